Context: an optimization exercise on an open-source flow, tuned for a short achievable clock period and few clock cycles. The choices shown serve that exercise and are no tape-out recipe.
At most, simulation tests tie the RTL to the original design; equivalence was not proved.
Order is by start time. A run may have started before the one above it ended, and the first run may already hold edits.
Some runs may be left out. An edit can pass the tests and still lose a function that they never use.
Function not checked in runs 1 to 8, 11 to 14, 21 to 23 and 28: the RTL went through the layout flow alone.
In runs 10 to 17 and 19 to 29 the design's own scripts or RTL, not TritonCTS, make the clock network.
The flow treats the clock pin as an ideal source. Dropping or thinning the clock tree relies on that and would not hold on a real chip.
No activity file was given, so power comes from the tool's default toggle rates.

### config.mk
export PLATFORM = sky130hd
export DESIGN_NAME = procesamiento
export DESIGN_NICKNAME = procesamiento
export VERILOG_FILES = /design/flow/design.v
export SDC_FILE = /design/flow/constraint.sdc
export NUM_CORES = 4
export LEC_CHECK = 0
export CAP_MARGIN = 20
export CORE_MARGIN = 2
export CORE_UTILIZATION = 40
export SLEW_MARGIN = 20
### constraint.sdc
create_clock -name core_clock -period 5.0 [get_ports {clk}]
set_input_delay 1.0000 -clock core_clock [delete_from_list [all_inputs] [get_ports {clk}]]
set_output_delay 1.0000 -clock core_clock [all_outputs]
set_load 0.01 [all_outputs]
### design.v
`timescale 10ns / 1ns
module procesamiento#(
		parameter n = 120,   
		parameter m = 160,   
		parameter AW = 15,		  
	    parameter DW = 12		  
		)
		(
		clk,
		rst,
		init_procesamiento,
		proc_addr_in,  
	    proc_data_in,  
	    color,
	    figure,
	    done
   );
        input clk;
		input rst;
		input init_procesamiento;
		output reg [AW-1: 0] proc_addr_in;  
	    input [DW-1: 0] proc_data_in;  
		output reg [1:0] color; 
		output reg [1:0] figure;
		output reg  done;
		reg [18:0] R;
		reg [18:0] G;
		reg [18:0] B;
		localparam min_R=1;
		localparam min_G=1;
		localparam min_B=1;
localparam INIT=0,ADD_COL=1,SEL_COL=2,ADD_ACH_MAY=3,DONE=4,CARGAR_DATO=5,NOTHING=6, imaSiz=19200;
reg Done,Add_Anc_May, Sel_Color, Add_Columna, Cargar_Dato, Reset;
reg [2:0]status;
reg was_init_procesamiento;  
reg aux_init_procesamiento;  
reg enable;
reg [7:0] col;
reg [6:0] fil;
localparam min_ancho_actual=7;
reg [7:0] ancho_actual;
reg [7:0] ancho_anterior;
reg [6:0] ancho_mayor;
reg [6:0] fila_valida;
always @(negedge clk) begin
    if(rst|Reset) begin
        color<=0; 
        figure<=0;
        done<=0;
        col<=1;
        fil<=1;
        ancho_actual<=0;
        ancho_anterior<=0;
        ancho_mayor<=0;
        fila_valida<=0;
        R<=0;
        G<=0;
        B<=0;
        aux_init_procesamiento<=0;
        proc_addr_in<=15'b1111_1111_1111_111;
        end
        else begin
        if(Cargar_Dato) begin
          proc_addr_in=proc_addr_in+1;
        end
        else if(Done) begin
        done<=1;
        aux_init_procesamiento<=0;
        if(ancho_actual>min_ancho_actual)begin 
                fila_valida<=fila_valida+1;
                if(ancho_anterior<ancho_actual)ancho_mayor<=ancho_mayor+1;
            end
        if(R>G&R>B) color<=1;  
        else if(G>R&G>B) color<=2;  
        else if(B>R&B>G) color<=3;  
        else color<=0;
        if(fila_valida>=ancho_mayor&ancho_mayor>(fila_valida>>1)) figure<=1; 
        else if((fila_valida>>1)>=ancho_mayor&ancho_mayor>(fila_valida>>2)) figure<=2;  
        else if(fila_valida>0) figure<=3;  
        else figure<=0;
        end
        else if (Add_Anc_May)begin
        fil<=fil+3;
        proc_addr_in<=proc_addr_in+2*m;
        col<=0;
            if(ancho_actual>min_ancho_actual)begin 
                fila_valida<=fila_valida+1;
                if(ancho_anterior<ancho_actual)ancho_mayor<=ancho_mayor+1;
            end
        ancho_anterior<=ancho_actual;
        ancho_actual<=0;       
        end
        else if (Sel_Color)begin
        ancho_actual<=ancho_actual+1;
        R<=R+proc_data_in[11:8];
        G<=G+proc_data_in[7:4];
        B<=B+proc_data_in[3:0];
        end
        else if (Add_Columna)begin
        col<=col+1; 
        end
    end        
end
always @(posedge clk)begin
    if(rst|Reset)begin
    status<=0;
    Done<=0;
    Add_Anc_May<=0; 
    Sel_Color<=0; 
    Add_Columna<=0; 
    Cargar_Dato<=0;
    Reset<=0;
    enable<=1;
    was_init_procesamiento<=0;
    end
    else begin
     case (status)
         INIT:begin
         Done<=0;
         Add_Anc_May<=0;
         Sel_Color<=0;
         Add_Columna<=0;
         Cargar_Dato<=0;
         if((~was_init_procesamiento)|enable)begin
            if(init_procesamiento|enable)begin
               was_init_procesamiento<=1;
               Reset<=0;
               status<=CARGAR_DATO;
               enable<=0;       
            end
         aux_init_procesamiento<=init_procesamiento;
         end
         if(~init_procesamiento) Reset<=1;
         end
         CARGAR_DATO:begin 
         Done<=0;
         Add_Anc_May<=0;
         Sel_Color<=0;
         Add_Columna<=0;
         Cargar_Dato<=1;
         if(proc_data_in[11:8]>=min_R|proc_data_in[7:4]>=min_G|proc_data_in[3:0]>=min_B) begin 
         status<=SEL_COL;
         end
         else if(col>=m) begin
         status<=ADD_ACH_MAY;
         end
         else status<=ADD_COL;
         end
         SEL_COL: begin
         Done<=0;
         Add_Anc_May<=0;
         Sel_Color<=1;
         Add_Columna<=0;
         Cargar_Dato<=0;
         if(col>=m)begin
         status<=ADD_ACH_MAY;
         end
         else status<=ADD_COL;
         end
         ADD_ACH_MAY:begin
         Add_Anc_May<=1;
         Sel_Color<=0;
         Add_Columna<=0;
         Cargar_Dato<=0;
         status<=ADD_COL;
         end
         ADD_COL:begin 
         Done<=0;
         Add_Anc_May<=0;
         Sel_Color<=0;
         Add_Columna<=1;
         Cargar_Dato<=0;
         if(fil>n) status=DONE;
         else status=CARGAR_DATO;      
         end
         DONE:begin
             Done<=1;
             Add_Anc_May<=0;
             Sel_Color<=0;
             Add_Columna<=0;
             Cargar_Dato<=0;
             was_init_procesamiento<=0;
         status<=NOTHING;
         end
         NOTHING:begin
             if(init_procesamiento)begin
                 status<=INIT;
                 enable<=1;
                 Reset<=1;  
              end
         end
         default: status<=INIT;
    endcase
 end
end
endmodule
### run.sh
#!/bin/bash
# synth_recipe.tcl (not shown) runs the flow's synth.tcl, then flattens the netlist and writes it again
# the make line also repeats each setting of config.mk as NAME=value (left out here)
make -C /OpenROAD-flow-scripts/flow DESIGN_CONFIG=/design/flow/config.mk WORK_HOME=/design/flow/orfs CLKGATE_MAP_FILE= SYNTH_SCRIPT=/design/flow/synth_recipe.tcl finish
==> run notes, run 1 <==
----------------------------------------------------
[Outcome]
  Result of the run ... complete, no violations

[Setup path]
  CP max stage delay ... 0.38 ns
  Worst setup path class ... input pin to flip-flop
  Arr. time, crit path ... approximately 2.8 ns
  Worst endpoint required time ... around 2.8 ns
  Internal reg-to-reg setup slack ... 0.31 ns
  Master of the slowest instance on the critical path ... fa_2
  Nature of the critical path endpoint ... flip-flop
  CP Max Fanout ... 3
  Reg-to-Reg Start ... Done
  Critical R2R Capture ... R[18]
  Number of cells traversed by the worst register-to-register path ... 7
  CP Launch Type ... input pin
  Cells along the critical path ... buf_8 -> ha_4 -> inv_2 -> fa_2 -> nor2b_4 -> o21ai_4 -> a2111oi_4 -> nor2b_4 -> nand4_1 -> xnor2_1 -> nor2_1
  Critical path's most frequent cell ... nor2b_4

[Clock tree]
  Bufs on Longest Clock Path ... 2
  Clock transition at path regs ... 0.03 ns
  Clock latency of the later-clocked register in the worst-skew pair ... approximately 0.46 ns
  TritonCTS clock tree ... built
  CTS H-Tree Depth ... 4
  Number of buffers inserted during clock tree synthesis ... 17
  Quantity of hold-fixing buffers added after cts ... 0
  Cell at the root of the clock tree ... clkbuf_16
  TritonCTS Sinks ... roughly 130

[Routing]
  Met3 layer wire length in the routed design ... 636 µm
  Number of DRC violations after detailed routing ... 0
  Top Layer Used ... met4
  Final ANT Viol Nets ... 0
  Wirelength per Cell ... around 13 µm
  Final WL ... a little under 20000 µm
  Per-cell via count in the routed design ... 5.01
  Count of routing violations after the opening detailed-route iteration ... approximately 280
  Wire length the detailed router placed on met1 ... 9570 µm
  TritonRoute pass-1 iters ... 5
  WL met2 ... between 8000 and 9000 µm
  Vias ... roughly 7000

[Power]
  Ratio of total power to cell area ... approximately 330 nW/µm²
  Static leakage ... between 4 and 5 nW
  Relative contribution of sequential cells to total power ... 0.358
  Clock share of power ... 0.510
  Net switching power figure ... approximately 1.1 mW
  Combinational share of power ... 0.133
  Maximum ir drop on the vdd rail ... 226 µV
  Internal power summed over all cells ... approximately 2.2 mW
  Switching part of the total power ... 0.328

[Yosys]
  Yosys warnings ... 1
  Synth Net Count ... ~1100
  Post-synth EDFFs ... 0
  Average cell area after synthesis ... 8.20 µm²
  Post-synth cell types ... 55
  Share of the yosys chip area belonging to registers ... 0.334
  Gate count of the mapped netlist ... 972
  Dominant cell by count in the synthesized netlist ... dfxtp_1
  Biggest area contributors in the synthesized netlist ... dfxtp_1 33%, ha_1 16%, nor2_1 5.3%
  Post-synth top area cell ... dfxtp_1
  Most instantiated cells after synthesis ... 133 x dfxtp_1, 113 x nor2_1, 103 x ha_1
  Register bit total from synthesis ... 133
  Top-area cell type share of the netlist area ... 0.334
  Most instantiated flip-flop cell in the synthesis netlist ... dfxtp_1
  Total standard cell area after synthesis ... roughly 8000 µm²
  Async SR Flop Fraction ... 0

[Finish]
  Number of diodes added for antenna fixing ... 0
  Non-filler instance count after layout ... between 1000 and 1500
  Number of nets in the finished design ... roughly 1300
  Final core utilization ... 0.517
  Layout area overhead ... 26.8%
  Layout cell share with drive strength beyond 1 ... 0.0945

[Timing]
  Setup TNS after final layout ... 0 ns
  Actual transition at the worst max-transition pin ... roughly 0.73 ns
  Hold violation total from the final report ... 0
  Setup slack of the critical path after layout ... about 0.038 ns
  Slew headroom ... 0.509
  Clock tree skew after final layout ... around 0.04 ns
  Final Slew Violations ... 0
  RSZ-0062 raised after global routing ... yes
  Worst Hold Margin ... about 0.45 ns
  Total setup violations reported at the end of the flow ... 0

[Worst hold path]
  End point of the most critical hold path ... ancho_anterior[0]
  Launch point of the worst hold path ... ancho_anterior[0]
  Worst Hold Depth ... 2
  Worst hold path class ... flip-flop to flip-flop

[Floorplan]
  Starting utilization of the core area ... 0.408
  Top-level I/O count ... 35
  Vert. Die Dim ... 145 µm
  Die Area ... roughly 21000 µm²
  Placeable core region ... slightly below 20000 µm²
  Number of cell rows ... between 50 and 60
  Width of the die ... 145 µm

[Global route]
  Vias in the first global route ... around 7200
  Overall routing resource usage ... 0.189
  Total congestion overflow after global routing ... 0
  First-pass GRT wire length ... 33300 µm
  Initial antenna violation count ... 0
  Maximum number of pins on one net before global-route repair ... 26

[Placed design]
  HPWL after detailed placement ... roughly 14000 µm
  Number of cells in the design after placement ... about 1300
  Worst-case setup slack after placement ... -0.991 ns
  Count of buffers inserted at the top-level ports ... 34
  Final estimated routing congestion in global placement ... between 0.8 and 0.9

[Job]
  Total of max-cap violations ... 0

----------------------------------------------------
-- cell usage in the layout, fill, tap and decap left out, types with 4 or more instances in the layout --
master and n:
a2111oi_0 4, clkdlybuf4s50_1 25, nor2b_1 6, nor3_1 13
mux2i_1 5, ha_1 99, o21ai_0 44, a21oi_1 76
xnor2_1 47, or3_1 15, inv_4 5, inv_2 4
nor4_1 7, dfxtp_1 133, inv_1 199, buf_12 4
clkbuf_16 18, o21a_1 8, nand3_1 48, and4_1 13
nand4_1 20, buf_4 38, nand2b_1 5, and3_1 12
nor2_1 113, nand2_1 94, a21o_1 12, xor2_1 26
or2_2 4, a211oi_1 9
-- power by group through the flow --
stage	Clock [mW]	Sequential [mW]	Combinational, mW
after floorplan	0.149	1.18	0.278
final	1.69	1.19	0.439
after global routing	1.87	1.19	0.492
after CTS	1.75	1.19	0.439
after global placement	0.149	1.20	0.430
after detailed placement	0.149	1.20	0.434
-- state kept, by name, indices dropped and copies added (netlist names), 2 cells and up --
register and flops:
B 19, G 19, R 19, proc_addr_in 15
ancho_actual 8, ancho_anterior 8, col 8, ancho_mayor 7
fil 7, fila_valida 7, status 3, color 2
figure 2
-- what timing repair did --
item	4_1_cts	5_1_grt
pin swaps	11	13
buffers inserted	2	2
endpoints found under the setup margin	35	19
gates resized for setup	25	16
-- worst max-delay path: cells and delay by family --
family,cells,cell delay [ns]
buf+inv,2,0.12
compound gates,2,0.45
simple gates,4,0.56
xor+xnor,1,0.18
fa+ha+maj,2,0.50
-- cell families after synthesis --
family,count (synthesis),share of synthesized area
adder cells (fa/ha/maj),107,0.171
XOR/XNOR,73,0.0802
AND/OR/NAND/NOR,367,0.223
buffers and inverters,108,0.0510
flip-flops,133,0.334
AO/OA/AOI/OAI,179,0.135
multiplexers,5,0.00628
-- metal layers --
metal,track usage,vias to the layer above
met5,0,-
met4,0.0922,0
met3,0.0440,24
met2,0.302,99
met1,0.241,3322
li1,-,3759
-- area by class of cell --
class	instances	area [µm²]
Timing Repair Buffer	76	694
Inverter	81	304
Multi-Input combinational cell	731	5050
Clock buffer	19	464
Sequential cell	133	2660
Tap cell	265	332
Clock inverter	134	598
Fill cell	1927	9430
-- worst max-delay path by stage --
stage	start	cells after the start	end	slack, ns
after floorplan	proc_data_in[4]	10	G[18]	-0.25
after global placement	proc_data_in[4]	11	G[18]	-0.96
after detailed placement	proc_data_in[4]	11	G[18]	-0.99
after CTS	proc_data_in[2]	10	B[6]	0.003
after global routing	proc_data_in[4]	11	G[18]	-0.04
final	proc_data_in[4]	11	G[18]	0.04
-- through the flow --
step / total power, mW / instance area, µm²
after detailed placement: 1.78 / 8920
after CTS: 3.37 / 10100
after global placement: 1.78 / 8920
after global routing: 3.55 / 10100
final: 3.31 / 10100
after floorplan: 1.60 / 8000
==> run 2: changes to the inputs <==
==> design.v (replaced) <==
`timescale 10ns / 1ns
module procesamiento#(
		parameter n = 120,
		parameter m = 160,
		parameter AW = 15,
		parameter DW = 12
		)
		(
		clk,
		rst,
		init_procesamiento,
		proc_addr_in,
		proc_data_in,
		color,
		figure,
		done
   );
input clk;
input rst;
input init_procesamiento;
output reg [AW-1:0] proc_addr_in;
input [DW-1:0] proc_data_in;
output reg [1:0] color;
output reg [1:0] figure;
output reg done;
localparam [14:0] IDLE_ADDR = 15'd158;
reg busy, rdv;
reg s0, s1, sA, s159, s160;       
reg first, fin, lastrow;
reg [7:0] pc;
reg [5:0] r;
reg [14:0] addr_p1;              
reg [14:0] X;                    
reg [14:0] c_m1, c_0;            
reg [14:0] c_159;                
reg [14:0] an, am1n, a0n;        
reg Snz;                         
reg rf3, rf4, fin3, fin4, fin5;   
wire start = ~busy & init_procesamiento;
wire rowend = (s159 & ~Snz) | s160;
always @(posedge clk) begin
	an   <= lastrow ? IDLE_ADDR : X + 15'd480;
	am1n <= lastrow ? 15'h7fff  : X + 15'd321;
	a0n  <= lastrow ? 15'd0     : X + 15'd322;
	c_159 <= X + 15'd1;
end
always @(posedge clk) begin
	if (rst) begin
		busy <= 0; rdv <= 0;
		s0 <= 1; s1 <= 0; sA <= 0; s159 <= 0; s160 <= 0;
		first <= 1; fin <= 0; lastrow <= 0;
		pc <= 0; r <= 0;
		proc_addr_in <= IDLE_ADDR;
		addr_p1 <= IDLE_ADDR + 15'd1;
		X <= IDLE_ADDR;
		c_m1 <= 15'h7fff;
		c_0 <= 15'd0;
	end else begin
		if (fin5) busy <= 0;
		if (rdv) begin
			if (s0) begin
				if (fin) begin
					rdv <= 0; first <= 1; fin <= 0; r <= 0; lastrow <= 0;
				end else begin
					s0 <= 0; s1 <= 1;
					proc_addr_in <= c_m1; addr_p1 <= c_0;
				end
			end
			if (s1) begin
				s1 <= 0; sA <= 1; pc <= 8'd2;
				proc_addr_in <= addr_p1; addr_p1 <= addr_p1 + 15'd1;
			end
			if (sA & ~s159) begin
				pc <= pc + 8'd1;
				s159 <= (pc == 8'd158);
				proc_addr_in <= addr_p1; addr_p1 <= addr_p1 + 15'd1;
			end
			if (s159 & Snz) begin
				sA <= 0; s159 <= 0; s160 <= 1;
				proc_addr_in <= c_159;
			end
			if (rowend) begin
				sA <= 0; s159 <= 0; s160 <= 0; s0 <= 1;
				proc_addr_in <= an;
				X <= an; c_m1 <= am1n; c_0 <= a0n;
				first <= 0;
				fin <= lastrow;
				r <= r + 6'd1;
				lastrow <= (r == 6'd38);
			end
		end else if (start) begin
			busy <= 1; rdv <= 1;
			s0 <= 0; s1 <= 1;
			proc_addr_in <= c_m1; addr_p1 <= c_0;
		end
	end
end
reg [11:0] d1;
reg f1_p0, f1_first, f1_fin, f1_pa, f1_p159, f1_p160;
wire v = rdv | start;
always @(posedge clk) begin
	d1 <= proc_data_in;
	f1_first <= first;
	f1_fin <= fin;
	if (rst) begin
		f1_p0 <= 0; f1_pa <= 0; f1_p159 <= 0; f1_p160 <= 0;
	end else begin
		f1_p0 <= v & s0;
		f1_pa <= rdv & sA;
		f1_p159 <= rdv & s159;
		f1_p160 <= rdv & s160;
	end
end
reg [11:0] t2, Sreg;
reg nz2, nz157, en2, re2, fin2, clr2;
wire nz1 = |d1;
always @(posedge clk) begin
	nz2 <= nz1;
	t2 <= f1_p0 ? Sreg : d1;
	if (f1_p0) begin Sreg <= d1; Snz <= nz1; end
	if (f1_p159) nz157 <= nz1;
	if (rst) begin
		en2 <= 0; re2 <= 0; fin2 <= 0; clr2 <= 0;
	end else begin
		en2 <= (f1_pa & nz2) | f1_p160 | (f1_p0 & ~f1_first & nz157);
		re2 <= f1_p0 & ~f1_first;
		fin2 <= f1_p0 & f1_fin;
		clr2 <= f1_p0 & f1_first;
	end
end
reg [7:0] Rl, Gl, Bl;
reg [8:0] Rh, Gh, Bh;
reg Rc, Gc, Bc;
reg [7:0] w, wb, wf, wprev;
reg wi;
reg [5:0] fv, am;
wire [3:0] tr = en2 ? t2[11:8] : 4'd0;
wire [3:0] tg = en2 ? t2[7:4]  : 4'd0;
wire [3:0] tb = en2 ? t2[3:0]  : 4'd0;
always @(posedge clk) begin
	if (clr2) begin
		Rl <= 0; Gl <= 0; Bl <= 0;
		Rh <= 0; Gh <= 0; Bh <= 0;
		Rc <= 0; Gc <= 0; Bc <= 0;
		w <= 0;
	end else begin
		{Rc, Rl} <= Rl + tr;
		{Gc, Gl} <= Gl + tg;
		{Bc, Bl} <= Bl + tb;
		Rh <= Rh + Rc;
		Gh <= Gh + Gc;
		Bh <= Bh + Bc;
		if (re2) w <= 0;
		else w <= w + en2;
	end
	if (re2) begin wb <= w; wi <= en2; end
	if (rf3) wf <= wb + wi;
	if (clr2) begin
		fv <= 0; am <= 0; wprev <= 0;
	end else if (rf4) begin
		if (wf > 8'd7) begin
			fv <= fv + 6'd1;
			if (wprev < wf) am <= am + 6'd1;
		end
		wprev <= wf;
	end
	if (rst) begin
		rf3 <= 0; rf4 <= 0; fin3 <= 0; fin4 <= 0; fin5 <= 0;
	end else begin
		rf3 <= re2;
		rf4 <= rf3;
		fin3 <= fin2;
		fin4 <= fin3;
		fin5 <= fin4;
	end
end
wire [16:0] R = {Rh, Rl};
wire [16:0] G = {Gh, Gl};
wire [16:0] B = {Bh, Bl};
reg rg, rb, gb, gr, br, bg;
always @(posedge clk) begin
	rg <= R > G; rb <= R > B;
	gr <= G > R; gb <= G > B;
	br <= B > R; bg <= B > G;
end
always @(posedge clk) begin
	if (rst) begin
		done <= 0; color <= 0; figure <= 0;
	end else if (start) begin
		done <= 0;
	end else if (fin5) begin
		done <= 1;
		if (rg & rb) color <= 2'd1;
		else if (gr & gb) color <= 2'd2;
		else if (br & bg) color <= 2'd3;
		else color <= 2'd0;
		if (fv >= am && am > (fv >> 1)) figure <= 2'd1;
		else if ((fv >> 1) >= am && am > (fv >> 2)) figure <= 2'd2;
		else if (fv > 0) figure <= 2'd3;
		else figure <= 2'd0;
	end
end
endmodule
==> run 2 against run 1 <==
  * Synthesized cell count rose by 60%
  * Total power is 76% higher
  * Still clean
  * Critical endpoint is now proc_addr_in[4]
  * Wire length grew 65%
  * Setup slack better by 2.0 ns
  * Combinational power is 3% higher
  * Critical path type unchanged
  * Global-route usage down 2.0 points
  * Clock power up 56%
  * First-iteration DRC count grew 69%
  * Via count grew 51%
  * Critical path depth down 3
  * Final cell count grew 43%
  * Sequential cell count rose by 188
==> run notes, run 2 <==
----------------------------------------------------
[Outcome]
  Result of the run ... complete, no violations

[Timing]
  Clock tree skew after final layout ... 0.00868 ns
  Ratio of final minimum period to clock period ... 0.588
  RSZ-0062 raised after global routing ... no
  Slew headroom ... 0.274
  Actual transition at the worst max-transition pin ... between 1 and 1.5 ns
  Final Slew Violations ... 0
  Total setup violations reported at the end of the flow ... 0
  Final Critical Period ... roughly 3 ns
  Hold violation total from the final report ... 0
  Highest achievable clock rate ... 0.340 GHz
  Setup TNS after final layout ... 0 ns

[Global route]
  Overall routing resource usage ... 0.169
  Total congestion overflow after global routing ... 0
  Maximum number of pins on one net before global-route repair ... 77
  Vias in the first global route ... approximately 11000
  First-pass GRT wire length ... 53400 µm
  Initial antenna violation count ... 0

[Setup path]
  Nature of the critical path endpoint ... flip-flop
  Critical R2R Capture ... proc_addr_in[1]
  Worst endpoint required time ... 5.44 ns
  Arr. time, crit path ... ~3.4 ns
  Worst setup path class ... input pin to flip-flop
  CP Max Fanout ... 21
  Critical path origin ... init_procesamiento
  Internal reg-to-reg setup slack ... about 2.1 ns
  Number of cells traversed by the worst register-to-register path ... 6
  Reg-to-Reg Start ... rdv
  CP Launch Type ... input pin

[Clock tree]
  Quantity of hold-fixing buffers added after cts ... 0
  CTS H-Tree Depth ... 2
  Count of buffers added by post-CTS timing repair for setup ... 0
  Gates resized, CTS repair ... 0
  TritonCTS Sinks ... around 320
  Clock transition at path regs ... 0.06 ns
  Bufs on Longest Clock Path ... 3
  Clock latency of the later-clocked register in the worst-skew pair ... approximately 0.52 ns
  Cell at the root of the clock tree ... clkbuf_16
  TritonCTS clock tree ... built
  Number of buffers inserted during clock tree synthesis ... 37

[Worst hold path]
  Worst hold path class ... flip-flop to flip-flop
  End point of the most critical hold path ... f1_first
  Worst Hold Depth ... 0
  Launch point of the worst hold path ... first

[Yosys]
  Synth Net Count ... 1684
  Biggest area contributors in the synthesized netlist ... dfxtp_1 40%, ha_1 9.3%, edfxtp_1 6.4%
  Post-synth cell types ... between 60 and 70
  Most instantiated cells after synthesis ... 290 x dfxtp_1, 146 x nand2_1, 118 x nor2_1
  Total standard cell area after synthesis ... roughly 15000 µm²
  Top-area cell type share of the netlist area ... 0.400
  Share of the yosys chip area belonging to registers ... 0.464
  Post-synth top area cell ... dfxtp_1
  Average cell area after synthesis ... a little over 9 µm²
  Async SR Flop Fraction ... 0
  Dominant cell by count in the synthesized netlist ... dfxtp_1
  Gate count of the mapped netlist ... ~1600
  Register bit total from synthesis ... approximately 320
  Post-synth EDFFs ... 31
  Yosys warnings ... 1
  Most instantiated flip-flop cell in the synthesis netlist ... dfxtp_1

[Power]
  Switching part of the total power ... 0.237
  Maximum ir drop on the vdd rail ... about 240 µV
  Total power of the final layout ... 5.84 mW
  Combinational share of power ... 0.078
  Internal power summed over all cells ... approximately 4.5 mW
  Net switching power figure ... 1.38 mW
  Relative contribution of sequential cells to total power ... 0.472
  Static leakage ... 6.61 nW
  Clock share of power ... 0.450
  Ratio of total power to cell area ... between 300 and 400 nW/µm²

[Finish]
  Most common library cell in the layout ignoring fill and taps ... dfxtp_1
  Commonest cells after routing, fill and taps aside ... 288 x dfxtp_1, 145 x nand2_1, 118 x nor2_1
  Layout cell share with drive strength beyond 1 ... 0.0771
  Fill cell instance count of the final layout ... roughly 3400
  Number of nets in the finished design ... about 1700
  Number of diodes added for antenna fixing ... 0
  Final core utilization ... 0.461
  Post-route design area ... 16500 µm²
  Layout area overhead ... 13.2%

[Routing]
  Final ANT Viol Nets ... 0
  Final WL ... between 30000 and 40000 µm
  Wirelength per Cell ... approximately 15 µm
  Count of routing violations after the opening detailed-route iteration ... ~480
  Per-cell via count in the routed design ... about 5.3
  TritonRoute pass-1 iters ... 5
  Vias ... roughly 11000
  Number of DRC violations after detailed routing ... 0

[Floorplan]
  Top-level I/O count ... 35
  Die Area ... 37900 µm²
  Number of cell rows ... 69
  Vert. Die Dim ... a little under 200 µm
  Width of the die ... ~190 µm
  Placeable core region ... 35700 µm²
  Starting utilization of the core area ... 0.407

[Placed design]
  Post-DP Area ... 15200 µm²
  HPWL after detailed placement ... between 20000 and 25000 µm
  Count of buffers inserted at the top-level ports ... 34
  Final estimated routing congestion in global placement ... roughly 0.82

[Job]
  Total of max-cap violations ... 0

----------------------------------------------------
-- run 2: cell count changes after synthesis, sizes merged, moves of 17 or more --
cell / change
dfxtp: +157
mux2: +17
and2: +19
nand3: +20
a21oi: +32
clkbuf: +24
nor2b: +18
o21ai: +35
buf: +26
nand2: +51
edfxtp: +31
-- run 2: power groups by stage --
stage | Combinational, mW | Sequential, mW | Clock (mW)
2_1_floorplan | 0.317 | 2.79 | 0
3_3_place_gp | 0.447 | 2.81 | 0
3_5_place_dp | 0.455 | 2.82 | 0
4_1_cts | 0.458 | 2.76 | 2.70
5_1_grt | 0.507 | 2.77 | 2.80
6_report | 0.454 | 2.76 | 2.63
-- run 2: worst max path at each step --
stage	endpoint	slack (ns)	depth (start not counted)
finish	proc_addr_in[4]	2.06	8
global route	proc_addr_in[1]	1.88	6
CTS	proc_addr_in[4]	2.09	8
detailed placement	proc_addr_in[4]	1.56	8
global placement	proc_addr_in[3]	1.60	8
floorplan	addr_p1[4]	2.81	6
-- run 2: worst max-delay path: stages --
cell	delay, ns
clkdlybuf4s50_1	0.48
nor2b_1	0.14
buf_4	0.16
nor2_1	0.11
a41oi_2	0.92
buf_4	0.31
nor3_1	0.06
a31oi_1	0.19
-- run 2: metal layers --
metal / share of wire / track usage
met2: 0.49 / 0.300
met3: 0.033 / 0.0255
met5: 0 / 0
met1: 0.46 / 0.210
met4: 0.025 / 0.0524
-- run 2: logic make-up after synthesis --
group	Yosys count	synth area share
multiplexers	29	0.0214
flip-flops	321	0.464
XOR/XNOR	72	0.0434
buffers and inverters	150	0.0408
AO/OA/AOI/OAI	334	0.149
adder cells (fa/ha/maj)	111	0.0971
AND/OR/NAND/NOR	541	0.184
-- run 2: layout make-up --
class,count,area (µm²),share of cell area
repair buffers,48,440,0.0268
clock inverters,10,97.6,0.00593
flip-flops and latches,321,6740,0.410
clock buffers,56,1100,0.0669
inverters,74,278,0.0169
multi-input cells,1087,7220,0.439
well taps,461,577,0.0351
-- run 2: metrics by stage --
stage	hold slack, ns	setup slack, ns	std cells
4_1_cts	0.372	2.09	2057
3_3_place_gp	0.362	1.60	1991
3_5_place_dp	0.361	1.56	1991
2_1_floorplan	0.331	2.81	1558
5_1_grt	0.373	1.88	2057
6_report	0.374	2.06	2057
==> run 3: changes to the inputs <==
--- a/config.mk
+++ b/config.mk
@@ -5,7 +5,10 @@
 export SDC_FILE = /design/flow/constraint.sdc
 export NUM_CORES = 4
 export LEC_CHECK = 0
+export ABC_CLOCK_PERIOD_IN_PS = 1500
 export CAP_MARGIN = 20
 export CORE_MARGIN = 2
 export CORE_UTILIZATION = 40
+export SETUP_SLACK_MARGIN = 3.5
 export SLEW_MARGIN = 20
+export TNS_END_PERCENT = 100
==> run 3 against run 2 <==
  * Fmax up 45%
  * Combinational power up 69%
  * Synthesized cell count unchanged
  * Final area up 24%
  * First-iteration DRC count up 34%
  * Critical path depth down 7
==> run notes, run 3 <==
----------------------------------------------------
[Routing]
  Final WL ... between 40000 and 50000 µm
  Per-cell via count in the routed design ... about 5.5
  Vias ... approximately 12000
  Count of routing violations after the opening detailed-route iteration ... roughly 640
  Number of DRC violations after detailed routing ... 0
  Final ANT Viol Nets ... 0
  TritonRoute pass-1 iters ... 5
  Wirelength per Cell ... ~18 µm

[Yosys]
  Top-area cell type share of the netlist area ... 0.400
  Post-synth cell types ... slightly below 70
  Synth Net Count ... 1684
  Biggest area contributors in the synthesized netlist ... dfxtp_1 40%, ha_1 9.3%, edfxtp_1 6.4%
  Dominant cell by count in the synthesized netlist ... dfxtp_1
  Register bit total from synthesis ... 321
  Total standard cell area after synthesis ... approximately 15000 µm²
  Most instantiated cells after synthesis ... 290 x dfxtp_1, 146 x nand2_1, 118 x nor2_1
  Post-synth top area cell ... dfxtp_1
  Most instantiated flip-flop cell in the synthesis netlist ... dfxtp_1
  Post-synth EDFFs ... 31
  Async SR Flop Fraction ... 0
  Average cell area after synthesis ... ~9.3 µm²
  Gate count of the mapped netlist ... ~1600
  Yosys warnings ... 1
  Share of the yosys chip area belonging to registers ... 0.464

[Clock tree]
  Number of buffers inserted during clock tree synthesis ... 37
  CTS H-Tree Depth ... 2
  TritonCTS clock tree ... built
  Clock transition at path regs ... 0.06 ns
  Cell at the root of the clock tree ... clkbuf_16
  TritonCTS Sinks ... about 320
  Quantity of hold-fixing buffers added after cts ... 0
  Clock latency of the later-clocked register in the worst-skew pair ... 0.54 ns
  Bufs on Longest Clock Path ... 3

[Timing]
  Final Critical Period ... approximately 2 ns
  Highest achievable clock rate ... 0.494 GHz
  Worst Hold Margin ... around 0.36 ns
  Final Slew Violations ... 0
  Clock tree skew after final layout ... about 0.038 ns
  Total setup violations reported at the end of the flow ... 0
  Actual transition at the worst max-transition pin ... roughly 0.65 ns
  Ratio of final minimum period to clock period ... 0.405
  Hold violation total from the final report ... 0
  Setup TNS after final layout ... 0 ns
  Slew headroom ... 0.566
  RSZ-0062 raised after global routing ... yes

[Finish]
  Post-route design area ... ~20000 µm²
  Most common library cell in the layout ignoring fill and taps ... dfxtp_1
  Number of diodes added for antenna fixing ... 0
  Layout cell share with drive strength beyond 1 ... 0.376
  Commonest cells after routing, fill and taps aside ... 196 x dfxtp_1, 130 x nand2_1, 115 x buf_4
  Fill cell instance count of the final layout ... approximately 3000
  Non-filler instance count after layout ... between 2000 and 2500
  Layout area overhead ... 40.1%
  Number of nets in the finished design ... around 1900

[Power]
  Combinational share of power ... 0.118
  Internal power summed over all cells ... 4.91 mW
  Switching part of the total power ... 0.244
  Ratio of total power to cell area ... 319 nW/µm²
  Net switching power figure ... about 1.6 mW
  Total power of the final layout ... 6.49 mW
  Maximum ir drop on the vdd rail ... a little under 200 µV
  Static leakage ... slightly above 8 nW
  Clock share of power ... 0.455
  Relative contribution of sequential cells to total power ... 0.427

[Setup path]
  Critical path buffers and inverters ... 1
  CP Launch Type ... flip-flop
  Nature of the critical path endpoint ... primary output
  Reg-to-Reg Start ... wf[2]
  Critical R2R Capture ... am[5]
  CP max stage delay ... about 0.37 ns
  Worst setup path class ... flip-flop to primary output
  Master of the slowest instance on the critical path ... dfxtp_2
  Worst endpoint required time ... around 4.0 ns
  Arr. time, crit path ... between 1 and 1.5 ns
  CP Max Fanout ... 2
  Cells along the critical path ... buf_6
  Number of cells traversed by the worst register-to-register path ... 7
  Internal reg-to-reg setup slack ... between 2 and 3 ns
  Cell family with most CP delay ... flip-flops

[Worst hold path]
  End point of the most critical hold path ... f1_first
  Worst Hold Depth ... 0
  Launch point of the worst hold path ... first
  Worst hold path class ... flip-flop to flip-flop

[Global route]
  Vias in the first global route ... 11862
  Layer with the highest usage ... met2
  Overall routing resource usage ... 0.202
  First-pass GRT wire length ... 62300 µm
  Global-route met2 utilization ... 0.346
  Maximum number of pins on one net before global-route repair ... 45
  Total congestion overflow after global routing ... 0
  Initial antenna violation count ... 0
  Met3 demand-to-capacity share in global routing ... 0.0342
  Global-route track usage on met1 ... 0.254

[Floorplan]
  Top-level I/O count ... 35
  Die Area ... ~38000 µm²
  Placeable core region ... between 30000 and 40000 µm²
  Number of cell rows ... 69
  Starting utilization of the core area ... 0.407
  Vert. Die Dim ... 195 µm
  Width of the die ... between 150 and 200 µm

[Placed design]
  HPWL after detailed placement ... between 20000 and 25000 µm
  Number of cells in the design after placement ... approximately 2000
  Count of buffers inserted at the top-level ports ... 34
  Final estimated routing congestion in global placement ... 0.788
  Post-DP Area ... between 15000 and 20000 µm²

[Outcome]
  Result of the run ... complete, no violations

[Job]
  Total of max-cap violations ... 0

----------------------------------------------------
[run 3: cell counts after synthesis]
No cell type changed its count.
[run 3: area by class of cell]
cell class / count / area [µm²] / share of cell area
inverters: 74 / 329 / 0.0162
flip-flops and latches: 321 / 6950 / 0.342
repair buffers: 209 / 2160 / 0.106
clock buffers: 47 / 1010 / 0.0498
well taps: 461 / 577 / 0.0283
multi-input cells: 1091 / 9010 / 0.443
clock inverters: 20 / 310 / 0.0152
[run 3: metal layers]
metal  vias up  wire length [µm]
li1       5876                 -
met2       312             19900
met4         0              1290
met3        93              2120
met1      5937             17400
met5         -                 0
[run 3: cell families after synthesis]
family | Yosys count | share of synthesized area
buffers and inverters | 150 | 0.0408
AO/OA/AOI/OAI | 334 | 0.149
flip-flops | 321 | 0.464
multiplexers | 29 | 0.0214
adder cells (fa/ha/maj) | 111 | 0.0971
AND/OR/NAND/NOR | 541 | 0.184
XOR/XNOR | 72 | 0.0434
[run 3: worst register-to-register path, stage by stage, from the launching register on]
cell and delay, ns:
edfxtp_1 0.40, inv_2 0.08, ha_4 0.19, a211o_1 0.32
a31oi_4 0.21, o311ai_4 0.15, nor4_2 0.18, mux2_2 0.35
[run 3: power groups by stage]
| stage | Combinational, mW | Sequential, mW | Clock, mW |
|---|---|---|---|
| after global placement | 0.451 | 2.83 | 0 |
| after CTS | 0.681 | 2.77 | 3.00 |
| after detailed placement | 0.460 | 2.83 | 0 |
| after floorplan | 0.345 | 2.79 | 0 |
| after global routing | 0.821 | 2.78 | 3.11 |
| final | 0.768 | 2.77 | 2.95 |
[run 3: worst max-delay path by stage]
| stage | cells past startpoint | from | slack, ns | to |
|---|---|---|---|---|
| after floorplan | 6 | init_procesamiento | 3.03 | addr_p1[4] |
| after global placement | 5 | rdv | 2.32 | addr_p1[2] |
| after detailed placement | 7 | init_procesamiento | 2.26 | proc_addr_in[5] |
| after CTS | 1 | proc_addr_in[14] | 2.98 | proc_addr_in[14] |
| after global routing | 7 | wf[2] | 2.91 | am[3] |
| final | 1 | proc_addr_in[5] | 2.98 | proc_addr_in[5] |
[run 3: what timing repair did]
action | 4_1_cts | 5_1_grt
setup buffers | 92 | 59
pin swaps | 89 | 93
setup endpoints to repair | 230 | 152
cloned | 14 | 4
resized for setup | 431 | 167
[run 3: through the flow]
step / utilization / setup WS, ns
after floorplan: - / 3.03
after global placement: 0.437 / 2.32
after detailed placement: 0.437 / 2.26
after CTS: 0.536 / 2.98
after global routing: 0.571 / 2.91
final: 0.571 / 2.98
==> run 4: changes to the inputs <==
--- a/config.mk
+++ b/config.mk
@@ -9,6 +9,6 @@
 export CAP_MARGIN = 20
 export CORE_MARGIN = 2
 export CORE_UTILIZATION = 40
-export SETUP_SLACK_MARGIN = 3.5
+export SETUP_SLACK_MARGIN = 3.0
 export SLEW_MARGIN = 20
 export TNS_END_PERCENT = 100
==> run 4 against run 3 <==
  * Count of clock-buffer cells in the layout down 1
  * Critical path type is now flip-flop to flip-flop
  * Combinational power is 35% lower
  * Setup slack better by 0.012 ns
  * Highest routed layer unchanged
  * Global-route usage fell by 2.6 points
  * Still clean
  * Synthesized cell count did not move
==> run notes, run 4 <==
----------------------------------------------------
[Outcome]
  Result of the run ... complete, no violations

[Timing]
  Slew headroom ... 0.394
  Hold violation total from the final report ... 0
  Total setup violations reported at the end of the flow ... 0
  Highest achievable clock rate ... 0.497 GHz
  Clock tree skew after final layout ... approximately 0.016 ns
  Setup TNS after final layout ... 0 ns
  RSZ-0062 raised after global routing ... yes
  Worst Hold Margin ... about 0.37 ns
  Ratio of final minimum period to clock period ... 0.402
  Final Slew Violations ... 0
  Final Critical Period ... 2.01 ns
  Actual transition at the worst max-transition pin ... about 0.9 ns

[Yosys]
  Async SR Flop Fraction ... 0
  Most instantiated cells after synthesis ... 290 x dfxtp_1, 146 x nand2_1, 118 x nor2_1
  Biggest area contributors in the synthesized netlist ... dfxtp_1 40%, ha_1 9.3%, edfxtp_1 6.4%
  Share of synthesized cell area in full adder, half adder and majority cells ... 0.0971
  Top-area cell type share of the netlist area ... 0.400
  Most instantiated flip-flop cell in the synthesis netlist ... dfxtp_1
  Combinational family with the most area after synthesis ... simple AND/OR/NAND/NOR gates
  Synth Net Count ... 1684
  Post-synth EDFFs ... 31
  Yosys warnings ... 1
  Register bit total from synthesis ... between 300 and 400
  Share of the yosys chip area belonging to registers ... 0.464
  Post-synth cell types ... between 60 and 70
  Fraction of the mapped netlist area in compound gates ... 0.149
  Gate count of the mapped netlist ... ~1600
  Area share of xor/xnor cells in the synthesized design ... 0.0434
  Total standard cell area after synthesis ... roughly 15000 µm²
  Post-synthesis mux area share ... 0.0214
  Average cell area after synthesis ... 9.32 µm²
  Post-Synth Simple-Gate Area ... 0.184
  Dominant cell by count in the synthesized netlist ... dfxtp_1
  Post-synth top area cell ... dfxtp_1

[Clock tree]
  Quantity of hold-fixing buffers added after cts ... 0
  Clock latency of the later-clocked register in the worst-skew pair ... around 0.53 ns
  Cell at the root of the clock tree ... clkbuf_16
  Number of buffers inserted during clock tree synthesis ... 36
  TritonCTS clock tree ... built
  Bufs on Longest Clock Path ... 3
  CTS H-Tree Depth ... 2
  TritonCTS Sinks ... 321
  Clock transition at path regs ... approximately 0.06 ns

[Setup path]
  CP Launch Type ... flip-flop
  Master of the slowest instance on the critical path ... edfxtp_1
  Number of cells traversed by the worst register-to-register path ... 9
  Worst setup path class ... flip-flop to flip-flop
  CP Max Fanout ... 4
  Critical path origin ... wf[2]
  Worst endpoint required time ... 5.37 ns
  Reg-to-Reg Start ... wf[2]
  Cells along the critical path ... inv_2 -> ha_4 -> a211o_1 -> a31oi_4 -> buf_4 -> buf_6 -> o311a_4 -> a31o_2 -> a21oi_2
  Critical R2R Capture ... am[2]
  Nature of the critical path endpoint ... flip-flop
  CP max stage delay ... roughly 0.4 ns
  Arr. time, crit path ... about 2.4 ns
  Internal reg-to-reg setup slack ... 2.99 ns

[Power]
  Maximum ir drop on the vdd rail ... around 210 µV
  Ratio of total power to cell area ... approximately 340 nW/µm²
  Static leakage ... between 6 and 7 nW

[Worst hold path]
  Launch point of the worst hold path ... first
  Worst hold path class ... flip-flop to flip-flop
  End point of the most critical hold path ... f1_first
  Worst Hold Depth ... 0

[Finish]
  Layout area overhead ... 17.5%
  Number of diodes added for antenna fixing ... 0
  Layout cell share with drive strength beyond 1 ... 0.153
  Post-route design area ... around 17000 µm²
  Most common library cell in the layout ignoring fill and taps ... dfxtp_1
  Number of nets in the finished design ... between 1500 and 2000
  Fill cell instance count of the final layout ... around 3400
  Commonest cells after routing, fill and taps aside ... 254 x dfxtp_1, 144 x nand2_1, 113 x nor2_1

[Global route]
  Maximum number of pins on one net before global-route repair ... between 70 and 80
  Initial antenna violation count ... 1
  First-pass GRT wire length ... about 55000 µm
  Overall routing resource usage ... 0.175
  Vias in the first global route ... approximately 11000
  Total congestion overflow after global routing ... 0

[Routing]
  Number of DRC violations after detailed routing ... 0
  Wirelength per Cell ... 16.1 µm
  Count of routing violations after the opening detailed-route iteration ... about 490
  Vias ... 11134
  TritonRoute pass-1 iters ... 5
  Final ANT Viol Nets ... 0
  Final WL ... between 30000 and 40000 µm
  Per-cell via count in the routed design ... ~5.3

[Placed design]
  HPWL after detailed placement ... about 22000 µm
  Final estimated routing congestion in global placement ... between 0.7 and 0.8
  Count of buffers inserted at the top-level ports ... 34
  Post-DP Area ... ~15000 µm²

[Floorplan]
  Starting utilization of the core area ... 0.407
  Vert. Die Dim ... 195 µm
  Die Area ... roughly 38000 µm²
  Width of the die ... approximately 190 µm
  Placeable core region ... 35700 µm²
  Number of cell rows ... 69
  Top-level I/O count ... 35

[Job]
  Total of max-cap violations ... 0

----------------------------------------------------
==> run 4: cell counts after synthesis <==
Identical to the previous run, type by type.
==> run 4: cell families after synthesis <==
kind of cell | count (synthesis)
XOR/XNOR | 72
AND/OR/NAND/NOR | 541
buffers and inverters | 150
flip-flops | 321
AO/OA/AOI/OAI | 334
adder cells (fa/ha/maj) | 111
multiplexers | 29
==> run 4: layout make-up <==
cell class / instances / area [µm²] / area share
flip-flops and latches: 321 / 6790 / 0.398
inverters: 74 / 282 / 0.0165
clock inverters: 16 / 146 / 0.00858
repair buffers: 75 / 728 / 0.0427
clock buffers: 46 / 1010 / 0.0591
well taps: 461 / 577 / 0.0338
multi-input cells: 1091 / 7540 / 0.442
==> run 4: what timing repair did <==
item,in CTS,in global routing
pin swaps,8,10
cloned,4,0
setup endpoints to repair,142,83
resized for setup,153,50
setup buffers,17,12
==> run 4: worst max-delay path by stage <==
stage,slack (ns),to,depth (start not counted)
2_1_floorplan,2.98,addr_p1[4],6
3_3_place_gp,1.72,proc_addr_in[1],7
3_5_place_dp,1.59,proc_addr_in[3],7
4_1_cts,2.90,am[5],7
5_1_grt,2.90,am[4],7
6_report,2.99,am[2],9
==> run 4: power by group <==
part           internal, mW  total [mW]  switching, mW
clock                  1.53        2.59           1.06
combinational         0.228       0.501          0.273
sequential             2.69        2.77         0.0843
total                  4.45        5.86           1.41
==> run 4: per-layer routing <==
metal	part of all wire	GRT usage
met1	0.45	0.219
met3	0.042	0.0278
met5	0	0
met2	0.49	0.309
met4	0.023	0.0570
==> run 4: critical path, delay by kind of cell (launching register included) <==
kind | cells | cell delay, ns
AOI/OAI and AO/OA | 5 | 0.92
buffers and inverters | 3 | 0.32
adders and majority gates | 1 | 0.21
DFF | 1 | 0.40
==> run 4: metrics by stage <==
step / setup WS (ns) / utilization / cells / power, mW
detailed placement: 1.59 / 0.428 / 1989 / 3.26
global placement: 1.72 / 0.428 / 1989 / 3.25
global route: 2.90 / 0.479 / 2084 / 6.10
CTS: 2.90 / 0.471 / 2072 / 5.90
finish: 2.99 / 0.479 / 2084 / 5.86
floorplan: 2.98 / - / 1558 / 3.11
==> run 5: changes to the inputs <==
--- a/design.v
+++ b/design.v
@@ -35,8 +35,9 @@
 reg [14:0] c_159;                
 reg [14:0] an, am1n, a0n;        
 reg Snz;                         
-reg rf3, rf4, fin3, fin4, fin5;   
-wire start = ~busy & init_procesamiento;
+reg rf3, rf4, rf5, fin3, fin4, fin5, fin7;   
+reg init_q;                      
+wire start = ~busy & init_q;
 wire rowend = (s159 & ~Snz) | s160;
 always @(posedge clk) begin
 	an   <= lastrow ? IDLE_ADDR : X + 15'd480;
@@ -44,19 +45,20 @@
 	a0n  <= lastrow ? 15'd0     : X + 15'd322;
 	c_159 <= X + 15'd1;
 end
-always @(posedge clk) begin
+always @(posedge clk) init_q <= ~rst & init_procesamiento;
+always @(posedge clk) begin
+	proc_addr_in <= IDLE_ADDR;
 	if (rst) begin
 		busy <= 0; rdv <= 0;
 		s0 <= 1; s1 <= 0; sA <= 0; s159 <= 0; s160 <= 0;
 		first <= 1; fin <= 0; lastrow <= 0;
 		pc <= 0; r <= 0;
-		proc_addr_in <= IDLE_ADDR;
 		addr_p1 <= IDLE_ADDR + 15'd1;
 		X <= IDLE_ADDR;
 		c_m1 <= 15'h7fff;
 		c_0 <= 15'd0;
 	end else begin
-		if (fin5) busy <= 0;
+		if (fin7) busy <= 0;
 		if (rdv) begin
 			if (s0) begin
 				if (fin) begin
@@ -114,89 +116,115 @@
 reg [11:0] t2, Sreg;
 reg nz2, nz157, en2, re2, fin2, clr2;
 wire nz1 = |d1;
+wire en1 = (f1_pa & nz2) | f1_p160 | (f1_p0 & ~f1_first & nz157);
 always @(posedge clk) begin
 	nz2 <= nz1;
-	t2 <= f1_p0 ? Sreg : d1;
+	t2 <= en1 ? (f1_p0 ? Sreg : d1) : 12'd0;
 	if (f1_p0) begin Sreg <= d1; Snz <= nz1; end
 	if (f1_p159) nz157 <= nz1;
 	if (rst) begin
 		en2 <= 0; re2 <= 0; fin2 <= 0; clr2 <= 0;
 	end else begin
-		en2 <= (f1_pa & nz2) | f1_p160 | (f1_p0 & ~f1_first & nz157);
+		en2 <= en1;
 		re2 <= f1_p0 & ~f1_first;
 		fin2 <= f1_p0 & f1_fin;
 		clr2 <= f1_p0 & f1_first;
 	end
 end
-reg [7:0] Rl, Gl, Bl;
-reg [8:0] Rh, Gh, Bh;
-reg Rc, Gc, Bc;
+reg [3:0] R0, R1, R2, G0, G1, G2, B0, B1, B2;
+reg [4:0] R3, G3, B3;
+reg Rk0, Rk1, Rk2, Gk0, Gk1, Gk2, Bk0, Bk1, Bk2;
 reg [7:0] w, wb, wf, wprev;
-reg wi;
+reg wi, wvld, wgt;
 reg [5:0] fv, am;
-wire [3:0] tr = en2 ? t2[11:8] : 4'd0;
-wire [3:0] tg = en2 ? t2[7:4]  : 4'd0;
-wire [3:0] tb = en2 ? t2[3:0]  : 4'd0;
+reg fin6;
 always @(posedge clk) begin
 	if (clr2) begin
-		Rl <= 0; Gl <= 0; Bl <= 0;
-		Rh <= 0; Gh <= 0; Bh <= 0;
-		Rc <= 0; Gc <= 0; Bc <= 0;
+		{Rk0, R0} <= 0; {Rk1, R1} <= 0; {Rk2, R2} <= 0; R3 <= 0;
+		{Gk0, G0} <= 0; {Gk1, G1} <= 0; {Gk2, G2} <= 0; G3 <= 0;
+		{Bk0, B0} <= 0; {Bk1, B1} <= 0; {Bk2, B2} <= 0; B3 <= 0;
 		w <= 0;
 	end else begin
-		{Rc, Rl} <= Rl + tr;
-		{Gc, Gl} <= Gl + tg;
-		{Bc, Bl} <= Bl + tb;
-		Rh <= Rh + Rc;
-		Gh <= Gh + Gc;
-		Bh <= Bh + Bc;
+		{Rk0, R0} <= R0 + t2[11:8];
+		{Rk1, R1} <= R1 + Rk0;
+		{Rk2, R2} <= R2 + Rk1;
+		R3 <= R3 + Rk2;
+		{Gk0, G0} <= G0 + t2[7:4];
+		{Gk1, G1} <= G1 + Gk0;
+		{Gk2, G2} <= G2 + Gk1;
+		G3 <= G3 + Gk2;
+		{Bk0, B0} <= B0 + t2[3:0];
+		{Bk1, B1} <= B1 + Bk0;
+		{Bk2, B2} <= B2 + Bk1;
+		B3 <= B3 + Bk2;
 		if (re2) w <= 0;
 		else w <= w + en2;
 	end
 	if (re2) begin wb <= w; wi <= en2; end
 	if (rf3) wf <= wb + wi;
+	if (rf4) begin
+		wvld <= wf > 8'd7;
+		wgt <= wprev < wf;
+	end
 	if (clr2) begin
 		fv <= 0; am <= 0; wprev <= 0;
-	end else if (rf4) begin
-		if (wf > 8'd7) begin
+	end else begin
+		if (rf4) wprev <= wf;
+		if (rf5 & wvld) begin
 			fv <= fv + 6'd1;
-			if (wprev < wf) am <= am + 6'd1;
+			if (wgt) am <= am + 6'd1;
 		end
-		wprev <= wf;
-	end
-	if (rst) begin
-		rf3 <= 0; rf4 <= 0; fin3 <= 0; fin4 <= 0; fin5 <= 0;
+	end
+	if (rst) begin
+		rf3 <= 0; rf4 <= 0; rf5 <= 0;
+		fin3 <= 0; fin4 <= 0; fin5 <= 0; fin6 <= 0; fin7 <= 0;
 	end else begin
 		rf3 <= re2;
 		rf4 <= rf3;
+		rf5 <= rf4;
 		fin3 <= fin2;
 		fin4 <= fin3;
 		fin5 <= fin4;
-	end
-end
-wire [16:0] R = {Rh, Rl};
-wire [16:0] G = {Gh, Gl};
-wire [16:0] B = {Bh, Bl};
-reg rg, rb, gb, gr, br, bg;
-always @(posedge clk) begin
-	rg <= R > G; rb <= R > B;
-	gr <= G > R; gb <= G > B;
-	br <= B > R; bg <= B > G;
-end
+		fin6 <= fin5;
+		fin7 <= fin6;
+	end
+end
+wire [16:0] R = {R3, R2, R1, R0};
+wire [16:0] G = {G3, G2, G1, G0};
+wire [16:0] B = {B3, B2, B1, B0};
+reg rg_h, rg_e, rg_l, gr_h, gr_l, rb_h, rb_e, rb_l, br_h, br_l, gb_h, gb_e, gb_l, bg_h, bg_l;
+reg fa, fb, fz;
+always @(posedge clk) begin
+	rg_h <= R[16:8] > G[16:8]; gr_h <= G[16:8] > R[16:8]; rg_e <= R[16:8] == G[16:8];
+	rg_l <= R[7:0] > G[7:0];   gr_l <= G[7:0] > R[7:0];
+	rb_h <= R[16:8] > B[16:8]; br_h <= B[16:8] > R[16:8]; rb_e <= R[16:8] == B[16:8];
+	rb_l <= R[7:0] > B[7:0];   br_l <= B[7:0] > R[7:0];
+	gb_h <= G[16:8] > B[16:8]; bg_h <= B[16:8] > G[16:8]; gb_e <= G[16:8] == B[16:8];
+	gb_l <= G[7:0] > B[7:0];   bg_l <= B[7:0] > G[7:0];
+	fa <= fv >= am && am > (fv >> 1);
+	fb <= (fv >> 1) >= am && am > (fv >> 2);
+	fz <= fv > 0;
+end
+wire rg = rg_h | (rg_e & rg_l);
+wire gr = gr_h | (rg_e & gr_l);
+wire rb = rb_h | (rb_e & rb_l);
+wire br = br_h | (rb_e & br_l);
+wire gb = gb_h | (gb_e & gb_l);
+wire bg = bg_h | (gb_e & bg_l);
 always @(posedge clk) begin
 	if (rst) begin
 		done <= 0; color <= 0; figure <= 0;
 	end else if (start) begin
 		done <= 0;
-	end else if (fin5) begin
+	end else if (fin7) begin
 		done <= 1;
 		if (rg & rb) color <= 2'd1;
 		else if (gr & gb) color <= 2'd2;
 		else if (br & bg) color <= 2'd3;
 		else color <= 2'd0;
-		if (fv >= am && am > (fv >> 1)) figure <= 2'd1;
-		else if ((fv >> 1) >= am && am > (fv >> 2)) figure <= 2'd2;
-		else if (fv > 0) figure <= 2'd3;
+		if (fa) figure <= 2'd1;
+		else if (fb) figure <= 2'd2;
+		else if (fz) figure <= 2'd3;
 		else figure <= 2'd0;
 	end
 end
--- a/config.mk
+++ b/config.mk
@@ -9,6 +9,6 @@
 export CAP_MARGIN = 20
 export CORE_MARGIN = 2
 export CORE_UTILIZATION = 40
-export SETUP_SLACK_MARGIN = 3.0
+export SETUP_SLACK_MARGIN = 3.5
 export SLEW_MARGIN = 20
 export TNS_END_PERCENT = 100
==> run 5 against run 4 <==
  * Utilization increased by 6.0 points
  * Sequential cell count is 24 higher
  * Non-clock buffer count is 81 higher
  * Wire length increased by 12%
  * Die area is 2.2% higher
  * Fmax is 1.1% lower
  * Largest power group unchanged
  * Critical endpoint is now color[0]
  * Sequential power increased by 9.4%
  * Synthesized cell count barely moved
  * Final cell count up 4.5%
==> run notes, run 5 <==
----------------------------------------------------
[Global route]
  Vias in the first global route ... between 10000 and 15000
  Total congestion overflow after global routing ... 0
  Maximum number of pins on one net before global-route repair ... 77
  Overall routing resource usage ... 0.187
  Initial antenna violation count ... 0
  First-pass GRT wire length ... ~58000 µm

[Floorplan]
  Top-level I/O count ... 35
  Number of cell rows ... 70
  Die Area ... between 30000 and 40000 µm²
  Width of the die ... 197 µm
  Placeable core region ... ~37000 µm²
  Vert. Die Dim ... 197 µm
  Starting utilization of the core area ... 0.406

[Clock tree]
  Clock transition at path regs ... roughly 0.060 ns
  Number of buffers inserted during clock tree synthesis ... 38
  Clock latency of the later-clocked register in the worst-skew pair ... between 0.5 and 0.6 ns
  CTS H-Tree Depth ... 2
  TritonCTS clock tree ... built
  Bufs on Longest Clock Path ... 3
  Cell at the root of the clock tree ... clkbuf_16
  TritonCTS Sinks ... approximately 350

[Timing]
  Hold violation total from the final report ... 0
  RSZ-0062 raised after global routing ... yes
  Setup TNS after final layout ... 0 ns
  Actual transition at the worst max-transition pin ... 0.907 ns
  Final Critical Period ... ~2.0 ns
  Total setup violations reported at the end of the flow ... 0
  Ratio of final minimum period to clock period ... 0.407
  Highest achievable clock rate ... slightly below 0.5 GHz
  Slew headroom ... 0.395
  Clock tree skew after final layout ... approximately 0.028 ns
  Final Slew Violations ... 0

[Routing]
  Count of routing violations after the opening detailed-route iteration ... approximately 570
  TritonRoute pass-1 iters ... 7
  Wirelength per Cell ... about 17 µm
  Per-cell via count in the routed design ... about 5.3
  Final WL ... 37500 µm
  Final ANT Viol Nets ... 0
  Vias ... between 10000 and 15000
  Number of DRC violations after detailed routing ... 0

[Setup path]
  CP Launch Type ... flip-flop
  Worst endpoint required time ... 4.00 ns
  Nature of the critical path endpoint ... primary output
  Cells along the critical path ... buf_6
  Critical path buffers and inverters ... 1
  Master of the slowest instance on the critical path ... dfxtp_4
  Worst setup path class ... flip-flop to primary output
  CP max stage delay ... 0.36 ns
  Cell family with most CP delay ... flip-flops
  Arr. time, crit path ... between 1 and 1.5 ns
  CP Max Fanout ... 2

[Yosys]
  Post-synth cell types ... between 60 and 70
  Total standard cell area after synthesis ... roughly 15000 µm²
  Yosys warnings ... 1
  Most instantiated flip-flop cell in the synthesis netlist ... dfxtp_1
  Average cell area after synthesis ... between 9 and 10 µm²
  Biggest area contributors in the synthesized netlist ... dfxtp_1 42%, ha_1 10%, edfxtp_1 6.7%
  Synth Net Count ... about 1700
  Gate count of the mapped netlist ... 1557
  Top-area cell type share of the netlist area ... 0.421
  Dominant cell by count in the synthesized netlist ... dfxtp_1
  Register bit total from synthesis ... around 350
  Async SR Flop Fraction ... 0
  Most instantiated cells after synthesis ... 312 x dfxtp_1, 159 x nor2_1, 139 x nand2_1
  Post-synth EDFFs ... 33
  Share of the yosys chip area belonging to registers ... 0.487
  Post-synth top area cell ... dfxtp_1

[Power]
  Static leakage ... 8.07 nW
  Ratio of total power to cell area ... around 340 nW/µm²
  Maximum ir drop on the vdd rail ... 221 µV

[Finish]
  Most common library cell in the layout ignoring fill and taps ... dfxtp_1
  Layout cell share with drive strength beyond 1 ... 0.311
  Commonest cells after routing, fill and taps aside ... 230 x dfxtp_1, 149 x nor2_1, 99 x ha_1
  Number of nets in the finished design ... roughly 1800
  Layout area overhead ... 32.9%
  Number of diodes added for antenna fixing ... 0
  Post-route design area ... between 15000 and 20000 µm²

[Outcome]
  Result of the run ... complete, no violations

[Placed design]
  Final estimated routing congestion in global placement ... approximately 0.78
  HPWL after detailed placement ... around 21000 µm
  Count of buffers inserted at the top-level ports ... 34
  Post-DP Area ... between 15000 and 20000 µm²

[Job]
  Total of max-cap violations ... 0

[Worst hold path]
  Worst hold path class ... flip-flop to flip-flop

----------------------------------------------------
run 5: where the power goes:
part	internal, mW	total, mW	switching [mW]
combinational	0.414	0.846	0.433
sequential	2.92	3.03	0.108
clock	1.64	2.79	1.15
run 5: cells by family (layout without fill, tap and decap cells):
family | count (synthesis) | after routing | synth area share
AND/OR/NAND/NOR | 569 | 570 | 0.188
adder cells (fa/ha/maj) | 123 | 123 | 0.105
AO/OA/AOI/OAI | 264 | 266 | 0.112
XOR/XNOR | 86 | 86 | 0.0507
multiplexers | 23 | 23 | 0.0157
buffers and inverters | 147 | 296 | 0.0403
flip-flops | 345 | 345 | 0.487
run 5: worst register-to-register path: cells and delay by family (launching register included):
family	cells	cell delay [ns]
and+or+nand+nor	3	0.39
muxes	1	0.33
DFF	1	0.39
AOI/OAI and AO/OA	1	0.23
buffers and inverters	3	0.38
run 5: path summary, 6_finish.rpt:
kind             from  endpoint  slack (ns)  cells past startpoint
max reg2reg       Snz      r[4]        3.21                      8
min reg2reg     first  f1_first        0.35                      0
max          color[0]  color[0]        2.97                      1
min             first  f1_first        0.35                      0
run 5: cell type report:
type / count / area [µm²]
clock inverters: 14 / 154
fillers: 3091 / 16900
multi-input cells: 1068 / 8340
well taps: 468 / 586
flip-flops and latches: 345 / 7410
repair buffers: 156 / 1850
inverters: 74 / 294
clock buffers: 52 / 1090
run 5: what timing repair did:
| item | 4_1_cts | 5_1_grt |
|---|---|---|
| gates resized for setup | 348 | 215 |
| gates cloned | 11 | 4 |
| endpoints found under the setup margin | 241 | 157 |
| setup buffers | 72 | 30 |
| hold buffers | 0 | 0 |
| pin swaps | 84 | 108 |
run 5: per-stage QoR:
| step | hold slack [ns] | std cells | power (mW) | setup WS (ns) | util |
|---|---|---|---|---|---|
| 4_1_cts | 0.352 | 2143 | 6.61 | 2.93 | 0.508 |
| 3_3_place_gp | 0.337 | 1994 | 3.69 | 2.56 | 0.427 |
| 3_5_place_dp | 0.340 | 1994 | 3.71 | 2.56 | 0.427 |
| 2_1_floorplan | 0.331 | 1557 | 3.53 | 3.24 | - |
| 5_1_grt | 0.362 | 2177 | 6.94 | 2.94 | 0.539 |
| 6_report | 0.353 | 2177 | 6.66 | 2.97 | 0.539 |
run 5: per-layer routing:
layer	share of wire	GRT usage	vias up	wire, µm
met1	0.45	0.237	5500	16900
met3	0.045	0.0354	106	1690
met2	0.47	0.313	249	17700
met5	0	0	-	0
met4	0.034	0.0755	0	1290
li1	-	-	5623	-
==> run 6: changes to the inputs <==
--- a/config.mk
+++ b/config.mk
@@ -9,6 +9,8 @@
 export CAP_MARGIN = 20
 export CORE_MARGIN = 2
 export CORE_UTILIZATION = 40
+export CTS_CLUSTER_DIAMETER = 80
+export CTS_CLUSTER_SIZE = 24
 export SETUP_SLACK_MARGIN = 3.5
 export SLEW_MARGIN = 20
 export TNS_END_PERCENT = 100
==> run 6 against run 5 <==
  * Still clean
  * Non-clock buffer count is 11 higher
  * Via count decreased by 0.60%
  * Sequential cell count stayed put
  * Critical path type unchanged
  * Highest routed layer unchanged
==> run notes, run 6 <==
----------------------------------------------------
[Outcome]
  Result of the run ... complete, no violations

[Setup path]
  Nature of the critical path endpoint ... primary output
  CP max stage delay ... around 0.37 ns
  Number of cells traversed by the worst register-to-register path ... 8
  Cells along the critical path ... buf_6
  Critical R2R Capture ... r[4]
  Cell family with most CP delay ... flip-flops
  Worst setup path class ... flip-flop to primary output
  Internal reg-to-reg setup slack ... approximately 3.2 ns
  Arr. time, crit path ... 1.03 ns
  CP Launch Type ... flip-flop
  CP Max Fanout ... 2
  Number of cells on the critical path ... 1
  Reg-to-Reg Start ... Snz
  Critical path buffers and inverters ... 1
  Worst endpoint required time ... ~4.0 ns
  Master of the slowest instance on the critical path ... dfxtp_4

[Floorplan]
  Number of cell rows ... 70
  Top-level I/O count ... 35
  Placeable core region ... 36600 µm²
  Die Area ... about 39000 µm²
  Starting utilization of the core area ... 0.406
  Width of the die ... around 200 µm
  Vert. Die Dim ... just under 200 µm

[Yosys]
  Async SR Flop Fraction ... 0
  Yosys warnings ... 1
  Dominant cell by count in the synthesized netlist ... dfxtp_1
  Gate count of the mapped netlist ... ~1600
  Most instantiated cells after synthesis ... 312 x dfxtp_1, 159 x nor2_1, 139 x nand2_1
  Total standard cell area after synthesis ... around 15000 µm²
  Most instantiated flip-flop cell in the synthesis netlist ... dfxtp_1
  Register bit total from synthesis ... about 350
  Post-synth top area cell ... dfxtp_1
  Top-area cell type share of the netlist area ... 0.421
  Post-synth cell types ... 62
  Average cell area after synthesis ... between 9 and 10 µm²
  Synth Net Count ... 1695
  Post-synth EDFFs ... 33
  Biggest area contributors in the synthesized netlist ... dfxtp_1 42%, ha_1 10%, edfxtp_1 6.7%
  Share of the yosys chip area belonging to registers ... 0.487

[Finish]
  Commonest cells after routing, fill and taps aside ... 231 x dfxtp_1, 152 x nor2_1, 96 x ha_1
  Number of diodes added for antenna fixing ... 0
  Final core utilization ... 0.525
  Number of nets in the finished design ... 1815
  Layout area overhead ... 29.5%
  Most common library cell in the layout ignoring fill and taps ... dfxtp_1
  Post-route design area ... just under 20000 µm²
  Layout cell share with drive strength beyond 1 ... 0.306

[Timing]
  Final Slew Violations ... 0
  Setup TNS after final layout ... 0 ns
  Setup slack of the critical path after layout ... between 2 and 3 ns
  RSZ-0062 raised after global routing ... yes
  Clock tree skew after final layout ... 0.0323 ns
  Actual transition at the worst max-transition pin ... roughly 0.9 ns
  Worst Hold Margin ... between 0.3 and 0.4 ns
  Hold violation total from the final report ... 0
  Final Critical Period ... ~2.0 ns
  Slew headroom ... 0.394
  Highest achievable clock rate ... a little under 0.5 GHz
  Total setup violations reported at the end of the flow ... 0
  Ratio of final minimum period to clock period ... 0.405

[Routing]
  TritonRoute pass-1 iters ... 5
  Final ANT Viol Nets ... 0
  Count of routing violations after the opening detailed-route iteration ... between 500 and 600
  Vias ... roughly 11000
  Number of DRC violations after detailed routing ... 0
  Per-cell via count in the routed design ... 5.29
  Wirelength per Cell ... 17.0 µm
  Final WL ... between 30000 and 40000 µm

[Worst hold path]
  Launch point of the worst hold path ... first
  End point of the most critical hold path ... f1_first
  Worst hold path class ... flip-flop to flip-flop
  Worst Hold Depth ... 0

[Placed design]
  Count of buffers inserted at the top-level ports ... 34
  HPWL after detailed placement ... ~21000 µm
  Final estimated routing congestion in global placement ... between 0.7 and 0.8
  Post-DP Area ... about 16000 µm²
  Worst-case setup slack after placement ... between 2 and 3 ns

[Power]
  Static leakage ... 7.86 nW
  Maximum ir drop on the vdd rail ... 193 µV
  Ratio of total power to cell area ... 296 nW/µm²

[Clock tree]
  Number of buffers inserted during clock tree synthesis ... 20
  CTS H-Tree Depth ... 1
  TritonCTS Sinks ... 345
  Bufs on Longest Clock Path ... 3
  Clock transition at path regs ... roughly 0.09 ns
  Cell at the root of the clock tree ... clkbuf_16
  Clock latency of the later-clocked register in the worst-skew pair ... 0.54 ns
  TritonCTS clock tree ... built

[Job]
  Total of max-cap violations ... 0

[Global route]
  Maximum number of pins on one net before global-route repair ... 77
  Initial antenna violation count ... 0
  First-pass GRT wire length ... about 56000 µm
  Vias in the first global route ... 10935
  Overall routing resource usage ... 0.177
  Total congestion overflow after global routing ... 0

----------------------------------------------------
-- run 6: logic make-up after synthesis --
kind of cell / after synthesis / synth area share
muxes: 23 / 0.0157
and+or+nand+nor: 569 / 0.188
xor gates and xnor gates: 86 / 0.0507
AOI/OAI and AO/OA: 264 / 0.112
adders and majority gates: 123 / 0.105
buffers and inverters: 147 / 0.0403
DFF: 345 / 0.487
-- run 6: final cells by class --
class	count	area [µm²]
well taps	468	586
fillers	3138	17400
clock inverters	9	113
inverters	74	292
repair buffers	167	1910
multi-input cells	1069	8370
clock buffers	25	541
flip-flops and latches	345	7420
-- run 6: per-layer routing --
metal	global-route usage	vias up	share of wire
met4	0.0409	0	0.027
met3	0.0198	66	0.037
li1	-	5598	-
met2	0.312	231	0.48
met5	0	-	0
met1	0.235	5514	0.45
-- run 6: worst max path at each step --
stage                          from     endpoint  slack (ns)
after floorplan                 rst  addr_p1[13]        3.24
after global placement          rst         clr2        2.56
after detailed placement        rst         clr2        2.56
after CTS                 figure[1]    figure[1]        2.94
after global routing      figure[1]    figure[1]        2.94
final                     figure[1]    figure[1]        2.97
-- run 6: where the power goes --
| part | switching (mW) | internal (mW) | total [mW] |
|---|---|---|---|
| Combinational | 0.429 | 0.421 | 0.850 |
| Sequential | 0.105 | 2.92 | 3.02 |
| Clock | 0.974 | 0.852 | 1.83 |
-- run 6: through the flow --
step,power (mW),instances
2_1_floorplan,3.53,1557
3_3_place_gp,3.69,1994
3_5_place_dp,3.71,1994
4_1_cts,5.65,2107
5_1_grt,5.94,2157
6_report,5.70,2157
-- run 6: what timing repair did --
item                       CTS  global route
buffers inserted            70            42
cloned                       9             8
pin swaps                   67           113
resized for setup          347           209
setup endpoints to repair  241           166
hold buffers                 0             0
==> run 7: changes to the inputs <==
--- a/config.mk
+++ b/config.mk
@@ -8,9 +8,8 @@
 export ABC_CLOCK_PERIOD_IN_PS = 1500
 export CAP_MARGIN = 20
 export CORE_MARGIN = 2
-export CORE_UTILIZATION = 40
-export CTS_CLUSTER_DIAMETER = 80
-export CTS_CLUSTER_SIZE = 24
+export CORE_UTILIZATION = 60
+export PLACE_DENSITY = 0.7
 export SETUP_SLACK_MARGIN = 3.5
 export SLEW_MARGIN = 20
 export TNS_END_PERCENT = 100
==> run 7 against run 6 <==
  * Final cell count down 5.6%
  * Hold slack better by 0.013 ns
  * Largest power group unchanged
  * Total power up 15%
  * Still clean on timing, DRC and antenna
  * Clock power up 44%
  * Critical path type unchanged
  * Wire length up 7.7%
  * Sequential cell count unchanged
  * Largest cell class unchanged
==> run notes, run 7 <==
----------------------------------------------------
[Setup path]
  CP Max Fanout ... 2
  CP Launch Type ... flip-flop
  Nature of the critical path endpoint ... primary output
  Number of cells traversed by the worst register-to-register path ... 6
  Critical R2R Capture ... addr_p1[13]
  Number of cells on the critical path ... 1
  Cells along the critical path ... buf_6
  Arr. time, crit path ... 0.99 ns
  Cell family with most CP delay ... flip-flops
  CP max stage delay ... ~0.37 ns
  Master of the slowest instance on the critical path ... dfxtp_2
  Worst endpoint required time ... 4.00 ns
  Reg-to-Reg Start ... addr_p1[1]
  Worst setup path class ... flip-flop to primary output
  Critical path buffers and inverters ... 1
  Critical path origin ... figure[0]
  Internal reg-to-reg setup slack ... around 3.3 ns
  Worst setup path endpoint ... figure[0]

[Floorplan]
  Number of cell rows ... 57
  Vert. Die Dim ... between 150 and 200 µm
  Top-level I/O count ... 35
  Width of the die ... 161 µm
  Starting utilization of the core area ... 0.611
  Die Area ... 26000 µm²
  Placeable core region ... 24300 µm²

[Finish]
  Layout cell share with drive strength beyond 1 ... 0.305
  Number of nets in the finished design ... roughly 1800
  Most common library cell in the layout ignoring fill and taps ... dfxtp_1
  Non-filler instance count after layout ... a little over 2000
  Number of diodes added for antenna fixing ... 0
  Commonest cells after routing, fill and taps aside ... 233 x dfxtp_1, 151 x nor2_1, 104 x nand2_1
  Layout area overhead ... 31.8%

[Yosys]
  Most instantiated cells after synthesis ... 312 x dfxtp_1, 159 x nor2_1, 139 x nand2_1
  Async SR Flop Fraction ... 0
  Register bit total from synthesis ... ~350
  Biggest area contributors in the synthesized netlist ... dfxtp_1 42%, ha_1 10%, edfxtp_1 6.7%
  Share of synthesized cell area in full adder, half adder and majority cells ... 0.105
  Area share of xor/xnor cells in the synthesized design ... 0.0507
  Fraction of the mapped netlist area in compound gates ... 0.112
  Top-area cell type share of the netlist area ... 0.421
  Synth Net Count ... around 1700
  Post-Synth Simple-Gate Area ... 0.188
  Share of the yosys chip area belonging to registers ... 0.487
  Post-synth top area cell ... dfxtp_1
  Combinational family with the most area after synthesis ... simple AND/OR/NAND/NOR gates
  Post-synth EDFFs ... 33
  Average cell area after synthesis ... 9.54 µm²
  Dominant cell by count in the synthesized netlist ... dfxtp_1
  Post-synth cell types ... 62
  Gate count of the mapped netlist ... roughly 1600
  Most instantiated flip-flop cell in the synthesis netlist ... dfxtp_1
  Total standard cell area after synthesis ... ~15000 µm²
  Post-synthesis mux area share ... 0.0157
  Yosys warnings ... 1

[Power]
  Maximum ir drop on the vdd rail ... approximately 280 µV
  Static leakage ... slightly above 8 nW
  Ratio of total power to cell area ... around 330 nW/µm²
  Total power of the final layout ... 6.53 mW

[Routing]
  WL met2 ... 19200 µm
  Per-cell via count in the routed design ... between 5 and 6
  Final ANT Viol Nets ... 0
  Number of DRC violations after detailed routing ... 0
  Met3 layer wire length in the routed design ... between 2000 and 2500 µm
  Top Layer Used ... met5
  Wirelength per Cell ... 19.3 µm
  Count of routing violations after the opening detailed-route iteration ... around 1000
  Vias ... 11939
  TritonRoute pass-1 iters ... 8
  Wire length the detailed router placed on met1 ... 16100 µm
  Final WL ... 39400 µm

[Outcome]
  Result of the run ... complete, no violations

[Clock tree]
  TritonCTS Sinks ... ~350
  Cell at the root of the clock tree ... clkbuf_16
  CTS H-Tree Depth ... 2
  Clock latency of the later-clocked register in the worst-skew pair ... 0.52 ns
  TritonCTS clock tree ... built
  Number of buffers inserted during clock tree synthesis ... 36
  Bufs on Longest Clock Path ... 3
  Clock transition at path regs ... roughly 0.06 ns

[Timing]
  Highest achievable clock rate ... about 0.50 GHz
  Final Critical Period ... between 1.5 and 2 ns
  Total setup violations reported at the end of the flow ... 0
  RSZ-0062 raised after global routing ... yes
  Ratio of final minimum period to clock period ... 0.398
  Hold violation total from the final report ... 0
  Final Slew Violations ... 0
  Clock tree skew after final layout ... approximately 0.017 ns
  Setup TNS after final layout ... 0 ns
  Actual transition at the worst max-transition pin ... 0.888 ns
  Slew headroom ... 0.408

[Placed design]
  HPWL after detailed placement ... approximately 20000 µm
  Count of buffers inserted at the top-level ports ... 34
  Final estimated routing congestion in global placement ... roughly 0.8
  Number of cells in the design after placement ... about 1800

[Global route]
  Maximum number of pins on one net before global-route repair ... slightly above 70
  Total congestion overflow after global routing ... 0
  Overall routing resource usage ... 0.267
  Initial antenna violation count ... 1
  Vias in the first global route ... between 10000 and 15000
  First-pass GRT wire length ... roughly 57000 µm

[Job]
  Total of max-cap violations ... 0

[Worst hold path]
  Worst hold path class ... flip-flop to flip-flop

----------------------------------------------------
## run 7: cell counts after synthesis
No cell type changed its count.
## run 7: repair_timing
item,in CTS,in global routing
resized for setup,293,264
gates cloned,8,4
pin swaps,60,116
endpoints found under the setup margin,221,145
hold buffers,0,0
setup buffers,73,45
## run 7: how the worst min path moves through the flow
| stage | endpoint | cells past startpoint | startpoint | slack [ns] |
|---|---|---|---|---|
| global placement | f1_first | 0 | first | 0.34 |
| floorplan | f1_first | 0 | first | 0.33 |
| global route | f1_first | 0 | first | 0.38 |
| finish | f1_first | 0 | first | 0.37 |
| CTS | f1_first | 0 | first | 0.37 |
| detailed placement | f1_first | 0 | first | 0.36 |
## run 7: area by class of cell
cell class                 count  area [µm²]
multi-input combinational   1070        8490
sequential                   345        7410
fill                        1424        4750
timing repair buffer         165        1810
clock buffer                  50        1100
tap                          324         405
inverter                      74         297
clock inverter                 9        57.6
## run 7: kinds of logic after synthesis
kind of cell    after synthesis
xor+xnor                     86
simple gates                569
flops                       345
buf+inv                     147
compound gates              264
mux                          23
fa+ha+maj                   123
## run 7: per-layer routing
metal,GRT usage,vias to the layer above
met1,0.342,5717
met5,0,-
met2,0.461,432
met4,0.102,2
li1,-,5633
met3,0.0352,155
## run 7: power breakdown
part / total [mW] / leakage (nW) / internal [mW] / switching, mW
clock: 2.63 / 0.570 / 1.53 / 1.10
combinational: 0.871 / 4.76 / 0.412 / 0.459
sequential: 3.03 / 2.85 / 2.92 / 0.108
## run 7: metrics by stage
step	utilization	setup slack [ns]	cell area (µm²)	hold slack [ns]
6_report	0.805	3.01	19600	0.370
4_1_cts	0.743	3.00	18100	0.365
3_5_place_dp	0.635	2.54	15400	0.357
5_1_grt	0.805	3.00	19600	0.377
2_1_floorplan	-	3.24	15000	0.331
3_3_place_gp	0.635	2.58	15400	0.342
==> run 8: changes to the inputs <==
--- a/config.mk
+++ b/config.mk
@@ -8,8 +8,8 @@
 export ABC_CLOCK_PERIOD_IN_PS = 1500
 export CAP_MARGIN = 20
 export CORE_MARGIN = 2
-export CORE_UTILIZATION = 60
-export PLACE_DENSITY = 0.7
+export CORE_UTILIZATION = 80
+export PLACE_DENSITY = 0.9
 export SETUP_SLACK_MARGIN = 3.5
 export SLEW_MARGIN = 20
 export TNS_END_PERCENT = 100
==> run 8 against run 7 <==
  * The flow now stops in 4_1_cts
  * Area after synthesis did not move
  * Synthesized cell count did not move
==> run notes, run 8 <==
----------------------------------------------------
[Outcome]
  Result of the run ... did not finish
  Last flow stage reached ... 4_1_cts
  Err ... [ERROR DPL-0038] Utilization greater than 100%, impossible to legalize

[Yosys]
  Post-synth cell types ... 62
  Gate count of the mapped netlist ... 1557
  Most instantiated cells after synthesis ... 312 x dfxtp_1, 159 x nor2_1, 139 x nand2_1
  Average cell area after synthesis ... 9.54 µm²
  Register bit total from synthesis ... 345
  Async SR Flop Fraction ... 0
  Most instantiated flip-flop cell in the synthesis netlist ... dfxtp_1
  Synth Net Count ... approximately 1700
  Yosys warnings ... 1
  Total standard cell area after synthesis ... approximately 15000 µm²
  Top-area cell type share of the netlist area ... 0.421
  Dominant cell by count in the synthesized netlist ... dfxtp_1
  Biggest area contributors in the synthesized netlist ... dfxtp_1 42%, ha_1 10%, edfxtp_1 6.7%
  Post-synth EDFFs ... 33
  Post-synth top area cell ... dfxtp_1
  Share of the yosys chip area belonging to registers ... 0.487

[Clock tree]
  Bufs on Longest Clock Path ... 3
  Cell at the root of the clock tree ... clkbuf_16
  CTS H-Tree Depth ... 2
  Number of buffers inserted during clock tree synthesis ... 35
  Count of buffers added by post-CTS timing repair for setup ... 84
  Quantity of hold-fixing buffers added after cts ... 0
  TritonCTS Sinks ... about 350
  Gates resized, CTS repair ... 444

[Placed design]
  Count of buffers inserted at the top-level ports ... 34
  HPWL after detailed placement ... roughly 22000 µm
  Worst-case setup slack after placement ... between 2 and 3 ns
  Final estimated routing congestion in global placement ... just under 0.9

[Floorplan]
  Number of cell rows ... 49
  Vert. Die Dim ... 140 µm
  Starting utilization of the core area ... 0.821
  Top-level I/O count ... 35
  Width of the die ... between 100 and 150 µm

----------------------------------------------------
-- run 8: worst max path at each step --
stage | from | end | slack, ns
3_5_place_dp | rst | pc[6] | 2.51
3_3_place_gp | rst | pc[4] | 2.56
2_1_floorplan | rst | addr_p1[13] | 3.24
-- run 8: stage by stage --
stage          utilization  area (µm²)  std cells
2_1_floorplan            -       15000       1557
3_3_place_gp         0.847       15300       1754
3_5_place_dp         0.847       15300       1754
-- run 8: cells by family after synthesis --
family | Yosys count | share of synthesized area
AND/OR/NAND/NOR | 569 | 0.188
buffers and inverters | 147 | 0.0403
multiplexers | 23 | 0.0157
adder cells (fa/ha/maj) | 123 | 0.105
XOR/XNOR | 86 | 0.0507
AO/OA/AOI/OAI | 264 | 0.112
flip-flops | 345 | 0.487
-- run 8: power by group through the flow --
stage	registers [mW]	logic [mW]	clock network, mW
2_1_floorplan	3.05	0.484	0
3_5_place_dp	3.08	0.625	0
3_3_place_gp	3.08	0.587	0
==> run 9: changes to the inputs <==
--- a/design.v
+++ b/design.v
@@ -23,28 +23,21 @@
 output reg [1:0] color;
 output reg [1:0] figure;
 output reg done;
-localparam [14:0] IDLE_ADDR = 15'd158;
+localparam [14:0] IDLE_ADDR = 15'd158;    
+reg init_q;                      
 reg busy, rdv;
-reg s0, s1, sA, s159, s160;       
+reg s0, s1, sA, s159, s160;      
 reg first, fin, lastrow;
 reg [7:0] pc;
 reg [5:0] r;
 reg [14:0] addr_p1;              
-reg [14:0] X;                    
-reg [14:0] c_m1, c_0;            
-reg [14:0] c_159;                
-reg [14:0] an, am1n, a0n;        
+reg [14:0] an;                   
+reg [14:0] bm, b0;               
 reg Snz;                         
-reg rf3, rf4, rf5, fin3, fin4, fin5, fin7;   
-reg init_q;                      
+reg fin7;                        
 wire start = ~busy & init_q;
 wire rowend = (s159 & ~Snz) | s160;
-always @(posedge clk) begin
-	an   <= lastrow ? IDLE_ADDR : X + 15'd480;
-	am1n <= lastrow ? 15'h7fff  : X + 15'd321;
-	a0n  <= lastrow ? 15'd0     : X + 15'd322;
-	c_159 <= X + 15'd1;
-end
+wire [14:0] inc = addr_p1 + 15'd1;
 always @(posedge clk) init_q <= ~rst & init_procesamiento;
 always @(posedge clk) begin
 	proc_addr_in <= IDLE_ADDR;
@@ -53,53 +46,49 @@
 		s0 <= 1; s1 <= 0; sA <= 0; s159 <= 0; s160 <= 0;
 		first <= 1; fin <= 0; lastrow <= 0;
 		pc <= 0; r <= 0;
-		addr_p1 <= IDLE_ADDR + 15'd1;
-		X <= IDLE_ADDR;
-		c_m1 <= 15'h7fff;
-		c_0 <= 15'd0;
+		addr_p1 <= 0;
+		an <= IDLE_ADDR; bm <= 15'h7fff; b0 <= 15'd0;
 	end else begin
 		if (fin7) busy <= 0;
+		if (start) busy <= 1;
+		if (s0 & (rdv | start)) begin
+			if (fin) begin
+				rdv <= 0; first <= 1; fin <= 0; r <= 0; lastrow <= 0;
+				an <= IDLE_ADDR; bm <= 15'h7fff; b0 <= 15'd0;
+			end else begin
+				rdv <= 1;
+				s0 <= 0; s1 <= 1;
+				proc_addr_in <= bm; addr_p1 <= b0;
+				an <= an + 15'd480; bm <= bm + 15'd480; b0 <= b0 + 15'd480;
+			end
+		end
 		if (rdv) begin
-			if (s0) begin
-				if (fin) begin
-					rdv <= 0; first <= 1; fin <= 0; r <= 0; lastrow <= 0;
-				end else begin
-					s0 <= 0; s1 <= 1;
-					proc_addr_in <= c_m1; addr_p1 <= c_0;
-				end
-			end
 			if (s1) begin
 				s1 <= 0; sA <= 1; pc <= 8'd2;
-				proc_addr_in <= addr_p1; addr_p1 <= addr_p1 + 15'd1;
+				proc_addr_in <= addr_p1; addr_p1 <= inc;
 			end
 			if (sA & ~s159) begin
 				pc <= pc + 8'd1;
 				s159 <= (pc == 8'd158);
-				proc_addr_in <= addr_p1; addr_p1 <= addr_p1 + 15'd1;
+				proc_addr_in <= addr_p1; addr_p1 <= inc;
 			end
 			if (s159 & Snz) begin
 				sA <= 0; s159 <= 0; s160 <= 1;
-				proc_addr_in <= c_159;
+				proc_addr_in <= inc;
 			end
 			if (rowend) begin
 				sA <= 0; s159 <= 0; s160 <= 0; s0 <= 1;
-				proc_addr_in <= an;
-				X <= an; c_m1 <= am1n; c_0 <= a0n;
+				proc_addr_in <= lastrow ? IDLE_ADDR : an;
 				first <= 0;
 				fin <= lastrow;
 				r <= r + 6'd1;
 				lastrow <= (r == 6'd38);
 			end
-		end else if (start) begin
-			busy <= 1; rdv <= 1;
-			s0 <= 0; s1 <= 1;
-			proc_addr_in <= c_m1; addr_p1 <= c_0;
 		end
 	end
 end
 reg [11:0] d1;
 reg f1_p0, f1_first, f1_fin, f1_pa, f1_p159, f1_p160;
-wire v = rdv | start;
 always @(posedge clk) begin
 	d1 <= proc_data_in;
 	f1_first <= first;
@@ -107,7 +96,7 @@
 	if (rst) begin
 		f1_p0 <= 0; f1_pa <= 0; f1_p159 <= 0; f1_p160 <= 0;
 	end else begin
-		f1_p0 <= v & s0;
+		f1_p0 <= (rdv | start) & s0;
 		f1_pa <= rdv & sA;
 		f1_p159 <= rdv & s159;
 		f1_p160 <= rdv & s160;
@@ -134,16 +123,15 @@
 reg [3:0] R0, R1, R2, G0, G1, G2, B0, B1, B2;
 reg [4:0] R3, G3, B3;
 reg Rk0, Rk1, Rk2, Gk0, Gk1, Gk2, Bk0, Bk1, Bk2;
-reg [7:0] w, wb, wf, wprev;
-reg wi, wvld, wgt;
+reg [7:0] w, wf, wprev;
+reg wvld, wgt;
 reg [5:0] fv, am;
-reg fin6;
+reg rf3, rf4, rf5, fin3, fin4, fin5, fin6;
 always @(posedge clk) begin
 	if (clr2) begin
 		{Rk0, R0} <= 0; {Rk1, R1} <= 0; {Rk2, R2} <= 0; R3 <= 0;
 		{Gk0, G0} <= 0; {Gk1, G1} <= 0; {Gk2, G2} <= 0; G3 <= 0;
 		{Bk0, B0} <= 0; {Bk1, B1} <= 0; {Bk2, B2} <= 0; B3 <= 0;
-		w <= 0;
 	end else begin
 		{Rk0, R0} <= R0 + t2[11:8];
 		{Rk1, R1} <= R1 + Rk0;
@@ -157,11 +145,10 @@
 		{Bk1, B1} <= B1 + Bk0;
 		{Bk2, B2} <= B2 + Bk1;
 		B3 <= B3 + Bk2;
-		if (re2) w <= 0;
-		else w <= w + en2;
-	end
-	if (re2) begin wb <= w; wi <= en2; end
-	if (rf3) wf <= wb + wi;
+	end
+	if (clr2 | rf3) w <= 0;
+	else w <= w + en2;
+	if (rf3) wf <= w;
 	if (rf4) begin
 		wvld <= wf > 8'd7;
 		wgt <= wprev < wf;
--- a/config.mk
+++ b/config.mk
@@ -8,8 +8,8 @@
 export ABC_CLOCK_PERIOD_IN_PS = 1500
 export CAP_MARGIN = 20
 export CORE_MARGIN = 2
-export CORE_UTILIZATION = 80
-export PLACE_DENSITY = 0.9
+export CORE_UTILIZATION = 60
+export PLACE_DENSITY = 0.7
 export SETUP_SLACK_MARGIN = 3.5
 export SLEW_MARGIN = 20
 export TNS_END_PERCENT = 100
==> run 9 against run 8 <==
  * Now clean on timing, DRC and antenna
  * Synthesized cell count down 19%
  * Area after synthesis down 19%
==> run notes, run 9 <==
----------------------------------------------------
[Outcome]
  Result of the run ... complete, no violations

[Finish]
  Number of nets in the finished design ... 1518
  Layout cell share with drive strength beyond 1 ... 0.271
  Most common library cell in the layout ignoring fill and taps ... dfxtp_1
  Top flop regs ... addr_p1 (15), proc_addr_in (15)
  Fill cell instance count of the final layout ... between 1000 and 1500
  Post-route design area ... 15400 µm²
  Layout area overhead ... 27.8%
  Number of diodes added for antenna fixing ... 0
  Commonest cells after routing, fill and taps aside ... 168 x dfxtp_1, 160 x nor2_1, 97 x ha_1

[Floorplan]
  Starting utilization of the core area ... 0.617
  Placeable core region ... 19600 µm²
  Number of cell rows ... between 50 and 60
  Die Area ... 21300 µm²
  Top-level I/O count ... 35
  Width of the die ... between 100 and 150 µm
  Vert. Die Dim ... 146 µm

[Timing]
  Hold violation total from the final report ... 0
  RSZ-0062 raised after global routing ... yes
  Highest achievable clock rate ... 0.504 GHz
  Total setup violations reported at the end of the flow ... 0
  Clock tree skew after final layout ... roughly 0.016 ns
  Setup TNS after final layout ... 0 ns
  Slew headroom ... 0.582
  Ratio of final minimum period to clock period ... 0.397
  Actual transition at the worst max-transition pin ... about 0.63 ns
  Final Slew Violations ... 0
  Final Critical Period ... a little under 2 ns

[Global route]
  Initial antenna violation count ... 0
  First-pass GRT wire length ... roughly 44000 µm
  Overall routing resource usage ... 0.246
  Maximum number of pins on one net before global-route repair ... slightly below 80
  Vias in the first global route ... 9114
  Total congestion overflow after global routing ... 0

[Routing]
  TritonRoute pass-1 iters ... 6
  Final ANT Viol Nets ... 0
  Final WL ... roughly 28000 µm
  Per-cell via count in the routed design ... between 5 and 6
  Number of DRC violations after detailed routing ... 0
  Count of routing violations after the opening detailed-route iteration ... 548
  Wirelength per Cell ... 16.7 µm
  Vias ... approximately 9500

[Clock tree]
  Number of buffers inserted during clock tree synthesis ... 27
  TritonCTS clock tree ... built
  Clock transition at path regs ... 0.06 ns
  CTS H-Tree Depth ... 1
  Bufs on Longest Clock Path ... 3
  Cell at the root of the clock tree ... clkbuf_16
  Clock latency of the later-clocked register in the worst-skew pair ... ~0.53 ns
  TritonCTS Sinks ... approximately 260

[Setup path]
  CP max stage delay ... 0.35 ns
  CP Max Fanout ... 1
  Worst setup path endpoint ... proc_addr_in[5]
  Number of cells on the critical path ... 1
  Cells along the critical path ... buf_6
  Worst setup path class ... flip-flop to primary output
  Number of cells traversed by the worst register-to-register path ... 7
  Reg-to-Reg Start ... addr_p1[5]
  Critical path origin ... proc_addr_in[5]
  Critical R2R Capture ... addr_p1[14]
  Nature of the critical path endpoint ... primary output
  Worst endpoint required time ... 4.00 ns
  CP Launch Type ... flip-flop
  Master of the slowest instance on the critical path ... dfxtp_2
  Arr. time, crit path ... ~1 ns
  Cell family with most CP delay ... flip-flops
  Critical path buffers and inverters ... 1
  Internal reg-to-reg setup slack ... about 3.4 ns

[Job]
  Total of max-cap violations ... 0

[Worst hold path]
  Worst hold path class ... flip-flop to flip-flop
  Launch point of the worst hold path ... first

[Power]
  Total power of the final layout ... ~5.5 mW
  Ratio of total power to cell area ... between 300 and 400 nW/µm²
  Static leakage ... 6.49 nW
  Maximum ir drop on the vdd rail ... ~300 µV

[Yosys]
  Most instantiated flip-flop cell in the synthesis netlist ... dfxtp_1
  Top-area cell type share of the netlist area ... 0.397
  Post-synth top area cell ... dfxtp_1
  Biggest area contributors in the synthesized netlist ... dfxtp_1 40%, ha_1 12%, edfxtp_1 6.0%
  Async SR Flop Fraction ... 0
  Average cell area after synthesis ... approximately 9.6 µm²
  Most instantiated cells after synthesis ... 240 x dfxtp_1, 166 x nor2_1, 116 x ha_1
  Synth Net Count ... ~1400
  Share of the yosys chip area belonging to registers ... 0.457
  Post-synth EDFFs ... 24
  Dominant cell by count in the synthesized netlist ... dfxtp_1
  Total standard cell area after synthesis ... approximately 12000 µm²
  Gate count of the mapped netlist ... ~1300
  Yosys warnings ... 1
  Post-synth cell types ... ~70
  Register bit total from synthesis ... about 260

[Placed design]
  HPWL after detailed placement ... approximately 17000 µm
  Final estimated routing congestion in global placement ... between 0.8 and 0.9
  Count of buffers inserted at the top-level ports ... 34
  Post-DP Area ... ~13000 µm²

----------------------------------------------------
## run 9: cell types whose count changed after synthesis, moves of 10 or more
cell	previous run	this run
o21ai_0	36	46
a31oi_1	27	5
dfxtp_1	312	240
clkbuf_1	50	25
xnor2_1	52	38
a21oi_1	91	69
nand3_1	58	48
nand3b_1	20	1
nand2_1	139	43
or2_2	16	3
## run 9: repair_timing
| item | CTS | global route |
|---|---|---|
| setup buffers | 66 | 30 |
| setup endpoints to repair | 142 | 112 |
| gates cloned | 3 | 3 |
| hold buffers | 0 | 0 |
| resized for setup | 269 | 127 |
| pin swaps | 50 | 68 |
## run 9: area by class of cell
type,instances,area (µm²),area share
Clock buffer,39,822,0.0532
Tap cell,265,332,0.0215
Sequential cell,264,5690,0.369
Inverter,75,299,0.0194
Clock inverter,10,129,0.00834
Multi-Input combinational cell,880,6930,0.449
Timing Repair Buffer,136,1240,0.0804
## run 9: how the worst min path moves through the flow
| stage | to | slack (ns) | cells past startpoint |
|---|---|---|---|
| after floorplan | f1_first | 0.33 | 0 |
| after global placement | f1_first | 0.40 | 0 |
| after detailed placement | f1_first | 0.41 | 0 |
| after CTS | f1_first | 0.42 | 0 |
| after global routing | f1_first | 0.43 | 0 |
| final | f1_first | 0.44 | 0 |
## run 9: metal layers
metal | wire (µm) | track usage | share of wire | vias up
met4 | 755 | 0.0730 | 0.027 | 0
li1 | - | - | - | 4664
met1 | 12300 | 0.327 | 0.44 | 4553
met2 | 13500 | 0.417 | 0.48 | 235
met5 | 0 | 0 | 0 | -
met3 | 1390 | 0.0379 | 0.050 | 65
## run 9: worst reg2reg max path, stage by stage (launching register included)
cell and delay (ns):
dfxtp_4 0.36, nand3_4 0.11, buf_6 0.14, nor4_4 0.31, buf_4 0.17, nor2_1 0.04, o21ai_0 0.20, a21oi_1 0.13
## run 9: where the power goes
part	switching [mW]	total, mW	internal (mW)
clock	0.815	2.11	1.29
combinational	0.484	0.940	0.456
sequential	0.139	2.43	2.29
## run 9: cells by family (layout without fill, tap and decap cells)
| family | after synthesis | count (layout) | synth area share |
|---|---|---|---|
| XOR/XNOR | 70 | 70 | 0.0507 |
| multiplexers | 25 | 25 | 0.0209 |
| adder cells (fa/ha/maj) | 119 | 119 | 0.125 |
| flip-flops | 264 | 264 | 0.457 |
| AO/OA/AOI/OAI | 219 | 221 | 0.116 |
| AND/OR/NAND/NOR | 443 | 445 | 0.190 |
| buffers and inverters | 123 | 260 | 0.0407 |
## run 9: metrics by stage
stage / hold slack, ns / std cells / setup WS [ns] / utilization
2_1_floorplan: 0.331 / 1263 / 3.35 / -
3_3_place_gp: 0.404 / 1518 / 2.37 / 0.647
3_5_place_dp: 0.407 / 1518 / 2.29 / 0.647
4_1_cts: 0.423 / 1636 / 3.01 / 0.751
5_1_grt: 0.427 / 1669 / 2.99 / 0.789
6_report: 0.437 / 1669 / 3.02 / 0.789
Testbench counts for the RTL of run 9, summed over its fixed seeds: cycles 615,532.
==> run 10: changes to the inputs <==
==> flow/run.sh (new file) <==
#!/bin/bash
# Standard ORFS layout, except that the clock tree is built by flow/cts_hook.tcl
# (a two-level tree of clkbuf_16: clock port -> 4 buffers -> leaf buffers ->
# flip-flops) in place of TritonCTS. Everything else is standard.sh.
set -euo pipefail
export PRE_CTS_TCL="$PWD/flow/cts_hook.tcl"
bash standard.sh > "$PWD/standard_flow.log" 2>&1
==> flow/cts_hook.tcl (new file) <==
# Custom clock tree, run as ORFS's PRE_CTS_TCL hook on the placed design.
# The clock port drives NMID clkbuf_16, each driving NSUB leaf clkbuf_16, each
# driving an equal share of the flip-flops, grouped by recursive bisection of
# their placed locations. TritonCTS is then skipped.

set ccts_nmid 4
set ccts_nsub 3
if {[info exists ::env(CCTS_NMID)]} { set ccts_nmid $::env(CCTS_NMID) }
if {[info exists ::env(CCTS_NSUB)]} { set ccts_nsub $::env(CCTS_NSUB) }

proc ccts_center {it} {
  set box [[$it getInst] getBBox]
  return [list [expr {([$box xMin] + [$box xMax]) / 2}] [expr {([$box yMin] + [$box yMax]) / 2}]]
}

# items: list of {x y payload}; split into n groups of near-equal size
proc ccts_split {items n} {
  if {$n <= 1} { return [list $items] }
  set xs [lmap i $items {lindex $i 0}]
  set ys [lmap i $items {lindex $i 1}]
  set dx [expr {[tcl::mathfunc::max {*}$xs] - [tcl::mathfunc::min {*}$xs]}]
  set dy [expr {[tcl::mathfunc::max {*}$ys] - [tcl::mathfunc::min {*}$ys]}]
  set key [expr {$dx >= $dy ? 0 : 1}]
  set sorted [lsort -integer -index $key $items]
  set n1 [expr {$n / 2}]
  set n2 [expr {$n - $n1}]
  set cut [expr {round([llength $sorted] * double($n1) / $n)}]
  set a [lrange $sorted 0 [expr {$cut - 1}]]
  set b [lrange $sorted $cut end]
  return [concat [ccts_split $a $n1] [ccts_split $b $n2]]
}

proc ccts_centroid {items} {
  set sx 0.0; set sy 0.0
  foreach i $items { set sx [expr {$sx + [lindex $i 0]}]; set sy [expr {$sy + [lindex $i 1]}] }
  set k [llength $items]
  return [list [expr {round($sx / $k)}] [expr {round($sy / $k)}]]
}

proc ccts_buffer {block master name x y innet} {
  set inst [odb::dbInst_create $block $master $name]
  set w [[$inst getMaster] getWidth]
  set h [[$inst getMaster] getHeight]
  $inst setLocation [expr {$x - $w / 2}] [expr {$y - $h / 2}]
  $inst setPlacementStatus PLACED
  set net [odb::dbNet_create $block "${name}_net"]
  $net setSigType CLOCK
  [$inst findITerm A] connect $innet
  [$inst findITerm X] connect $net
  return $net
}

set block [ord::get_db_block]
set master [[ord::get_db] findMaster sky130_fd_sc_hd__clkbuf_16]
set clknet [$block findNet clk]
$clknet setSigType CLOCK

set sinks {}
foreach it [$clknet getITerms] {
  lassign [ccts_center $it] x y
  lappend sinks [list $x $y $it]
}
puts "ccts: [llength $sinks] clock sinks, $ccts_nmid x $ccts_nsub leaf buffers"

set mi 0
foreach mgroup [ccts_split $sinks $ccts_nmid] {
  set leaves [ccts_split $mgroup $ccts_nsub]
  set lcent [lmap l $leaves {ccts_centroid $l}]
  lassign [ccts_centroid $lcent] mx my
  set mnet [ccts_buffer $block $master "ccts_mid_$mi" $mx $my $clknet]
  set li 0
  foreach l $leaves c $lcent {
    lassign $c lx ly
    set lnet [ccts_buffer $block $master "ccts_leaf_${mi}_$li" $lx $ly $mnet]
    foreach s $l {
      set it [lindex $s 2]
      $it disconnect
      $it connect $lnet
    }
    puts "ccts: leaf ${mi}_$li at $lx $ly drives [llength $l] sinks"
    incr li
  }
  incr mi
}

global_connect
set_propagated_clock [all_clocks]

# TritonCTS is replaced by the tree above.
rename clock_tree_synthesis ccts_unused_clock_tree_synthesis
proc clock_tree_synthesis {args} { puts "ccts: TritonCTS skipped" }
==> standard.sh (new file) <==
#!/bin/bash
# synth_recipe.tcl (not shown) runs the flow's synth.tcl, then flattens the netlist and writes it again
# the make line also repeats each setting of config.mk as NAME=value (left out here)
make -C /OpenROAD-flow-scripts/flow DESIGN_CONFIG=/design/flow/config.mk WORK_HOME=/design/flow/orfs CLKGATE_MAP_FILE= SYNTH_SCRIPT=/design/flow/synth_recipe.tcl "${@:-finish}"
removed: run.sh
==> run 10 against run 9 <==
  * Still clean on timing, DRC and antenna
  * Wire length is 0.14% higher
  * Critical path depth did not move
  * Setup slack improved by 0.20 ns
  * Global-route usage shrank 0.35 points
  * Area after synthesis did not move
  * Via count fell by 0.45%
  * Sequential share of layout area rose by 0.72 points
  * Fmax grew 11%
==> run notes, run 10 <==
----------------------------------------------------
[Yosys]
  Post-synth cell types ... a little under 70
  Synth Net Count ... between 1000 and 1500
  Async SR Flop Fraction ... 0
  Yosys warnings ... 1
  Register bit total from synthesis ... 264
  Most instantiated flip-flop cell in the synthesis netlist ... dfxtp_1
  Top-area cell type share of the netlist area ... 0.397
  Biggest area contributors in the synthesized netlist ... dfxtp_1 40%, ha_1 12%, edfxtp_1 6.0%
  Post-synth top area cell ... dfxtp_1
  Post-synth EDFFs ... 24
  Share of the yosys chip area belonging to registers ... 0.457
  Average cell area after synthesis ... 9.57 µm²
  Dominant cell by count in the synthesized netlist ... dfxtp_1
  Most instantiated cells after synthesis ... 240 x dfxtp_1, 166 x nor2_1, 116 x ha_1
  Gate count of the mapped netlist ... between 1000 and 1500
  Total standard cell area after synthesis ... approximately 12000 µm²

[Power]
  Ratio of total power to cell area ... 304 nW/µm²
  Maximum ir drop on the vdd rail ... between 300 and 400 µV
  Static leakage ... 6.32 nW

[Global route]
  Vias in the first global route ... between 9000 and 10000
  First-pass GRT wire length ... 43800 µm
  Total congestion overflow after global routing ... 0
  Overall routing resource usage ... 0.243
  Initial antenna violation count ... 0
  Maximum number of pins on one net before global-route repair ... 78

[Timing]
  Ratio of final minimum period to clock period ... 0.357
  Actual transition at the worst max-transition pin ... 0.634 ns
  Final Critical Period ... ~1.8 ns
  Clock tree skew after final layout ... between 0.02 and 0.025 ns
  Worst Hold Margin ... 0.428 ns
  Total setup violations reported at the end of the flow ... 0
  Final Slew Violations ... 0
  Setup TNS after final layout ... 0 ns
  Slew headroom ... 0.576
  Highest achievable clock rate ... around 0.56 GHz
  Hold violation total from the final report ... 0
  RSZ-0062 raised after global routing ... yes

[Floorplan]
  Top-level I/O count ... 35
  Die Area ... approximately 21000 µm²
  Vert. Die Dim ... between 100 and 150 µm
  Number of cell rows ... 51
  Placeable core region ... between 15000 and 20000 µm²
  Starting utilization of the core area ... 0.617
  Width of the die ... between 100 and 150 µm

[Setup path]
  Worst endpoint required time ... ~4 ns
  Arr. time, crit path ... 0.79 ns
  Nature of the critical path endpoint ... primary output
  Cells along the critical path ... buf_6
  Cell family with most CP delay ... flip-flops
  CP Launch Type ... flip-flop
  Master of the slowest instance on the critical path ... dfxtp_2
  CP max stage delay ... between 0.3 and 0.4 ns
  Worst setup path class ... flip-flop to primary output
  CP Max Fanout ... 1
  Critical path buffers and inverters ... 1

[Outcome]
  Result of the run ... complete, no violations

[Placed design]
  Final estimated routing congestion in global placement ... between 0.8 and 0.9
  Count of buffers inserted at the top-level ports ... 34
  HPWL after detailed placement ... roughly 17000 µm

[Routing]
  TritonRoute pass-1 iters ... 5
  Final ANT Viol Nets ... 0
  Count of routing violations after the opening detailed-route iteration ... 720
  Vias ... ~9500
  Per-cell via count in the routed design ... between 5 and 6
  Final WL ... approximately 28000 µm
  Wirelength per Cell ... about 17 µm
  Number of DRC violations after detailed routing ... 0

[Finish]
  Layout area overhead ... 25.4%
  Most common library cell in the layout ignoring fill and taps ... dfxtp_1
  Multi-input gate area in the final layout ... approximately 7000 µm²
  Fill cell instance count of the final layout ... ~1300
  Register area ... roughly 5700 µm²
  Number of nets in the finished design ... ~1500
  Top flop regs ... addr_p1 (15), proc_addr_in (15)
  Layout cell share with drive strength beyond 1 ... 0.276
  Number of diodes added for antenna fixing ... 0
  Final core utilization ... 0.774
  Commonest cells after routing, fill and taps aside ... 164 x dfxtp_1, 161 x nor2_1, 95 x ha_1

[Clock tree]
  Clock latency of the later-clocked register in the worst-skew pair ... ~0.31 ns
  Quantity of hold-fixing buffers added after cts ... 0
  Clock transition at path regs ... about 0.10 ns

[Worst hold path]
  Worst hold path class ... flip-flop to flip-flop

[Job]
  Total of max-cap violations ... 0

----------------------------------------------------
[run 10: cell count changes in the layout (fill, tap and decap cells not counted), sizes merged]
cell and delta:
a21oi +1, buf +6, bufinv -3, clkbuf -18
clkinv -5, clkinvlp -1, dlymetal6s2s -1, inv -1
o21a -1, o21ai -1
[run 10: repair_timing]
action                                  CTS  global route
buffers inserted                         65            38
endpoints found under the setup margin  144           101
pin swaps                                45            79
gates cloned                              4             4
resized for setup                       273           140
[run 10: through the flow]
| stage | worst slack [ns] | instances | power (mW) | cell area (µm²) |
|---|---|---|---|---|
| CTS | 3.23 | 1603 | 4.49 | 14300 |
| global route | 3.21 | 1645 | 4.82 | 15200 |
| finish | 3.21 | 1645 | 4.60 | 15200 |
| detailed placement | 2.29 | 1518 | 3.20 | 12700 |
| floorplan | 3.35 | 1263 | 2.99 | 12200 |
| global placement | 2.37 | 1518 | 3.17 | 12700 |
[run 10: layer usage]
| metal | wire, µm | share of wire | global-route usage |
|---|---|---|---|
| met2 | 13600 | 0.49 | 0.429 |
| met1 | 12200 | 0.43 | 0.329 |
| met4 | 683 | 0.024 | 0.0426 |
| met5 | 0 | 0 | 0 |
| met3 | 1520 | 0.054 | 0.0210 |
[run 10: area by class of cell]
class                   instances  share of cell area
plain buffers                  16              0.0264
inverters                      75              0.0197
multi-input cells             879               0.461
flip-flops and latches        264               0.376
well taps                     265              0.0219
repair buffers                146              0.0950
[run 10: kinds of logic after synthesis]
logic type,after synthesis,share of synthesized area
adder cells (fa/ha/maj),119,0.125
multiplexers,25,0.0209
buffers and inverters,123,0.0407
AO/OA/AOI/OAI,219,0.116
XOR/XNOR,70,0.0507
flip-flops,264,0.457
AND/OR/NAND/NOR,443,0.190
[run 10: where the power goes]
group	internal [mW]	switching [mW]	total (mW)
combinational	0.479	0.499	0.978
sequential	2.29	0.137	2.43
clock	0.576	0.623	1.20
total	3.34	1.26	4.60
[run 10: worst reg2reg max path, cell delays in order (launching register included)]
cell and delay, ns:
dfxtp_4 0.39, ha_4 0.17, nand3_4 0.08, nor4_4 0.35, xor2_1 0.13, a221oi_2 0.36, nor3_2 0.09
[run 10: path summary, 6_finish.rpt]
| check | from | end | slack, ns | cells past startpoint |
|---|---|---|---|---|
| worst max-delay path | proc_addr_in[8] | proc_addr_in[8] | 3.21 | 1 |
| worst min-delay path | first | f1_first | 0.43 | 0 |
| worst max register to register | addr_p1[0] | proc_addr_in[14] | 3.32 | 6 |
| worst min register to register | first | f1_first | 0.43 | 0 |
==> run 11: changes to the inputs <==
--- a/design.v
+++ b/design.v
@@ -31,13 +31,15 @@
 reg [7:0] pc;
 reg [5:0] r;
 reg [14:0] addr_p1;              
+reg lo_ones;                     
+reg [14:0] c159;                 
 reg [14:0] an;                   
 reg [14:0] bm, b0;               
 reg Snz;                         
-reg fin7;                        
+reg fin7, fin8;                  
 wire start = ~busy & init_q;
 wire rowend = (s159 & ~Snz) | s160;
-wire [14:0] inc = addr_p1 + 15'd1;
+wire [14:0] inc = {lo_ones ? addr_p1[14:5] + 10'd1 : addr_p1[14:5], addr_p1[4:0] + 5'd1};
 always @(posedge clk) init_q <= ~rst & init_procesamiento;
 always @(posedge clk) begin
 	proc_addr_in <= IDLE_ADDR;
@@ -46,39 +48,40 @@
 		s0 <= 1; s1 <= 0; sA <= 0; s159 <= 0; s160 <= 0;
 		first <= 1; fin <= 0; lastrow <= 0;
 		pc <= 0; r <= 0;
-		addr_p1 <= 0;
+		addr_p1 <= 0; lo_ones <= 0; c159 <= 15'd159;
 		an <= IDLE_ADDR; bm <= 15'h7fff; b0 <= 15'd0;
 	end else begin
-		if (fin7) busy <= 0;
+		if (fin8) busy <= 0;
 		if (start) busy <= 1;
 		if (s0 & (rdv | start)) begin
 			if (fin) begin
 				rdv <= 0; first <= 1; fin <= 0; r <= 0; lastrow <= 0;
-				an <= IDLE_ADDR; bm <= 15'h7fff; b0 <= 15'd0;
+				an <= IDLE_ADDR; bm <= 15'h7fff; b0 <= 15'd0; c159 <= 15'd159;
 			end else begin
 				rdv <= 1;
 				s0 <= 0; s1 <= 1;
-				proc_addr_in <= bm; addr_p1 <= b0;
+				proc_addr_in <= bm; addr_p1 <= b0; lo_ones <= &b0[4:0];
 				an <= an + 15'd480; bm <= bm + 15'd480; b0 <= b0 + 15'd480;
 			end
 		end
 		if (rdv) begin
 			if (s1) begin
 				s1 <= 0; sA <= 1; pc <= 8'd2;
-				proc_addr_in <= addr_p1; addr_p1 <= inc;
+				proc_addr_in <= addr_p1; addr_p1 <= inc; lo_ones <= addr_p1[4:0] == 5'd30;
 			end
 			if (sA & ~s159) begin
 				pc <= pc + 8'd1;
 				s159 <= (pc == 8'd158);
-				proc_addr_in <= addr_p1; addr_p1 <= inc;
+				proc_addr_in <= addr_p1; addr_p1 <= inc; lo_ones <= addr_p1[4:0] == 5'd30;
 			end
 			if (s159 & Snz) begin
 				sA <= 0; s159 <= 0; s160 <= 1;
-				proc_addr_in <= inc;
+				proc_addr_in <= c159;
 			end
 			if (rowend) begin
 				sA <= 0; s159 <= 0; s160 <= 0; s0 <= 1;
 				proc_addr_in <= lastrow ? IDLE_ADDR : an;
+				c159 <= c159 + 15'd480;
 				first <= 0;
 				fin <= lastrow;
 				r <= r + 6'd1;
@@ -164,7 +167,7 @@
 	end
 	if (rst) begin
 		rf3 <= 0; rf4 <= 0; rf5 <= 0;
-		fin3 <= 0; fin4 <= 0; fin5 <= 0; fin6 <= 0; fin7 <= 0;
+		fin3 <= 0; fin4 <= 0; fin5 <= 0; fin6 <= 0; fin7 <= 0; fin8 <= 0;
 	end else begin
 		rf3 <= re2;
 		rf4 <= rf3;
@@ -174,36 +177,39 @@
 		fin5 <= fin4;
 		fin6 <= fin5;
 		fin7 <= fin6;
+		fin8 <= fin7;
 	end
 end
 wire [16:0] R = {R3, R2, R1, R0};
 wire [16:0] G = {G3, G2, G1, G0};
 wire [16:0] B = {B3, B2, B1, B0};
-reg rg_h, rg_e, rg_l, gr_h, gr_l, rb_h, rb_e, rb_l, br_h, br_l, gb_h, gb_e, gb_l, bg_h, bg_l;
+function [2:0] cmp3;             
+	input [5:0] a, b;
+	cmp3 = {a > b, a < b, a == b};
+endfunction
+reg [2:0] cRG2, cRG1, cRG0, cRB2, cRB1, cRB0, cGB2, cGB1, cGB0;
+reg rg, gr, rb, br, gb, bg;
 reg fa, fb, fz;
 always @(posedge clk) begin
-	rg_h <= R[16:8] > G[16:8]; gr_h <= G[16:8] > R[16:8]; rg_e <= R[16:8] == G[16:8];
-	rg_l <= R[7:0] > G[7:0];   gr_l <= G[7:0] > R[7:0];
-	rb_h <= R[16:8] > B[16:8]; br_h <= B[16:8] > R[16:8]; rb_e <= R[16:8] == B[16:8];
-	rb_l <= R[7:0] > B[7:0];   br_l <= B[7:0] > R[7:0];
-	gb_h <= G[16:8] > B[16:8]; bg_h <= B[16:8] > G[16:8]; gb_e <= G[16:8] == B[16:8];
-	gb_l <= G[7:0] > B[7:0];   bg_l <= B[7:0] > G[7:0];
+	cRG2 <= cmp3({1'b0, R[16:12]}, {1'b0, G[16:12]}); cRG1 <= cmp3(R[11:6], G[11:6]); cRG0 <= cmp3(R[5:0], G[5:0]);
+	cRB2 <= cmp3({1'b0, R[16:12]}, {1'b0, B[16:12]}); cRB1 <= cmp3(R[11:6], B[11:6]); cRB0 <= cmp3(R[5:0], B[5:0]);
+	cGB2 <= cmp3({1'b0, G[16:12]}, {1'b0, B[16:12]}); cGB1 <= cmp3(G[11:6], B[11:6]); cGB0 <= cmp3(G[5:0], B[5:0]);
+	rg <= cRG2[2] | (cRG2[0] & (cRG1[2] | (cRG1[0] & cRG0[2])));
+	gr <= cRG2[1] | (cRG2[0] & (cRG1[1] | (cRG1[0] & cRG0[1])));
+	rb <= cRB2[2] | (cRB2[0] & (cRB1[2] | (cRB1[0] & cRB0[2])));
+	br <= cRB2[1] | (cRB2[0] & (cRB1[1] | (cRB1[0] & cRB0[1])));
+	gb <= cGB2[2] | (cGB2[0] & (cGB1[2] | (cGB1[0] & cGB0[2])));
+	bg <= cGB2[1] | (cGB2[0] & (cGB1[1] | (cGB1[0] & cGB0[1])));
 	fa <= fv >= am && am > (fv >> 1);
 	fb <= (fv >> 1) >= am && am > (fv >> 2);
 	fz <= fv > 0;
 end
-wire rg = rg_h | (rg_e & rg_l);
-wire gr = gr_h | (rg_e & gr_l);
-wire rb = rb_h | (rb_e & rb_l);
-wire br = br_h | (rb_e & br_l);
-wire gb = gb_h | (gb_e & gb_l);
-wire bg = bg_h | (gb_e & bg_l);
 always @(posedge clk) begin
 	if (rst) begin
 		done <= 0; color <= 0; figure <= 0;
 	end else if (start) begin
 		done <= 0;
-	end else if (fin7) begin
+	end else if (fin8) begin
 		done <= 1;
 		if (rg & rb) color <= 2'd1;
 		else if (gr & gb) color <= 2'd2;
==> run 11 against run 10 <==
  * Fmax down 0.98%
  * Setup slack worse by 0.018 ns
  * Synthesized cell count is 9.9% higher
  * Still clean on timing, DRC and antenna
  * Largest power group unchanged
==> run notes, run 11 <==
----------------------------------------------------
[Routing]
  Number of DRC violations after detailed routing ... 0
  Count of routing violations after the opening detailed-route iteration ... ~1000
  Wirelength per Cell ... ~19 µm
  Vias ... 11015
  Per-cell via count in the routed design ... roughly 6.1
  TritonRoute pass-1 iters ... 6
  Final WL ... about 35000 µm
  Final ANT Viol Nets ... 0

[Global route]
  Vias in the first global route ... just over 10000
  Global-route met2 utilization ... 0.442
  First-pass GRT wire length ... just over 50000 µm
  Overall routing resource usage ... 0.262
  Layer with the highest usage ... met2
  Met3 demand-to-capacity share in global routing ... 0.0316
  Maximum number of pins on one net before global-route repair ... 72
  Total congestion overflow after global routing ... 0
  Initial antenna violation count ... 0
  Global-route track usage on met1 ... 0.357

[Yosys]
  Post-synth cell types ... 81
  Share of the yosys chip area belonging to registers ... 0.457
  Gate count of the mapped netlist ... 1388
  Most instantiated flip-flop cell in the synthesis netlist ... dfxtp_1
  Post-synth top area cell ... dfxtp_1
  Most instantiated cells after synthesis ... 272 x dfxtp_1, 125 x nor2_1, 119 x ha_1
  Average cell area after synthesis ... roughly 9.7 µm²
  Register bit total from synthesis ... 296
  Synth Net Count ... 1525
  Biggest area contributors in the synthesized netlist ... dfxtp_1 40%, ha_1 11%, edfxtp_1 5.3%
  Top-area cell type share of the netlist area ... 0.404
  Yosys warnings ... 1
  Async SR Flop Fraction ... 0
  Dominant cell by count in the synthesized netlist ... dfxtp_1
  Post-synth EDFFs ... 24
  Total standard cell area after synthesis ... about 13000 µm²

[Timing]
  Final Slew Violations ... 0
  Total setup violations reported at the end of the flow ... 0
  Ratio of final minimum period to clock period ... 0.361
  Hold violation total from the final report ... 0
  Highest achievable clock rate ... between 0.5 and 0.6 GHz
  Clock tree skew after final layout ... around 0.037 ns
  RSZ-0062 raised after global routing ... yes
  Setup slack of the critical path after layout ... roughly 3.2 ns
  Slew headroom ... 0.596
  Final Critical Period ... between 1.5 and 2 ns
  Setup TNS after final layout ... 0 ns
  Worst Hold Margin ... about 0.38 ns
  Actual transition at the worst max-transition pin ... 0.605 ns

[Setup path]
  CP Launch Type ... flip-flop
  Cell family with most CP delay ... flip-flops
  Arr. time, crit path ... 0.80 ns
  CP max stage delay ... between 0.3 and 0.4 ns
  Worst setup path class ... flip-flop to primary output
  Critical path buffers and inverters ... 1
  CP Max Fanout ... 1
  Reg-to-Reg Start ... s159
  Nature of the critical path endpoint ... primary output
  Cells along the critical path ... buf_6
  Master of the slowest instance on the critical path ... dfxtp_2
  Worst endpoint required time ... 4.00 ns
  Critical path origin ... proc_addr_in[3]

[Placed design]
  Worst-case setup slack after placement ... 2.18 ns
  HPWL after detailed placement ... ~19000 µm
  Post-DP Area ... 13900 µm²
  Final estimated routing congestion in global placement ... 0.838
  Count of buffers inserted at the top-level ports ... 34

[Floorplan]
  Die Area ... 23700 µm²
  Starting utilization of the core area ... 0.614
  Number of cell rows ... 54
  Placeable core region ... ~22000 µm²
  Top-level I/O count ... 35
  Vert. Die Dim ... 154 µm
  Width of the die ... about 150 µm

[Power]
  Maximum ir drop on the vdd rail ... between 300 and 400 µV
  Static leakage ... roughly 6.8 nW
  Ratio of total power to cell area ... slightly above 300 nW/µm²

[Finish]
  Commonest cells after routing, fill and taps aside ... 198 x dfxtp_1, 121 x nor2_1, 100 x ha_1
  Top flop regs ... addr_p1 (15), c159 (15), proc_addr_in (15)
  Layout area overhead ... 25.5%
  Final core utilization ... 0.770
  Most common library cell in the layout ignoring fill and taps ... dfxtp_1
  Number of nets in the finished design ... ~1700
  Multi-input gate area in the final layout ... between 7000 and 8000 µm²
  Register area ... around 6300 µm²
  Number of diodes added for antenna fixing ... 0
  Layout cell share with drive strength beyond 1 ... 0.270
  Post-route design area ... roughly 17000 µm²
  Fill cell instance count of the final layout ... 1436

[Outcome]
  Result of the run ... complete, no violations

[Worst hold path]
  Worst hold path class ... flip-flop to flip-flop
  Launch point of the worst hold path ... first

[Clock tree]
  Quantity of hold-fixing buffers added after cts ... 0
  Clock latency of the later-clocked register in the worst-skew pair ... ~0.33 ns
  Clock transition at path regs ... roughly 0.11 ns

[Job]
  Total of max-cap violations ... 0

----------------------------------------------------
## run 11: final timing paths
path,end,slack [ns],cells past startpoint
max,proc_addr_in[3],3.20,1
min,f1_first,0.38,0
min reg2reg,f1_first,0.38,0
max reg2reg,addr_p1[10],3.36,5
## run 11: per-layer routing
layer | wire length (µm) | vias up
li1 | - | 5178
met1 | 14700 | 5216
met2 | 15900 | 472
met3 | 2830 | 149
met4 | 1490 | 0
met5 | 0 | -
## run 11: area by class of cell
type | count | share of cell area
repair inverters | 2 | 0.00104
plain buffers | 16 | 0.0237
flip-flops and latches | 296 | 0.373
multi-input cells | 942 | 0.450
well taps | 280 | 0.0207
repair buffers | 174 | 0.108
inverters | 94 | 0.0230
## run 11: cells by family after synthesis
group                      Yosys count  share of synthesized area
and+or+nand+nor                    444                      0.170
DFF                                296                      0.457
AOI/OAI and AO/OA                  270                      0.141
buffers and inverters              159                     0.0497
adders and majority gates          122                      0.115
xor gates and xnor gates            62                     0.0403
muxes                               35                     0.0264
## run 11: stage by stage
step	std cells	power (mW)
2_1_floorplan	1388	3.33
3_3_place_gp	1643	3.51
3_5_place_dp	1643	3.53
4_1_cts	1745	4.96
5_1_grt	1804	5.37
6_report	1804	5.15
## run 11: report_power, final
group | internal (mW) | total [mW] | switching (mW) | leakage (nW)
Combinational | 0.566 | 1.12 | 0.550 | 4.15
Sequential | 2.60 | 2.74 | 0.144 | 2.46
Clock | 0.579 | 1.29 | 0.710 | 0.197
## run 11: timing repair
action / 4_1_cts / 5_1_grt
pin swaps: 47 / 95
endpoints found under the hold margin: 0 / 0
gates cloned: 12 / 5
endpoints found under the setup margin: 171 / 125
resized for setup: 269 / 142
buffers inserted: 74 / 54
==> run 12: changes to the inputs <==
--- a/flow/cts_hook.tcl
+++ b/flow/cts_hook.tcl
@@ -4,7 +4,7 @@
 # their placed locations. TritonCTS is then skipped.
 
 set ccts_nmid 4
-set ccts_nsub 3
+set ccts_nsub 4
 if {[info exists ::env(CCTS_NMID)]} { set ccts_nmid $::env(CCTS_NMID) }
 if {[info exists ::env(CCTS_NSUB)]} { set ccts_nsub $::env(CCTS_NSUB) }
 
==> run 12 against run 11 <==
  * Sequential power about the same
  * First-iteration DRC count up 6.6%
  * Final cell count up 0.17%
  * Wire length about the same
  * Hold slack better by 0.0011 ns
  * Via count about the same
  * Critical path depth unchanged
  * Largest cell class unchanged
==> run notes, run 12 <==
----------------------------------------------------
[Yosys]
  Async SR Flop Fraction ... 0
  Post-synth EDFFs ... 24
  Total standard cell area after synthesis ... around 13000 µm²
  Most instantiated flip-flop cell in the synthesis netlist ... dfxtp_1
  Average cell area after synthesis ... about 10 µm²
  Post-synth cell types ... 81
  Register bit total from synthesis ... roughly 300
  Share of the yosys chip area belonging to registers ... 0.457
  Post-synth top area cell ... dfxtp_1
  Dominant cell by count in the synthesized netlist ... dfxtp_1
  Yosys warnings ... 1
  Synth Net Count ... about 1500
  Top-area cell type share of the netlist area ... 0.404
  Biggest area contributors in the synthesized netlist ... dfxtp_1 40%, ha_1 11%, edfxtp_1 5.3%
  Gate count of the mapped netlist ... between 1000 and 1500
  Most instantiated cells after synthesis ... 272 x dfxtp_1, 125 x nor2_1, 119 x ha_1

[Global route]
  Overall routing resource usage ... 0.255
  Maximum number of pins on one net before global-route repair ... ~70
  First-pass GRT wire length ... just over 50000 µm
  Vias in the first global route ... 10153
  Total congestion overflow after global routing ... 0
  Initial antenna violation count ... 0

[Timing]
  Setup TNS after final layout ... 0 ns
  Actual transition at the worst max-transition pin ... around 0.6 ns
  Ratio of final minimum period to clock period ... 0.363
  Total setup violations reported at the end of the flow ... 0
  Clock tree skew after final layout ... 0.0304 ns
  Highest achievable clock rate ... 0.551 GHz
  Hold violation total from the final report ... 0
  RSZ-0062 raised after global routing ... yes
  Final Slew Violations ... 0
  Slew headroom ... 0.599
  Final Critical Period ... 1.81 ns
  Setup slack of the critical path after layout ... between 3 and 4 ns

[Floorplan]
  Vert. Die Dim ... 154 µm
  Top-level I/O count ... 35
  Placeable core region ... 22000 µm²
  Die Area ... between 20000 and 25000 µm²
  Number of cell rows ... 54
  Width of the die ... around 150 µm
  Starting utilization of the core area ... 0.614

[Power]
  Static leakage ... ~7 nW
  Maximum ir drop on the vdd rail ... about 310 µV
  Ratio of total power to cell area ... a little over 300 nW/µm²

[Setup path]
  Master of the slowest instance on the critical path ... dfxtp_2
  Cells along the critical path ... buf_6
  Critical path buffers and inverters ... 1
  CP max stage delay ... 0.38 ns
  Worst endpoint required time ... ~4.0 ns
  Arr. time, crit path ... 0.81 ns
  Cell family with most CP delay ... flip-flops
  CP Max Fanout ... 1
  Nature of the critical path endpoint ... primary output
  Worst setup path class ... flip-flop to primary output
  CP Launch Type ... flip-flop
  Internal reg-to-reg setup slack ... 3.30 ns

[Routing]
  TritonRoute pass-1 iters ... 9
  Number of DRC violations after detailed routing ... 0
  Final ANT Viol Nets ... 0
  Count of routing violations after the opening detailed-route iteration ... around 1100
  Final WL ... about 35000 µm
  Wirelength per Cell ... slightly below 20 µm
  Vias ... ~11000
  Per-cell via count in the routed design ... just over 6

[Outcome]
  Result of the run ... complete, no violations

[Finish]
  Layout cell share with drive strength beyond 1 ... 0.269
  Number of nets in the finished design ... 1666
  Layout area overhead ... 26.1%
  Number of diodes added for antenna fixing ... 0
  Most common library cell in the layout ignoring fill and taps ... dfxtp_1
  Top flop regs ... addr_p1 (15), c159 (15), proc_addr_in (15)
  Commonest cells after routing, fill and taps aside ... 200 x dfxtp_1, 122 x nor2_1, 101 x ha_1

[Clock tree]
  Quantity of hold-fixing buffers added after cts ... 0
  Clock latency of the later-clocked register in the worst-skew pair ... around 0.32 ns
  Clock transition at path regs ... about 0.090 ns

[Placed design]
  HPWL after detailed placement ... roughly 19000 µm
  Final estimated routing congestion in global placement ... roughly 0.84
  Worst-case setup slack after placement ... between 2 and 2.5 ns
  Count of buffers inserted at the top-level ports ... 34

[Worst hold path]
  Worst hold path class ... flip-flop to flip-flop

[Job]
  Total of max-cap violations ... 0

----------------------------------------------------
run 12: where the power goes:
group	switching, mW	internal (mW)
registers	0.142	2.60
clock network	0.740	0.716
logic	0.541	0.555
total	1.42	3.87
run 12: cells by family after synthesis:
family	Yosys count	synth area share
flops	296	0.457
fa+ha+maj	122	0.115
mux	35	0.0264
simple gates	444	0.170
compound gates	270	0.141
xor+xnor	62	0.0403
buf+inv	159	0.0497
run 12: final cells by class:
| class | instances | area, µm² |
|---|---|---|
| timing repair buffer | 174 | 1820 |
| inverter | 94 | 384 |
| fill | 1388 | 4960 |
| tap | 280 | 350 |
| buffer | 20 | 500 |
| sequential | 296 | 6310 |
| multi-input combinational | 942 | 7620 |
| timing repair inverter | 1 | 16.3 |
run 12: per-stage QoR:
stage | instance area [µm²] | power (mW) | std cells | hold WS, ns | utilization
4_1_cts | 15700 | 5.10 | 1739 | 0.361 | 0.716
6_report | 17000 | 5.29 | 1807 | 0.379 | 0.774
3_3_place_gp | 13900 | 3.51 | 1643 | 0.336 | 0.635
5_1_grt | 17000 | 5.52 | 1807 | 0.385 | 0.774
3_5_place_dp | 13900 | 3.53 | 1643 | 0.348 | 0.635
2_1_floorplan | 13600 | 3.33 | 1388 | 0.331 | -
run 12: final timing paths:
kind / start / end / cells after the start
hold reg to reg: first / f1_first / 0
setup reg to reg: busy / addr_p1[14] / 6
hold / removal: first / f1_first / 0
setup / recovery: proc_addr_in[1] / proc_addr_in[1] / 1
run 12: repair_timing:
action                                  CTS  global route
buffers inserted                         65            64
pin swaps                                40            89
endpoints found under the setup margin  172           120
resized for setup                       254           182
gates cloned                             11             4
run 12: layer usage:
metal  routed length [µm]  vias up  GRT usage
met3                 2600      165     0.0366
li1                     -     5183          -
met5                    0        -          0
met4                 1650        0     0.0761
met1                14800     5175      0.351
met2                16000      502      0.422
==> run 13: changes to the inputs <==
--- a/flow/cts_hook.tcl
+++ b/flow/cts_hook.tcl
@@ -4,7 +4,7 @@
 # their placed locations. TritonCTS is then skipped.
 
 set ccts_nmid 4
-set ccts_nsub 4
+set ccts_nsub 6
 if {[info exists ::env(CCTS_NMID)]} { set ccts_nmid $::env(CCTS_NMID) }
 if {[info exists ::env(CCTS_NSUB)]} { set ccts_nsub $::env(CCTS_NSUB) }
 
==> run 13 against run 12 <==
  * Synthesized cell count stayed put
  * Global-route usage is 0.67 points higher
  * Highest routed layer unchanged
  * Sequential power hardly changed
  * Wire length is 4.0% higher
  * Via count is 1.2% higher
  * Final area is 1.2% higher
  * Critical path depth stayed put
  * Total power is 6.6% higher
  * Sequential cell count stayed put
  * Clock skew is 0.014 ns higher
  * Final cell count is 0.33% higher
  * Setup slack worse by 0.0088 ns
==> run notes, run 13 <==
----------------------------------------------------
[Outcome]
  Result of the run ... complete, no violations

[Finish]
  Non-filler instance count after layout ... about 1800
  Commonest cells after routing, fill and taps aside ... 201 x dfxtp_1, 122 x nor2_1, 98 x ha_1
  Number of diodes added for antenna fixing ... 0
  Layout area overhead ... 27.6%
  Layout cell share with drive strength beyond 1 ... 0.272
  Top flop regs ... addr_p1 (15), c159 (15), proc_addr_in (15)
  Number of nets in the finished design ... between 1500 and 2000
  Fill cell instance count of the final layout ... roughly 1400
  Post-route design area ... roughly 17000 µm²
  Most common library cell in the layout ignoring fill and taps ... dfxtp_1

[Setup path]
  CP max stage delay ... about 0.36 ns
  Worst setup path class ... flip-flop to primary output
  Reg-to-Reg Start ... s159
  Arr. time, crit path ... 0.82 ns
  Cells along the critical path ... buf_6
  CP Max Fanout ... 1
  Critical path origin ... proc_addr_in[4]
  Critical path buffers and inverters ... 1
  Cell family with most CP delay ... flip-flops
  Worst endpoint required time ... about 4.0 ns
  Master of the slowest instance on the critical path ... dfxtp_4
  CP Launch Type ... flip-flop
  Nature of the critical path endpoint ... primary output

[Floorplan]
  Number of cell rows ... 54
  Width of the die ... 154 µm
  Starting utilization of the core area ... 0.614
  Top-level I/O count ... 35
  Die Area ... approximately 24000 µm²
  Vert. Die Dim ... 154 µm
  Placeable core region ... 22000 µm²

[Yosys]
  Fraction of the mapped netlist area in compound gates ... 0.141
  Total standard cell area after synthesis ... about 13000 µm²
  Share of synthesized cell area in full adder, half adder and majority cells ... 0.115
  Share of the yosys chip area belonging to registers ... 0.457
  Register bit total from synthesis ... 296
  Biggest area contributors in the synthesized netlist ... dfxtp_1 40%, ha_1 11%, edfxtp_1 5.3%
  Yosys warnings ... 1
  Post-Synth Simple-Gate Area ... 0.170
  Average cell area after synthesis ... approximately 9.7 µm²
  Most instantiated cells after synthesis ... 272 x dfxtp_1, 125 x nor2_1, 119 x ha_1
  Post-synth top area cell ... dfxtp_1
  Gate count of the mapped netlist ... between 1000 and 1500
  Post-synthesis mux area share ... 0.0265
  Dominant cell by count in the synthesized netlist ... dfxtp_1
  Post-synth EDFFs ... 24
  Most instantiated flip-flop cell in the synthesis netlist ... dfxtp_1
  Area share of xor/xnor cells in the synthesized design ... 0.0403
  Synth Net Count ... 1525
  Async SR Flop Fraction ... 0
  Combinational family with the most area after synthesis ... simple AND/OR/NAND/NOR gates
  Post-synth cell types ... a little over 80
  Top-area cell type share of the netlist area ... 0.404

[Timing]
  Actual transition at the worst max-transition pin ... about 0.60 ns
  Final Slew Violations ... 0
  Total setup violations reported at the end of the flow ... 0
  Clock tree skew after final layout ... ~0.045 ns
  Hold violation total from the final report ... 0
  Highest achievable clock rate ... 0.549 GHz
  RSZ-0062 raised after global routing ... yes
  Ratio of final minimum period to clock period ... 0.365
  Final Critical Period ... ~1.8 ns
  Slew headroom ... 0.602
  Setup TNS after final layout ... 0 ns

[Global route]
  First-pass GRT wire length ... ~52000 µm
  Initial antenna violation count ... 0
  Overall routing resource usage ... 0.262
  Vias in the first global route ... about 10000
  Maximum number of pins on one net before global-route repair ... 72
  Total congestion overflow after global routing ... 0

[Routing]
  Count of routing violations after the opening detailed-route iteration ... 1140
  Final WL ... 36400 µm
  Per-cell via count in the routed design ... between 6 and 7
  TritonRoute pass-1 iters ... 6
  Number of DRC violations after detailed routing ... 0
  Wirelength per Cell ... around 20 µm
  Final ANT Viol Nets ... 0
  Vias ... between 10000 and 15000

[Worst hold path]
  Launch point of the worst hold path ... first
  Worst hold path class ... flip-flop to flip-flop

[Power]
  Static leakage ... between 6 and 7 nW
  Maximum ir drop on the vdd rail ... about 280 µV
  Ratio of total power to cell area ... 328 nW/µm²

[Placed design]
  Number of cells in the design after placement ... 1643
  Final estimated routing congestion in global placement ... 0.838
  Post-DP Area ... between 10000 and 15000 µm²
  Count of buffers inserted at the top-level ports ... 34
  HPWL after detailed placement ... 18700 µm

[Clock tree]
  Clock transition at path regs ... 0.07 ns
  Clock latency of the later-clocked register in the worst-skew pair ... around 0.34 ns

[Job]
  Total of max-cap violations ... 0

----------------------------------------------------
## run 13: cell counts after synthesis
No cell type changed its count.
## run 13: metrics by stage
stage | setup slack (ns) | util | hold slack [ns] | power, mW
final | 3.18 | 0.783 | 0.370 | 5.64
after global routing | 3.17 | 0.783 | 0.383 | 5.89
after CTS | 3.20 | 0.732 | 0.359 | 5.45
after detailed placement | 2.18 | 0.635 | 0.348 | 3.53
after global placement | 2.16 | 0.635 | 0.336 | 3.51
after floorplan | 3.24 | - | 0.331 | 3.33
## run 13: what timing repair did
item	4_1_cts	5_1_grt
hold endpoints to repair	0	0
gates resized for setup	260	168
setup buffers	74	52
endpoints found under the setup margin	171	121
hold buffers	0	0
cloned	11	5
pin swaps	50	84
## run 13: power by group
group	internal (mW)	switching (mW)
Sequential	2.60	0.146
Combinational	0.552	0.547
Clock	0.989	0.802
## run 13: final timing paths
path	to	slack, ns	cells past startpoint
hold reg to reg	f1_first	0.37	0
setup / recovery	proc_addr_in[4]	3.18	1
setup reg to reg	pc[7]	3.27	6
hold / removal	f1_first	0.37	0
## run 13: area by class of cell
class,instances,area (µm²),area share
multi-input cells,941,7600,0.442
repair buffers,171,1810,0.105
inverters,94,403,0.0234
repair inverters,3,32.5,0.00189
flip-flops and latches,296,6300,0.366
well taps,280,350,0.0204
plain buffers,28,701,0.0407
## run 13: per-layer routing
metal / global-route usage / wire length [µm] / vias to the layer above
met3: 0.0361 / 2940 / 190
met1: 0.353 / 14800 / 5244
met2: 0.446 / 16600 / 533
met4: 0.0703 / 1990 / 0
met5: 0 / 0 / -
li1: - / - / 5193
## run 13: cell families after synthesis
logic type	count (synthesis)
compound gates	270
xor+xnor	62
fa+ha+maj	122
buf+inv	159
flops	296
mux	35
simple gates	444
==> run 14: changes to the inputs <==
--- a/flow/cts_hook.tcl
+++ b/flow/cts_hook.tcl
@@ -4,7 +4,7 @@
 # their placed locations. TritonCTS is then skipped.
 
 set ccts_nmid 4
-set ccts_nsub 6
+set ccts_nsub 3
 if {[info exists ::env(CCTS_NMID)]} { set ccts_nmid $::env(CCTS_NMID) }
 if {[info exists ::env(CCTS_NSUB)]} { set ccts_nsub $::env(CCTS_NSUB) }
 
@@ -55,6 +55,36 @@
 set clknet [$block findNet clk]
 $clknet setSigType CLOCK
 
+# Move each flip-flop that drives an output port's buffer next to that buffer,
+# so the flip-flop's output wire is short; detailed placement legalizes it.
+set die [$block getDieArea]
+set dcx [expr {([$die xMin] + [$die xMax]) / 2}]
+set dcy [expr {([$die yMin] + [$die yMax]) / 2}]
+foreach bt [$block getBTerms] {
+  if {[$bt getIoType] ne "OUTPUT"} { continue }
+  set n [$bt getNet]
+  if {$n eq "NULL"} { continue }
+  set buf ""
+  foreach it [$n getITerms] { if {[$it isOutputSignal]} { set buf [$it getInst] } }
+  if {$buf eq ""} { continue }
+  set a [$buf findITerm A]
+  if {$a eq "NULL" || [$a getNet] eq "NULL"} { continue }
+  set ff ""
+  foreach it [[$a getNet] getITerms] { if {[$it isOutputSignal]} { set ff [$it getInst] } }
+  if {$ff eq "" || ![string match "*dfxtp*" [[$ff getMaster] getName]]} { continue }
+  set bb [$buf getBBox]
+  set bx [expr {([$bb xMin] + [$bb xMax]) / 2}]
+  set by [expr {([$bb yMin] + [$bb yMax]) / 2}]
+  set dx [expr {$dcx - $bx}]
+  set dy [expr {$dcy - $by}]
+  set d [expr {sqrt($dx * $dx + $dy * $dy) + 1.0}]
+  set step 6000
+  set fx [expr {round($bx + $step * $dx / $d - [[$ff getMaster] getWidth] / 2)}]
+  set fy [expr {round($by + $step * $dy / $d - [[$ff getMaster] getHeight] / 2)}]
+  $ff setLocation $fx $fy
+  puts "ccts: [$ff getName] moved next to [$buf getName]"
+}
+
 set sinks {}
 foreach it [$clknet getITerms] {
   lassign [ccts_center $it] x y
==> run 14 against run 13 <==
  * Clock power decreased by 27%
  * Final cell count increased by 0.50%
  * First-iteration DRC count is 4.8% higher
  * Utilization increased by 1.2 points
  * Wire length up 4.4%
  * Die area stayed put
  * Setup slack improved by 0.023 ns
  * Synthesized cell count unchanged
==> run notes, run 14 <==
----------------------------------------------------
[Yosys]
  Most instantiated cells after synthesis ... 272 x dfxtp_1, 125 x nor2_1, 119 x ha_1
  Share of the yosys chip area belonging to registers ... 0.457
  Post-synth EDFFs ... 24
  Register bit total from synthesis ... 296
  Async SR Flop Fraction ... 0
  Post-synth cell types ... 81
  Gate count of the mapped netlist ... around 1400
  Post-synth top area cell ... dfxtp_1
  Dominant cell by count in the synthesized netlist ... dfxtp_1
  Top-area cell type share of the netlist area ... 0.404
  Yosys warnings ... 1
  Average cell area after synthesis ... 9.71 µm²
  Biggest area contributors in the synthesized netlist ... dfxtp_1 40%, ha_1 11%, edfxtp_1 5.3%
  Synth Net Count ... roughly 1500
  Most instantiated flip-flop cell in the synthesis netlist ... dfxtp_1
  Total standard cell area after synthesis ... approximately 13000 µm²

[Worst hold path]
  Worst hold path class ... flip-flop to flip-flop

[Timing]
  Setup TNS after final layout ... 0 ns
  Total setup violations reported at the end of the flow ... 0
  Slew headroom ... 0.586
  Final Critical Period ... about 1.8 ns
  Clock tree skew after final layout ... ~0.049 ns
  Highest achievable clock rate ... 0.556 GHz
  Ratio of final minimum period to clock period ... 0.360
  Hold violation total from the final report ... 0
  Final Slew Violations ... 0
  Actual transition at the worst max-transition pin ... a little over 0.6 ns
  Setup slack of the critical path after layout ... between 3 and 4 ns
  RSZ-0062 raised after global routing ... yes

[Global route]
  Vias in the first global route ... 10287
  Initial antenna violation count ... 0
  Global-route met2 utilization ... 0.449
  Layer with the highest usage ... met2
  First-pass GRT wire length ... 52300 µm
  Maximum number of pins on one net before global-route repair ... 72
  Overall routing resource usage ... 0.264
  Met3 demand-to-capacity share in global routing ... 0.0231
  Global-route track usage on met1 ... 0.365
  Total congestion overflow after global routing ... 0

[Finish]
  Number of diodes added for antenna fixing ... 0
  Layout area overhead ... 29.5%
  Number of nets in the finished design ... 1681
  Fill cell instance count of the final layout ... roughly 1300
  Most common library cell in the layout ignoring fill and taps ... dfxtp_1
  Commonest cells after routing, fill and taps aside ... 198 x dfxtp_1, 121 x nor2_1, 107 x buf_4
  Top flop regs ... addr_p1 (15), c159 (15), proc_addr_in (15)
  Non-filler instance count after layout ... roughly 1800
  Layout cell share with drive strength beyond 1 ... 0.303

[Floorplan]
  Top-level I/O count ... 35
  Vert. Die Dim ... 154 µm
  Number of cell rows ... 54
  Die Area ... ~24000 µm²
  Placeable core region ... about 22000 µm²
  Width of the die ... 154 µm
  Starting utilization of the core area ... 0.614

[Routing]
  Final ANT Viol Nets ... 0
  Number of DRC violations after detailed routing ... 0
  TritonRoute pass-1 iters ... 6
  Wirelength per Cell ... between 20 and 25 µm
  Per-cell via count in the routed design ... 6.33
  Count of routing violations after the opening detailed-route iteration ... approximately 1200
  Final WL ... 38000 µm
  Vias ... 11539

[Placed design]
  Count of buffers inserted at the top-level ports ... 34
  Number of cells in the design after placement ... between 1500 and 2000
  HPWL after detailed placement ... 18700 µm
  Worst-case setup slack after placement ... around 2.2 ns
  Final estimated routing congestion in global placement ... ~0.84

[Setup path]
  CP Max Fanout ... 5
  Worst endpoint required time ... 5.20 ns
  Arr. time, crit path ... 2.00 ns
  CP Launch Type ... flip-flop
  Worst setup path class ... flip-flop to flip-flop
  Nature of the critical path endpoint ... flip-flop

[Power]
  Static leakage ... 6.96 nW
  Maximum ir drop on the vdd rail ... between 300 and 400 µV
  Total power of the final layout ... between 5 and 6 mW
  Ratio of total power to cell area ... 298 nW/µm²

[Clock tree]
  Clock latency of the later-clocked register in the worst-skew pair ... around 0.34 ns
  Clock transition at path regs ... 0.12 ns

[Outcome]
  Result of the run ... complete, no violations

[Job]
  Total of max-cap violations ... 0

----------------------------------------------------
==> run 14: cell counts after synthesis <==
No cell type changed its count.
==> run 14: cell families (layout without fill, tap and decap cells) <==
family | Yosys count | in the layout | share of synthesized area
XOR/XNOR | 62 | 62 | 0.0403
flip-flops | 296 | 296 | 0.457
buffers and inverters | 159 | 304 | 0.0497
AO/OA/AOI/OAI | 270 | 277 | 0.141
multiplexers | 35 | 35 | 0.0264
AND/OR/NAND/NOR | 444 | 446 | 0.170
adder cells (fa/ha/maj) | 122 | 122 | 0.115
==> run 14: cell type report <==
cell class | instances | area (µm²) | area share
buffer | 16 | 400 | 0.0229
inverter | 94 | 398 | 0.0228
multi-input combinational | 942 | 7940 | 0.455
sequential | 296 | 6320 | 0.362
tap | 280 | 350 | 0.0201
timing repair buffer | 191 | 2010 | 0.115
timing repair inverter | 3 | 36.3 | 0.00208
==> run 14: final timing paths <==
kind	slack, ns	cells past startpoint	startpoint	endpoint
max	3.20	6	s1	addr_p1[10]
min	0.38	0	first	f1_first
min reg2reg	0.38	0	first	f1_first
max reg2reg	3.20	6	s1	addr_p1[10]
==> run 14: critical path, cell delays in order (launching register included) <==
cell        delay, ns
dfxtp_4          0.43
clkinvlp_4       0.14
buf_4            0.18
a21oi_4          0.25
buf_4            0.18
mux2i_1          0.08
o311ai_1         0.39
==> run 14: stage by stage <==
step / hold slack (ns) / utilization / cell area (µm²)
after floorplan: 0.331 / - / 13600
after global placement: 0.336 / 0.635 / 13900
after detailed placement: 0.348 / 0.635 / 13900
after CTS: 0.363 / 0.727 / 16000
after global routing: 0.394 / 0.795 / 17500
final: 0.380 / 0.795 / 17500
==> run 14: where the power goes <==
part | internal, mW | switching, mW | total [mW]
Combinational | 0.576 | 0.579 | 1.15
Clock | 0.580 | 0.716 | 1.30
Sequential | 2.60 | 0.145 | 2.74
Total | 3.75 | 1.44 | 5.19
==> run 14: per-layer routing <==
| metal | wire (µm) | vias up |
|---|---|---|
| met4 | 2090 | 0 |
| met2 | 17300 | 643 |
| met1 | 15500 | 5453 |
| met3 | 3150 | 226 |
| li1 | - | 5217 |
| met5 | 0 | - |
==> run 14: what timing repair did <==
action / in CTS / in global routing
pin swaps: 49 / 105
hold buffers: 0 / 0
cloned: 11 / 8
setup endpoints to repair: 171 / 123
endpoints found under the hold margin: 0 / 0
gates resized for setup: 270 / 211
buffers inserted: 88 / 56
==> run 15: changes to the inputs <==
--- a/design.v
+++ b/design.v
@@ -27,66 +27,72 @@
 reg init_q;                      
 reg busy, rdv;
 reg s0, s1, sA, s159, s160;      
+reg s0go;                        
 reg first, fin, lastrow;
 reg [7:0] pc;
 reg [5:0] r;
 reg [14:0] addr_p1;              
 reg lo_ones;                     
-reg [14:0] c159;                 
 reg [14:0] an;                   
 reg [14:0] bm, b0;               
+reg [14:0] c159;                 
 reg Snz;                         
 reg fin7, fin8;                  
 wire start = ~busy & init_q;
 wire rowend = (s159 & ~Snz) | s160;
+wire sel_bm = s0go | (s0 & start);
+wire sel_p1 = s1 | (sA & ~s159);
+wire sel_c159 = s159 & Snz;
 wire [14:0] inc = {lo_ones ? addr_p1[14:5] + 10'd1 : addr_p1[14:5], addr_p1[4:0] + 5'd1};
 always @(posedge clk) init_q <= ~rst & init_procesamiento;
 always @(posedge clk) begin
-	proc_addr_in <= IDLE_ADDR;
+	if (sel_bm) proc_addr_in <= bm;
+	else if (sel_p1) proc_addr_in <= addr_p1;
+	else if (sel_c159) proc_addr_in <= c159;
+	else proc_addr_in <= an;
+	addr_p1 <= s0 ? b0 : inc;
+	lo_ones <= s0 ? &b0[4:0] : addr_p1[4:0] == 5'd30;
+	if (sel_bm) begin
+		an <= lastrow ? IDLE_ADDR : an + 15'd480;
+		bm <= bm + 15'd480;
+		b0 <= b0 + 15'd480;
+	end else if (~busy) begin
+		an <= IDLE_ADDR; bm <= 15'h7fff; b0 <= 15'd0;
+	end
+	if (rowend) c159 <= c159 + 15'd480;
+	else if (~busy) c159 <= 15'd159;
+end
+always @(posedge clk) begin
 	if (rst) begin
 		busy <= 0; rdv <= 0;
-		s0 <= 1; s1 <= 0; sA <= 0; s159 <= 0; s160 <= 0;
+		s0 <= 1; s1 <= 0; sA <= 0; s159 <= 0; s160 <= 0; s0go <= 0;
 		first <= 1; fin <= 0; lastrow <= 0;
 		pc <= 0; r <= 0;
-		addr_p1 <= 0; lo_ones <= 0; c159 <= 15'd159;
-		an <= IDLE_ADDR; bm <= 15'h7fff; b0 <= 15'd0;
 	end else begin
 		if (fin8) busy <= 0;
-		if (start) busy <= 1;
+		if (start) begin busy <= 1; rdv <= 1; end
 		if (s0 & (rdv | start)) begin
 			if (fin) begin
 				rdv <= 0; first <= 1; fin <= 0; r <= 0; lastrow <= 0;
-				an <= IDLE_ADDR; bm <= 15'h7fff; b0 <= 15'd0; c159 <= 15'd159;
 			end else begin
-				rdv <= 1;
 				s0 <= 0; s1 <= 1;
-				proc_addr_in <= bm; addr_p1 <= b0; lo_ones <= &b0[4:0];
-				an <= an + 15'd480; bm <= bm + 15'd480; b0 <= b0 + 15'd480;
 			end
 		end
-		if (rdv) begin
-			if (s1) begin
-				s1 <= 0; sA <= 1; pc <= 8'd2;
-				proc_addr_in <= addr_p1; addr_p1 <= inc; lo_ones <= addr_p1[4:0] == 5'd30;
-			end
-			if (sA & ~s159) begin
-				pc <= pc + 8'd1;
-				s159 <= (pc == 8'd158);
-				proc_addr_in <= addr_p1; addr_p1 <= inc; lo_ones <= addr_p1[4:0] == 5'd30;
-			end
-			if (s159 & Snz) begin
-				sA <= 0; s159 <= 0; s160 <= 1;
-				proc_addr_in <= c159;
-			end
-			if (rowend) begin
-				sA <= 0; s159 <= 0; s160 <= 0; s0 <= 1;
-				proc_addr_in <= lastrow ? IDLE_ADDR : an;
-				c159 <= c159 + 15'd480;
-				first <= 0;
-				fin <= lastrow;
-				r <= r + 6'd1;
-				lastrow <= (r == 6'd38);
-			end
+		if (s1) begin
+			s1 <= 0; sA <= 1;
+		end
+		pc <= s1 ? 8'd3 : pc + 8'd1;
+		if (sA & ~s159) s159 <= (pc == 8'd159);
+		if (sel_c159) begin
+			sA <= 0; s159 <= 0; s160 <= 1;
+		end
+		s0go <= rowend & ~lastrow;
+		if (rowend) begin
+			sA <= 0; s159 <= 0; s160 <= 0; s0 <= 1;
+			first <= 0;
+			fin <= lastrow;
+			r <= r + 6'd1;
+			lastrow <= (r == 6'd38);
 		end
 	end
 end
@@ -100,9 +106,9 @@
 		f1_p0 <= 0; f1_pa <= 0; f1_p159 <= 0; f1_p160 <= 0;
 	end else begin
 		f1_p0 <= (rdv | start) & s0;
-		f1_pa <= rdv & sA;
-		f1_p159 <= rdv & s159;
-		f1_p160 <= rdv & s160;
+		f1_pa <= sA;
+		f1_p159 <= s159;
+		f1_p160 <= s160;
 	end
 end
 reg [11:0] t2, Sreg;
==> run 15 against run 14 <==
  * Die area decreased by 6.3%
  * Largest cell class is now registers
  * Hold slack got worse by 0.017 ns
  * Critical endpoint is now proc_addr_in[12]
  * Clock skew down 0.040 ns
  * Sequential share of layout area up 8.2 points
  * Utilization down 7.6 points
  * Final area down 14%
  * Final cell count decreased by 13%
  * Largest power group unchanged
  * Critical path type is now flip-flop to primary output
  * Critical path depth is 5 lower
==> run notes, run 15 <==
----------------------------------------------------
[Finish]
  Number of diodes added for antenna fixing ... 0
  Post-route design area ... between 10000 and 15000 µm²
  Layout area overhead ... 18.7%
  Top flop regs ... addr_p1 (15), proc_addr_in (15)
  Commonest cells after routing, fill and taps aside ... 172 x dfxtp_1, 132 x nor2_1, 98 x ha_1
  Multi-input gate area in the final layout ... slightly above 6000 µm²
  Layout cell share with drive strength beyond 1 ... 0.214
  Register area ... around 6600 µm²
  Number of nets in the finished design ... roughly 1500
  Most common library cell in the layout ignoring fill and taps ... dfxtp_1
  Fill cell instance count of the final layout ... approximately 1500

[Yosys]
  Share of the yosys chip area belonging to registers ... 0.521
  Average cell area after synthesis ... 10.4 µm²
  Yosys warnings ... 1
  Register bit total from synthesis ... between 200 and 300
  Top-area cell type share of the netlist area ... 0.345
  Post-synth top area cell ... dfxtp_1
  Async SR Flop Fraction ... 0
  Synth Net Count ... 1351
  Total standard cell area after synthesis ... 12600 µm²
  Post-synth EDFFs ... 74
  Post-synth cell types ... 56
  Dominant cell by count in the synthesized netlist ... dfxtp_1
  Biggest area contributors in the synthesized netlist ... dfxtp_1 34%, edfxtp_1 18%, ha_1 12%
  Most instantiated flip-flop cell in the synthesis netlist ... dfxtp_1
  Most instantiated cells after synthesis ... 217 x dfxtp_1, 133 x nor2_1, 118 x ha_1
  Gate count of the mapped netlist ... approximately 1200

[Placed design]
  HPWL after detailed placement ... ~15000 µm
  Worst-case setup slack after placement ... 2.27 ns
  Post-DP Area ... 13200 µm²
  Final estimated routing congestion in global placement ... just under 0.8
  Count of buffers inserted at the top-level ports ... 34

[Routing]
  Count of routing violations after the opening detailed-route iteration ... roughly 450
  Per-cell via count in the routed design ... around 5.5
  Final ANT Viol Nets ... 0
  Number of DRC violations after detailed routing ... 0
  Wirelength per Cell ... about 16 µm
  Final WL ... about 25000 µm
  TritonRoute pass-1 iters ... 5
  Vias ... between 8000 and 9000

[Global route]
  First-pass GRT wire length ... 39200 µm
  Vias in the first global route ... ~8100
  Maximum number of pins on one net before global-route repair ... 53
  Initial antenna violation count ... 0
  Total congestion overflow after global routing ... 0
  Overall routing resource usage ... 0.211

[Timing]
  Hold violation total from the final report ... 0
  Total setup violations reported at the end of the flow ... 0
  Worst Hold Margin ... roughly 0.36 ns
  Clock tree skew after final layout ... around 0.0095 ns
  Highest achievable clock rate ... 0.571 GHz
  Actual transition at the worst max-transition pin ... 0.607 ns
  Final Critical Period ... about 1.8 ns
  Ratio of final minimum period to clock period ... 0.350
  Slew headroom ... 0.595
  Setup slack of the critical path after layout ... about 3.2 ns
  Final Slew Violations ... 0
  RSZ-0062 raised after global routing ... yes
  Setup TNS after final layout ... 0 ns

[Setup path]
  Worst setup path endpoint ... proc_addr_in[12]
  Worst setup path class ... flip-flop to primary output
  CP max stage delay ... around 0.32 ns
  Reg-to-Reg Start ... b0[6]
  Worst endpoint required time ... approximately 4 ns
  Cells along the critical path ... buf_2
  Nature of the critical path endpoint ... primary output
  CP Max Fanout ... 1
  Cell family with most CP delay ... flip-flops
  Arr. time, crit path ... about 0.75 ns
  Critical path buffers and inverters ... 1
  Number of cells traversed by the worst register-to-register path ... 4
  Critical R2R Capture ... b0[12]
  Critical path origin ... proc_addr_in[12]
  Master of the slowest instance on the critical path ... dfxtp_2
  CP Launch Type ... flip-flop
  Internal reg-to-reg setup slack ... between 3 and 4 ns
  Number of cells on the critical path ... 1

[Power]
  Maximum ir drop on the vdd rail ... roughly 270 µV
  Static leakage ... between 6 and 7 nW
  Total power of the final layout ... 5.58 mW
  Ratio of total power to cell area ... about 370 nW/µm²

[Clock tree]
  Clock transition at path regs ... about 0.090 ns
  Clock latency of the later-clocked register in the worst-skew pair ... approximately 0.30 ns

[Floorplan]
  Top-level I/O count ... 35
  Die Area ... between 20000 and 25000 µm²
  Starting utilization of the core area ... 0.606
  Number of cell rows ... 53
  Placeable core region ... roughly 21000 µm²
  Width of the die ... roughly 150 µm
  Vert. Die Dim ... between 100 and 150 µm

[Outcome]
  Result of the run ... complete, no violations

[Worst hold path]
  Worst Hold Depth ... 0
  Worst hold path class ... flip-flop to flip-flop

[Job]
  Total of max-cap violations ... 0

----------------------------------------------------
==> run 15: cell types whose count changed after synthesis, sizes merged, moves of 10 or more <==
cell     delta
and2       -14
mux2i      -12
o2111ai    -12
dfxtp      -55
a21o       -13
edfxtp     +50
nand3      +11
a211oi     +13
buf        -24
o211ai     -16
a21boi     -10
and4       -17
==> run 15: what timing repair did <==
| action | in CTS | in global routing |
|---|---|---|
| setup endpoints to repair | 228 | 128 |
| pin swaps | 27 | 38 |
| buffers inserted | 40 | 38 |
| gates cloned | 3 | 0 |
| gates resized for setup | 189 | 100 |
| hold buffers | 0 | 0 |
==> run 15: metrics by stage <==
step	util	cells
final	0.719	1589
after global routing	0.719	1589
after CTS	0.682	1551
after detailed placement	0.633	1492
after global placement	0.633	1492
after floorplan	-	1215
==> run 15: worst reg2reg max path, delay by kind of cell, from the launching register on <==
kind	cells	cell delay (ns)
xor gates and xnor gates	1	0.18
DFF	1	0.45
and+or+nand+nor	3	0.75
==> run 15: worst min path at each step <==
stage / endpoint / start
finish: f1_first / first
CTS: f1_first / first
floorplan: f1_first / first
global route: f1_first / first
detailed placement: f1_first / first
global placement: f1_first / first
==> run 15: metal layers <==
metal	part of all wire	global-route usage	vias up
li1	-	-	4385
met1	0.46	0.295	4129
met2	0.49	0.365	128
met3	0.035	0.0180	29
met4	0.018	0.0362	0
met5	0	0	-
==> run 15: logic make-up (layout without fill, tap and decap cells) <==
family,Yosys count,in the layout,share of synthesized area
XOR/XNOR,79,79,0.0549
AND/OR/NAND/NOR,415,415,0.163
flip-flops,291,291,0.521
adder cells (fa/ha/maj),121,121,0.122
AO/OA/AOI/OAI,162,165,0.0817
buffers and inverters,125,221,0.0401
multiplexers,22,22,0.0176
==> run 15: layout make-up <==
type,count,share of cell area
Multi-Input combinational cell,802,0.417
Buffer,16,0.0268
Inverter,90,0.0227
Tap cell,275,0.0230
Sequential cell,291,0.444
Timing Repair Buffer,115,0.0669
==> run 15: where the power goes <==
part | internal, mW | total (mW) | switching, mW
clock | 0.578 | 1.24 | 0.665
sequential | 2.75 | 2.97 | 0.221
combinational | 0.706 | 1.37 | 0.660
Testbench counts for the RTL of run 15, summed over its fixed seeds: cycles 615,628.
==> run 16: changes to the inputs <==
--- a/flow/cts_hook.tcl
+++ b/flow/cts_hook.tcl
@@ -1,10 +1,11 @@
 # Custom clock tree, run as ORFS's PRE_CTS_TCL hook on the placed design.
-# The clock port drives NMID clkbuf_16, each driving NSUB leaf clkbuf_16, each
+# The clock port drives NMID clkbuf_16, each driving NSUB leaf buffers, each
 # driving an equal share of the flip-flops, grouped by recursive bisection of
 # their placed locations. TritonCTS is then skipped.
 
 set ccts_nmid 4
-set ccts_nsub 3
+set ccts_nsub 6
+set ccts_leaf sky130_fd_sc_hd__clkbuf_8
 if {[info exists ::env(CCTS_NMID)]} { set ccts_nmid $::env(CCTS_NMID) }
 if {[info exists ::env(CCTS_NSUB)]} { set ccts_nsub $::env(CCTS_NSUB) }
 
@@ -52,6 +53,7 @@
 
 set block [ord::get_db_block]
 set master [[ord::get_db] findMaster sky130_fd_sc_hd__clkbuf_16]
+set lmaster [[ord::get_db] findMaster $ccts_leaf]
 set clknet [$block findNet clk]
 $clknet setSigType CLOCK
 
@@ -101,7 +103,7 @@
   set li 0
   foreach l $leaves c $lcent {
     lassign $c lx ly
-    set lnet [ccts_buffer $block $master "ccts_leaf_${mi}_$li" $lx $ly $mnet]
+    set lnet [ccts_buffer $block $lmaster "ccts_leaf_${mi}_$li" $lx $ly $mnet]
     foreach s $l {
       set it [lindex $s 2]
       $it disconnect
==> run 16 against run 15 <==
  * Via count rose by 0.63%
  * Final area barely moved
  * Critical path depth did not move
  * Wire length rose by 0.97%
  * Global-route usage rose by 0.38 points
  * Die area did not move
  * Clock skew rose by 0.0075 ns
  * Utilization barely moved
  * Final cell count rose by 0.44%
  * Sequential share of layout area barely moved
==> run notes, run 16 <==
----------------------------------------------------
[Outcome]
  Result of the run ... complete, no violations

[Finish]
  Fill cell instance count of the final layout ... ~1500
  Commonest cells after routing, fill and taps aside ... 172 x dfxtp_1, 132 x nor2_1, 96 x ha_1
  Number of diodes added for antenna fixing ... 0
  Top flop regs ... addr_p1 (15), proc_addr_in (15)
  Number of nets in the finished design ... roughly 1500
  Layout area overhead ... 18.7%
  Layout cell share with drive strength beyond 1 ... 0.220
  Non-filler instance count after layout ... around 1600
  Multi-input gate area in the final layout ... 6250 µm²
  Register area ... approximately 6600 µm²
  Most common library cell in the layout ignoring fill and taps ... dfxtp_1

[Setup path]
  Worst setup path endpoint ... proc_addr_in[9]
  CP Max Fanout ... 1
  Number of cells on the critical path ... 1
  Worst setup path class ... flip-flop to primary output
  Nature of the critical path endpoint ... primary output
  Master of the slowest instance on the critical path ... dfxtp_2
  Cells along the critical path ... buf_6
  Number of cells traversed by the worst register-to-register path ... 4
  Internal reg-to-reg setup slack ... between 3 and 4 ns
  CP max stage delay ... approximately 0.33 ns
  Cell family with most CP delay ... flip-flops
  Critical path buffers and inverters ... 1
  Critical path origin ... proc_addr_in[9]
  Reg-to-Reg Start ... b0[6]
  CP Launch Type ... flip-flop
  Worst endpoint required time ... 4.00 ns
  Critical R2R Capture ... b0[14]
  Arr. time, crit path ... 0.76 ns

[Yosys]
  Gate count of the mapped netlist ... between 1000 and 1500
  Most instantiated flip-flop cell in the synthesis netlist ... dfxtp_1
  Yosys warnings ... 1
  Post-synth cell types ... 56
  Average cell area after synthesis ... 10.4 µm²
  Biggest area contributors in the synthesized netlist ... dfxtp_1 34%, edfxtp_1 18%, ha_1 12%
  Dominant cell by count in the synthesized netlist ... dfxtp_1
  Async SR Flop Fraction ... 0
  Share of the yosys chip area belonging to registers ... 0.521
  Post-synth top area cell ... dfxtp_1
  Register bit total from synthesis ... around 290
  Synth Net Count ... between 1000 and 1500
  Total standard cell area after synthesis ... ~13000 µm²
  Post-synth EDFFs ... 74
  Top-area cell type share of the netlist area ... 0.345
  Most instantiated cells after synthesis ... 217 x dfxtp_1, 133 x nor2_1, 118 x ha_1

[Routing]
  Count of routing violations after the opening detailed-route iteration ... 386
  Per-cell via count in the routed design ... 5.47
  TritonRoute pass-1 iters ... 5
  Final ANT Viol Nets ... 0
  Wirelength per Cell ... ~16 µm
  Number of DRC violations after detailed routing ... 0
  Vias ... just under 9000
  Final WL ... around 25000 µm

[Timing]
  Setup slack of the critical path after layout ... approximately 3.2 ns
  Clock tree skew after final layout ... ~0.017 ns
  Total setup violations reported at the end of the flow ... 0
  Setup TNS after final layout ... 0 ns
  Worst Hold Margin ... between 0.3 and 0.4 ns
  Final Critical Period ... between 1.5 and 2 ns
  Actual transition at the worst max-transition pin ... a little over 0.6 ns
  Highest achievable clock rate ... roughly 0.57 GHz
  RSZ-0062 raised after global routing ... yes
  Ratio of final minimum period to clock period ... 0.351
  Slew headroom ... 0.587
  Hold violation total from the final report ... 0
  Final Slew Violations ... 0

[Floorplan]
  Placeable core region ... 20800 µm²
  Vert. Die Dim ... 149 µm
  Top-level I/O count ... 35
  Starting utilization of the core area ... 0.606
  Number of cell rows ... between 50 and 60
  Die Area ... approximately 22000 µm²
  Width of the die ... ~150 µm

[Job]
  Total of max-cap violations ... 0

[Global route]
  Maximum number of pins on one net before global-route repair ... 53
  Total congestion overflow after global routing ... 0
  Initial antenna violation count ... 0
  Vias in the first global route ... roughly 8400
  Overall routing resource usage ... 0.215
  First-pass GRT wire length ... ~40000 µm

[Placed design]
  Number of cells in the design after placement ... approximately 1500
  Count of buffers inserted at the top-level ports ... 34
  HPWL after detailed placement ... around 15000 µm
  Final estimated routing congestion in global placement ... about 0.8
  Worst-case setup slack after placement ... about 2.3 ns

[Power]
  Static leakage ... between 6 and 7 nW
  Ratio of total power to cell area ... 374 nW/µm²
  Maximum ir drop on the vdd rail ... about 250 µV
  Total power of the final layout ... around 5.6 mW

[Clock tree]
  Clock latency of the later-clocked register in the worst-skew pair ... ~0.31 ns
  Clock transition at path regs ... about 0.090 ns

[Worst hold path]
  Worst hold path class ... flip-flop to flip-flop
  Worst Hold Depth ... 0

----------------------------------------------------
==> run 16: power by group <==
group / switching [mW] / total, mW / leakage [nW] / internal (mW)
clock: 0.703 / 1.28 / 0.222 / 0.576
combinational: 0.651 / 1.35 / 3.43 / 0.696
sequential: 0.223 / 2.97 / 2.53 / 2.75
total: 1.58 / 5.60 / 6.18 / 4.02
==> run 16: how the worst min path moves through the flow <==
| stage | from | endpoint | slack (ns) |
|---|---|---|---|
| after detailed placement | first | f1_first | 0.35 |
| after floorplan | first | f1_first | 0.32 |
| after CTS | first | f1_first | 0.36 |
| after global routing | first | f1_first | 0.37 |
| after global placement | first | f1_first | 0.35 |
| final | first | f1_first | 0.36 |
==> run 16: logic make-up (layout without fill, tap and decap cells) <==
logic type / Yosys count / after routing / synth area share
adder cells (fa/ha/maj): 121 / 121 / 0.122
AND/OR/NAND/NOR: 415 / 415 / 0.163
multiplexers: 22 / 22 / 0.0176
AO/OA/AOI/OAI: 162 / 165 / 0.0817
XOR/XNOR: 79 / 79 / 0.0549
flip-flops: 291 / 291 / 0.521
buffers and inverters: 125 / 228 / 0.0401
==> run 16: layout make-up <==
class | count | area share
Buffer | 28 | 0.0288
Inverter | 90 | 0.0229
Multi-Input combinational cell | 802 | 0.418
Sequential cell | 291 | 0.444
Tap cell | 275 | 0.0230
Timing Repair Buffer | 110 | 0.0639
==> run 16: what timing repair did <==
| action | CTS | global route |
|---|---|---|
| pin swaps | 31 | 44 |
| gates cloned | 3 | 0 |
| gates resized for setup | 180 | 108 |
| hold buffers | 0 | 0 |
| setup endpoints to repair | 227 | 127 |
| buffers inserted | 41 | 32 |
==> run 16: routing by layer <==
metal | share of wire | routed length, µm | global-route usage
met5 | 0 | 0 | 0
met2 | 0.48 | 12000 | 0.372
met4 | 0.021 | 537 | 0.0467
met3 | 0.044 | 1090 | 0.0315
met1 | 0.45 | 11400 | 0.287
==> run 16: per-stage QoR <==
step	area [µm²]	utilization
after global placement	13200	0.633
final	15000	0.719
after floorplan	12700	-
after detailed placement	13200	0.633
after CTS	14200	0.683
after global routing	15000	0.719
==> run 17: changes to the inputs <==
--- a/flow/cts_hook.tcl
+++ b/flow/cts_hook.tcl
@@ -4,8 +4,8 @@
 # their placed locations. TritonCTS is then skipped.
 
 set ccts_nmid 4
-set ccts_nsub 6
-set ccts_leaf sky130_fd_sc_hd__clkbuf_8
+set ccts_nsub 8
+set ccts_leaf sky130_fd_sc_hd__clkbuf_4
 if {[info exists ::env(CCTS_NMID)]} { set ccts_nmid $::env(CCTS_NMID) }
 if {[info exists ::env(CCTS_NSUB)]} { set ccts_nsub $::env(CCTS_NSUB) }
 
==> run 17 against run 16 <==
  * Still clean on timing, DRC and antenna
  * Clock skew up 0.0074 ns
  * Via count increased by 0.85%
  * Clock power fell by 11%
  * Combinational power hardly changed
==> run notes, run 17 <==
----------------------------------------------------
[Outcome]
  Result of the run ... complete, no violations

[Finish]
  Post-route design area ... 15000 µm²
  Number of diodes added for antenna fixing ... 0
  Commonest cells after routing, fill and taps aside ... 163 x dfxtp_1, 132 x nor2_1, 94 x ha_1
  Layout cell share with drive strength beyond 1 ... 0.240
  Number of nets in the finished design ... approximately 1500
  Layout area overhead ... 18.9%
  Final core utilization ... 0.720
  Top flop regs ... addr_p1 (15), proc_addr_in (15)
  Non-filler instance count after layout ... around 1600
  Most common library cell in the layout ignoring fill and taps ... dfxtp_1

[Power]
  Clock share of power ... 0.208
  Maximum ir drop on the vdd rail ... roughly 250 µV
  Static leakage ... between 6 and 7 nW
  Relative contribution of sequential cells to total power ... 0.545
  Ratio of total power to cell area ... approximately 360 nW/µm²
  Internal power summed over all cells ... slightly below 4 mW
  Net switching power figure ... roughly 1.6 mW
  Switching part of the total power ... 0.287
  Combinational share of power ... 0.247

[Setup path]
  Arr. time, crit path ... roughly 0.78 ns
  Cells along the critical path ... buf_6
  Worst setup path class ... flip-flop to primary output
  CP max stage delay ... approximately 0.34 ns
  Worst endpoint required time ... roughly 4.0 ns
  Number of cells traversed by the worst register-to-register path ... 4
  Nature of the critical path endpoint ... primary output
  Cell family with most CP delay ... flip-flops
  Reg-to-Reg Start ... an[6]
  CP Max Fanout ... 2
  Critical path buffers and inverters ... 1
  Critical R2R Capture ... an[14]
  Internal reg-to-reg setup slack ... around 3.4 ns
  CP Launch Type ... flip-flop
  Critical path origin ... color[0]
  Master of the slowest instance on the critical path ... dfxtp_2

[Routing]
  Count of routing violations after the opening detailed-route iteration ... around 390
  Number of DRC violations after detailed routing ... 0
  Final ANT Viol Nets ... 0
  TritonRoute pass-1 iters ... 5
  Vias ... slightly below 9000
  Per-cell via count in the routed design ... around 5.5
  Final WL ... 25400 µm
  Wirelength per Cell ... ~16 µm

[Worst hold path]
  Worst hold path class ... flip-flop to flip-flop
  Launch point of the worst hold path ... first
  End point of the most critical hold path ... f1_first
  Worst Hold Depth ... 0

[Yosys]
  Area share of xor/xnor cells in the synthesized design ... 0.0549
  Yosys warnings ... 1
  Post-synth EDFFs ... 74
  Dominant cell by count in the synthesized netlist ... dfxtp_1
  Gate count of the mapped netlist ... between 1000 and 1500
  Synth Net Count ... ~1400
  Average cell area after synthesis ... approximately 10 µm²
  Post-synth top area cell ... dfxtp_1
  Biggest area contributors in the synthesized netlist ... dfxtp_1 34%, edfxtp_1 18%, ha_1 12%
  Share of synthesized cell area in full adder, half adder and majority cells ... 0.122
  Async SR Flop Fraction ... 0
  Most instantiated cells after synthesis ... 217 x dfxtp_1, 133 x nor2_1, 118 x ha_1
  Top-area cell type share of the netlist area ... 0.345
  Fraction of the mapped netlist area in compound gates ... 0.0817
  Combinational family with the most area after synthesis ... simple AND/OR/NAND/NOR gates
  Post-synth cell types ... 56
  Total standard cell area after synthesis ... roughly 13000 µm²
  Share of the yosys chip area belonging to registers ... 0.521
  Post-synthesis mux area share ... 0.0176
  Register bit total from synthesis ... slightly below 300
  Post-Synth Simple-Gate Area ... 0.163
  Most instantiated flip-flop cell in the synthesis netlist ... dfxtp_1

[Job]
  Total of max-cap violations ... 0

[Floorplan]
  Die Area ... between 20000 and 25000 µm²
  Vert. Die Dim ... 149 µm
  Placeable core region ... between 20000 and 25000 µm²
  Number of cell rows ... 53
  Starting utilization of the core area ... 0.606
  Width of the die ... roughly 150 µm
  Top-level I/O count ... 35

[Clock tree]
  Clock latency of the later-clocked register in the worst-skew pair ... 0.33 ns
  Clock transition at path regs ... about 0.11 ns
  Quantity of hold-fixing buffers added after cts ... 0

[Placed design]
  Final estimated routing congestion in global placement ... around 0.79
  Number of cells in the design after placement ... about 1500
  HPWL after detailed placement ... 15500 µm
  Count of buffers inserted at the top-level ports ... 34
  Post-DP Area ... roughly 13000 µm²

[Timing]
  Final Slew Violations ... 0
  Clock tree skew after final layout ... 0.0243 ns
  Hold violation total from the final report ... 0
  Final Critical Period ... ~1.8 ns
  RSZ-0062 raised after global routing ... yes
  Setup TNS after final layout ... 0 ns
  Total setup violations reported at the end of the flow ... 0
  Highest achievable clock rate ... roughly 0.56 GHz
  Actual transition at the worst max-transition pin ... roughly 0.59 ns
  Slew headroom ... 0.603
  Ratio of final minimum period to clock period ... 0.356

[Global route]
  Vias in the first global route ... 8295
  First-pass GRT wire length ... around 40000 µm
  Overall routing resource usage ... 0.213
  Total congestion overflow after global routing ... 0
  Maximum number of pins on one net before global-route repair ... 53
  Initial antenna violation count ... 0

----------------------------------------------------
run 17: routing by layer:
metal / wire length (µm) / GRT usage / vias up
li1: - / - / 4445
met1: 11700 / 0.295 / 4159
met2: 12300 / 0.363 / 157
met3: 988 / 0.0281 / 39
met4: 417 / 0.0395 / 0
met5: 0 / 0 / -
run 17: power groups by stage:
stage                     logic [mW]  registers [mW]  clock network (mW)
final                           1.35            2.97                1.14
after global routing            1.51            3.01                1.27
after CTS                       1.15            2.96                1.17
after detailed placement        1.02            3.00                   0
after global placement         0.997            3.00                   0
after floorplan                0.761            2.94                   0
run 17: worst max path at each step:
| stage | to | slack (ns) | cells past startpoint |
|---|---|---|---|
| floorplan | c159[13] | 3.48 | 6 |
| global placement | s159 | 2.29 | 5 |
| detailed placement | s159 | 2.27 | 5 |
| CTS | proc_addr_in[2] | 3.22 | 1 |
| global route | color[0] | 3.18 | 1 |
| finish | color[0] | 3.22 | 1 |
run 17: cell families after synthesis:
logic type,Yosys count
compound gates,162
xor+xnor,79
fa+ha+maj,121
buf+inv,125
flops,291
mux,22
simple gates,415
run 17: final cells by class:
| type | instances | area [µm²] |
|---|---|---|
| plain buffers | 36 | 340 |
| fillers | 1494 | 5830 |
| inverters | 90 | 340 |
| multi-input cells | 802 | 6270 |
| flip-flops and latches | 291 | 6660 |
| well taps | 275 | 344 |
| repair buffers | 118 | 1040 |
run 17: repair_timing:
item / in CTS / in global routing
endpoints found under the setup margin: 229 / 129
pin swaps: 27 / 43
buffers inserted: 45 / 36
cloned: 3 / 0
gates resized for setup: 191 / 119
run 17: per-stage QoR:
step / worst slack, ns / hold WS, ns / power (mW)
detailed placement: 2.27 / 0.350 / 4.02
global route: 3.18 / 0.376 / 5.79
global placement: 2.29 / 0.352 / 3.99
floorplan: 3.48 / 0.323 / 3.71
CTS: 3.22 / 0.364 / 5.28
finish: 3.22 / 0.361 / 5.46
==> run 18: changes to the inputs <==
==> flow/run.sh (replaced) <==
#!/bin/bash
# Standard ORFS layout, except that the clock tree is built by flow/cts_hook.tcl
# (a two-level tree of clock inverters: clock port -> 4 inverters -> leaf inverters ->
# flip-flops) in place of TritonCTS. Everything else is standard.sh.
set -euo pipefail
export PRE_CTS_TCL="$PWD/flow/cts_hook.tcl"
bash standard.sh > "$PWD/standard_flow.log" 2>&1
--- a/flow/cts_hook.tcl
+++ b/flow/cts_hook.tcl
@@ -1,11 +1,13 @@
 # Custom clock tree, run as ORFS's PRE_CTS_TCL hook on the placed design.
-# The clock port drives NMID clkbuf_16, each driving NSUB leaf buffers, each
-# driving an equal share of the flip-flops, grouped by recursive bisection of
-# their placed locations. TritonCTS is then skipped.
+# The clock port drives NMID clock inverters, each driving NSUB leaf clock
+# inverters, each driving an equal share of the flip-flops, grouped by
+# recursive bisection of their placed locations; the two inversions cancel.
+# TritonCTS is then skipped.
 
 set ccts_nmid 4
-set ccts_nsub 8
-set ccts_leaf sky130_fd_sc_hd__clkbuf_4
+set ccts_nsub 2
+set ccts_mid sky130_fd_sc_hd__clkinv_16
+set ccts_leaf sky130_fd_sc_hd__clkinv_16
 if {[info exists ::env(CCTS_NMID)]} { set ccts_nmid $::env(CCTS_NMID) }
 if {[info exists ::env(CCTS_NSUB)]} { set ccts_nsub $::env(CCTS_NSUB) }
 
@@ -47,12 +49,14 @@
   set net [odb::dbNet_create $block "${name}_net"]
   $net setSigType CLOCK
   [$inst findITerm A] connect $innet
-  [$inst findITerm X] connect $net
+  set out [$inst findITerm X]
+  if {$out eq "NULL"} { set out [$inst findITerm Y] }
+  $out connect $net
   return $net
 }
 
 set block [ord::get_db_block]
-set master [[ord::get_db] findMaster sky130_fd_sc_hd__clkbuf_16]
+set master [[ord::get_db] findMaster $ccts_mid]
 set lmaster [[ord::get_db] findMaster $ccts_leaf]
 set clknet [$block findNet clk]
 $clknet setSigType CLOCK
==> run 18 against run 17 <==
  * Area after synthesis unchanged
  * The flow now stops in 4_1_cts
  * Synthesized cell count unchanged
==> run notes, run 18 <==
----------------------------------------------------
[Outcome]
  Result of the run ... did not finish
  Last flow stage reached ... 4_1_cts
  Err ... [ERROR DPL-0038] Utilization greater than 100%, impossible to legalize

[Floorplan]
  Number of cell rows ... 53
  Width of the die ... 149 µm
  Top-level I/O count ... 35
  Vert. Die Dim ... around 150 µm
  Starting utilization of the core area ... 0.606

[Yosys]
  Combinational family with the most area after synthesis ... simple AND/OR/NAND/NOR gates
  Register bit total from synthesis ... slightly below 300
  Async SR Flop Fraction ... 0
  Post-synth EDFFs ... 74
  Top-area cell type share of the netlist area ... 0.345
  Synth Net Count ... between 1000 and 1500
  Post-synthesis mux area share ... 0.0176
  Average cell area after synthesis ... 10.4 µm²
  Most instantiated cells after synthesis ... 217 x dfxtp_1, 133 x nor2_1, 118 x ha_1
  Share of synthesized cell area in full adder, half adder and majority cells ... 0.122
  Post-Synth Simple-Gate Area ... 0.163
  Post-synth cell types ... 56
  Yosys warnings ... 1
  Dominant cell by count in the synthesized netlist ... dfxtp_1
  Biggest area contributors in the synthesized netlist ... dfxtp_1 34%, edfxtp_1 18%, ha_1 12%
  Fraction of the mapped netlist area in compound gates ... 0.0817
  Post-synth top area cell ... dfxtp_1
  Gate count of the mapped netlist ... roughly 1200
  Most instantiated flip-flop cell in the synthesis netlist ... dfxtp_1
  Share of the yosys chip area belonging to registers ... 0.521
  Total standard cell area after synthesis ... roughly 13000 µm²
  Area share of xor/xnor cells in the synthesized design ... 0.0549

[Placed design]
  Number of cells in the design after placement ... 1492
  Final estimated routing congestion in global placement ... roughly 0.79
  Count of buffers inserted at the top-level ports ... 34
  HPWL after detailed placement ... roughly 15000 µm
  Worst-case setup slack after placement ... approximately 2.3 ns

----------------------------------------------------
run 18: cell counts after synthesis:
No cell type changed its count.
run 18: per-stage QoR:
stage                     area [µm²]  hold WS [ns]
after global placement         13200         0.352
after floorplan                12700         0.323
after detailed placement       13200         0.350
run 18: kinds of logic after synthesis:
| group | Yosys count |
|---|---|
| mux | 22 |
| fa+ha+maj | 121 |
| flops | 291 |
| buf+inv | 125 |
| compound gates | 162 |
| simple gates | 415 |
| xor+xnor | 79 |
run 18: worst max path at each step:
stage | start | to | slack (ns) | cells past startpoint
floorplan | c159[5] | c159[13] | 3.48 | 6
global placement | rst | s159 | 2.29 | 5
detailed placement | rst | s159 | 2.27 | 5
run 18: power groups by stage:
| stage | logic [mW] | registers [mW] | clock network, mW |
|---|---|---|---|
| after floorplan | 0.761 | 2.94 | 0 |
| after global placement | 0.997 | 3.00 | 0 |
| after detailed placement | 1.02 | 3.00 | 0 |
==> run 19: changes to the inputs <==
--- a/flow/cts_hook.tcl
+++ b/flow/cts_hook.tcl
@@ -5,9 +5,9 @@
 # TritonCTS is then skipped.
 
 set ccts_nmid 4
-set ccts_nsub 2
+set ccts_nsub 3
 set ccts_mid sky130_fd_sc_hd__clkinv_16
-set ccts_leaf sky130_fd_sc_hd__clkinv_16
+set ccts_leaf sky130_fd_sc_hd__clkinv_8
 if {[info exists ::env(CCTS_NMID)]} { set ccts_nmid $::env(CCTS_NMID) }
 if {[info exists ::env(CCTS_NSUB)]} { set ccts_nsub $::env(CCTS_NSUB) }
 
@@ -125,3 +125,8 @@
 # TritonCTS is replaced by the tree above.
 rename clock_tree_synthesis ccts_unused_clock_tree_synthesis
 proc clock_tree_synthesis {args} { puts "ccts: TritonCTS skipped" }
+
+# repair_clock_inverters would clone the leaf inverters next to every
+# flip-flop; the tree above is already placed as intended.
+rename repair_clock_inverters ccts_unused_repair_clock_inverters
+proc repair_clock_inverters {args} { puts "ccts: repair_clock_inverters skipped" }
==> run 19 against run 18 <==
  * Now clean on timing, DRC and antenna
  * Area after synthesis unchanged
  * Synthesized cell count unchanged
==> run notes, run 19 <==
----------------------------------------------------
[Floorplan]
  Width of the die ... about 150 µm
  Number of cell rows ... between 50 and 60
  Top-level I/O count ... 35
  Vert. Die Dim ... 149 µm
  Starting utilization of the core area ... 0.606
  Die Area ... 22200 µm²
  Placeable core region ... approximately 21000 µm²

[Timing]
  Highest achievable clock rate ... about 0.61 GHz
  Setup TNS after final layout ... 0 ns
  Total setup violations reported at the end of the flow ... 0
  Clock tree skew after final layout ... a little over 0.01 ns
  Ratio of final minimum period to clock period ... 0.329
  Actual transition at the worst max-transition pin ... ~0.8 ns
  Final Critical Period ... between 1.5 and 2 ns
  Final Slew Violations ... 0
  Slew headroom ... 0.467
  Hold violation total from the final report ... 0
  RSZ-0062 raised after global routing ... yes

[Routing]
  Wire length the detailed router placed on met1 ... 11600 µm
  TritonRoute pass-1 iters ... 5
  Count of routing violations after the opening detailed-route iteration ... approximately 430
  Top Layer Used ... met4
  Final WL ... approximately 25000 µm
  WL met2 ... 12000 µm
  Per-cell via count in the routed design ... 5.49
  Number of DRC violations after detailed routing ... 0
  Final ANT Viol Nets ... 0
  Wirelength per Cell ... between 15 and 20 µm
  Met3 layer wire length in the routed design ... approximately 840 µm
  Vias ... 8726

[Finish]
  Layout cell share with drive strength beyond 1 ... 0.215
  Most common library cell in the layout ignoring fill and taps ... dfxtp_1
  Number of nets in the finished design ... ~1500
  Number of diodes added for antenna fixing ... 0
  Commonest cells after routing, fill and taps aside ... 172 x dfxtp_1, 132 x nor2_1, 98 x ha_1
  Post-route design area ... 14900 µm²
  Layout area overhead ... 17.9%
  Top flop regs ... addr_p1 (15), proc_addr_in (15)

[Setup path]
  Internal reg-to-reg setup slack ... approximately 3.4 ns
  Critical path buffers and inverters ... 0
  Cells along the critical path ... or4_4 -> nand4_1 -> xor2_1 -> nor2_1
  Master of the slowest instance on the critical path ... or4_4
  CP Max Fanout ... 4
  Worst endpoint required time ... just under 5 ns
  CP max stage delay ... roughly 0.61 ns
  Nature of the critical path endpoint ... flip-flop
  CP Launch Type ... flip-flop
  Arr. time, crit path ... approximately 1.5 ns
  Worst setup path class ... flip-flop to flip-flop
  Cell family with most CP delay ... simple AND/OR/NAND/NOR gates

[Placed design]
  Post-DP Area ... about 13000 µm²
  HPWL after detailed placement ... around 15000 µm
  Final estimated routing congestion in global placement ... 0.793
  Count of buffers inserted at the top-level ports ... 34

[Global route]
  First-pass GRT wire length ... about 40000 µm
  Vias in the first global route ... ~8000
  Total congestion overflow after global routing ... 0
  Maximum number of pins on one net before global-route repair ... between 50 and 60
  Overall routing resource usage ... 0.213
  Initial antenna violation count ... 0

[Yosys]
  Biggest area contributors in the synthesized netlist ... dfxtp_1 34%, edfxtp_1 18%, ha_1 12%
  Most instantiated cells after synthesis ... 217 x dfxtp_1, 133 x nor2_1, 118 x ha_1
  Yosys warnings ... 1
  Share of the yosys chip area belonging to registers ... 0.521
  Total standard cell area after synthesis ... between 10000 and 15000 µm²
  Gate count of the mapped netlist ... ~1200
  Synth Net Count ... 1351
  Dominant cell by count in the synthesized netlist ... dfxtp_1
  Async SR Flop Fraction ... 0
  Post-synth EDFFs ... 74
  Top-area cell type share of the netlist area ... 0.345
  Most instantiated flip-flop cell in the synthesis netlist ... dfxtp_1
  Post-synth cell types ... 56
  Register bit total from synthesis ... 291
  Average cell area after synthesis ... 10.4 µm²
  Post-synth top area cell ... dfxtp_1

[Job]
  Total of max-cap violations ... 0

[Worst hold path]
  Worst hold path class ... flip-flop to flip-flop

[Clock tree]
  Clock transition at path regs ... about 0.090 ns
  Clock latency of the later-clocked register in the worst-skew pair ... around 0.16 ns
  Quantity of hold-fixing buffers added after cts ... 0

[Outcome]
  Result of the run ... complete, no violations

[Power]
  Maximum ir drop on the vdd rail ... 266 µV
  Static leakage ... just over 6 nW
  Ratio of total power to cell area ... between 300 and 400 nW/µm²

----------------------------------------------------
-- run 19: cell counts after synthesis --
Identical to the previous run, type by type.
-- run 19: final timing paths --
kind | start | to | cells past startpoint
min reg2reg | first | f1_first | 0
max | b0[5] | b0[14] | 4
max reg2reg | b0[5] | b0[14] | 4
min | first | f1_first | 0
-- run 19: area by class of cell --
type                    count  area [µm²]
flip-flops and latches    291        6650
multi-input cells         801        6190
fillers                  1498        5950
repair buffers            116        1030
inverters                 106         658
well taps                 275         344
-- run 19: per-stage QoR --
| stage | std cells | power, mW | utilization | setup WS (ns) | hold slack, ns |
|---|---|---|---|---|---|
| global route | 1589 | 5.61 | 0.714 | 3.27 | 0.380 |
| finish | 1589 | 5.28 | 0.714 | 3.35 | 0.364 |
| detailed placement | 1492 | 4.02 | 0.633 | 2.27 | 0.350 |
| CTS | 1552 | 5.08 | 0.679 | 3.39 | 0.365 |
| global placement | 1492 | 3.99 | 0.633 | 2.29 | 0.352 |
| floorplan | 1215 | 3.71 | - | 3.48 | 0.323 |
-- run 19: power by group --
part	switching, mW	internal (mW)
clock network	0.769	0.181
logic	0.662	0.700
registers	0.219	2.75
total	1.65	3.63
-- run 19: logic make-up after synthesis --
| family | Yosys count | share of synthesized area |
|---|---|---|
| compound gates | 162 | 0.0817 |
| buf+inv | 125 | 0.0401 |
| simple gates | 415 | 0.163 |
| xor+xnor | 79 | 0.0549 |
| flops | 291 | 0.521 |
| fa+ha+maj | 121 | 0.122 |
| mux | 22 | 0.0176 |
-- run 19: worst register-to-register path, stage by stage (launching register included) --
cell	delay, ns
edfxtp_1	0.42
or4_4	0.61
nand4_1	0.14
xor2_1	0.15
nor2_1	0.06
-- run 19: per-layer routing --
| layer | up-vias | track usage |
|---|---|---|
| met5 | - | 0 |
| met4 | 0 | 0.0319 |
| met3 | 31 | 0.0183 |
| met2 | 165 | 0.368 |
| met1 | 4145 | 0.300 |
| li1 | 4385 | - |
-- run 19: repair_timing --
action / CTS / global route
gates cloned: 2 / 2
setup buffers: 42 / 35
gates resized for setup: 193 / 95
endpoints found under the setup margin: 228 / 118
pin swaps: 27 / 43
==> run 20: changes to the inputs <==
--- a/flow/cts_hook.tcl
+++ b/flow/cts_hook.tcl
@@ -5,9 +5,9 @@
 # TritonCTS is then skipped.
 
 set ccts_nmid 4
-set ccts_nsub 3
+set ccts_nsub 2
 set ccts_mid sky130_fd_sc_hd__clkinv_16
-set ccts_leaf sky130_fd_sc_hd__clkinv_8
+set ccts_leaf sky130_fd_sc_hd__clkinv_16
 if {[info exists ::env(CCTS_NMID)]} { set ccts_nmid $::env(CCTS_NMID) }
 if {[info exists ::env(CCTS_NSUB)]} { set ccts_nsub $::env(CCTS_NSUB) }
 
==> run 20 against run 19 <==
  * Largest cell class unchanged
  * Critical path type unchanged
  * Synthesized cell count unchanged
  * Via count down 0.46%
  * Total power up 0.84%
  * Setup slack better by 0.0063 ns
  * Clock skew about the same
  * Utilization grew 0.31 points
  * Area after synthesis did not move
  * Die area unchanged
  * Register-to-register slack barely moved
  * Largest power group unchanged
  * Still clean on timing, DRC and antenna
  * Sequential cell count unchanged
  * First-iteration DRC count increased by 0.70%
  * Wire length up 0.48%
==> run notes, run 20 <==
----------------------------------------------------
[Routing]
  Wirelength per Cell ... 15.8 µm
  Per-cell via count in the routed design ... 5.49
  Number of DRC violations after detailed routing ... 0
  Vias ... a little under 9000
  Count of routing violations after the opening detailed-route iteration ... around 430
  TritonRoute pass-1 iters ... 5
  Final WL ... 25000 µm
  Final ANT Viol Nets ... 0

[Yosys]
  Average cell area after synthesis ... 10.4 µm²
  Most instantiated flip-flop cell in the synthesis netlist ... dfxtp_1
  Gate count of the mapped netlist ... roughly 1200
  Post-synth EDFFs ... 74
  Biggest area contributors in the synthesized netlist ... dfxtp_1 34%, edfxtp_1 18%, ha_1 12%
  Dominant cell by count in the synthesized netlist ... dfxtp_1
  Most instantiated cells after synthesis ... 217 x dfxtp_1, 133 x nor2_1, 118 x ha_1
  Combinational family with the most area after synthesis ... simple AND/OR/NAND/NOR gates
  Share of synthesized cell area in full adder, half adder and majority cells ... 0.122
  Post-synth top area cell ... dfxtp_1
  Post-synth cell types ... 56
  Share of the yosys chip area belonging to registers ... 0.521
  Yosys warnings ... 1
  Post-Synth Simple-Gate Area ... 0.163
  Total standard cell area after synthesis ... between 10000 and 15000 µm²
  Async SR Flop Fraction ... 0
  Area share of xor/xnor cells in the synthesized design ... 0.0549
  Register bit total from synthesis ... a little under 300
  Top-area cell type share of the netlist area ... 0.345
  Synth Net Count ... ~1400
  Post-synthesis mux area share ... 0.0176
  Fraction of the mapped netlist area in compound gates ... 0.0817

[Finish]
  Commonest cells after routing, fill and taps aside ... 171 x dfxtp_1, 132 x nor2_1, 97 x ha_1
  Number of diodes added for antenna fixing ... 0
  Top flop regs ... addr_p1 (15), proc_addr_in (15)
  Layout area overhead ... 18.4%
  Most common library cell in the layout ignoring fill and taps ... dfxtp_1
  Number of nets in the finished design ... ~1400
  Layout cell share with drive strength beyond 1 ... 0.210
  Post-route design area ... approximately 15000 µm²

[Timing]
  Ratio of final minimum period to clock period ... 0.328
  Total setup violations reported at the end of the flow ... 0
  Clock tree skew after final layout ... 0.0107 ns
  Final Critical Period ... approximately 1.6 ns
  Actual transition at the worst max-transition pin ... 0.804 ns
  RSZ-0062 raised after global routing ... yes
  Slew headroom ... 0.464
  Highest achievable clock rate ... around 0.61 GHz
  Hold violation total from the final report ... 0
  Final Slew Violations ... 0
  Setup TNS after final layout ... 0 ns

[Placed design]
  Post-DP Area ... 13200 µm²
  Final estimated routing congestion in global placement ... between 0.7 and 0.8
  Count of buffers inserted at the top-level ports ... 34
  HPWL after detailed placement ... between 15000 and 20000 µm

[Setup path]
  Critical path origin ... an[5]
  Worst setup path class ... flip-flop to flip-flop
  CP Launch Type ... flip-flop
  Worst endpoint required time ... 4.92 ns
  Reg-to-Reg Start ... an[5]
  Number of cells traversed by the worst register-to-register path ... 4
  Internal reg-to-reg setup slack ... between 3 and 4 ns
  Nature of the critical path endpoint ... flip-flop
  Worst setup path endpoint ... an[14]
  Arr. time, crit path ... 1.56 ns
  Critical R2R Capture ... an[14]
  CP Max Fanout ... 4

[Clock tree]
  Clock latency of the later-clocked register in the worst-skew pair ... 0.16 ns
  Clock transition at path regs ... approximately 0.080 ns
  Quantity of hold-fixing buffers added after cts ... 0

[Power]
  Relative contribution of sequential cells to total power ... 0.558
  Clock share of power ... 0.189
  Net switching power figure ... ~1.7 mW
  Internal power summed over all cells ... around 3.7 mW
  Combinational share of power ... 0.253
  Ratio of total power to cell area ... around 360 nW/µm²
  Maximum ir drop on the vdd rail ... slightly below 200 µV
  Switching part of the total power ... 0.314
  Static leakage ... roughly 6 nW

[Job]
  Total of max-cap violations ... 0

[Worst hold path]
  Worst hold path class ... flip-flop to flip-flop

[Global route]
  Initial antenna violation count ... 0
  Maximum number of pins on one net before global-route repair ... 53
  Total congestion overflow after global routing ... 0
  First-pass GRT wire length ... around 39000 µm
  Overall routing resource usage ... 0.209
  Vias in the first global route ... just over 8000

[Outcome]
  Result of the run ... complete, no violations

[Floorplan]
  Width of the die ... about 150 µm
  Number of cell rows ... between 50 and 60
  Starting utilization of the core area ... 0.606
  Placeable core region ... 20800 µm²
  Die Area ... roughly 22000 µm²
  Top-level I/O count ... 35
  Vert. Die Dim ... 149 µm

----------------------------------------------------
-- run 20: cell counts after synthesis --
Identical to the previous run, type by type.
-- run 20: logic make-up (layout without fill, tap and decap cells) --
kind of cell             Yosys count  count (layout)
XOR/XNOR                          79              79
buffers and inverters            125             214
multiplexers                      22              22
AO/OA/AOI/OAI                    162             164
AND/OR/NAND/NOR                  415             415
flip-flops                       291             291
adder cells (fa/ha/maj)          121             121
-- run 20: routing by layer --
metal  vias to the layer above  share of wire  GRT usage
met5                         -              0          0
met1                      4133           0.48      0.302
met4                         0          0.019     0.0319
met2                       148           0.47      0.359
met3                        34          0.031     0.0110
li1                       4371              -          -
-- run 20: stage by stage --
step	setup WS, ns	power (mW)	util	hold slack, ns	std cells
floorplan	3.48	3.71	-	0.323	1215
global placement	2.29	3.99	0.633	0.352	1492
CTS	3.38	5.11	0.678	0.368	1545
finish	3.36	5.33	0.717	0.369	1581
global route	3.26	5.66	0.717	0.379	1581
detailed placement	2.27	4.02	0.633	0.350	1492
-- run 20: repair_timing --
item | 4_1_cts | 5_1_grt
gates cloned | 2 | 3
resized for setup | 183 | 108
buffers inserted | 39 | 33
pin swaps | 26 | 48
setup endpoints to repair | 226 | 116
-- run 20: layout make-up --
| class | count | area [µm²] |
|---|---|---|
| fillers | 1485 | 5890 |
| repair buffers | 112 | 1040 |
| flip-flops and latches | 291 | 6650 |
| multi-input cells | 801 | 6200 |
| well taps | 275 | 344 |
| inverters | 102 | 703 |
-- run 20: how the worst min path moves through the flow --
stage          startpoint  endpoint  slack, ns  depth (start not counted)
3_3_place_gp        first  f1_first       0.35                          0
5_1_grt             first  f1_first       0.38                          0
4_1_cts             first  f1_first       0.37                          0
2_1_floorplan       first  f1_first       0.32                          0
3_5_place_dp        first  f1_first       0.35                          0
6_report            first  f1_first       0.37                          0
-- run 20: worst max-delay path, cell delays in order, from the launching register on --
cell and delay [ns]:
edfxtp_1 0.43, or4_4 0.60, nand4_1 0.15, xor2_1 0.16
nor2_1 0.06
-- run 20: power groups by stage --
| stage | Combinational (mW) | Sequential, mW | Clock, mW |
|---|---|---|---|
| floorplan | 0.761 | 2.94 | 0 |
| global placement | 0.997 | 3.00 | 0 |
| detailed placement | 1.02 | 3.00 | 0 |
| CTS | 1.13 | 2.95 | 1.03 |
| global route | 1.52 | 3.01 | 1.13 |
| finish | 1.35 | 2.97 | 1.00 |
==> run 21: changes to the inputs <==
--- a/design.v
+++ b/design.v
@@ -24,13 +24,15 @@
 output reg [1:0] figure;
 output reg done;
 localparam [14:0] IDLE_ADDR = 15'd158;    
+reg rst_q;
+always @(posedge clk) rst_q <= rst;
 reg init_q;                      
 reg busy, rdv;
 reg s0, s1, sA, s159, s160;      
 reg s0go;                        
-reg first, fin, lastrow;
+reg first, fin;
 reg [7:0] pc;
-reg [5:0] r;
+reg [5:0] rn;                    
 reg [14:0] addr_p1;              
 reg lo_ones;                     
 reg [14:0] an;                   
@@ -39,11 +41,13 @@
 reg Snz;                         
 reg fin7, fin8;                  
 wire start = ~busy & init_q;
+wire lastrow = rn == 6'd0;       
 wire rowend = (s159 & ~Snz) | s160;
 wire sel_bm = s0go | (s0 & start);
 wire sel_p1 = s1 | (sA & ~s159);
 wire sel_c159 = s159 & Snz;
 wire [14:0] inc = {lo_ones ? addr_p1[14:5] + 10'd1 : addr_p1[14:5], addr_p1[4:0] + 5'd1};
+wire [14:0] base = {rn, 9'd0} - {4'd0, rn, 5'd0};     
 always @(posedge clk) init_q <= ~rst & init_procesamiento;
 always @(posedge clk) begin
 	if (sel_bm) proc_addr_in <= bm;
@@ -52,32 +56,28 @@
 	else proc_addr_in <= an;
 	addr_p1 <= s0 ? b0 : inc;
 	lo_ones <= s0 ? &b0[4:0] : addr_p1[4:0] == 5'd30;
-	if (sel_bm) begin
-		an <= lastrow ? IDLE_ADDR : an + 15'd480;
-		bm <= bm + 15'd480;
-		b0 <= b0 + 15'd480;
-	end else if (~busy) begin
-		an <= IDLE_ADDR; bm <= 15'h7fff; b0 <= 15'd0;
-	end
-	if (rowend) c159 <= c159 + 15'd480;
-	else if (~busy) c159 <= 15'd159;
-end
-always @(posedge clk) begin
-	if (rst) begin
+	an <= base + 15'd158;
+	bm <= base - 15'd1;
+	b0 <= base;
+	c159 <= lastrow ? 15'd18879 : base - 15'd321;
+end
+always @(posedge clk) begin
+	if (rst_q) begin
 		busy <= 0; rdv <= 0;
 		s0 <= 1; s1 <= 0; sA <= 0; s159 <= 0; s160 <= 0; s0go <= 0;
-		first <= 1; fin <= 0; lastrow <= 0;
-		pc <= 0; r <= 0;
+		first <= 1; fin <= 0;
+		pc <= 0; rn <= 0;
 	end else begin
 		if (fin8) busy <= 0;
 		if (start) begin busy <= 1; rdv <= 1; end
 		if (s0 & (rdv | start)) begin
 			if (fin) begin
-				rdv <= 0; first <= 1; fin <= 0; r <= 0; lastrow <= 0;
+				rdv <= 0; first <= 1; fin <= 0;
 			end else begin
 				s0 <= 0; s1 <= 1;
 			end
 		end
+		if (sel_bm) rn <= (rn == 6'd39) ? 6'd0 : rn + 6'd1;
 		if (s1) begin
 			s1 <= 0; sA <= 1;
 		end
@@ -91,8 +91,6 @@
 			sA <= 0; s159 <= 0; s160 <= 0; s0 <= 1;
 			first <= 0;
 			fin <= lastrow;
-			r <= r + 6'd1;
-			lastrow <= (r == 6'd38);
 		end
 	end
 end
@@ -102,7 +100,7 @@
 	d1 <= proc_data_in;
 	f1_first <= first;
 	f1_fin <= fin;
-	if (rst) begin
+	if (rst_q) begin
 		f1_p0 <= 0; f1_pa <= 0; f1_p159 <= 0; f1_p160 <= 0;
 	end else begin
 		f1_p0 <= (rdv | start) & s0;
@@ -120,7 +118,7 @@
 	t2 <= en1 ? (f1_p0 ? Sreg : d1) : 12'd0;
 	if (f1_p0) begin Sreg <= d1; Snz <= nz1; end
 	if (f1_p159) nz157 <= nz1;
-	if (rst) begin
+	if (rst_q) begin
 		en2 <= 0; re2 <= 0; fin2 <= 0; clr2 <= 0;
 	end else begin
 		en2 <= en1;
@@ -132,7 +130,7 @@
 reg [3:0] R0, R1, R2, G0, G1, G2, B0, B1, B2;
 reg [4:0] R3, G3, B3;
 reg Rk0, Rk1, Rk2, Gk0, Gk1, Gk2, Bk0, Bk1, Bk2;
-reg [7:0] w, wf, wprev;
+reg [7:0] w, wq, wprev;
 reg wvld, wgt;
 reg [5:0] fv, am;
 reg rf3, rf4, rf5, fin3, fin4, fin5, fin6;
@@ -157,21 +155,18 @@
 	end
 	if (clr2 | rf3) w <= 0;
 	else w <= w + en2;
-	if (rf3) wf <= w;
-	if (rf4) begin
-		wvld <= wf > 8'd7;
-		wgt <= wprev < wf;
-	end
+	wq <= w;
+	wvld <= wq > 8'd7;
+	wgt <= wprev < wq;
+	if (clr2) wprev <= 0;
+	else if (rf4) wprev <= wq;
 	if (clr2) begin
-		fv <= 0; am <= 0; wprev <= 0;
-	end else begin
-		if (rf4) wprev <= wf;
-		if (rf5 & wvld) begin
-			fv <= fv + 6'd1;
-			if (wgt) am <= am + 6'd1;
-		end
-	end
-	if (rst) begin
+		fv <= 0; am <= 0;
+	end else begin
+		fv <= fv + (rf5 & wvld);
+		am <= am + (rf5 & wvld & wgt);
+	end
+	if (rst_q) begin
 		rf3 <= 0; rf4 <= 0; rf5 <= 0;
 		fin3 <= 0; fin4 <= 0; fin5 <= 0; fin6 <= 0; fin7 <= 0; fin8 <= 0;
 	end else begin
@@ -211,7 +206,7 @@
 	fz <= fv > 0;
 end
 always @(posedge clk) begin
-	if (rst) begin
+	if (rst_q) begin
 		done <= 0; color <= 0; figure <= 0;
 	end else if (start) begin
 		done <= 0;
==> run 21 against run 20 <==
  * Wire length is 4.8% lower
  * Sequential power is 1% lower
  * First-iteration DRC count shrank 0.69%
  * Critical endpoint is now bm[14]
  * Final area is 1.1% lower
  * Still clean
==> run notes, run 21 <==
----------------------------------------------------
[Routing]
  Vias ... 8137
  Wirelength per Cell ... between 15 and 20 µm
  Final ANT Viol Nets ... 0
  Per-cell via count in the routed design ... 5.28
  Final WL ... approximately 24000 µm
  Number of DRC violations after detailed routing ... 0
  Count of routing violations after the opening detailed-route iteration ... between 400 and 500
  TritonRoute pass-1 iters ... 8

[Timing]
  Setup TNS after final layout ... 0 ns
  Highest achievable clock rate ... 0.473 GHz
  Final Critical Period ... roughly 2.1 ns
  Total setup violations reported at the end of the flow ... 0
  Hold violation total from the final report ... 0
  Clock tree skew after final layout ... 0.0116 ns
  Slew headroom ... 0.653
  Worst Hold Margin ... 0.352 ns
  Actual transition at the worst max-transition pin ... 0.520 ns
  Ratio of final minimum period to clock period ... 0.423
  RSZ-0062 raised after global routing ... yes
  Final Slew Violations ... 0

[Setup path]
  Worst endpoint required time ... just over 5 ns
  Nature of the critical path endpoint ... flip-flop
  Worst setup path class ... flip-flop to flip-flop
  Arr. time, crit path ... between 2 and 2.5 ns
  CP Launch Type ... flip-flop
  CP Max Fanout ... 4

[Power]
  Ratio of total power to cell area ... 374 nW/µm²
  Static leakage ... 6.33 nW
  Clock share of power ... 0.179
  Internal power summed over all cells ... ~3.7 mW
  Relative contribution of sequential cells to total power ... 0.531
  Combinational share of power ... 0.290
  Net switching power figure ... around 1.8 mW
  Maximum ir drop on the vdd rail ... approximately 220 µV
  Switching part of the total power ... 0.323

[Yosys]
  Register bit total from synthesis ... between 200 and 300
  Share of synthesized cell area in full adder, half adder and majority cells ... 0.135
  Post-synth cell types ... 57
  Area share of xor/xnor cells in the synthesized design ... 0.0579
  Share of the yosys chip area belonging to registers ... 0.503
  Dominant cell by count in the synthesized netlist ... dfxtp_1
  Top-area cell type share of the netlist area ... 0.443
  Total standard cell area after synthesis ... approximately 12000 µm²
  Combinational family with the most area after synthesis ... simple AND/OR/NAND/NOR gates
  Post-Synth Simple-Gate Area ... 0.150
  Most instantiated cells after synthesis ... 265 x dfxtp_1, 133 x nor2_1, 124 x ha_1
  Gate count of the mapped netlist ... 1172
  Post-synth top area cell ... dfxtp_1
  Average cell area after synthesis ... around 10 µm²
  Post-synthesis mux area share ... 0.0354
  Most instantiated flip-flop cell in the synthesis netlist ... dfxtp_1
  Synth Net Count ... around 1300
  Post-synth EDFFs ... 24
  Async SR Flop Fraction ... 0
  Fraction of the mapped netlist area in compound gates ... 0.0779
  Biggest area contributors in the synthesized netlist ... dfxtp_1 44%, ha_1 13%, edfxtp_1 6.0%
  Yosys warnings ... 1

[Clock tree]
  Quantity of hold-fixing buffers added after cts ... 0
  Clock latency of the later-clocked register in the worst-skew pair ... about 0.17 ns
  Clock transition at path regs ... roughly 0.080 ns

[Placed design]
  Final estimated routing congestion in global placement ... between 0.8 and 0.9
  Post-DP Area ... 12600 µm²
  HPWL after detailed placement ... 14400 µm
  Count of buffers inserted at the top-level ports ... 34

[Finish]
  Commonest cells after routing, fill and taps aside ... 208 x dfxtp_1, 129 x nor2_1, 97 x ha_1
  Number of diodes added for antenna fixing ... 0
  Register area ... 6130 µm²
  Layout area overhead ... 23.3%
  Fill cell instance count of the final layout ... 1326
  Top flop regs ... addr_p1 (15), proc_addr_in (15)
  Number of nets in the finished design ... ~1400
  Layout cell share with drive strength beyond 1 ... 0.265
  Multi-input gate area in the final layout ... roughly 6400 µm²
  Most common library cell in the layout ignoring fill and taps ... dfxtp_1
  Post-route design area ... 14800 µm²

[Floorplan]
  Die Area ... approximately 21000 µm²
  Placeable core region ... 19500 µm²
  Top-level I/O count ... 35
  Number of cell rows ... a little over 50
  Vert. Die Dim ... 145 µm
  Width of the die ... between 100 and 150 µm
  Starting utilization of the core area ... 0.613

[Global route]
  Total congestion overflow after global routing ... 0
  Initial antenna violation count ... 0
  Overall routing resource usage ... 0.208
  First-pass GRT wire length ... 37900 µm
  Maximum number of pins on one net before global-route repair ... 46
  Vias in the first global route ... around 7900

[Worst hold path]
  Worst hold path class ... flip-flop to flip-flop

[Outcome]
  Result of the run ... complete, no violations

[Job]
  Total of max-cap violations ... 0

----------------------------------------------------
## run 21: cell types whose count changed in the layout (fill, tap and decap cells not counted), moves of 13 or more
| cell | previous run | this run |
|---|---|---|
| and3_1 | 19 | 6 |
| buf_6 | 19 | 41 |
| dfxtp_1 | 171 | 208 |
| edfxtp_1 | 74 | 24 |
| nand2_1 | 62 | 44 |
| o21ai_0 | 36 | 20 |
| or3_1 | 14 | 0 |
## run 21: critical path: stages (launching register included)
cell and delay [ns]:
dfxtp_2 0.34, inv_2 0.05, ha_4 0.25, a211o_4 0.35, or3b_4 0.41, xnor2_4 0.17
buf_6 0.15, nand4b_1 0.12, xnor2_1 0.15
## run 21: path summary, 6_finish.rpt
path / cells after the start / slack [ns] / start / to
worst max-delay path: 8 / 2.89 / rn[5] / bm[14]
worst min-delay path: 0 / 0.35 / first / f1_first
worst max register to register: 8 / 2.89 / rn[5] / bm[14]
worst min register to register: 0 / 0.35 / first / f1_first
## run 21: through the flow
| step | power [mW] | cells | util | setup slack, ns |
|---|---|---|---|---|
| after floorplan | 3.80 | 1172 | - | 2.84 |
| after global placement | 4.12 | 1440 | 0.647 | 2.70 |
| after detailed placement | 4.15 | 1440 | 0.647 | 2.64 |
| after CTS | 5.31 | 1509 | 0.710 | 2.95 |
| after global routing | 5.88 | 1542 | 0.756 | 2.80 |
| final | 5.52 | 1542 | 0.756 | 2.89 |
## run 21: logic make-up after synthesis
logic type	after synthesis
simple gates	363
flops	289
compound gates	145
buf+inv	130
fa+ha+maj	127
xor+xnor	77
mux	41
## run 21: layer usage
| metal | GRT usage | vias to the layer above | share of wire |
|---|---|---|---|
| met2 | 0.371 | 134 | 0.49 |
| met1 | 0.289 | 3834 | 0.47 |
| met4 | 0.0230 | 0 | 0.019 |
| met5 | 0 | - | 0 |
| li1 | - | 4134 | - |
| met3 | 0.0101 | 35 | 0.023 |
## run 21: power by group through the flow
stage | registers (mW) | logic, mW | clock network [mW]
finish | 2.93 | 1.60 | 0.985
floorplan | 2.90 | 0.899 | 0
global placement | 2.96 | 1.16 | 0
global route | 2.98 | 1.78 | 1.12
detailed placement | 2.97 | 1.18 | 0
CTS | 2.91 | 1.38 | 1.02
## run 21: what timing repair did
action,4_1_cts,5_1_grt
endpoints found under the setup margin,154,81
pin swaps,47,67
endpoints found under the hold margin,0,0
setup buffers,57,31
gates resized for setup,214,152
cloned,0,2
## run 21: area by class of cell
| class | count | area share |
|---|---|---|
| Tap cell | 265 | 0.0225 |
| Sequential cell | 289 | 0.415 |
| Inverter | 107 | 0.0496 |
| Timing Repair Buffer | 126 | 0.0786 |
| Multi-Input combinational cell | 755 | 0.434 |
==> run 22: changes to the inputs <==
--- a/design.v
+++ b/design.v
@@ -47,7 +47,16 @@
 wire sel_p1 = s1 | (sA & ~s159);
 wire sel_c159 = s159 & Snz;
 wire [14:0] inc = {lo_ones ? addr_p1[14:5] + 10'd1 : addr_p1[14:5], addr_p1[4:0] + 5'd1};
-wire [14:0] base = {rn, 9'd0} - {4'd0, rn, 5'd0};     
+function [14:0] row_tab;
+	input [5:0] k;
+	input integer off;           
+	integer i;
+	begin
+		row_tab = 15'd0;
+		for (i = 0; i < 40; i = i + 1)
+			row_tab = row_tab | ({15{k == i}} & ((480 * i + off + 32768) % 32768));
+	end
+endfunction
 always @(posedge clk) init_q <= ~rst & init_procesamiento;
 always @(posedge clk) begin
 	if (sel_bm) proc_addr_in <= bm;
@@ -56,10 +65,10 @@
 	else proc_addr_in <= an;
 	addr_p1 <= s0 ? b0 : inc;
 	lo_ones <= s0 ? &b0[4:0] : addr_p1[4:0] == 5'd30;
-	an <= base + 15'd158;
-	bm <= base - 15'd1;
-	b0 <= base;
-	c159 <= lastrow ? 15'd18879 : base - 15'd321;
+	an <= row_tab(rn, 158);
+	bm <= row_tab(rn, -1);
+	b0 <= row_tab(rn, 0);
+	c159 <= lastrow ? 15'd18879 : row_tab(rn, -321);
 end
 always @(posedge clk) begin
 	if (rst_q) begin
==> run 22 against run 21 <==
  * Die area increased by 7.2%
  * Via count grew 19%
  * First-iteration DRC count is 83% higher
  * Fmax up 15%
  * Global-route usage is 3.8 points higher
  * Sequential power hardly changed
  * Clock power is 0.4% higher
  * Final area grew 3.3%
==> run notes, run 22 <==
----------------------------------------------------
[Timing]
  Final Slew Violations ... 0
  Setup TNS after final layout ... 0 ns
  Total setup violations reported at the end of the flow ... 0
  Final Critical Period ... 1.85 ns
  Actual transition at the worst max-transition pin ... between 0.5 and 0.6 ns
  Setup slack of the critical path after layout ... 3.15 ns
  Worst Hold Margin ... about 0.36 ns
  Clock tree skew after final layout ... between 0.01 and 0.015 ns
  RSZ-0062 raised after global routing ... yes
  Hold violation total from the final report ... 0
  Slew headroom ... 0.602
  Ratio of final minimum period to clock period ... 0.369
  Highest achievable clock rate ... about 0.54 GHz

[Setup path]
  Worst setup path class ... flip-flop to flip-flop
  Arr. time, crit path ... 1.89 ns
  Internal reg-to-reg setup slack ... ~3.2 ns
  CP Max Fanout ... 6
  Nature of the critical path endpoint ... flip-flop
  CP Launch Type ... flip-flop
  Worst endpoint required time ... between 5 and 6 ns

[Finish]
  Layout cell share with drive strength beyond 1 ... 0.221
  Most common library cell in the layout ignoring fill and taps ... dfxtp_1
  Non-filler instance count after layout ... about 1700
  Number of nets in the finished design ... 1548
  Number of diodes added for antenna fixing ... 0
  Commonest cells after routing, fill and taps aside ... 214 x dfxtp_1, 137 x nor2_1, 97 x ha_1
  Top flop regs ... addr_p1 (15), proc_addr_in (15)
  Final core utilization ... 0.725
  Layout area overhead ... 18.5%

[Placed design]
  Final estimated routing congestion in global placement ... around 0.94
  Worst-case setup slack after placement ... ~2.5 ns
  Number of cells in the design after placement ... 1600
  HPWL after detailed placement ... roughly 18000 µm
  Count of buffers inserted at the top-level ports ... 34

[Yosys]
  Yosys warnings ... 1
  Total standard cell area after synthesis ... approximately 13000 µm²
  Biggest area contributors in the synthesized netlist ... dfxtp_1 42%, ha_1 11%, edfxtp_1 5.6%
  Post-synth EDFFs ... 24
  Most instantiated flip-flop cell in the synthesis netlist ... dfxtp_1
  Synth Net Count ... ~1500
  Post-synth cell types ... just over 80
  Async SR Flop Fraction ... 0
  Most instantiated cells after synthesis ... 267 x dfxtp_1, 148 x nor2_1, 117 x ha_1
  Average cell area after synthesis ... between 9 and 10 µm²
  Register bit total from synthesis ... around 290
  Gate count of the mapped netlist ... 1340
  Post-synth top area cell ... dfxtp_1
  Dominant cell by count in the synthesized netlist ... dfxtp_1
  Top-area cell type share of the netlist area ... 0.415
  Share of the yosys chip area belonging to registers ... 0.471

[Clock tree]
  Clock transition at path regs ... roughly 0.08 ns
  Clock latency of the later-clocked register in the worst-skew pair ... approximately 0.17 ns

[Floorplan]
  Placeable core region ... 21000 µm²
  Vert. Die Dim ... ~150 µm
  Die Area ... roughly 23000 µm²
  Number of cell rows ... between 50 and 60
  Starting utilization of the core area ... 0.612
  Top-level I/O count ... 35
  Width of the die ... approximately 150 µm

[Routing]
  Wirelength per Cell ... 17.4 µm
  Per-cell via count in the routed design ... around 5.7
  TritonRoute pass-1 iters ... 8
  Final ANT Viol Nets ... 0
  Number of DRC violations after detailed routing ... 0
  Count of routing violations after the opening detailed-route iteration ... slightly below 800
  Final WL ... 29300 µm
  Vias ... ~9700

[Power]
  Static leakage ... 6.35 nW
  Ratio of total power to cell area ... roughly 350 nW/µm²
  Maximum ir drop on the vdd rail ... 225 µV

[Global route]
  Initial antenna violation count ... 1
  Maximum number of pins on one net before global-route repair ... between 50 and 60
  Total congestion overflow after global routing ... 0
  First-pass GRT wire length ... 45900 µm
  Overall routing resource usage ... 0.246
  Vias in the first global route ... about 9400

[Job]
  Total of max-cap violations ... 0

[Outcome]
  Result of the run ... complete, no violations

[Worst hold path]
  Worst hold path class ... flip-flop to flip-flop

----------------------------------------------------
-- run 22: cell count changes after synthesis, moves of 12 or more --
cell     change
nor2_1      +15
a21oi_1     +44
nand3_1     +17
nand2_1     +34
buf_2       +12
o21ai_0     +18
-- run 22: routing by layer --
layer | vias to the layer above | part of all wire | GRT usage | wire (µm)
met4 | 0 | 0.029 | 0.0608 | 850
met2 | 341 | 0.46 | 0.403 | 13600
met3 | 95 | 0.056 | 0.0230 | 1630
met1 | 4518 | 0.45 | 0.351 | 13200
met5 | - | 0 | 0 | 0
li1 | 4729 | - | - | -
-- run 22: logic make-up after synthesis --
group,synth area share
AO/OA/AOI/OAI,0.118
XOR/XNOR,0.0402
adder cells (fa/ha/maj),0.118
buffers and inverters,0.0487
flip-flops,0.471
multiplexers,0.0181
AND/OR/NAND/NOR,0.185
-- run 22: path summary, 6_finish.rpt --
path,start,endpoint,depth (start not counted)
worst max-delay path,rn[0],an[7],8
worst max register to register,rn[0],an[7],8
worst min-delay path,first,f1_first,0
worst min register to register,first,f1_first,0
-- run 22: report_power, final --
group / internal [mW] / total [mW] / switching, mW
logic: 0.700 / 1.40 / 0.695
clock network: 0.206 / 0.989 / 0.782
registers: 2.69 / 2.90 / 0.211
total: 3.59 / 5.28 / 1.69
-- run 22: area by class of cell --
| type | count | area (µm²) |
|---|---|---|
| multi-input combinational | 909 | 7010 |
| sequential | 291 | 6170 |
| fill | 1498 | 5780 |
| timing repair buffer | 111 | 1010 |
| inverter | 100 | 703 |
| tap | 275 | 344 |
-- run 22: repair_timing --
action | CTS | global route
setup buffers | 45 | 26
hold buffers | 0 | 0
endpoints found under the setup margin | 187 | 104
pin swaps | 53 | 48
cloned | 2 | 1
gates resized for setup | 228 | 104
-- run 22: worst max-delay path, cell delays in order, from the launching register on --
cell	delay [ns]
dfxtp_4	0.41
inv_4	0.06
ha_4	0.19
or2_4	0.30
buf_4	0.16
a22oi_2	0.18
o21bai_2	0.13
nor3_2	0.17
nand3_1	0.12
-- run 22: metrics by stage --
step	area [µm²]	total power, mW
CTS	14600	5.13
detailed placement	13400	4.00
global route	15200	5.61
floorplan	13000	3.68
global placement	13400	3.98
finish	15200	5.28
==> run 23: changes to the inputs <==
--- a/design.v
+++ b/design.v
@@ -32,7 +32,7 @@
 reg s0go;                        
 reg first, fin;
 reg [7:0] pc;
-reg [5:0] rn;                    
+reg [39:0] rn;                   
 reg [14:0] addr_p1;              
 reg lo_ones;                     
 reg [14:0] an;                   
@@ -41,20 +41,20 @@
 reg Snz;                         
 reg fin7, fin8;                  
 wire start = ~busy & init_q;
-wire lastrow = rn == 6'd0;       
+wire lastrow = rn[0];            
 wire rowend = (s159 & ~Snz) | s160;
 wire sel_bm = s0go | (s0 & start);
 wire sel_p1 = s1 | (sA & ~s159);
 wire sel_c159 = s159 & Snz;
 wire [14:0] inc = {lo_ones ? addr_p1[14:5] + 10'd1 : addr_p1[14:5], addr_p1[4:0] + 5'd1};
 function [14:0] row_tab;
-	input [5:0] k;
+	input [39:0] k;
 	input integer off;           
 	integer i;
 	begin
 		row_tab = 15'd0;
 		for (i = 0; i < 40; i = i + 1)
-			row_tab = row_tab | ({15{k == i}} & ((480 * i + off + 32768) % 32768));
+			row_tab = row_tab | ({15{k[i]}} & ((480 * i + off + 32768) % 32768));
 	end
 endfunction
 always @(posedge clk) init_q <= ~rst & init_procesamiento;
@@ -75,7 +75,7 @@
 		busy <= 0; rdv <= 0;
 		s0 <= 1; s1 <= 0; sA <= 0; s159 <= 0; s160 <= 0; s0go <= 0;
 		first <= 1; fin <= 0;
-		pc <= 0; rn <= 0;
+		pc <= 0; rn <= 40'd1;
 	end else begin
 		if (fin8) busy <= 0;
 		if (start) begin busy <= 1; rdv <= 1; end
@@ -86,7 +86,7 @@
 				s0 <= 0; s1 <= 1;
 			end
 		end
-		if (sel_bm) rn <= (rn == 6'd39) ? 6'd0 : rn + 6'd1;
+		if (sel_bm) rn <= {rn[38:0], rn[39]};
 		if (s1) begin
 			s1 <= 0; sA <= 1;
 		end
==> run 23 against run 22 <==
  * Via count fell by 1.9%
  * Critical endpoint is now bm[13]
  * Utilization fell by 2.1 points
  * Clock power rose by 8%
  * Critical path type unchanged
  * Synthesized cell count rose by 2.9%
==> run notes, run 23 <==
----------------------------------------------------
[Finish]
  Post-route design area ... roughly 15000 µm²
  Number of nets in the finished design ... ~1600
  Fill cell instance count of the final layout ... roughly 1700
  Multi-input gate area in the final layout ... 6540 µm²
  Commonest cells after routing, fill and taps aside ... 233 x dfxtp_1, 153 x nand2_1, 138 x nor2_1
  Layout cell share with drive strength beyond 1 ... 0.183
  Number of diodes added for antenna fixing ... 0
  Most common library cell in the layout ignoring fill and taps ... dfxtp_1
  Register bank with the most flops ... rn
  Max FFs per register ... 40
  Register area ... between 6000 and 7000 µm²
  Top flop regs ... rn (40), addr_p1 (15), proc_addr_in (15)
  Layout area overhead ... 16.2%

[Timing]
  Clock tree skew after final layout ... 0.0127 ns
  RSZ-0062 raised after global routing ... yes
  Setup TNS after final layout ... 0 ns
  Total setup violations reported at the end of the flow ... 0
  Slew headroom ... 0.609
  Actual transition at the worst max-transition pin ... slightly below 0.6 ns
  Highest achievable clock rate ... ~0.53 GHz
  Final Slew Violations ... 0
  Final Critical Period ... roughly 1.9 ns
  Worst Hold Margin ... about 0.36 ns
  Hold violation total from the final report ... 0
  Ratio of final minimum period to clock period ... 0.375

[Power]
  Switching part of the total power ... 0.311
  Internal power summed over all cells ... ~3.8 mW
  Ratio of total power to cell area ... roughly 360 nW/µm²
  Combinational share of power ... 0.232
  Maximum ir drop on the vdd rail ... 309 µV
  Relative contribution of sequential cells to total power ... 0.573
  Net switching power figure ... 1.70 mW
  Static leakage ... 6.39 nW
  Clock share of power ... 0.195

[Yosys]
  Post-synth cell types ... 56
  Register bit total from synthesis ... about 330
  Synth Net Count ... ~1500
  Gate count of the mapped netlist ... around 1400
  Post-synth top area cell ... dfxtp_1
  Share of the yosys chip area belonging to registers ... 0.513
  Average cell area after synthesis ... between 9 and 10 µm²
  Most instantiated flip-flop cell in the synthesis netlist ... dfxtp_1
  Most instantiated cells after synthesis ... 301 x dfxtp_1, 156 x nand2_1, 145 x nor2_1
  Dominant cell by count in the synthesized netlist ... dfxtp_1
  Top-area cell type share of the netlist area ... 0.458
  Total standard cell area after synthesis ... about 13000 µm²
  Yosys warnings ... 1
  Async SR Flop Fraction ... 0
  Biggest area contributors in the synthesized netlist ... dfxtp_1 46%, ha_1 11%, edfxtp_1 5.5%
  Post-synth EDFFs ... 24

[Setup path]
  Worst setup path class ... flip-flop to flip-flop
  Number of cells traversed by the worst register-to-register path ... 4
  CP Max Fanout ... 4
  CP Launch Type ... flip-flop
  Worst endpoint required time ... 5.05 ns
  Arr. time, crit path ... 1.93 ns
  Nature of the critical path endpoint ... flip-flop

[Routing]
  Vias ... approximately 9500
  Wirelength per Cell ... 16.4 µm
  Count of routing violations after the opening detailed-route iteration ... around 640
  Per-cell via count in the routed design ... around 5.6
  TritonRoute pass-1 iters ... 5
  Final WL ... about 28000 µm
  Final ANT Viol Nets ... 0
  Number of DRC violations after detailed routing ... 0

[Placed design]
  HPWL after detailed placement ... 18200 µm
  Count of buffers inserted at the top-level ports ... 34
  Post-DP Area ... 13700 µm²
  Final estimated routing congestion in global placement ... about 0.9

[Global route]
  First-pass GRT wire length ... around 45000 µm
  Initial antenna violation count ... 0
  Maximum number of pins on one net before global-route repair ... between 70 and 80
  Overall routing resource usage ... 0.227
  Total congestion overflow after global routing ... 0
  Vias in the first global route ... approximately 9000

[Floorplan]
  Number of cell rows ... 54
  Placeable core region ... between 20000 and 25000 µm²
  Die Area ... around 23000 µm²
  Width of the die ... 152 µm
  Top-level I/O count ... 35
  Starting utilization of the core area ... 0.606
  Vert. Die Dim ... 152 µm

[Clock tree]
  Clock latency of the later-clocked register in the worst-skew pair ... between 0.15 and 0.2 ns
  Clock transition at path regs ... 0.09 ns

[Worst hold path]
  Worst hold path class ... flip-flop to flip-flop
  Worst Hold Depth ... 0

[Outcome]
  Result of the run ... complete, no violations

[Job]
  Total of max-cap violations ... 0

----------------------------------------------------
run 23: cell count changes after synthesis, sizes merged, moves of 12 or more:
cell / before / now
nand2: 83 / 156
dfxtp: 267 / 301
a21oi: 76 / 96
buf: 31 / 11
clkbuf: 23 / 41
nor4: 9 / 24
o21ai: 58 / 46
run 23: stage by stage:
step	util	setup slack [ns]	total power, mW	instances
finish	0.704	3.12	5.48	1709
floorplan	-	3.22	3.86	1379
global placement	0.631	2.71	4.13	1644
CTS	0.673	3.10	5.34	1683
global route	0.704	3.06	5.79	1709
detailed placement	0.631	2.60	4.17	1644
run 23: kinds of logic after synthesis:
kind of cell | Yosys count | share of synthesized area
flops | 325 | 0.513
xor+xnor | 54 | 0.0360
simple gates | 535 | 0.199
buf+inv | 136 | 0.0402
mux | 22 | 0.0168
compound gates | 191 | 0.0831
fa+ha+maj | 116 | 0.112
run 23: path summary, 6_finish.rpt:
check	startpoint	end	slack, ns
setup / recovery	rn[23]	bm[13]	3.12
hold / removal	w[0]	wq[0]	0.36
setup reg to reg	rn[23]	bm[13]	3.12
hold reg to reg	w[0]	wq[0]	0.36
run 23: critical path: stages, from the launching register on:
cell and delay (ns):
dfxtp_4 0.36, or2_1 0.25, or4_4 0.46, nand4b_1 0.26
or3_4 0.42
run 23: area by class of cell:
cell class / instances / area share
tap: 280 / 0.0229
inverter: 96 / 0.0447
sequential: 325 / 0.450
timing repair buffer: 87 / 0.0540
multi-input combinational: 921 / 0.428
run 23: per-layer routing:
metal | global-route usage | up-vias | wire (µm)
met5 | 0 | - | 0
met4 | 0.0378 | 0 | 586
met3 | 0.0145 | 56 | 973
met2 | 0.375 | 192 | 13000
met1 | 0.335 | 4500 | 13400
li1 | - | 4754 | -
run 23: what timing repair did:
item | 4_1_cts | 5_1_grt
pin swaps | 27 | 40
resized for setup | 197 | 116
setup endpoints to repair | 175 | 126
setup buffers | 25 | 24
cloned | 2 | 2
hold endpoints to repair | 0 | 0
hold buffers | 0 | 0
run 23: power groups by stage:
stage / clock (mW) / sequential, mW / combinational (mW)
floorplan: 0 / 3.12 / 0.742
global placement: 0 / 3.18 / 0.946
detailed placement: 0 / 3.19 / 0.982
CTS: 1.10 / 3.13 / 1.11
global route: 1.20 / 3.17 / 1.41
finish: 1.07 / 3.14 / 1.27
==> run 24: changes to the inputs <==
--- a/design.v
+++ b/design.v
@@ -32,61 +32,63 @@
 reg s0go;                        
 reg first, fin;
 reg [7:0] pc;
-reg [39:0] rn;                   
+reg [5:0] r;                     
+reg lastrow, row38;              
 reg [14:0] addr_p1;              
 reg lo_ones;                     
 reg [14:0] an;                   
-reg [14:0] bm, b0;               
+reg [14:0] q_bm, q_c159, q_an;   
 reg [14:0] c159;                 
 reg Snz;                         
 reg fin7, fin8;                  
 wire start = ~busy & init_q;
-wire lastrow = rn[0];            
 wire rowend = (s159 & ~Snz) | s160;
-wire sel_bm = s0go | (s0 & start);
-wire sel_p1 = s1 | (sA & ~s159);
+wire sel_p1 = s0go | (s0 & start) | s1 | (sA & ~s159);
 wire sel_c159 = s159 & Snz;
 wire [14:0] inc = {lo_ones ? addr_p1[14:5] + 10'd1 : addr_p1[14:5], addr_p1[4:0] + 5'd1};
-function [14:0] row_tab;
-	input [39:0] k;
-	input integer off;           
-	integer i;
-	begin
-		row_tab = 15'd0;
-		for (i = 0; i < 40; i = i + 1)
-			row_tab = row_tab | ({15{k[i]}} & ((480 * i + off + 32768) % 32768));
-	end
-endfunction
 always @(posedge clk) init_q <= ~rst & init_procesamiento;
 always @(posedge clk) begin
-	if (sel_bm) proc_addr_in <= bm;
+	if (rst_q) proc_addr_in <= IDLE_ADDR;
 	else if (sel_p1) proc_addr_in <= addr_p1;
 	else if (sel_c159) proc_addr_in <= c159;
 	else proc_addr_in <= an;
-	addr_p1 <= s0 ? b0 : inc;
-	lo_ones <= s0 ? &b0[4:0] : addr_p1[4:0] == 5'd30;
-	an <= row_tab(rn, 158);
-	bm <= row_tab(rn, -1);
-	b0 <= row_tab(rn, 0);
-	c159 <= lastrow ? 15'd18879 : row_tab(rn, -321);
+	q_bm <= an - 15'd159;
+	q_c159 <= an + 15'd1;
+	q_an <= an + 15'd480;
+	if (rowend) begin
+		addr_p1 <= q_bm; lo_ones <= &q_bm[4:0];
+	end else if (~busy & ~init_q) begin
+		addr_p1 <= 15'h7fff; lo_ones <= 1'b1;
+	end else begin
+		addr_p1 <= inc; lo_ones <= addr_p1[4:0] == 5'd30;
+	end
+	if (rowend) begin
+		an <= row38 ? IDLE_ADDR : q_an;
+		c159 <= q_c159;
+	end else if (start) begin
+		an <= 15'd638;               
+	end else if (~busy) begin
+		an <= IDLE_ADDR;
+		c159 <= 15'd159;             
+	end
 end
 always @(posedge clk) begin
 	if (rst_q) begin
 		busy <= 0; rdv <= 0;
 		s0 <= 1; s1 <= 0; sA <= 0; s159 <= 0; s160 <= 0; s0go <= 0;
 		first <= 1; fin <= 0;
-		pc <= 0; rn <= 40'd1;
+		pc <= 0; r <= 0; lastrow <= 0; row38 <= 0;
 	end else begin
 		if (fin8) busy <= 0;
 		if (start) begin busy <= 1; rdv <= 1; end
 		if (s0 & (rdv | start)) begin
 			if (fin) begin
 				rdv <= 0; first <= 1; fin <= 0;
+				r <= 0; lastrow <= 0; row38 <= 0;
 			end else begin
 				s0 <= 0; s1 <= 1;
 			end
 		end
-		if (sel_bm) rn <= {rn[38:0], rn[39]};
 		if (s1) begin
 			s1 <= 0; sA <= 1;
 		end
@@ -100,6 +102,9 @@
 			sA <= 0; s159 <= 0; s160 <= 0; s0 <= 1;
 			first <= 0;
 			fin <= lastrow;
+			r <= r + 6'd1;
+			row38 <= r == 6'd37;
+			lastrow <= row38;
 		end
 	end
 end
==> run 24 against run 23 <==
  * Clock power is essentially flat
  * Global-route usage fell by 1.6 points
  * Largest cell class unchanged
  * Critical path type is now flip-flop to primary output
  * Register-to-register slack improved by 0.32 ns
  * Setup slack improved by 0.26 ns
==> run notes, run 24 <==
----------------------------------------------------
[Outcome]
  Result of the run ... complete, no violations

[Yosys]
  Average cell area after synthesis ... 10.7 µm²
  Area share of xor/xnor cells in the synthesized design ... 0.0559
  Register bit total from synthesis ... ~320
  Dominant cell by count in the synthesized netlist ... dfxtp_1
  Post-synth cell types ... 58
  Share of the yosys chip area belonging to registers ... 0.532
  Post-synth top area cell ... dfxtp_1
  Gate count of the mapped netlist ... around 1200
  Share of synthesized cell area in full adder, half adder and majority cells ... 0.117
  Combinational family with the most area after synthesis ... simple AND/OR/NAND/NOR gates
  Async SR Flop Fraction ... 0
  Post-synthesis mux area share ... 0.0152
  Biggest area contributors in the synthesized netlist ... dfxtp_1 41%, edfxtp_1 12%, ha_1 11%
  Most instantiated flip-flop cell in the synthesis netlist ... dfxtp_1
  Top-area cell type share of the netlist area ... 0.409
  Most instantiated cells after synthesis ... 269 x dfxtp_1, 122 x nor2_1, 118 x ha_1
  Yosys warnings ... 1
  Synth Net Count ... 1371
  Total standard cell area after synthesis ... 13200 µm²
  Post-synth EDFFs ... 54
  Post-Synth Simple-Gate Area ... 0.154
  Fraction of the mapped netlist area in compound gates ... 0.0870

[Finish]
  Post-route design area ... between 15000 and 20000 µm²
  Number of diodes added for antenna fixing ... 0
  Number of nets in the finished design ... between 1000 and 1500
  Non-filler instance count after layout ... around 1600
  Most common library cell in the layout ignoring fill and taps ... dfxtp_1
  Layout cell share with drive strength beyond 1 ... 0.205
  Final core utilization ... 0.713
  Commonest cells after routing, fill and taps aside ... 215 x dfxtp_1, 111 x nor2_1, 98 x ha_1
  Layout area overhead ... 17.4%

[Setup path]
  Nature of the critical path endpoint ... primary output
  Cells along the critical path ... buf_6
  Worst setup path class ... flip-flop to primary output
  Critical path buffers and inverters ... 1
  CP Max Fanout ... 2
  CP max stage delay ... 0.34 ns
  Arr. time, crit path ... between 0.6 and 0.7 ns
  Worst endpoint required time ... ~4.0 ns
  Reg-to-Reg Start ... sA
  Critical path origin ... color[0]
  CP Launch Type ... flip-flop
  Cell family with most CP delay ... flip-flops
  Master of the slowest instance on the critical path ... dfxtp_2

[Timing]
  Setup slack of the critical path after layout ... approximately 3.4 ns
  Setup TNS after final layout ... 0 ns
  RSZ-0062 raised after global routing ... yes
  Clock tree skew after final layout ... between 0.01 and 0.015 ns
  Final Critical Period ... roughly 1.6 ns
  Final Slew Violations ... 0
  Highest achievable clock rate ... a little over 0.6 GHz
  Ratio of final minimum period to clock period ... 0.322
  Worst Hold Margin ... 0.353 ns
  Actual transition at the worst max-transition pin ... 0.699 ns
  Total setup violations reported at the end of the flow ... 0
  Hold violation total from the final report ... 0
  Slew headroom ... 0.534

[Routing]
  Final WL ... 25500 µm
  TritonRoute pass-1 iters ... 5
  Count of routing violations after the opening detailed-route iteration ... a little over 400
  Number of DRC violations after detailed routing ... 0
  Per-cell via count in the routed design ... 5.43
  Vias ... between 8000 and 9000
  Final ANT Viol Nets ... 0
  Wirelength per Cell ... approximately 16 µm

[Placed design]
  HPWL after detailed placement ... ~16000 µm
  Worst-case setup slack after placement ... 1.75 ns
  Post-DP Area ... between 10000 and 15000 µm²
  Number of cells in the design after placement ... roughly 1500
  Final estimated routing congestion in global placement ... 0.832
  Count of buffers inserted at the top-level ports ... 34

[Floorplan]
  Placeable core region ... approximately 22000 µm²
  Number of cell rows ... 54
  Die Area ... approximately 23000 µm²
  Width of the die ... around 150 µm
  Vert. Die Dim ... ~150 µm
  Starting utilization of the core area ... 0.607
  Top-level I/O count ... 35

[Global route]
  Total congestion overflow after global routing ... 0
  Initial antenna violation count ... 0
  Maximum number of pins on one net before global-route repair ... 61
  Overall routing resource usage ... 0.211
  First-pass GRT wire length ... approximately 42000 µm
  Vias in the first global route ... ~8400

[Power]
  Net switching power figure ... ~1.8 mW
  Static leakage ... ~6.4 nW
  Maximum ir drop on the vdd rail ... 207 µV
  Ratio of total power to cell area ... ~370 nW/µm²
  Internal power summed over all cells ... between 3 and 4 mW
  Relative contribution of sequential cells to total power ... 0.564
  Combinational share of power ... 0.253
  Switching part of the total power ... 0.308
  Clock share of power ... 0.183
  Total power of the final layout ... approximately 5.8 mW

[Worst hold path]
  Worst hold path class ... flip-flop to flip-flop
  Launch point of the worst hold path ... first

[Job]
  Total of max-cap violations ... 0

[Clock tree]
  Clock latency of the later-clocked register in the worst-skew pair ... 0.17 ns
  Clock transition at path regs ... approximately 0.09 ns
  Quantity of hold-fixing buffers added after cts ... 0

----------------------------------------------------
-- run 24: path summary, 6_finish.rpt --
kind                       to  slack [ns]  cells after the start
min reg2reg          f1_first        0.35                      0
min                  f1_first        0.35                      0
max reg2reg  proc_addr_in[13]        3.44                      6
max                  color[0]        3.39                      1
-- run 24: layout make-up --
type	instances	area, µm²
Timing Repair Buffer	115	1040
Multi-Input combinational cell	786	6280
Tap cell	280	350
Inverter	95	679
Sequential cell	323	7100
Fill cell	1596	6230
-- run 24: timing repair --
action	CTS	global route
endpoints found under the setup margin	221	76
resized for setup	167	119
buffers inserted	48	29
gates cloned	4	0
pin swaps	38	50
-- run 24: logic make-up (layout without fill, tap and decap cells) --
group | after synthesis | in the layout
multiplexers | 20 | 20
AO/OA/AOI/OAI | 163 | 165
adder cells (fa/ha/maj) | 121 | 121
flip-flops | 323 | 323
AND/OR/NAND/NOR | 395 | 396
XOR/XNOR | 84 | 84
buffers and inverters | 129 | 210
-- run 24: metal layers --
layer	routed length, µm	track usage	vias up	share of wire
met5	0	0	-	0
met4	470	0.0258	0	0.018
met3	830	0.0156	36	0.032
met2	12200	0.361	143	0.48
met1	12000	0.305	4091	0.47
li1	-	-	4407	-
-- run 24: power groups by stage --
stage | clock network (mW) | logic (mW) | registers (mW)
finish | 1.05 | 1.46 | 3.25
global route | 1.18 | 1.64 | 3.30
CTS | 1.08 | 1.28 | 3.23
detailed placement | 0 | 1.10 | 3.29
global placement | 0 | 1.08 | 3.29
floorplan | 0 | 0.862 | 3.20
Testbench counts for the RTL of run 24, summed over its fixed seeds: cycles 615,628.
==> run 25: changes to the inputs <==
--- a/flow/cts_hook.tcl
+++ b/flow/cts_hook.tcl
@@ -5,7 +5,7 @@
 # TritonCTS is then skipped.
 
 set ccts_nmid 4
-set ccts_nsub 2
+set ccts_nsub 3
 set ccts_mid sky130_fd_sc_hd__clkinv_16
 set ccts_leaf sky130_fd_sc_hd__clkinv_16
 if {[info exists ::env(CCTS_NMID)]} { set ccts_nmid $::env(CCTS_NMID) }
==> run 25 against run 24 <==
  * Still clean
  * Area after synthesis did not move
  * First-iteration DRC count fell by 17%
  * Critical endpoint is now proc_addr_in[12]
  * Wire length rose by 0.45%
  * Synthesized cell count did not move
  * Setup slack got worse by 0.0057 ns
==> run notes, run 25 <==
----------------------------------------------------
[Yosys]
  Top-area cell type share of the netlist area ... 0.409
  Biggest area contributors in the synthesized netlist ... dfxtp_1 41%, edfxtp_1 12%, ha_1 11%
  Post-synth EDFFs ... 54
  Yosys warnings ... 1
  Async SR Flop Fraction ... 0
  Total standard cell area after synthesis ... around 13000 µm²
  Gate count of the mapped netlist ... about 1200
  Post-synth cell types ... 58
  Synth Net Count ... roughly 1400
  Post-synth top area cell ... dfxtp_1
  Most instantiated cells after synthesis ... 269 x dfxtp_1, 122 x nor2_1, 118 x ha_1
  Register bit total from synthesis ... about 320
  Most instantiated flip-flop cell in the synthesis netlist ... dfxtp_1
  Share of the yosys chip area belonging to registers ... 0.532
  Average cell area after synthesis ... ~11 µm²
  Dominant cell by count in the synthesized netlist ... dfxtp_1

[Clock tree]
  Clock latency of the later-clocked register in the worst-skew pair ... ~0.18 ns
  Quantity of hold-fixing buffers added after cts ... 0
  Clock transition at path regs ... about 0.070 ns

[Setup path]
  Cell family with most CP delay ... flip-flops
  Internal reg-to-reg setup slack ... 3.44 ns
  Number of cells traversed by the worst register-to-register path ... 6
  Worst setup path class ... flip-flop to primary output
  Nature of the critical path endpoint ... primary output
  Critical R2R Capture ... proc_addr_in[12]
  Worst endpoint required time ... ~4.0 ns
  CP max stage delay ... ~0.33 ns
  Critical path buffers and inverters ... 1
  Master of the slowest instance on the critical path ... dfxtp_2
  Cells along the critical path ... buf_6
  Arr. time, crit path ... 0.62 ns
  CP Max Fanout ... 1
  CP Launch Type ... flip-flop
  Reg-to-Reg Start ... init_q

[Timing]
  Ratio of final minimum period to clock period ... 0.323
  Setup TNS after final layout ... 0 ns
  Final Slew Violations ... 0
  Total setup violations reported at the end of the flow ... 0
  Hold violation total from the final report ... 0
  Slew headroom ... 0.508
  Highest achievable clock rate ... 0.618 GHz
  RSZ-0062 raised after global routing ... yes
  Clock tree skew after final layout ... 0.0103 ns
  Final Critical Period ... about 1.6 ns
  Actual transition at the worst max-transition pin ... around 0.74 ns

[Finish]
  Post-route design area ... around 16000 µm²
  Final core utilization ... 0.715
  Most common library cell in the layout ignoring fill and taps ... dfxtp_1
  Number of diodes added for antenna fixing ... 0
  Non-filler instance count after layout ... between 1500 and 2000
  Commonest cells after routing, fill and taps aside ... 218 x dfxtp_1, 111 x nor2_1, 102 x ha_1
  Layout area overhead ... 17.8%
  Multi-input gate area in the final layout ... roughly 6200 µm²
  Layout cell share with drive strength beyond 1 ... 0.199
  Register area ... ~7100 µm²
  Number of nets in the finished design ... 1463
  Fill cell instance count of the final layout ... 1593

[Power]
  Total power of the final layout ... just under 6 mW
  Static leakage ... between 6 and 7 nW
  Maximum ir drop on the vdd rail ... 321 µV
  Ratio of total power to cell area ... 381 nW/µm²

[Routing]
  TritonRoute pass-1 iters ... 5
  Number of DRC violations after detailed routing ... 0
  Vias ... between 8000 and 9000
  Top Layer Used ... met4
  Wirelength per Cell ... between 15 and 20 µm
  Final WL ... 25700 µm
  Wire length the detailed router placed on met1 ... ~12000 µm
  WL met2 ... around 12000 µm
  Per-cell via count in the routed design ... 5.46
  Count of routing violations after the opening detailed-route iteration ... roughly 330
  Final ANT Viol Nets ... 0
  Met3 layer wire length in the routed design ... 1070 µm

[Placed design]
  Count of buffers inserted at the top-level ports ... 34
  Final estimated routing congestion in global placement ... roughly 0.83
  Number of cells in the design after placement ... between 1500 and 2000
  Post-DP Area ... about 14000 µm²
  HPWL after detailed placement ... between 15000 and 20000 µm

[Floorplan]
  Width of the die ... about 150 µm
  Number of cell rows ... 54
  Placeable core region ... ~22000 µm²
  Starting utilization of the core area ... 0.607
  Top-level I/O count ... 35
  Die Area ... roughly 23000 µm²
  Vert. Die Dim ... between 150 and 200 µm

[Worst hold path]
  Launch point of the worst hold path ... first
  Worst hold path class ... flip-flop to flip-flop
  End point of the most critical hold path ... f1_first
  Worst Hold Depth ... 0

[Global route]
  Initial antenna violation count ... 1
  Vias in the first global route ... 8370
  First-pass GRT wire length ... 41900 µm
  Total congestion overflow after global routing ... 0
  Maximum number of pins on one net before global-route repair ... around 60
  Overall routing resource usage ... 0.214

[Job]
  Total of max-cap violations ... 0

[Outcome]
  Result of the run ... complete, no violations

----------------------------------------------------
==> run 25: cell types whose count changed in the layout (fill, tap and decap cells not counted), sizes merged <==
cell / delta
clkinv: +4
buf: +2
==> run 25: how the worst max path moves through the flow <==
stage	to	cells after the start	from	slack, ns
CTS	proc_addr_in[12]	1	proc_addr_in[12]	3.38
floorplan	proc_addr_in[1]	4	busy	3.45
global route	color[0]	1	color[0]	3.35
finish	proc_addr_in[12]	1	proc_addr_in[12]	3.38
global placement	addr_p1[6]	5	Snz	1.88
detailed placement	addr_p1[6]	5	Snz	1.75
==> run 25: layout make-up <==
class	instances	area share
tap	280	0.0226
timing repair buffer	117	0.0667
multi-input combinational	786	0.401
sequential	323	0.458
inverter	99	0.0517
==> run 25: cell families after synthesis <==
| logic type | share of synthesized area |
|---|---|
| AOI/OAI and AO/OA | 0.0870 |
| buffers and inverters | 0.0392 |
| xor gates and xnor gates | 0.0559 |
| adders and majority gates | 0.117 |
| muxes | 0.0152 |
| DFF | 0.532 |
| and+or+nand+nor | 0.154 |
==> run 25: metrics by stage <==
step           hold slack, ns  setup slack, ns
2_1_floorplan           0.323             3.45
3_3_place_gp            0.336             1.88
4_1_cts                 0.353             3.38
3_5_place_dp            0.338             1.75
6_report                0.354             3.38
5_1_grt                 0.362             3.35
==> run 25: power breakdown <==
part / total, mW / internal (mW) / leakage (nW) / switching, mW
Combinational: 1.44 / 0.751 / 3.55 / 0.692
Sequential: 3.25 / 3.02 / 2.74 / 0.236
Clock: 1.22 / 0.258 / 0.183 / 0.963
Total: 5.92 / 4.02 / 6.46 / 1.89
==> run 25: metal layers <==
metal  track usage  up-vias
li1              -     4412
met1         0.309     4146
met2         0.362      167
met3        0.0176       42
met4        0.0334        0
met5             0        -
==> run 25: timing repair <==
action | in CTS | in global routing
pin swaps | 36 | 34
gates resized for setup | 165 | 110
endpoints found under the setup margin | 215 | 76
setup buffers | 47 | 32
cloned | 4 | 0
==> run 26: changes to the inputs <==
--- a/flow/cts_hook.tcl
+++ b/flow/cts_hook.tcl
@@ -5,7 +5,7 @@
 # TritonCTS is then skipped.
 
 set ccts_nmid 4
-set ccts_nsub 3
+set ccts_nsub 2
 set ccts_mid sky130_fd_sc_hd__clkinv_16
 set ccts_leaf sky130_fd_sc_hd__clkinv_16
 if {[info exists ::env(CCTS_NMID)]} { set ccts_nmid $::env(CCTS_NMID) }
@@ -88,6 +88,7 @@
   set fx [expr {round($bx + $step * $dx / $d - [[$ff getMaster] getWidth] / 2)}]
   set fy [expr {round($by + $step * $dy / $d - [[$ff getMaster] getHeight] / 2)}]
   $ff setLocation $fx $fy
+  $buf swapMaster [[ord::get_db] findMaster sky130_fd_sc_hd__buf_8]
   puts "ccts: [$ff getName] moved next to [$buf getName]"
 }
 
==> run 26 against run 25 <==
  * Register-to-register slack hardly changed
  * Synthesized cell count stayed put
  * Setup slack worse by 0.015 ns
  * Clock power is 14% lower
  * Critical path depth stayed put
  * Critical path type unchanged
==> run notes, run 26 <==
----------------------------------------------------
[Power]
  Ratio of total power to cell area ... approximately 370 nW/µm²
  Maximum ir drop on the vdd rail ... just over 200 µV
  Total power of the final layout ... between 5 and 6 mW
  Relative contribution of sequential cells to total power ... 0.564
  Clock share of power ... 0.182
  Internal power summed over all cells ... between 3 and 4 mW
  Net switching power figure ... between 1.5 and 2 mW
  Switching part of the total power ... 0.308
  Static leakage ... approximately 6.4 nW
  Combinational share of power ... 0.254

[Outcome]
  Result of the run ... complete, no violations

[Timing]
  Highest achievable clock rate ... 0.613 GHz
  Actual transition at the worst max-transition pin ... 0.707 ns
  Final Critical Period ... approximately 1.6 ns
  Final Slew Violations ... 0
  Ratio of final minimum period to clock period ... 0.327
  Setup slack of the critical path after layout ... 3.37 ns
  Hold violation total from the final report ... 0
  Setup TNS after final layout ... 0 ns
  RSZ-0062 raised after global routing ... yes
  Clock tree skew after final layout ... 0.0122 ns
  Total setup violations reported at the end of the flow ... 0
  Slew headroom ... 0.529

[Job]
  Total of max-cap violations ... 0

[Setup path]
  Cells along the critical path ... buf_8
  Master of the slowest instance on the critical path ... dfxtp_2
  Cell family with most CP delay ... flip-flops
  Critical path buffers and inverters ... 1
  Nature of the critical path endpoint ... primary output
  Worst endpoint required time ... about 4.0 ns
  CP Launch Type ... flip-flop
  CP max stage delay ... 0.37 ns
  CP Max Fanout ... 1
  Internal reg-to-reg setup slack ... around 3.5 ns
  Worst setup path class ... flip-flop to primary output
  Arr. time, crit path ... around 0.63 ns

[Routing]
  Number of DRC violations after detailed routing ... 0
  TritonRoute pass-1 iters ... 5
  Wirelength per Cell ... roughly 16 µm
  Count of routing violations after the opening detailed-route iteration ... ~370
  Vias ... between 8000 and 9000
  Final WL ... 25500 µm
  Final ANT Viol Nets ... 0
  Per-cell via count in the routed design ... between 5 and 6

[Yosys]
  Top-area cell type share of the netlist area ... 0.409
  Most instantiated flip-flop cell in the synthesis netlist ... dfxtp_1
  Post-synth top area cell ... dfxtp_1
  Post-synth cell types ... 58
  Synth Net Count ... 1371
  Share of the yosys chip area belonging to registers ... 0.532
  Dominant cell by count in the synthesized netlist ... dfxtp_1
  Gate count of the mapped netlist ... ~1200
  Biggest area contributors in the synthesized netlist ... dfxtp_1 41%, edfxtp_1 12%, ha_1 11%
  Register bit total from synthesis ... ~320
  Total standard cell area after synthesis ... ~13000 µm²
  Yosys warnings ... 1
  Average cell area after synthesis ... ~11 µm²
  Post-synth EDFFs ... 54
  Most instantiated cells after synthesis ... 269 x dfxtp_1, 122 x nor2_1, 118 x ha_1
  Async SR Flop Fraction ... 0

[Finish]
  Number of diodes added for antenna fixing ... 0
  Commonest cells after routing, fill and taps aside ... 213 x dfxtp_1, 109 x nor2_1, 101 x ha_1
  Layout area overhead ... 17.6%
  Number of nets in the finished design ... 1454
  Layout cell share with drive strength beyond 1 ... 0.199
  Most common library cell in the layout ignoring fill and taps ... dfxtp_1
  Final core utilization ... 0.714

[Worst hold path]
  Worst hold path class ... flip-flop to flip-flop

[Global route]
  Maximum number of pins on one net before global-route repair ... 61
  Vias in the first global route ... approximately 8300
  Initial antenna violation count ... 0
  Total congestion overflow after global routing ... 0
  First-pass GRT wire length ... 41900 µm
  Overall routing resource usage ... 0.213

[Floorplan]
  Die Area ... roughly 23000 µm²
  Starting utilization of the core area ... 0.607
  Width of the die ... approximately 150 µm
  Vert. Die Dim ... around 150 µm
  Number of cell rows ... 54
  Placeable core region ... ~22000 µm²
  Top-level I/O count ... 35

[Clock tree]
  Quantity of hold-fixing buffers added after cts ... 0
  Clock latency of the later-clocked register in the worst-skew pair ... approximately 0.17 ns
  Clock transition at path regs ... about 0.09 ns

[Placed design]
  Worst-case setup slack after placement ... 1.75 ns
  Final estimated routing congestion in global placement ... about 0.83
  HPWL after detailed placement ... about 16000 µm
  Count of buffers inserted at the top-level ports ... 34

----------------------------------------------------
-- run 26: worst paths after layout --
kind | depth (start not counted) | from | end
worst max-delay path | 1 | proc_addr_in[9] | proc_addr_in[9]
worst min-delay path | 0 | first | f1_first
worst max register to register | 6 | init_q | proc_addr_in[6]
worst min register to register | 0 | first | f1_first
-- run 26: logic make-up (layout without fill, tap and decap cells) --
group | count (synthesis) | count (layout) | synth area share
AOI/OAI and AO/OA | 163 | 165 | 0.0870
xor gates and xnor gates | 84 | 84 | 0.0559
adders and majority gates | 121 | 121 | 0.117
buffers and inverters | 129 | 207 | 0.0392
DFF | 323 | 323 | 0.532
muxes | 20 | 20 | 0.0152
and+or+nand+nor | 395 | 396 | 0.154
-- run 26: per-layer routing --
metal / vias to the layer above / GRT usage / part of all wire
met5: - / 0 / 0
met4: 0 / 0.0276 / 0.021
met3: 35 / 0.0125 / 0.028
met2: 138 / 0.364 / 0.47
met1: 4091 / 0.310 / 0.48
li1: 4393 / - / -
-- run 26: area by class of cell --
| cell class | instances | area (µm²) |
|---|---|---|
| flip-flops and latches | 323 | 7100 |
| repair buffers | 112 | 1100 |
| multi-input cells | 786 | 6240 |
| well taps | 280 | 350 |
| fillers | 1580 | 6210 |
| inverters | 95 | 677 |
-- run 26: power by group through the flow --
stage / Combinational, mW / Clock (mW) / Sequential [mW]
floorplan: 0.862 / 0 / 3.20
global placement: 1.08 / 0 / 3.29
detailed placement: 1.10 / 0 / 3.29
CTS: 1.30 / 1.09 / 3.24
global route: 1.65 / 1.18 / 3.30
finish: 1.47 / 1.05 / 3.26
-- run 26: repair_timing --
action	in CTS	in global routing
pin swaps	38	41
resized for setup	88	97
endpoints found under the setup margin	219	77
buffers inserted	43	31
gates cloned	4	0
-- run 26: through the flow --
step	cell area (µm²)	hold WS, ns	std cells
after floorplan	13300	0.323	1235
after global placement	13700	0.336	1506
after detailed placement	13700	0.338	1506
after CTS	14900	0.358	1565
after global routing	15500	0.364	1596
final	15500	0.354	1596
==> run 27: changes to the inputs <==
--- a/flow/cts_hook.tcl
+++ b/flow/cts_hook.tcl
@@ -5,9 +5,9 @@
 # TritonCTS is then skipped.
 
 set ccts_nmid 4
-set ccts_nsub 2
+set ccts_nsub 4
 set ccts_mid sky130_fd_sc_hd__clkinv_16
-set ccts_leaf sky130_fd_sc_hd__clkinv_16
+set ccts_leaf sky130_fd_sc_hd__clkinv_8
 if {[info exists ::env(CCTS_NMID)]} { set ccts_nmid $::env(CCTS_NMID) }
 if {[info exists ::env(CCTS_NSUB)]} { set ccts_nsub $::env(CCTS_NSUB) }
 
@@ -88,7 +88,6 @@
   set fx [expr {round($bx + $step * $dx / $d - [[$ff getMaster] getWidth] / 2)}]
   set fy [expr {round($by + $step * $dy / $d - [[$ff getMaster] getHeight] / 2)}]
   $ff setLocation $fx $fy
-  $buf swapMaster [[ord::get_db] findMaster sky130_fd_sc_hd__buf_8]
   puts "ccts: [$ff getName] moved next to [$buf getName]"
 }
 
==> run 27 against run 26 <==
  * Via count is 0.89% higher
  * Final area about the same
  * Critical path depth stayed put
  * Sequential power about the same
  * Area after synthesis is the same
  * Wire length increased by 0.62%
  * Highest routed layer unchanged
==> run notes, run 27 <==
----------------------------------------------------
[Placed design]
  Final estimated routing congestion in global placement ... around 0.83
  HPWL after detailed placement ... 16300 µm
  Number of cells in the design after placement ... ~1500
  Worst-case setup slack after placement ... roughly 1.7 ns
  Count of buffers inserted at the top-level ports ... 34

[Yosys]
  Post-synth cell types ... 58
  Post-synth top area cell ... dfxtp_1
  Top-area cell type share of the netlist area ... 0.409
  Async SR Flop Fraction ... 0
  Post-synthesis mux area share ... 0.0152
  Share of synthesized cell area in full adder, half adder and majority cells ... 0.117
  Most instantiated flip-flop cell in the synthesis netlist ... dfxtp_1
  Synth Net Count ... approximately 1400
  Register bit total from synthesis ... 323
  Fraction of the mapped netlist area in compound gates ... 0.0870
  Total standard cell area after synthesis ... about 13000 µm²
  Average cell area after synthesis ... around 11 µm²
  Post-Synth Simple-Gate Area ... 0.154
  Combinational family with the most area after synthesis ... simple AND/OR/NAND/NOR gates
  Area share of xor/xnor cells in the synthesized design ... 0.0559
  Share of the yosys chip area belonging to registers ... 0.532
  Post-synth EDFFs ... 54
  Dominant cell by count in the synthesized netlist ... dfxtp_1
  Most instantiated cells after synthesis ... 269 x dfxtp_1, 122 x nor2_1, 118 x ha_1
  Gate count of the mapped netlist ... 1235
  Yosys warnings ... 1
  Biggest area contributors in the synthesized netlist ... dfxtp_1 41%, edfxtp_1 12%, ha_1 11%

[Finish]
  Number of nets in the finished design ... roughly 1500
  Register area ... 7100 µm²
  Multi-input gate area in the final layout ... 6280 µm²
  Layout area overhead ... 17.5%
  Non-filler instance count after layout ... ~1600
  Most common library cell in the layout ignoring fill and taps ... dfxtp_1
  Number of diodes added for antenna fixing ... 0
  Commonest cells after routing, fill and taps aside ... 216 x dfxtp_1, 106 x nor2_1, 100 x ha_1
  Layout cell share with drive strength beyond 1 ... 0.209
  Fill cell instance count of the final layout ... ~1600
  Final core utilization ... 0.713

[Setup path]
  CP Launch Type ... flip-flop
  Critical path buffers and inverters ... 1
  Cells along the critical path ... buf_6
  Nature of the critical path endpoint ... primary output
  Arr. time, crit path ... around 0.61 ns
  Worst setup path class ... flip-flop to primary output
  CP Max Fanout ... 2
  CP max stage delay ... about 0.33 ns
  Master of the slowest instance on the critical path ... dfxtp_2
  Cell family with most CP delay ... flip-flops
  Worst endpoint required time ... about 4 ns

[Timing]
  Final Critical Period ... roughly 1.6 ns
  Highest achievable clock rate ... around 0.62 GHz
  Setup slack of the critical path after layout ... about 3.4 ns
  Total setup violations reported at the end of the flow ... 0
  Final Slew Violations ... 0
  Worst Hold Margin ... 0.349 ns
  Clock tree skew after final layout ... 0.00817 ns
  Ratio of final minimum period to clock period ... 0.321
  Slew headroom ... 0.525
  Actual transition at the worst max-transition pin ... approximately 0.71 ns
  Setup TNS after final layout ... 0 ns
  Hold violation total from the final report ... 0
  RSZ-0062 raised after global routing ... yes

[Power]
  Relative contribution of sequential cells to total power ... 0.561
  Maximum ir drop on the vdd rail ... about 270 µV
  Net switching power figure ... 1.81 mW
  Static leakage ... ~6.4 nW
  Switching part of the total power ... 0.312
  Clock share of power ... 0.188
  Combinational share of power ... 0.251
  Ratio of total power to cell area ... ~370 nW/µm²
  Internal power summed over all cells ... roughly 4.0 mW

[Routing]
  Count of routing violations after the opening detailed-route iteration ... between 300 and 400
  Final WL ... ~26000 µm
  TritonRoute pass-1 iters ... 4
  Per-cell via count in the routed design ... 5.45
  Final ANT Viol Nets ... 0
  Vias ... 8734
  Number of DRC violations after detailed routing ... 0
  Wirelength per Cell ... ~16 µm

[Global route]
  Total congestion overflow after global routing ... 0
  Vias in the first global route ... around 8400
  Overall routing resource usage ... 0.214
  Maximum number of pins on one net before global-route repair ... approximately 60
  Initial antenna violation count ... 0
  First-pass GRT wire length ... about 42000 µm

[Floorplan]
  Placeable core region ... about 22000 µm²
  Vert. Die Dim ... ~150 µm
  Die Area ... roughly 23000 µm²
  Number of cell rows ... 54
  Starting utilization of the core area ... 0.607
  Top-level I/O count ... 35
  Width of the die ... around 150 µm

[Clock tree]
  Clock latency of the later-clocked register in the worst-skew pair ... roughly 0.16 ns
  Quantity of hold-fixing buffers added after cts ... 0
  Clock transition at path regs ... 0.08 ns

[Job]
  Total of max-cap violations ... 0

[Outcome]
  Result of the run ... complete, no violations

[Worst hold path]
  Worst hold path class ... flip-flop to flip-flop

----------------------------------------------------
[run 27: cell types whose count changed in the layout (fill, tap and decap cells not counted), moves of 3 or more]
| cell | before | now |
|---|---|---|
| buf_4 | 66 | 60 |
| buf_8 | 21 | 1 |
| clkinv_16 | 12 | 4 |
| inv_1 | 72 | 69 |
| dfxtp_1 | 213 | 216 |
| buf_2 | 1 | 5 |
| buf_6 | 6 | 26 |
| nor2_1 | 109 | 106 |
| clkinv_8 | 0 | 16 |
| dfxtp_2 | 45 | 42 |
| inv_2 | 9 | 12 |
[run 27: per-stage QoR]
step,instance area (µm²),power [mW]
final,15500,5.80
after global routing,15500,6.16
after CTS,14700,5.63
after detailed placement,13700,4.39
after global placement,13700,4.36
after floorplan,13300,4.06
[run 27: area by class of cell]
type / instances / share of cell area
Inverter: 103 / 0.0450
Multi-Input combinational cell: 786 / 0.406
Sequential cell: 323 / 0.459
Tap cell: 280 / 0.0226
Timing Repair Buffer: 112 / 0.0674
[run 27: logic make-up (layout without fill, tap and decap cells)]
kind of cell | Yosys count | after routing
xor gates and xnor gates | 84 | 84
adders and majority gates | 121 | 121
and+or+nand+nor | 395 | 396
DFF | 323 | 323
buffers and inverters | 129 | 215
muxes | 20 | 20
AOI/OAI and AO/OA | 163 | 165
[run 27: layer usage]
| metal | routed length [µm] | global-route usage | share of wire |
|---|---|---|---|
| met1 | 12000 | 0.308 | 0.47 |
| met2 | 12200 | 0.363 | 0.47 |
| met3 | 838 | 0.0154 | 0.033 |
| met4 | 630 | 0.0360 | 0.025 |
| met5 | 0 | 0 | 0 |
[run 27: worst paths after layout]
path	startpoint	to	slack, ns	cells after the start
worst max-delay path	color[0]	color[0]	3.39	1
worst max register to register	an[6]	q_c159[11]	3.42	6
worst min register to register	first	f1_first	0.35	0
worst min-delay path	first	f1_first	0.35	0
[run 27: timing repair]
item / 4_1_cts / 5_1_grt
setup buffers: 46 / 28
resized for setup: 162 / 130
cloned: 4 / 0
pin swaps: 35 / 39
setup endpoints to repair: 210 / 86
[run 27: power groups by stage]
stage | Combinational [mW] | Clock [mW] | Sequential (mW)
after CTS | 1.28 | 1.13 | 3.23
after detailed placement | 1.10 | 0 | 3.29
after global placement | 1.08 | 0 | 3.29
final | 1.46 | 1.09 | 3.25
after global routing | 1.63 | 1.23 | 3.30
after floorplan | 0.862 | 0 | 3.20
==> run 28: changes to the inputs <==
--- a/design.v
+++ b/design.v
@@ -108,37 +108,24 @@
 		end
 	end
 end
-reg [11:0] d1;
-reg f1_p0, f1_first, f1_fin, f1_pa, f1_p159, f1_p160;
-always @(posedge clk) begin
-	d1 <= proc_data_in;
-	f1_first <= first;
-	f1_fin <= fin;
-	if (rst_q) begin
-		f1_p0 <= 0; f1_pa <= 0; f1_p159 <= 0; f1_p160 <= 0;
-	end else begin
-		f1_p0 <= (rdv | start) & s0;
-		f1_pa <= sA;
-		f1_p159 <= s159;
-		f1_p160 <= s160;
-	end
-end
+wire p0 = (rdv | start) & s0;
+wire [11:0] d1 = proc_data_in;
 reg [11:0] t2, Sreg;
 reg nz2, nz157, en2, re2, fin2, clr2;
 wire nz1 = |d1;
-wire en1 = (f1_pa & nz2) | f1_p160 | (f1_p0 & ~f1_first & nz157);
+wire en1 = (sA & nz2) | s160 | (p0 & ~first & nz157);
 always @(posedge clk) begin
 	nz2 <= nz1;
-	t2 <= en1 ? (f1_p0 ? Sreg : d1) : 12'd0;
-	if (f1_p0) begin Sreg <= d1; Snz <= nz1; end
-	if (f1_p159) nz157 <= nz1;
+	t2 <= en1 ? (p0 ? Sreg : d1) : 12'd0;
+	if (p0) begin Sreg <= d1; Snz <= nz1; end
+	if (s159) nz157 <= nz1;
 	if (rst_q) begin
 		en2 <= 0; re2 <= 0; fin2 <= 0; clr2 <= 0;
 	end else begin
 		en2 <= en1;
-		re2 <= f1_p0 & ~f1_first;
-		fin2 <= f1_p0 & f1_fin;
-		clr2 <= f1_p0 & f1_first;
+		re2 <= p0 & ~first;
+		fin2 <= p0 & fin;
+		clr2 <= p0 & first;
 	end
 end
 reg [3:0] R0, R1, R2, G0, G1, G2, B0, B1, B2;
==> run 28 against run 27 <==
  * Sequential share of layout area down 1.2 points
  * First-iteration DRC count up 20%
  * Final area is 2.4% lower
  * Fmax is 5.7% lower
  * Via count shrank 1.4%
  * Final cell count is 1.7% lower
  * Clock power is essentially flat
  * Hold slack better by 0.014 ns
  * Synthesized cell count fell by 1.4%
  * Critical path type is now input pin to flip-flop
  * Largest power group unchanged
==> run notes, run 28 <==
----------------------------------------------------
[Yosys]
  Total standard cell area after synthesis ... 12900 µm²
  Gate count of the mapped netlist ... between 1000 and 1500
  Top-area cell type share of the netlist area ... 0.390
  Share of the yosys chip area belonging to registers ... 0.516
  Most instantiated cells after synthesis ... 251 x dfxtp_1, 119 x ha_1, 110 x nor2_1
  Share of synthesized cell area in full adder, half adder and majority cells ... 0.120
  Post-synthesis mux area share ... 0.00622
  Post-synth top area cell ... dfxtp_1
  Biggest area contributors in the synthesized netlist ... dfxtp_1 39%, edfxtp_1 13%, ha_1 12%
  Area share of xor/xnor cells in the synthesized design ... 0.0578
  Register bit total from synthesis ... 305
  Most instantiated flip-flop cell in the synthesis netlist ... dfxtp_1
  Combinational family with the most area after synthesis ... simple AND/OR/NAND/NOR gates
  Synth Net Count ... 1355
  Post-synth cell types ... 68
  Post-Synth Simple-Gate Area ... 0.158
  Async SR Flop Fraction ... 0
  Yosys warnings ... 1
  Fraction of the mapped netlist area in compound gates ... 0.101
  Post-synth EDFFs ... 54
  Dominant cell by count in the synthesized netlist ... dfxtp_1
  Average cell area after synthesis ... between 10 and 15 µm²

[Routing]
  TritonRoute pass-1 iters ... 5
  Per-cell via count in the routed design ... 5.46
  Vias ... between 8000 and 9000
  Wirelength per Cell ... ~16 µm
  Final ANT Viol Nets ... 0
  Final WL ... between 20000 and 30000 µm
  Count of routing violations after the opening detailed-route iteration ... 448
  Number of DRC violations after detailed routing ... 0

[Global route]
  Total congestion overflow after global routing ... 0
  First-pass GRT wire length ... 41400 µm
  Initial antenna violation count ... 0
  Overall routing resource usage ... 0.225
  Vias in the first global route ... approximately 8400
  Maximum number of pins on one net before global-route repair ... 51

[Timing]
  Actual transition at the worst max-transition pin ... 0.498 ns
  Final Critical Period ... between 1.5 and 2 ns
  Clock tree skew after final layout ... roughly 0.013 ns
  Ratio of final minimum period to clock period ... 0.341
  RSZ-0062 raised after global routing ... yes
  Highest achievable clock rate ... 0.587 GHz
  Setup TNS after final layout ... 0 ns
  Final Slew Violations ... 0
  Slew headroom ... 0.668
  Hold violation total from the final report ... 0
  Total setup violations reported at the end of the flow ... 0
  Setup slack of the critical path after layout ... around 3.3 ns

[Setup path]
  Nature of the critical path endpoint ... flip-flop
  Cell family with most CP delay ... simple AND/OR/NAND/NOR gates
  Worst endpoint required time ... 4.89 ns
  Arr. time, crit path ... around 1.6 ns
  Cells along the critical path ... buf_8 -> nor4_4 -> nand3_2
  Master of the slowest instance on the critical path ... nor4_4
  CP Launch Type ... input pin
  CP max stage delay ... ~0.32 ns
  Critical path buffers and inverters ... 1
  Worst setup path class ... input pin to flip-flop
  CP Max Fanout ... 3

[Floorplan]
  Top-level I/O count ... 35
  Number of cell rows ... 53
  Placeable core region ... around 21000 µm²
  Die Area ... 22700 µm²
  Starting utilization of the core area ... 0.613
  Width of the die ... 151 µm
  Vert. Die Dim ... roughly 150 µm

[Finish]
  Non-filler instance count after layout ... 1577
  Number of nets in the finished design ... 1441
  Commonest cells after routing, fill and taps aside ... 199 x dfxtp_1, 108 x nor2_1, 100 x ha_1
  Fill cell instance count of the final layout ... 1518
  Most common library cell in the layout ignoring fill and taps ... dfxtp_1
  Layout area overhead ... 17.3%
  Number of diodes added for antenna fixing ... 0
  Register area ... 6750 µm²
  Multi-input gate area in the final layout ... about 6300 µm²
  Layout cell share with drive strength beyond 1 ... 0.213
  Final core utilization ... 0.718

[Job]
  Total of max-cap violations ... 0

[Clock tree]
  Clock latency of the later-clocked register in the worst-skew pair ... 0.17 ns
  Clock transition at path regs ... 0.07 ns
  Quantity of hold-fixing buffers added after cts ... 0

[Placed design]
  Number of cells in the design after placement ... about 1500
  Final estimated routing congestion in global placement ... between 0.8 and 0.9
  HPWL after detailed placement ... roughly 17000 µm
  Count of buffers inserted at the top-level ports ... 34
  Worst-case setup slack after placement ... around 2.3 ns

[Outcome]
  Result of the run ... complete, no violations

[Power]
  Ratio of total power to cell area ... approximately 340 nW/µm²
  Static leakage ... approximately 6.3 nW
  Maximum ir drop on the vdd rail ... 257 µV

[Worst hold path]
  Worst hold path class ... flip-flop to flip-flop

----------------------------------------------------
[run 28: changes by cell type after synthesis, moves of 5 or more]
cell      change
nand2_1      +16
a311oi_1      -9
a311oi_2     +10
nor2_1       -12
dfxtp_1      -18
and2_1        +5
nand3_1       -9
mux2i_1      -12
[run 28: cell type report]
class,instances,share of cell area
inverter,105,0.0472
multi-input combinational,788,0.420
sequential,305,0.447
tap,275,0.0228
timing repair buffer,103,0.0624
timing repair inverter,1,0.000414
[run 28: logic make-up (layout without fill, tap and decap cells)]
family / after synthesis / in the layout
adder cells (fa/ha/maj): 122 / 122
multiplexers: 8 / 8
buffers and inverters: 128 / 209
AO/OA/AOI/OAI: 173 / 175
AND/OR/NAND/NOR: 397 / 398
XOR/XNOR: 85 / 85
flip-flops: 305 / 305
[run 28: final timing paths]
kind                   startpoint       to  slack [ns]  cells past startpoint
setup / recovery  proc_data_in[5]      Snz        3.30                      3
hold / removal               w[0]    wq[0]        0.36                      0
setup reg to reg            G2[1]  cGB1[2]        3.46                      6
hold reg to reg              w[0]    wq[0]        0.36                      0
[run 28: per-layer routing]
layer	share of wire	vias to the layer above	GRT usage	wire [µm]
li1	-	4351	-	-
met2	0.46	149	0.375	11900
met4	0.022	0	0.0448	553
met3	0.034	35	0.0161	870
met1	0.48	4074	0.325	12400
met5	0	-	0	0
[run 28: where the power goes]
part           switching (mW)  total (mW)  internal (mW)
registers               0.179        2.95           2.77
clock network           0.866        1.08          0.209
logic                   0.526        1.10          0.573
[run 28: timing repair]
item,4_1_cts,5_1_grt
cloned,4,2
setup buffers,43,20
resized for setup,222,116
pin swaps,38,36
endpoints found under the setup margin,259,132
[run 28: per-stage QoR]
stage | hold WS (ns) | power [mW] | cell area, µm²
after floorplan | 0.334 | 3.58 | 13000
after global placement | 0.340 | 3.81 | 13500
after detailed placement | 0.353 | 3.84 | 13500
after CTS | 0.365 | 5.03 | 14500
after global routing | 0.383 | 5.42 | 15100
final | 0.363 | 5.12 | 15100
==> run 29: changes to the inputs <==
--- a/design.v
+++ b/design.v
@@ -113,12 +113,13 @@
 reg [11:0] t2, Sreg;
 reg nz2, nz157, en2, re2, fin2, clr2;
 wire nz1 = |d1;
-wire en1 = (sA & nz2) | s160 | (p0 & ~first & nz157);
+wire en1 = (sA & nz2) | s160 | (p0 & ~first & (Snz ? nz157 : nz2));
 always @(posedge clk) begin
 	nz2 <= nz1;
 	t2 <= en1 ? (p0 ? Sreg : d1) : 12'd0;
-	if (p0) begin Sreg <= d1; Snz <= nz1; end
-	if (s159) nz157 <= nz1;
+	if (p0) Sreg <= d1;
+	Snz <= |Sreg;
+	if (s160) nz157 <= nz2;
 	if (rst_q) begin
 		en2 <= 0; re2 <= 0; fin2 <= 0; clr2 <= 0;
 	end else begin
==> run 29 against run 28 <==
  * Still clean on timing, DRC and antenna
  * First-iteration DRC count shrank 8.0%
  * Clock skew shrank 0.0047 ns
  * Wire length shrank 0.47%
  * Via count grew 0.62%
  * Sequential share of layout area grew 0.21 points
  * Clock power is essentially flat
  * Utilization shrank 0.64 points
  * Critical endpoint is now proc_addr_in[6]
==> run notes, run 29 <==
----------------------------------------------------
[Outcome]
  Result of the run ... complete, no violations

[Floorplan]
  Width of the die ... about 150 µm
  Vert. Die Dim ... between 150 and 200 µm
  Top-level I/O count ... 35
  Placeable core region ... 21000 µm²
  Number of cell rows ... 53
  Starting utilization of the core area ... 0.612
  Die Area ... 22600 µm²

[Setup path]
  Nature of the critical path endpoint ... primary output
  Worst endpoint required time ... 4.00 ns
  Number of cells traversed by the worst register-to-register path ... 6
  CP Launch Type ... flip-flop
  Reg-to-Reg Start ... sA
  CP Max Fanout ... 1
  Arr. time, crit path ... 0.60 ns
  Number of cells on the critical path ... 1
  Master of the slowest instance on the critical path ... dfxtp_1
  CP max stage delay ... approximately 0.31 ns
  Critical R2R Capture ... proc_addr_in[10]
  Worst setup path class ... flip-flop to primary output
  Cells along the critical path ... buf_2
  Internal reg-to-reg setup slack ... 3.43 ns
  Critical path buffers and inverters ... 1
  Cell family with most CP delay ... flip-flops

[Yosys]
  Biggest area contributors in the synthesized netlist ... dfxtp_1 39%, edfxtp_1 12%, ha_1 12%
  Most instantiated cells after synthesis ... 252 x dfxtp_1, 119 x ha_1, 107 x nor2_1
  Yosys warnings ... 1
  Most instantiated flip-flop cell in the synthesis netlist ... dfxtp_1
  Share of the yosys chip area belonging to registers ... 0.516
  Gate count of the mapped netlist ... approximately 1200
  Post-synth EDFFs ... between 50 and 60
  Total standard cell area after synthesis ... ~13000 µm²
  Synth Net Count ... roughly 1400
  Post-synth top area cell ... dfxtp_1
  Register bit total from synthesis ... slightly above 300
  Dominant cell by count in the synthesized netlist ... dfxtp_1
  Top-area cell type share of the netlist area ... 0.392
  Post-synth cell types ... ~60
  Average cell area after synthesis ... 10.6 µm²
  Async SR Flop Fraction ... 0

[Timing]
  Actual transition at the worst max-transition pin ... around 0.68 ns
  Clock tree skew after final layout ... roughly 0.0079 ns
  Total setup violations reported at the end of the flow ... 0
  Slew headroom ... 0.549
  Final Critical Period ... roughly 1.6 ns
  Hold violation total from the final report ... 0
  RSZ-0062 raised after global routing ... yes
  Setup TNS after final layout ... 0 ns
  Setup slack of the critical path after layout ... approximately 3.4 ns
  Ratio of final minimum period to clock period ... 0.320
  Worst Hold Margin ... around 0.36 ns
  Final Slew Violations ... 0
  Highest achievable clock rate ... ~0.62 GHz

[Global route]
  Initial antenna violation count ... 0
  Layer with the highest usage ... met2
  First-pass GRT wire length ... 40800 µm
  Global-route met2 utilization ... 0.381
  Maximum number of pins on one net before global-route repair ... 53
  Vias in the first global route ... about 8300
  Met3 demand-to-capacity share in global routing ... 0.0182
  Total congestion overflow after global routing ... 0
  Overall routing resource usage ... 0.220
  Global-route track usage on met1 ... 0.308

[Power]
  Combinational share of power ... 0.213
  Maximum ir drop on the vdd rail ... roughly 230 µV
  Switching part of the total power ... 0.305
  Internal power summed over all cells ... roughly 3.5 mW
  Clock share of power ... 0.209
  Relative contribution of sequential cells to total power ... 0.578
  Ratio of total power to cell area ... 340 nW/µm²
  Net switching power figure ... 1.55 mW
  Static leakage ... 6.19 nW

[Finish]
  Layout area overhead ... 16.4%
  Number of nets in the finished design ... between 1000 and 1500
  Layout cell share with drive strength beyond 1 ... 0.209
  Most common library cell in the layout ignoring fill and taps ... dfxtp_1
  Commonest cells after routing, fill and taps aside ... 205 x dfxtp_1, 104 x nor2_1, 103 x ha_1
  Final core utilization ... 0.712
  Number of diodes added for antenna fixing ... 0
  Post-route design area ... between 10000 and 15000 µm²

[Worst hold path]
  End point of the most critical hold path ... wq[0]
  Launch point of the worst hold path ... w[0]
  Worst hold path class ... flip-flop to flip-flop
  Worst Hold Depth ... 0

[Clock tree]
  Clock transition at path regs ... ~0.07 ns
  Clock latency of the later-clocked register in the worst-skew pair ... between 0.15 and 0.2 ns

[Job]
  Total of max-cap violations ... 0

[Placed design]
  HPWL after detailed placement ... roughly 17000 µm
  Final estimated routing congestion in global placement ... 0.828
  Count of buffers inserted at the top-level ports ... 34
  Post-DP Area ... 13400 µm²
  Worst-case setup slack after placement ... 2.53 ns

[Routing]
  Wirelength per Cell ... roughly 16 µm
  Per-cell via count in the routed design ... between 5 and 6
  TritonRoute pass-1 iters ... 5
  Vias ... about 8700
  Final WL ... around 26000 µm
  Count of routing violations after the opening detailed-route iteration ... 412
  Final ANT Viol Nets ... 0
  Number of DRC violations after detailed routing ... 0

----------------------------------------------------
[run 29: changes by cell type after synthesis, moves of 5 or more]
cell	delta
nand3_1	+12
xnor2_1	+9
xor2_1	-10
a22o_1	+12
nor3_1	+5
a21oi_1	-6
nand2_1	-20
[run 29: area by class of cell]
type,instances,area [µm²]
multi-input combinational,781,6250
sequential,305,6720
timing repair buffer,108,946
inverter,105,709
fill,1554,6050
tap,275,344
[run 29: logic make-up (layout without fill, tap and decap cells)]
family,Yosys count,count (layout),synth area share
AO/OA/AOI/OAI,175,176,0.103
flip-flops,305,305,0.516
adder cells (fa/ha/maj),122,122,0.120
XOR/XNOR,84,84,0.0572
AND/OR/NAND/NOR,388,390,0.156
buffers and inverters,130,213,0.0407
multiplexers,9,9,0.00701
[run 29: power by group through the flow]
stage / combinational (mW) / sequential (mW) / clock, mW
3_3_place_gp: 0.832 / 2.98 / 0
3_5_place_dp: 0.849 / 2.99 / 0
5_1_grt: 1.20 / 2.97 / 1.20
6_report: 1.08 / 2.94 / 1.06
4_1_cts: 0.999 / 2.93 / 1.11
2_1_floorplan: 0.658 / 2.92 / 0
[run 29: metrics by stage]
step	power [mW]	std cells
after floorplan	3.58	1213
after global placement	3.82	1482
after detailed placement	3.84	1482
after CTS	5.04	1553
after global routing	5.38	1574
final	5.09	1574
[run 29: what timing repair did]
| item | CTS | global route |
|---|---|---|
| pin swaps | 34 | 39 |
| cloned | 6 | 0 |
| setup endpoints to repair | 247 | 103 |
| setup buffers | 45 | 21 |
| resized for setup | 206 | 102 |
| hold buffers | 0 | 0 |
[run 29: worst max-delay path by stage]
stage	start	endpoint
after floorplan	an[0]	q_bm[12]
after global placement	Snz	addr_p1[6]
after detailed placement	Snz	addr_p1[6]
after CTS	proc_addr_in[6]	proc_addr_in[6]
after global routing	proc_addr_in[6]	proc_addr_in[6]
final	proc_addr_in[6]	proc_addr_in[6]
[run 29: routing by layer]
layer	vias up	share of wire
met2	149	0.48
met5	-	0
met4	0	0.019
met3	37	0.033
li1	4357	-
met1	4119	0.47
Testbench counts for the RTL of run 29, summed over its fixed seeds: cycles 615,532.

==> static timing again, ports no longer ideal <==
Ports are ideal in the flow. The routed layouts listed here were re-timed in OpenROAD.
Step 1, drivers: a clkbuf_16 drives clk and a buf_2 each remaining input, both assumed.
Step 2 adds t to the input delays and takes it off the output delays; t is the mean of the earliest and latest rising clock arrival at the registers after step 1. Input paths then give back, and output paths get back, about the clock's delay inside the block.
a / b / c = ideal / step 1 / step 2; a / b = the first two.
run | t (ns) | setup WS [ns] | latest minus earliest clock arrival (ns) | worst slew at a driven data input, ns
run 2 | 0.569 | 2.058 / 2.078 / 1.510 | 0.010 / 0.009 | 0.03
run 3 | 0.575 | 2.976 / 2.925 / 2.633 | 0.038 / 0.037 | 0.08
run 4 | 0.574 | 2.988 / 2.947 / 2.512 | 0.023 / 0.023 | 0.08
run 5 | 0.602 | 2.966 / 2.911 / 2.893 | 0.031 / 0.032 | 0.04
run 6 | 0.581 | 2.975 / 2.919 / 2.809 | 0.037 / 0.037 | 0.04
run 7 | 0.567 | 3.009 / 2.955 / 2.777 | 0.020 / 0.020 | 0.09
run 9 | 0.571 | 3.017 / 2.967 / 2.978 | 0.017 / 0.018 | 0.05
run 10 | 0.401 | 3.213 / 3.107 / 3.128 | 0.025 / 0.025 | 0.19
run 11 | 0.415 | 3.195 / 3.093 / 2.912 | 0.039 / 0.040 | 0.16
run 12 | 0.410 | 3.186 / 3.082 / 2.879 | 0.031 / 0.031 | 0.17
run 13 | 0.423 | 3.177 / 3.076 / 2.887 | 0.046 / 0.046 | 0.18
run 14 | 0.416 | 3.200 / 3.098 / 2.904 | 0.052 / 0.052 | 0.18
run 15 | 0.399 | 3.250 / 3.150 / 3.210 | 0.012 / 0.012 | 0.03
run 16 | 0.403 | 3.243 / 3.140 / 3.205 | 0.021 / 0.021 | 0.03
run 17 | 0.417 | 3.218 / 3.119 / 3.202 | 0.029 / 0.028 | 0.03
run 19 | 0.377 | 3.353 / 3.177 / 3.314 | 0.012 / 0.013 | 0.06
run 20 | 0.383 | 3.359 / 3.171 / 3.075 | 0.012 / 0.012 | 0.18
run 21 | 0.377 | 2.886 / 2.885 / 2.885 | 0.014 / 0.014 | 0.03
run 22 | 0.379 | 3.155 / 3.155 / 3.155 | 0.016 / 0.017 | 0.03
run 23 | 0.384 | 3.124 / 3.124 / 3.124 | 0.014 / 0.014 | 0.03
run 24 | 0.384 | 3.388 / 3.165 / 3.327 | 0.014 / 0.015 | 0.03
run 25 | 0.402 | 3.383 / 3.150 / 3.331 | 0.015 / 0.017 | 0.03
run 26 | 0.383 | 3.367 / 3.143 / 3.329 | 0.014 / 0.014 | 0.03
run 27 | 0.384 | 3.393 / 3.168 / 3.326 | 0.009 / 0.009 | 0.03
run 28 | 0.383 | 3.296 / 3.165 / 3.092 | 0.015 / 0.014 | 0.05
run 29 | 0.381 | 3.398 / 3.174 / 3.323 | 0.010 / 0.011 | 0.04
After both steps every run listed still meets setup and hold. For run 2, which loses most, drivers alone change the setup slack by +0.020 ns; drivers and shift together by -0.548 ns.
